From an optimization exercise on the open Yosys and OpenROAD flow, aimed at small area; shortcuts taken in it are not production practice. RTL that was checked went through simulation tests only; none was proved equivalent to the original. The runs stand in the order in which they began. Some may have run side by side, so a run need not build on the results above it, and the first need not be the original design. Some runs may be left out. An edit can pass the tests and still lose a function that they never use. No functional check of the RTL was part of runs 4 to 7 and 15. The clock cells of runs 6 to 27 come from the design's own scripts or RTL, not from TritonCTS. The clock input has no modelled driver; a real chip could not lean on it and would need a root buffer or a full tree.

**flow/design.v**
```verilog
`timescale 1ns/1ps
module sync_fifo #(
  parameter integer                 DATA_WIDTH = 8,
  parameter integer                 DEPTH = 8,
  parameter bit                     FALL_THROUGH = 1'b0,
  parameter bit                     ZERO_IF_EMPTY = 1'b0,
  parameter bit                     EN_DATA_COUNT = 1'b0,
  parameter bit                     EN_FULL_PORT = 1'b0,
  parameter bit                     EN_EMPTY_PORT = 1'b0,
  parameter integer                 ADDR_WIDTH = $clog2(DEPTH+1)
) (
  input  logic                      clk,
  input  logic                      reset,
  input  logic                      flush,
  input  logic [DATA_WIDTH-1:0]     wdata,
  input  logic                      wvalid,
  output logic                      wready,
  output logic [DATA_WIDTH-1:0]     rdata,
  output logic                      rvalid,
  input  logic                      rready,
  output logic [ADDR_WIDTH-1:0]     data_count,
  output logic                      empty,
  output logic                      full
);
  if (DEPTH == 0) begin : g_degenerate
    assign data_count = '0;
    assign rvalid = wvalid;
    assign wready = rready;
    assign rdata  = wdata;
    assign full   = '0;
    assign empty  = '0;
  end : g_degenerate
  else begin : g_fifo
    localparam integer PTR_WIDTH = (DEPTH == 1) ? 2 : $clog2(DEPTH) + 1;
    localparam integer ROLL_OVER = DEPTH - 1;
    logic                             i_full;
    logic                             i_empty;
    logic                             incr_wptr;
    logic                             incr_rptr;
    logic [PTR_WIDTH-1:0]             wptr;
    logic [PTR_WIDTH-1:0]             rptr;
    logic [PTR_WIDTH-1:0]             next_wptr;
    logic [PTR_WIDTH-1:0]             next_rptr;
    logic [DATA_WIDTH-1:0]            i_rdata;
    logic [DATA_WIDTH-1:0]            mem_rdata;
    assign incr_rptr = rvalid & rready;
    assign incr_wptr = wvalid & wready;
    assign wready = ~i_full;
    assign full   = EN_FULL_PORT ? i_full : 1'b0;
    if (FALL_THROUGH) begin : g_ft
      logic ft_empty;
      assign i_rdata  = (i_empty & wvalid) ? wdata : mem_rdata;
      assign ft_empty = i_empty & ~wvalid;
      assign empty = EN_EMPTY_PORT ? ft_empty : 0;
      assign rvalid   = ~ft_empty;
    end : g_ft
    else begin : g_normal
      assign i_rdata = mem_rdata;
      assign empty = EN_EMPTY_PORT ? i_empty : 1'b0;
      assign rvalid  = ~i_empty;
    end : g_normal
    if (ZERO_IF_EMPTY) begin : g_o_zeros
      assign rdata = empty ? '0 : i_rdata;
    end : g_o_zeros
    else begin : g_normal_o
      assign rdata = i_rdata;
    end : g_normal_o
    if (EN_DATA_COUNT) begin : g_data_count_port
      always_comb begin : comb_data_count
        if (i_full) begin
          data_count = ADDR_WIDTH'(DEPTH);
        end
        else if (wptr[PTR_WIDTH-1] == rptr[PTR_WIDTH-1]) begin
          data_count = ADDR_WIDTH'(wptr[PTR_WIDTH-2:0]) - ADDR_WIDTH'(rptr[PTR_WIDTH-2:0]);
        end
        else begin
          data_count = ADDR_WIDTH'(DEPTH) + ADDR_WIDTH'(wptr[PTR_WIDTH-2:0]) - ADDR_WIDTH'(rptr[PTR_WIDTH-2:0]);
        end
      end : comb_data_count
    end : g_data_count_port
    else begin : g_dummy_data_count_port
      assign data_count = '0;
    end :g_dummy_data_count_port
    always_comb begin : comb_rptr
      next_rptr = rptr;
      if (incr_rptr) begin
        if (rptr[PTR_WIDTH-2:0] == ROLL_OVER[PTR_WIDTH-2:0]) begin
          next_rptr = {~rptr[PTR_WIDTH-1], {(PTR_WIDTH-1){1'b0}}};
        end
        else begin
          next_rptr = rptr + 1'b1;
        end
      end
    end : comb_rptr
    always_comb begin : comb_wptr
      next_wptr = wptr;
      if (incr_wptr) begin
        if (wptr[PTR_WIDTH-2:0] == ROLL_OVER[PTR_WIDTH-2:0]) begin
          next_wptr = {~wptr[PTR_WIDTH-1], {(PTR_WIDTH-1){1'b0}}};
        end
        else begin
          next_wptr = wptr + 1'b1;
        end
      end
    end : comb_wptr
    always_ff @(posedge clk or posedge reset) begin : ff_rptr
      if (reset) begin
        rptr <= '0;
      end
      else if (flush) begin
        rptr <= '0;
      end
      else if (incr_rptr) begin
        rptr <= next_rptr;
      end
    end : ff_rptr
    always_ff @(posedge clk or posedge reset) begin : ff_wptr
      if (reset) begin
        wptr <= '0;
      end
      else if (flush) begin
        wptr <= '0;
      end
      else if (incr_wptr) begin
        wptr <= next_wptr;
      end
    end : ff_wptr
    assign i_full = (wptr == {~rptr[PTR_WIDTH-1], rptr[PTR_WIDTH-2:0]});
    assign i_empty = (wptr == rptr);
    if (DEPTH == 1) begin : g_1_depth_buffer
      logic [DATA_WIDTH-1:0] mem;
      assign mem_rdata = mem;
      always_ff @(posedge clk or posedge reset) begin : ff_mem
        if (reset) begin
          mem <= '0;
        end
        else if (incr_wptr) begin
          mem <= wdata;
        end
      end : ff_mem
    end : g_1_depth_buffer
    else begin : g_depth_mem
      logic [DATA_WIDTH-1:0] mem [DEPTH];
      assign mem_rdata = mem[rptr[PTR_WIDTH-2:0]];
      always_ff @(posedge clk) begin : ff_mem
        if (incr_wptr) begin
          mem[wptr[PTR_WIDTH-2:0]] <= wdata;
        end
      end : ff_mem
    end : g_depth_mem
  end : g_fifo
endmodule
`timescale 1ns/1ps
module axi_addr #(
  parameter bit     ALIGN_ADDR = 1'b1,
  parameter         ADDR_WIDTH = 12,
  parameter         DATA_WIDTH = 32
)(
  input  logic [ADDR_WIDTH-1:0]     addr,
  input  logic [1:0]                burst,
  input  logic [2:0]                size,
  input  logic [7:0]                len,
  output logic [ADDR_WIDTH-1:0]     next_addr
);
  localparam        DATA_SIZE = $clog2(DATA_WIDTH) - 3;
  typedef enum bit [1:0] {
    FIXED = 0,
    INCR = 1,
    WRAP = 2,
    RESERVED = 3
  } burst_e;
  function automatic logic [6:0] gen_align_mask(input bit [2:0] sz);
    case (sz)
      3'b000: gen_align_mask = 7'h7f;
      3'b001: gen_align_mask = 7'h7e;
      3'b010: gen_align_mask = 7'h7c;
      3'b011: gen_align_mask = 7'h78;
      3'b100: gen_align_mask = 7'h70;
      3'b101: gen_align_mask = 7'h60;
      3'b110: gen_align_mask = 7'h40;
      3'b111: gen_align_mask = 7'h00;
    endcase
  endfunction
  logic [ADDR_WIDTH-1:0]    wrap_mask;
  logic [6:0]               align_mask;
  logic [ADDR_WIDTH-1:0]    n_bytes;
  burst_e                   i_burst;
  assign i_burst = burst_e'(burst);
  assign n_bytes = 'h1 << size;
  assign wrap_mask = {{(ADDR_WIDTH-4){1'b0}}, len[3:0]} << size;
  always_comb begin : comb_next_addr
    align_mask = '0;
    next_addr = (i_burst == FIXED) ? addr : addr + n_bytes;
    unique if (i_burst == INCR) begin
      if (ALIGN_ADDR) begin : g_align_addr
        align_mask = gen_align_mask(size);
        next_addr[DATA_SIZE-1:0] = next_addr[DATA_SIZE-1:0] & align_mask[DATA_SIZE-1:0];
      end : g_align_addr
    end
    else if (i_burst == WRAP) begin
      next_addr = (addr & ~wrap_mask) | (next_addr & wrap_mask);
    end
    else begin
      next_addr = next_addr;
    end
  end : comb_next_addr
endmodule
`timescale 1ns/1ps
module axi4_adapter #(
  parameter integer                     AXI_ID_WIDTH = 1,
  parameter integer                     AXI_ADDR_WIDTH = 12,
  parameter integer                     AXI_DATA_WIDTH = 32,
  parameter bit                         ALIGN_ADDR = 1'b1,
  parameter bit                         EN_SEC_MODE = 1'b1,
  parameter bit                         NO_SEC_FAIL = 0,
  parameter bit                         DECOUPLE_W = 1,
  parameter integer                     AXI_BYTE_COUNT  = AXI_DATA_WIDTH / 8
)(
  input  logic                          aclk,
  input  logic                          aresetn,
  input  logic [AXI_ID_WIDTH-1:0]       awid,
  input  logic [AXI_ADDR_WIDTH-1:0]     awaddr,
  input  logic [7:0]                    awlen,
  input  logic [2:0]                    awsize,
  input  logic [1:0]                    awburst,
  /*verilator lint_off UNUSED*/
  input  logic                          awlock,
  input  logic [3:0]                    awcache,
  /*verilator lint_on UNUSED*/
  input  logic [2:0]                    awprot,
  /*verilator lint_off UNUSED*/
  input  logic [3:0]                    awqos,
  input  logic [3:0]                    awregion,
  /*verilator lint_on UNUSED*/
  input  logic                          awvalid,
  output logic                          awready,
  input  logic [AXI_DATA_WIDTH-1:0]     wdata,
  input  logic [AXI_BYTE_COUNT-1:0]     wstrb,
  input  logic                          wlast,
  input  logic                          wvalid,
  output logic                          wready,
  output logic [AXI_ID_WIDTH-1:0]       bid,
  output logic [1:0]                    bresp,
  output logic                          bvalid,
  input  logic                          bready,
  input  logic [AXI_ID_WIDTH-1:0]       arid,
  input  logic [AXI_ADDR_WIDTH-1:0]     araddr,
  input  logic [7:0]                    arlen,
  input  logic [2:0]                    arsize,
  input  logic [1:0]                    arburst,
  /*verilator lint_off UNUSED*/
  input  logic                          arlock,
  input  logic [3:0]                    arcache,
  /*verilator lint_on UNUSED*/
  input  logic [2:0]                    arprot,
  /*verilator lint_off UNUSED*/
  input  logic [3:0]                    arqos,
  input  logic [3:0]                    arregion,
  /*verilator lint_on UNUSED*/
  input  logic                          arvalid,
  output logic                          arready,
  output logic [AXI_ID_WIDTH-1:0]       rid,
  output logic [AXI_DATA_WIDTH-1:0]     rdata,
  output logic [1:0]                    rresp,
  output logic                          rlast,
  output logic                          rvalid,
  input  logic                          rready,
  output logic [AXI_ADDR_WIDTH-1:0]     rif_waddr,
  input  logic                          rif_wvalid,
  output logic                          rif_wr_req,
  output logic [AXI_BYTE_COUNT-1:0]     rif_wstrb,
  output logic [AXI_DATA_WIDTH-1:0]     rif_wdata,
  output logic [AXI_ADDR_WIDTH-1:0]     rif_raddr,
  input  logic                          rif_rvalid,
  output logic                          rif_rd_req,
  input  logic [AXI_DATA_WIDTH-1:0]     rif_rdata
);
  localparam AW_DW = AXI_ID_WIDTH + AXI_ADDR_WIDTH + 13 + integer'(EN_SEC_MODE);
  localparam DSIZE = $clog2(AXI_DATA_WIDTH) - 3;
  if (($clog2(AXI_DATA_WIDTH) < 3) || (2 ** $clog2(AXI_DATA_WIDTH) != AXI_DATA_WIDTH)) begin
    $fatal(1, "AXI4 Adapter expected DATA_WIDTH >= 8-bit and be a power of 2, but got DATA_WIDTH = %d", AXI_DATA_WIDTH);
  end
  logic                         reset;
  logic [AXI_ID_WIDTH-1:0]      awid_q;
  logic [7:0]                   awlen_q;
  logic [2:0]                   awsize_q;
  logic [1:0]                   awburst_q;
  logic                         aw_sec;
  logic [AXI_ADDR_WIDTH-1:0]    waddr;
  logic [AXI_ADDR_WIDTH-1:0]    next_wr_addr;
  logic [AXI_ADDR_WIDTH-1:0]    next_waddr;
  logic                         wready_d;
  logic                         i_bvalid;
  logic [AXI_ID_WIDTH-1:0]      i_bid;
  logic                         w_beat_last;
  logic                         b_wait;
  logic [7:0]                   arlen_q;
  logic [2:0]                   arsize_q;
  logic [1:0]                   arburst_q;
  logic                         arport_0_q;
  logic                         ar_sec;
  logic [AXI_ADDR_WIDTH-1:0]    raddr;
  logic [AXI_ADDR_WIDTH-1:0]    next_raddr;
  logic [AXI_ID_WIDTH-1:0]      i_rid;
  logic [AXI_ADDR_WIDTH-1:0]    i_raddr;
  logic [7:0]                   i_rlen;
  logic [2:0]                   i_rsize;
  logic [1:0]                   i_rburst;
  logic [AXI_ID_WIDTH-1:0]      rid_d;
  logic [AXI_DATA_WIDTH-1:0]    rdata_d;
  logic                         rlast_d;
  logic                         rd_req;
  logic [AXI_ADDR_WIDTH-1:0]    i_rif_raddr;
  logic                         load_r_cnt;
  logic                         en_r_cnt_4_0;
  logic                         en_r_cnt_8_5;
  logic [8:0]                   r_cnt;
  logic [4:0]                   r_cnt_4_0;
  logic [3:0]                   r_cnt_8_5;
  logic [8:0]                   next_r_cnt;
  logic                         wr_err;
  logic                         rd_err;
  logic                         rif_w_err;
  logic                         rif_r_err;
  logic                         rresp_0;
  logic [AW_DW-1:0]             aw_buf_wdata;
  logic [AW_DW-1:0]             aw_buf_rdata;
  logic                         aw_buf_wready;
  logic                         aw_buf_wvalid;
  logic                         aw_buf_rready;
  logic                         aw_buf_rvalid;
  logic                         aw_buf_rready_d;
  logic                         i_aw_buf_rready;
  assign reset = ~aresetn;
  if (EN_SEC_MODE) begin : g_buf_data_with_sec
    assign aw_buf_wdata = {awaddr, awlen, awsize, awburst, awprot[1], awid};
    assign awid_q = aw_buf_rdata[0+:AXI_ID_WIDTH];
  end : g_buf_data_with_sec
  else begin : g_buf_data
    assign aw_buf_wdata = {awaddr, awlen, awsize, awburst, awid};
    assign awid_q = aw_buf_rdata[0+:AXI_ID_WIDTH];
  end : g_buf_data
  assign aw_buf_wvalid = awvalid;
  assign awready = aw_buf_wready;
  sync_fifo #(
    .FALL_THROUGH   (~DECOUPLE_W),
    .DATA_WIDTH     (AW_DW),
    .DEPTH          (1)
  ) u_aw_buf (
    .clk            (aclk),
    .reset          (reset),
    .flush          (1'b0),
    .wdata          (aw_buf_wdata),
    .wvalid         (aw_buf_wvalid),
    .wready         (aw_buf_wready),
    .rdata          (aw_buf_rdata),
    .rvalid         (aw_buf_rvalid),
    .rready         (aw_buf_rready),
    /*verilator lint_off PINCONNECTEMPTY*/
    .data_count     (),
    .empty          (),
    .full           ()
    /*verilator lint_on PINCONNECTEMPTY*/
  );
  always_comb begin : comb_aw_buf_rready
    aw_buf_rready = i_aw_buf_rready;
    if (wvalid && wready && wlast && (!bvalid || bready))
      aw_buf_rready = 1'b1;
  end : comb_aw_buf_rready
  always_comb begin : c_aw_buf_rready_d
    aw_buf_rready_d = i_aw_buf_rready;
    if (aw_buf_rready && aw_buf_rvalid) begin
      aw_buf_rready_d = 1'b0;
    end
    else if (wvalid & wready) begin
      aw_buf_rready_d = wlast & (~bvalid | bready);
    end
    else if (!awready) begin
      if (wready || (i_bvalid && !bready)) begin
        aw_buf_rready_d = 1'b0;
      end
      else begin
        aw_buf_rready_d = 1'b1;
      end
    end
  end : c_aw_buf_rready_d
  always_ff @(posedge aclk or negedge aresetn) begin : ff_i_aw_buf_rready
    if (!aresetn) begin
      i_aw_buf_rready <= 1'b1;
    end
    else if (aw_buf_rready_d ^ i_aw_buf_rready) begin
      i_aw_buf_rready <= aw_buf_rready_d;
    end
  end : ff_i_aw_buf_rready
  always_comb begin : comb_wready
    wready_d = wready;
    if (aw_buf_rready && aw_buf_rvalid) begin
      wready_d = 1'b1;
    end
    else if (wvalid & wready & wlast) begin
      wready_d = 1'b0;
    end
  end : comb_wready
  always_ff @(posedge aclk or negedge aresetn) begin : ff_wready
    if (!aresetn) begin
      wready <= 1'b0;
    end
    else if (wready ^ wready_d) begin
      wready <= wready_d;
    end
  end : ff_wready
  if (EN_SEC_MODE) begin : g_ff_sec_aw
    always_ff @(posedge aclk or negedge aresetn) begin : ff_aw
      if (!aresetn) begin
        awlen_q   <= '0;
        awsize_q  <= '0;
        awburst_q <= '0;
      end
      else if (aw_buf_rready) begin
        {awlen_q, awsize_q, awburst_q, aw_sec} <= aw_buf_rdata[AW_DW-AXI_ADDR_WIDTH-1:AXI_ID_WIDTH];
      end
    end : ff_aw
  end
  else begin : g_ff_aw
    always_ff @(posedge aclk or negedge aresetn) begin : ff_aw
      if (!aresetn) begin
        awlen_q   <= '0;
        awsize_q  <= '0;
        awburst_q <= '0;
      end
      else if (aw_buf_rready) begin
        {awlen_q, awsize_q, awburst_q} <= aw_buf_rdata[AW_DW-AXI_ADDR_WIDTH-1:AXI_ID_WIDTH];
      end
    end : ff_aw
  end : g_ff_aw
  always_comb begin : comb_waddr
    next_waddr = waddr;
    if (aw_buf_rready) begin
      next_waddr = aw_buf_rdata[AW_DW-1:AW_DW-AXI_ADDR_WIDTH];
    end
    else if (wvalid) begin
      next_waddr = next_wr_addr;
    end
  end : comb_waddr
  always_ff @(posedge aclk or negedge aresetn) begin : ff_waddr
    if (!aresetn) begin
      waddr <= '0;
    end
    else if (aw_buf_rready || wvalid) begin
      waddr <= next_waddr;
    end
  end : ff_waddr
  axi_addr #(
    .ALIGN_ADDR   (ALIGN_ADDR),
    .ADDR_WIDTH   (AXI_ADDR_WIDTH),
    .DATA_WIDTH   (AXI_DATA_WIDTH)
  ) u_axi_waddr (
  	.addr         (waddr),
    .burst        (awburst_q),
    .size         (awsize_q),
    .len          (awlen_q),
    .next_addr    (next_wr_addr)
  );
  assign rif_wr_req = (~EN_SEC_MODE | aw_sec) & wvalid & wready;
  assign rif_waddr  = (DSIZE > 0) ?
    {waddr[AXI_ADDR_WIDTH-1:DSIZE], {(DSIZE){1'b0}}} : waddr;
  assign rif_wdata  = wdata;
  assign rif_wstrb  = wstrb;
  if (NO_SEC_FAIL) begin : g_w_err
    assign rif_w_err = (EN_SEC_MODE) ? (aw_sec & ~rif_wvalid) : ~rif_wvalid;
  end : g_w_err
  else begin : g_sec_w_err
    assign rif_w_err  = EN_SEC_MODE ? (~aw_sec | ~rif_wvalid) : ~rif_wvalid;
  end : g_sec_w_err
  assign bresp[1] = (bvalid) ? wr_err : 1'b0;
  assign bresp[0] = 1'b0;
  always_ff @(posedge aclk or negedge aresetn) begin : ff_wr_err
    if (!aresetn) begin
      wr_err <= 1'b0;
    end
    else if (wvalid & wready) begin
      wr_err <= wr_err | rif_w_err;
    end
    else if (bready) begin
      wr_err <= 1'b0;
    end
  end : ff_wr_err
  assign b_wait = bvalid & ~bready;
  assign w_beat_last = wvalid & wready & wlast;
  always_ff @(posedge aclk or negedge aresetn) begin : ff_i_bvalid
    if (!aresetn) begin
      i_bvalid <= 1'b0;
    end
    else if (w_beat_last && b_wait) begin
      i_bvalid <= 1'b1;
    end
    else if (bready) begin
      i_bvalid <= 1'b0;
    end
  end : ff_i_bvalid
  always_ff @(posedge aclk or negedge aresetn) begin : ff_bvalid
    if (!aresetn) begin
      bvalid <= 1'b0;
    end
    else if (w_beat_last) begin
      bvalid <= 1'b1;
    end
    else if (bready) begin
      bvalid <= i_bvalid;
    end
  end : ff_bvalid
  always_ff @(posedge aclk or negedge aresetn) begin : ff_i_bid
    if (!aresetn) begin
      i_bid <= '0;
    end
    else if (aw_buf_rready) begin
      i_bid <= awid_q;
    end
  end: ff_i_bid
  always_ff @(posedge aclk or negedge aresetn) begin : ff_bid
    if (!aresetn) begin
      bid <= '0;
    end
    else if (!bvalid || bready) begin
      bid <= i_bid;
    end
  end: ff_bid
  always_ff @(posedge aclk or negedge aresetn) begin : ff_aready
    if (!aresetn) begin
      arready <= 1'b1;
    end
    else if (arready & arvalid) begin
      arready <= (arlen == 0) & rd_req;
    end
    else if (rready && rvalid && !arready) begin
      arready <= (r_cnt <= 2);
    end
  end : ff_aready
  assign r_cnt = {r_cnt_8_5, r_cnt_4_0};
  always_comb begin : comb_r_cnt
    next_r_cnt = r_cnt;
    if (load_r_cnt) begin
      next_r_cnt = (arlen + 1) + ((rvalid && !rready) ? 1 : 0);
    end
    else if (rready && rvalid) begin
      next_r_cnt = r_cnt - 1;
    end
  end : comb_r_cnt
  assign load_r_cnt = arvalid & arready;
  assign en_r_cnt_4_0 = load_r_cnt | (rready & rvalid);
  assign en_r_cnt_8_5 = en_r_cnt_4_0 & ~(|r_cnt_4_0);
  always_ff @(posedge aclk or negedge aresetn) begin : ff_r_cnt_4_0
    if (!aresetn) begin
      r_cnt_4_0 <= '0;
    end
    else if (en_r_cnt_4_0) begin
      r_cnt_4_0 <= next_r_cnt[4:0];
    end
  end : ff_r_cnt_4_0
  always_ff @(posedge aclk or negedge aresetn) begin : ff_r_cnt_8_5
    if (!aresetn) begin
      r_cnt_8_5 <= '0;
    end
    else if (en_r_cnt_8_5) begin
      r_cnt_8_5 <= next_r_cnt[8:5];
    end
  end : ff_r_cnt_8_5
  assign i_raddr  = arready ? araddr  : raddr;
  assign i_rlen   = arready ? arlen   : arlen_q;
  assign i_rsize  = arready ? arsize  : arsize_q;
  assign i_rburst = arready ? arburst : arburst_q;
  always_ff @(posedge aclk or negedge aresetn) begin : ff_raddr
    if (!aresetn) begin
      raddr <= '0;
    end
    else if (rd_req) begin
      raddr <= next_raddr;
    end
    else if (arready) begin
      raddr <= araddr;
    end
  end : ff_raddr
  always_ff @(posedge aclk or negedge aresetn) begin : ff_ar
    if (!aresetn) begin
      arburst_q   <= '0;
      arsize_q    <= '0;
      arlen_q     <= '0;
      arport_0_q  <= '0;
    end
    else if (arready) begin
      arburst_q   <= arburst;
      arsize_q    <= arsize;
      arlen_q     <= arlen;
      arport_0_q  <= arprot[1];
    end
  end : ff_ar
  axi_addr #(
    .ALIGN_ADDR   (ALIGN_ADDR),
    .ADDR_WIDTH   (AXI_ADDR_WIDTH),
    .DATA_WIDTH   (AXI_DATA_WIDTH)
  ) u_axi_raddr (
  	.addr         (i_raddr),
    .burst        (i_rburst),
    .size         (i_rsize),
    .len          (i_rlen),
    .next_addr    (next_raddr)
  );
  always_ff @(posedge aclk or negedge aresetn) begin : ff_i_rid
    if (!aresetn) begin
      i_rid <= '0;
    end
    else if (arready) begin
      i_rid <= arid;
    end
  end : ff_i_rid
  always_comb begin : comb_rid
    rid_d = rid;
    if (arvalid & arready) begin
      rid_d = arid;
    end
    else begin
      rid_d = i_rid;
    end
  end : comb_rid
  always_ff @(posedge aclk or negedge aresetn) begin : ff_rid
    if (!aresetn) begin
      rid <= '0;
    end
    else if (!arvalid || arready) begin
      rid <= rid_d;
    end
  end : ff_rid
  always_ff @(posedge aclk or negedge aresetn) begin : ff_rvalid
    if (!aresetn) begin
      rvalid <= 1'b0;
    end
    else if (rd_req) begin
      rvalid <= 1'b1;
    end
    else if (rready) begin
      rvalid <= 1'b0;
    end
  end : ff_rvalid
  always_ff @(posedge aclk or negedge aresetn) begin : ff_rdata
    if (!aresetn) begin
      rdata <= '0;
    end
    else if (rd_req) begin
      rdata <= rdata_d;
    end
  end : ff_rdata
  always_comb begin : comb_rlast
    rlast_d = rlast;
    if (!rvalid || rready) begin
      if (arvalid && arready) begin
        rlast_d = (arlen == 0);
      end
      else if (rvalid) begin
        rlast_d = (r_cnt == 2);
      end
      else begin
        rlast_d = (r_cnt == 1);
      end
    end
  end : comb_rlast
  always_ff @(posedge aclk or negedge aresetn) begin : ff_rlast
    if (!aresetn) begin
      rlast <= 1'b0;
    end
    else if (rlast_d ^ rlast) begin
      rlast <= rlast_d;
    end
  end : ff_rlast
  always_comb begin : comb_rd_req
    rd_req = arvalid | ~arready;
    if (rvalid && !rready) begin
      rd_req = 1'b0;
    end
  end : comb_rd_req
  assign i_rif_raddr = arready ? araddr : raddr;
  assign rif_raddr = (DSIZE > 0) ?
  {i_rif_raddr[AXI_ADDR_WIDTH-1:DSIZE], {(DSIZE){1'b0}}} : i_rif_raddr;
  assign ar_sec = arready ? arprot[1] : arport_0_q;
  assign rif_rd_req = (~EN_SEC_MODE | ar_sec) & rd_req;
  assign rdata_d = (EN_SEC_MODE) ? (ar_sec ? rif_rdata : '0) : rif_rdata;
  assign rresp_0 = 1'b0;
  assign rresp = {rd_err, rresp_0};
  if (NO_SEC_FAIL) begin : g_r_err
    assign rif_r_err = (EN_SEC_MODE) ? (ar_sec & ~rif_rvalid) : ~rif_rvalid;
  end : g_r_err
  else begin : g_sec_r_err
    assign rif_r_err = (EN_SEC_MODE) ? (~ar_sec | ~rif_rvalid) : ~rif_rvalid;
  end : g_sec_r_err
  always_ff @(posedge aclk or negedge aresetn) begin : ff_rd_err
    if (!aresetn) begin
      rd_err <= 1'b0;
    end
    else if (rd_req) begin
      rd_err <= rif_r_err;
    end
    else if (rd_err) begin
      rd_err <= 1'b0;
    end
  end : ff_rd_err
endmodule
```
**flow/run.sh**
```bash
#!/bin/bash
# synth_recipe.tcl (not shown) runs the flow's synth.tcl, then flattens the netlist and writes it again
# the make line also repeats each setting of config.mk as NAME=value (left out here)
make -C /OpenROAD-flow-scripts/flow DESIGN_CONFIG=/design/flow/config.mk WORK_HOME=/design/flow/orfs CLKGATE_MAP_FILE= SYNTH_SCRIPT=/design/flow/synth_recipe.tcl finish
```
**flow/config.mk**
```make
export PLATFORM = sky130hd
export DESIGN_NAME = axi4_adapter
export DESIGN_NICKNAME = axi4_adapter
export VERILOG_FILES = /design/flow/design.v
export SDC_FILE = /design/flow/constraint.sdc
export NUM_CORES = 4
export LEC_CHECK = 0
export CAP_MARGIN = 20
export CORE_MARGIN = 2
export CORE_UTILIZATION = 40
export SLEW_MARGIN = 20
```
**flow/constraint.sdc**
```tcl
create_clock -name core_clock -period 4.0 [get_ports {aclk}]
set_input_delay 0.8000 -clock core_clock [delete_from_list [all_inputs] [get_ports {aclk}]]
set_output_delay 0.8000 -clock core_clock [all_outputs]
set_load 0.01 [all_outputs]
```
==> results of run 1 <==
-- how the worst min path moves through the flow --
stage | startpoint | end | slack (ns) | cells past startpoint
CTS | u_aw_buf.g_fifo.g_1_depth_buffer.mem[1] | aw_sec | 0.45 | 0
finish | aresetn | wr_err | 0.45 | 1
floorplan | u_aw_buf.g_fifo.g_1_depth_buffer.mem[1] | aw_sec | 0.42 | 0
global route | u_aw_buf.g_fifo.g_1_depth_buffer.mem[1] | aw_sec | 0.47 | 0
global placement | u_aw_buf.g_fifo.g_1_depth_buffer.mem[1] | aw_sec | 0.43 | 0
detailed placement | u_aw_buf.g_fifo.g_1_depth_buffer.mem[1] | aw_sec | 0.44 | 0
-- flip-flops by register name, summed over array words and instances, names as in the netlist, 2 cells and up --
| name | cells |
|---|---|
| awlen_q | 4 |
| arsize_q | 3 |
| r_cnt_8_5 | 4 |
| waddr | 12 |
| arlen_q | 4 |
| awburst_q | 2 |
| arburst_q | 2 |
| u_aw_buf.g_fifo.g_1_depth_buffer.mem | 23 |
| raddr | 12 |
| r_cnt_4_0 | 5 |
| rdata | 32 |
| awsize_q | 3 |
-- layout by cell type, fill, tap and decap left out, types with 16 or more instances in the layout --
master	instances
ha_1	27
o21ai_0	38
a22o_1	32
mux2i_1	16
clkdlybuf4s50_1	154
nand2_1	60
clkbuf_16	17
inv_1	24
mux2_2	44
dfrtp_1	120
nand3_1	17
nor2_1	41
a21oi_1	35
-- kinds of logic after synthesis --
family	count (synthesis)
multiplexers	69
AND/OR/NAND/NOR	196
other	1
XOR/XNOR	24
flip-flops	123
buffers and inverters	116
AO/OA/AOI/OAI	190
adder cells (fa/ha/maj)	29
-- cell type report --
class | instances | area share
clock inverter | 11 | 0.0202
clock buffer | 21 | 0.0476
tap | 229 | 0.0303
multi-input combinational | 514 | 0.391
inverter | 27 | 0.0107
sequential | 123 | 0.326
timing repair buffer | 166 | 0.174
-- stage by stage --
| step | utilization | hold slack [ns] |
|---|---|---|
| finish | 0.523 | 0.445 |
| floorplan | - | 0.419 |
| detailed placement | 0.487 | 0.437 |
| global route | 0.523 | 0.468 |
| CTS | 0.523 | 0.449 |
| global placement | 0.487 | 0.428 |
-- routing by layer --
layer	share of wire	routed length, um	global-route usage	up-vias
met3	0.088	1650	0.0715	25
li1	-	-	-	2853
met5	0.00069	13	0	-
met2	0.46	8730	0.322	257
met1	0.44	8250	0.254	2933
met4	0.0086	162	0.0494	2
==> impl_metrics.env, run 1 <==
export IMPL_run_status="complete, no violations"
export IMPL_relSlewSlack=0.444
export IMPL_arrival_ns=2.68
export IMPL_multi_input_area_mm2=0.00370
export IMPL_overflow=0
export IMPL_final_area_mm2=0.00946
export IMPL_die_h_um=140
export IMPL_cp_depth=5
export IMPL_slew_violations=0
export IMPL_place_hpwl_um=13400
export IMPL_drive_gt1_frac=0.126
export IMPL_synthTopCellsByCount="dfrtp_1, nand2_1, buf_4"
export IMPL_drc=0
export IMPL_drt_iter0_drc=368
export IMPL_cts_tree="done"
export IMPL_async_flop_share=0.992
export IMPL_clk_pin_slew_ns=0.05
export IMPL_critPathRequiredTime_ns=3.20
export IMPL_endpoint_kind="output pin"
export IMPL_grt_first_pass_wirelength_um=31500
export IMPL_numCtsBuffers=17
export IMPL_io_pins=268
export IMPL_vias=6070
export IMPL_ant_nets=0
export IMPL_syn_instance_count=748
export IMPL_place_congestion=0.871
export IMPL_io_buffer_count=155
export IMPL_filler_cell_count=1600
export IMPL_skew_ns=0.00951
export IMPL_dp_slack_ns=0.254
export IMPL_wire_per_inst_um=17.2
export IMPL_synthAdderAreaFrac=0.0509
export IMPL_diodes=0
export IMPL_rrSetupSlack_ns=0.79
export IMPL_synth_avg_cell_area_um2=9.92
export IMPL_crit_chain="clkdlybuf4s50_1, and2b_1, or2_2, nor2b_2, clkdlybuf4s50_1"
export IMPL_netlist_area_leader_share=0.405
export IMPL_critical_path_class="input port to output pin"
export IMPL_path_buf_inv=2
export IMPL_grt_antenna_before_repair=1
export IMPL_synth_top_family_by_area="compound AO/OA/AOI/OAI gates"
export IMPL_timing_fmax_mhz=287
export IMPL_die_w_um=140
export IMPL_instances_no_fill=1091
export IMPL_cts_sinks=123
export IMPL_syn_area_mm2=0.00742
export IMPL_fp_coreArea_mm2=0.0181
export IMPL_grt_pass1_vias=6247
export IMPL_worstPathMaxFanout=4
export IMPL_grt_max_degree=68
export IMPL_cts_resized_gates=0
export IMPL_fin_crit_sh=0.870
export IMPL_rsz0062_at_grt="false"
export IMPL_fp_dieArea_mm2=0.0197
export IMPL_cpMaxStageDelayCell="clkdlybuf4s50_1"
export IMPL_r2r_end="waddr[8]"
export IMPL_setup_ws_ns=0.520
export IMPL_crit_family="buffers and inverters"
export IMPL_dr_pass1_iters=5
export IMPL_startpoint_type="input port"
export IMPL_finalSetupViolCount=0
export IMPL_worstSetupEndpoint="rif_rd_req"
export IMPL_seq_area_frac_synth=0.416
export IMPL_min_path_type="input port to async pin"
export IMPL_routed_via_density=5.56
export IMPL_synth_xor_area_frac=0.0283
export IMPL_worstSetupStartpoint="rready"
export IMPL_worst_pin_slew_ns=0.834
export IMPL_final_nets=1040
export IMPL_synth_top_area_cell="dfrtp_1"
export IMPL_wl_um=18800
export IMPL_synthFlopType="dfrtp_1"
export IMPL_gr_usage_all_layers=0.198
export IMPL_yosysMostFrequentCell="dfrtp_1"
export IMPL_cts_max_level=4
export IMPL_yosys_warnings=3
export IMPL_synth_area_leaders="dfrtp_1, mux2_2, buf_4"
export IMPL_start_util=0.410
export IMPL_cts_post_setup_buffers_inserted=0
export IMPL_cts_hold_fix_buffers=0
export IMPL_cts_root_buf="clkbuf_16"
export IMPL_muxShareOfSynthArea=0.107
export IMPL_regArea_mm2=0.00309
export IMPL_dp_cells=1059
export IMPL_reg2regPathDepth=8
export IMPL_max_stage_delay_ns=0.57
export IMPL_yosysUniqueCellTypes=72
export IMPL_synth_compound_area_frac=0.177
export IMPL_synth_edf_count=1
export IMPL_min_period_ns=3.48
export IMPL_finalSetupTns_ns=0
export IMPL_timing_final_hold_violations=0
export IMPL_syn_to_final_growth_pct=27.4
export IMPL_crit_top_cell="clkdlybuf4s50_1"
export IMPL_insertion_delay_ns=0.41
export IMPL_num_rows=49
export IMPL_ys_ff_latch=123
export IMPL_cap_violations=0
export IMPL_r2r_start="awsize_q[0]"
export IMPL_synth_simple_area_share=0.130
export IMPL_postPlaceCellArea_mm2=0.00881
export IMPL_clock_path_buffers=2
Power of run 1 is not shown: the default activity estimate is doubtful for this run.
==> run 2, diff against run 1 <==
==> flow/design.v (replaced) <==
`timescale 1ns/1ps
`timescale 1ns/1ps
module axi_addr (
  input  logic [11:0]   addr,
  input  logic          inc,
  input  logic          wrap,
  input  logic [1:0]    size,
  input  logic [3:1]    len,
  output logic [11:0]   next_addr
);
  logic [11:0] lo;       
  logic [11:0] m;        
  logic [5:0]  wm;       
  logic [12:0] c;
  assign lo = {10'h3ff, ~size[1], ~size[1] & ~size[0]};
  assign wm = {2'b00, len, 1'b1} << size;
  assign m  = wrap ? {6'h00, wm} : lo;
  always_comb begin : comb_carry
    c[0] = inc & ~size[1] & ~size[0];
    c[1] = m[1] & ((inc & ~size[1] & size[0]) | (c[0] & addr[0]));
    c[2] = m[2] & ((inc & size[1]) | (c[1] & addr[1]));
    for (int i = 3; i <= 12; i++) begin
      c[i] = ((i < 12) ? m[i] : 1'b1) & c[i-1] & addr[i-1];
    end
  end : comb_carry
  assign next_addr = lo & (addr ^ c[11:0]);
endmodule
`timescale 1ns/1ps
module axi4_adapter #(
  parameter integer                     AXI_ID_WIDTH = 1,
  parameter integer                     AXI_ADDR_WIDTH = 12,
  parameter integer                     AXI_DATA_WIDTH = 32,
  parameter bit                         ALIGN_ADDR = 1'b1,
  parameter bit                         EN_SEC_MODE = 1'b1,
  parameter bit                         NO_SEC_FAIL = 0,
  parameter bit                         DECOUPLE_W = 1,
  parameter integer                     AXI_BYTE_COUNT  = AXI_DATA_WIDTH / 8
)(
  input  logic                          aclk,
  input  logic                          aresetn,
  input  logic [AXI_ID_WIDTH-1:0]       awid,
  input  logic [AXI_ADDR_WIDTH-1:0]     awaddr,
  input  logic [7:0]                    awlen,
  input  logic [2:0]                    awsize,
  input  logic [1:0]                    awburst,
  /*verilator lint_off UNUSED*/
  input  logic                          awlock,
  input  logic [3:0]                    awcache,
  /*verilator lint_on UNUSED*/
  input  logic [2:0]                    awprot,
  /*verilator lint_off UNUSED*/
  input  logic [3:0]                    awqos,
  input  logic [3:0]                    awregion,
  /*verilator lint_on UNUSED*/
  input  logic                          awvalid,
  output logic                          awready,
  input  logic [AXI_DATA_WIDTH-1:0]     wdata,
  input  logic [AXI_BYTE_COUNT-1:0]     wstrb,
  input  logic                          wlast,
  input  logic                          wvalid,
  output logic                          wready,
  output logic [AXI_ID_WIDTH-1:0]       bid,
  output logic [1:0]                    bresp,
  output logic                          bvalid,
  input  logic                          bready,
  input  logic [AXI_ID_WIDTH-1:0]       arid,
  input  logic [AXI_ADDR_WIDTH-1:0]     araddr,
  input  logic [7:0]                    arlen,
  input  logic [2:0]                    arsize,
  input  logic [1:0]                    arburst,
  /*verilator lint_off UNUSED*/
  input  logic                          arlock,
  input  logic [3:0]                    arcache,
  /*verilator lint_on UNUSED*/
  input  logic [2:0]                    arprot,
  /*verilator lint_off UNUSED*/
  input  logic [3:0]                    arqos,
  input  logic [3:0]                    arregion,
  /*verilator lint_on UNUSED*/
  input  logic                          arvalid,
  output logic                          arready,
  output logic [AXI_ID_WIDTH-1:0]       rid,
  output logic [AXI_DATA_WIDTH-1:0]     rdata,
  output logic [1:0]                    rresp,
  output logic                          rlast,
  output logic                          rvalid,
  input  logic                          rready,
  output logic [AXI_ADDR_WIDTH-1:0]     rif_waddr,
  input  logic                          rif_wvalid,
  output logic                          rif_wr_req,
  output logic [AXI_BYTE_COUNT-1:0]     rif_wstrb,
  output logic [AXI_DATA_WIDTH-1:0]     rif_wdata,
  output logic [AXI_ADDR_WIDTH-1:0]     rif_raddr,
  input  logic                          rif_rvalid,
  output logic                          rif_rd_req,
  input  logic [AXI_DATA_WIDTH-1:0]     rif_rdata
);
  logic                         aw_full;
  logic [11:0]                  awb_addr;
  logic [1:0]                   awb_size;
  logic [1:0]                   awb_burst;
  logic [3:1]                   awb_len;
  logic                         awb_sec;
  logic                         awb_id;
  logic                         aw_pop_en;    
  logic [11:0]                  waddr;
  logic [1:0]                   aw_size_q;
  logic [1:0]                   aw_burst_q;
  logic [3:1]                   aw_len_q;
  logic                         aw_sec;
  logic                         i_bid;
  logic                         i_bvalid;
  logic                         wr_err;
  logic                         w_hs;
  logic                         w_last_hs;
  logic                         b_free;
  logic                         aw_pop;
  logic                         aw_take;
  logic                         aw_load;
  logic [11:0]                  next_waddr;
  assign awready   = ~aw_full;
  assign w_hs      = wvalid & wready;
  assign w_last_hs = w_hs & wlast;
  assign b_free    = ~bvalid | bready;
  assign aw_pop    = aw_pop_en | (w_last_hs & b_free);
  assign aw_take   = aw_pop & aw_full;
  always_ff @(posedge aclk or negedge aresetn) begin : ff_aw_full
    if (!aresetn) begin
      aw_full <= 1'b0;
    end
    else if (aw_full) begin
      aw_full <= ~aw_pop;
    end
    else begin
      aw_full <= awvalid;
    end
  end : ff_aw_full
  always_ff @(posedge aclk) begin : ff_awb
    if (awvalid && !aw_full) begin
      awb_addr  <= awaddr;
      awb_size  <= awsize[1:0];
      awb_burst <= awburst;
      awb_len   <= awlen[3:1];
      awb_sec   <= awprot[1];
      awb_id    <= awid;
    end
  end : ff_awb
  always_ff @(posedge aclk or negedge aresetn) begin : ff_aw_pop_en
    if (!aresetn) begin
      aw_pop_en <= 1'b1;
    end
    else if (aw_take) begin
      aw_pop_en <= 1'b0;
    end
    else if (w_hs) begin
      aw_pop_en <= wlast & b_free;
    end
    else if (aw_full) begin
      aw_pop_en <= ~(wready | (i_bvalid & ~bready));
    end
  end : ff_aw_pop_en
  always_ff @(posedge aclk or negedge aresetn) begin : ff_wready
    if (!aresetn) begin
      wready <= 1'b0;
    end
    else if (aw_take) begin
      wready <= 1'b1;
    end
    else if (w_last_hs) begin
      wready <= 1'b0;
    end
  end : ff_wready
  assign aw_load = ~wready | w_last_hs;
  always_ff @(posedge aclk) begin : ff_aw_q
    if (aw_load) begin
      aw_size_q  <= awb_size;
      aw_burst_q <= awb_burst;
      aw_len_q   <= awb_len;
      aw_sec     <= awb_sec;
    end
  end : ff_aw_q
  axi_addr u_axi_waddr (
    .addr       (waddr),
    .inc        (wvalid & (aw_burst_q != 2'd0)),
    .wrap       (aw_burst_q[1]),
    .size       (aw_size_q),
    .len        (aw_len_q),
    .next_addr  (next_waddr)
  );
  always_ff @(posedge aclk) begin : ff_waddr
    waddr <= aw_load ? awb_addr : next_waddr;
  end : ff_waddr
  assign rif_wr_req = aw_sec & w_hs;
  assign rif_waddr  = {waddr[11:2], 2'b00};
  assign rif_wdata  = wdata;
  assign rif_wstrb  = wstrb;
  assign bresp = {wr_err, 1'b0};
  always_ff @(posedge aclk or negedge aresetn) begin : ff_wr_err
    if (!aresetn) begin
      wr_err <= 1'b0;
    end
    else if (w_hs) begin
      wr_err <= wr_err | ~aw_sec | ~rif_wvalid;
    end
    else if (bready) begin
      wr_err <= 1'b0;
    end
  end : ff_wr_err
  always_ff @(posedge aclk or negedge aresetn) begin : ff_i_bvalid
    if (!aresetn) begin
      i_bvalid <= 1'b0;
    end
    else if (w_last_hs && bvalid && !bready) begin
      i_bvalid <= 1'b1;
    end
    else if (bready) begin
      i_bvalid <= 1'b0;
    end
  end : ff_i_bvalid
  always_ff @(posedge aclk or negedge aresetn) begin : ff_bvalid
    if (!aresetn) begin
      bvalid <= 1'b0;
    end
    else if (w_last_hs) begin
      bvalid <= 1'b1;
    end
    else if (bready) begin
      bvalid <= i_bvalid;
    end
  end : ff_bvalid
  always_ff @(posedge aclk) begin : ff_bid
    if (aw_pop) begin
      i_bid <= awb_id;
    end
    if (b_free) begin
      bid <= i_bid;
    end
  end : ff_bid
  logic                         rd_req;
  logic                         ar_hs;
  logic                         ar_sec;
  logic                         ar_sec_q;
  logic [11:0]                  raddr;
  logic [11:0]                  i_raddr;
  logic [11:0]                  next_raddr;
  logic [1:0]                   ar_size_q;
  logic [1:0]                   ar_burst_q;
  logic [3:1]                   ar_len_q;
  logic [1:0]                   i_rsize;
  logic [1:0]                   i_rburst;
  logic [3:1]                   i_rlen;
  logic                         i_rid;
  logic                         rd_err;
  logic                         en_r_cnt_4_0;
  logic                         en_r_cnt_8_5;
  logic [4:0]                   r_cnt_4_0;
  logic [3:0]                   r_cnt_8_5;
  logic [8:0]                   r_cnt;
  logic [8:0]                   next_r_cnt;
  logic                         rlast_d;
  assign ar_hs  = arvalid & arready;
  assign rd_req = (arvalid | ~arready) & ~(rvalid & ~rready);
  always_ff @(posedge aclk or negedge aresetn) begin : ff_arready
    if (!aresetn) begin
      arready <= 1'b1;
    end
    else if (ar_hs) begin
      arready <= (arlen == 8'd0) & rd_req;
    end
    else if (rready && rvalid && !arready) begin
      arready <= (r_cnt <= 9'd2);
    end
  end : ff_arready
  assign r_cnt = {r_cnt_8_5, r_cnt_4_0};
  assign next_r_cnt = ar_hs ? (9'(arlen) + 9'd1 + 9'(rvalid & ~rready)) : (r_cnt - 9'd1);
  assign en_r_cnt_4_0 = ar_hs | (rready & rvalid);
  assign en_r_cnt_8_5 = en_r_cnt_4_0 & ~(|r_cnt_4_0);
  always_ff @(posedge aclk or negedge aresetn) begin : ff_r_cnt
    if (!aresetn) begin
      r_cnt_4_0 <= '0;
      r_cnt_8_5 <= '0;
    end
    else begin
      if (en_r_cnt_4_0) begin
        r_cnt_4_0 <= next_r_cnt[4:0];
      end
      if (en_r_cnt_8_5) begin
        r_cnt_8_5 <= next_r_cnt[8:5];
      end
    end
  end : ff_r_cnt
  assign i_raddr  = arready ? araddr : raddr;
  assign i_rsize  = arready ? arsize[1:0] : ar_size_q;
  assign i_rburst = arready ? arburst : ar_burst_q;
  assign i_rlen   = arready ? arlen[3:1] : ar_len_q;
  assign ar_sec   = arready ? arprot[1] : ar_sec_q;
  axi_addr u_axi_raddr (
    .addr       (i_raddr),
    .inc        (rd_req & (i_rburst != 2'd0)),
    .wrap       (i_rburst[1]),
    .size       (i_rsize),
    .len        (i_rlen),
    .next_addr  (next_raddr)
  );
  always_ff @(posedge aclk) begin : ff_raddr
    raddr      <= next_raddr;
    ar_size_q  <= i_rsize;
    ar_burst_q <= i_rburst;
    ar_len_q   <= i_rlen;
    ar_sec_q   <= ar_sec;
  end : ff_raddr
  always_ff @(posedge aclk) begin : ff_rid
    if (arready) begin
      i_rid <= arid;
    end
    if (!arvalid || arready) begin
      rid <= ar_hs ? arid : i_rid;
    end
  end : ff_rid
  always_ff @(posedge aclk or negedge aresetn) begin : ff_rvalid
    if (!aresetn) begin
      rvalid <= 1'b0;
    end
    else begin
      rvalid <= rd_req | (rvalid & ~rready);
    end
  end : ff_rvalid
  always_ff @(posedge aclk) begin : ff_rdata
    if (rd_req) begin
      rdata <= ar_sec ? rif_rdata : '0;
    end
    rd_err <= rd_req & (~ar_sec | ~rif_rvalid);
  end : ff_rdata
  assign rresp = {rd_err, 1'b0};
  always_comb begin : comb_rlast
    rlast_d = rlast;
    if (!rvalid || rready) begin
      if (ar_hs) begin
        rlast_d = (arlen == 8'd0);
      end
      else if (rvalid) begin
        rlast_d = (r_cnt == 9'd2);
      end
      else begin
        rlast_d = (r_cnt == 9'd1);
      end
    end
  end : comb_rlast
  always_ff @(posedge aclk) begin : ff_rlast
    rlast <= rlast_d;
  end : ff_rlast
  assign rif_rd_req = ar_sec & rd_req;
  assign rif_raddr  = {i_raddr[11:2], 2'b00};
endmodule
==> run 2 against run 1 <==
Against the previous run:
- utilization is 2.6 points higher
- critical path depth is 1 higher
- still clean
- synthesized cell count is 35% lower
- first-iteration DRC count is 18% lower
- design area is 20% lower
- critical endpoint unchanged
==> impl_metrics.env, run 2 <==
export IMPL_routed_via_density=4.90
export IMPL_io_buffer_count=152
export IMPL_synth_top_area_cell="edfxtp_1"
export IMPL_num_rows=43
export IMPL_die_w_um=122
export IMPL_drive_gt1_frac=0.0956
export IMPL_run_status="complete, no violations"
export IMPL_yosys_warnings=2
export IMPL_timing_final_hold_violations=0
export IMPL_cts_resized_gates=0
export IMPL_ys_ff_latch=116
export IMPL_critPathRequiredTime_ns=3.20
export IMPL_crit_chain="clkdlybuf4s50_1, nor2b_1, inv_1, o21ai_0, nor2_1, clkdlybuf4s50_1"
export IMPL_largest_reg_flops=32
export IMPL_cts_root_buf="clkbuf_16"
export IMPL_cts_tree="done"
export IMPL_min_period_ns=3.36
export IMPL_met1_usage=0.200
export IMPL_gr_usage_all_layers=0.167
export IMPL_overflow=0
export IMPL_critical_path_class="input port to output pin"
export IMPL_fin_crit_sh=0.840
export IMPL_arrival_ns=2.56
export IMPL_io_pins=268
export IMPL_final_common_cell="clkdlybuf4s50_1"
export IMPL_wl_um=12300
export IMPL_synth_area_leaders="edfxtp_1, dfxtp_1, buf_4"
export IMPL_async_flop_share=0.147
export IMPL_wire_per_inst_um=15.4
export IMPL_path_buf_inv=3
export IMPL_cts_post_setup_buffers_inserted=0
export IMPL_finalSetupViolCount=0
export IMPL_worstPathMaxFanout=4
export IMPL_grt_first_pass_wirelength_um=19100
export IMPL_syn_instance_count=487
export IMPL_vias=3902
export IMPL_slew_violations=0
export IMPL_crit_top_cell="clkdlybuf4s50_1"
export IMPL_finalSetupTns_ns=0
export IMPL_synth_edf_count=66
export IMPL_start_util=0.405
export IMPL_seq_area_frac_synth=0.552
export IMPL_grt_met2_usage=0.268
export IMPL_clock_path_buffers=2
export IMPL_busiest_layer="met2"
export IMPL_synth_avg_cell_area_um2=11.4
export IMPL_fp_dieArea_mm2=0.0149
export IMPL_worst_pin_slew_ns=0.891
export IMPL_yosysUniqueCellTypes=56
export IMPL_cts_sinks=116
export IMPL_crit_family="buffers and inverters"
export IMPL_startpoint_type="input port"
export IMPL_cpMaxStageDelayCell="clkdlybuf4s50_1"
export IMPL_numCtsBuffers=17
export IMPL_cap_violations=0
export IMPL_drt_iter0_drc=300
export IMPL_rsz0062_at_grt="false"
export IMPL_netlist_area_leader_share=0.356
export IMPL_synthTopCellsByCount="edfxtp_1, buf_4, nand2_1"
export IMPL_timing_fmax_mhz=298
export IMPL_synthFlopType="edfxtp_1"
export IMPL_insertion_delay_ns=0.40
export IMPL_syn_to_final_growth_pct=35.4
export IMPL_min_path_type="flop to flop"
export IMPL_place_hpwl_um=8980
export IMPL_fp_coreArea_mm2=0.0137
export IMPL_drc=0
export IMPL_syn_area_mm2=0.00556
export IMPL_grt_max_degree=34
export IMPL_cts_hold_fix_buffers=0
export IMPL_yosysMostFrequentCell="edfxtp_1"
export IMPL_layout_common_cells="clkdlybuf4s50_1, edfxtp_1, nand2_1"
export IMPL_place_congestion=0.782
export IMPL_diodes=0
export IMPL_skew_ns=0.00650
export IMPL_cts_max_level=4
export IMPL_dr_pass1_iters=5
export IMPL_top_register="rdata"
export IMPL_endpoint_kind="output pin"
export IMPL_grt_use_met3=0.0595
export IMPL_ant_nets=0
export IMPL_final_nets=775
export IMPL_grt_antenna_before_repair=0
export IMPL_clk_pin_slew_ns=0.05
export IMPL_die_h_um=122
export IMPL_max_stage_delay_ns=0.52
export IMPL_relSlewSlack=0.405
export IMPL_grt_pass1_vias=3885
run 2: cell count changes in the layout (fill, tap and decap cells not counted), moves of 13 or more:
cell,before,now
a22o_1,32,2
ha_1,27,9
nand2_1,60,40
nor2_1,41,12
a21oi_1,35,14
mux2_2,44,9
dfrtp_1,120,15
dfxtp_1,0,33
o21ai_0,38,25
nor2b_1,4,38
edfxtp_1,1,66
run 2: per-layer routing:
layer	vias up	wire length, um
met2	155	5950
met1	1846	5160
met4	0	246
li1	1877	-
met3	24	899
met5	-	0
run 2: final cells by class:
| class | instances | area (um2) |
|---|---|---|
| clock buffer | 27 | 483 |
| inverter | 31 | 119 |
| multi-input combinational | 278 | 1930 |
| fill | 1191 | 6190 |
| clock inverter | 5 | 124 |
| timing repair buffer | 160 | 1580 |
| tap | 180 | 225 |
| sequential | 116 | 3070 |
run 2: path summary, 6_finish.rpt:
check	from	end	slack [ns]	cells past startpoint
max	rready	rif_rd_req	0.64	6
min	awb_sec	aw_sec	0.42	0
max reg2reg	arready	raddr[9]	0.77	10
min reg2reg	awb_sec	aw_sec	0.42	0
max in group asynchronous	aresetn	r_cnt_4_0[1]	2.63	1
min in group asynchronous	aresetn	r_cnt_8_5[0]	0.87	1
run 2: cells by family (layout without fill, tap and decap cells):
logic type | after synthesis | in the layout | share of synthesized area
buffers and inverters | 98 | 223 | 0.108
DFF | 116 | 116 | 0.552
AOI/OAI and AO/OA | 70 | 70 | 0.0855
xor gates and xnor gates | 28 | 28 | 0.0441
muxes | 26 | 26 | 0.0556
and+or+nand+nor | 139 | 139 | 0.135
adders and majority gates | 9 | 9 | 0.0202
other | 1 | 6 | 0.000674
run 2: metrics by stage:
step	hold slack [ns]	worst slack [ns]	cell area [um2]	instances	util
6_report	0.417	0.639	7530	797	0.549
5_1_grt	0.425	0.449	7530	797	0.549
4_1_cts	0.419	0.580	7530	797	0.549
3_5_place_dp	0.407	0.274	6920	765	0.505
3_3_place_gp	0.402	0.270	6920	765	0.505
2_1_floorplan	0.400	0.909	5580	492	-
Power of run 2 is not shown: the default activity estimate is doubtful for this run.
==> run 3, diff against run 2 <==
==> flow/flow/run.sh (new file) <==
#!/bin/bash
# Standard ORFS layout, with 1x port buffers and a clock tree of small
# buffers without dummy loads. Each tool's output is logged in this folder.
set -euo pipefail
export BUFFER_PORTS_ARGS="-buffer_cell sky130_fd_sc_hd__buf_1"
export CTS_ARGS="-sink_clustering_enable -repair_clock_nets -dont_use_dummy_load -buf_list {sky130_fd_sc_hd__clkbuf_4 sky130_fd_sc_hd__clkbuf_8}"
bash standard.sh > standard.log 2>&1
==> flow/standard.sh (new file) <==
#!/bin/bash
# synth_recipe.tcl (not shown) runs the flow's synth.tcl, then flattens the netlist and writes it again
# the make line also repeats each setting of config.mk as NAME=value (left out here)
make -C /OpenROAD-flow-scripts/flow DESIGN_CONFIG=/design/flow/config.mk WORK_HOME=/design/flow/orfs CLKGATE_MAP_FILE= SYNTH_SCRIPT=/design/flow/synth_recipe.tcl "${@:-finish}"
removed: flow/run.sh
==> run 3 against run 2 <==
Against the previous run:
- first-iteration DRC count down 35%
- sequential cell count did not move
- global-route usage down 1.1 points
- synthesized cell count stayed put
- die area unchanged
- utilization is 9.7 points lower
- largest cell class unchanged
==> impl_metrics.env, run 3 <==
export IMPL_synthTopCellsByCount="edfxtp_1, buf_4, nand2_1"
export IMPL_relSlewSlack=0.427
export IMPL_dr_pass1_iters=4
export IMPL_regArea_mm2=0.00307
export IMPL_critical_path_class="flop to flop"
export IMPL_worstPathMaxFanout=10
export IMPL_syn_to_final_growth_pct=11.3
export IMPL_ys_ff_latch=116
export IMPL_cpMaxStageDelayCell="dfstp_2"
export IMPL_multi_input_area_mm2=0.00193
export IMPL_arrival_ns=3.60
export IMPL_fp_coreArea_mm2=0.0137
export IMPL_grt_first_pass_wirelength_um=17900
export IMPL_critPathRequiredTime_ns=4.30
export IMPL_endpoint_kind="flop"
export IMPL_vias=3800
export IMPL_yosysMostFrequentCell="edfxtp_1"
export IMPL_startpoint_type="flop"
export IMPL_clk_pin_slew_ns=0.07
export IMPL_slew_violations=0
export IMPL_skew_ns=0.0227
export IMPL_wl_um=11500
export IMPL_max_stage_delay_ns=0.76
export IMPL_min_period_ns=3.30
export IMPL_cts_hold_fix_buffers=0
export IMPL_io_buffer_count=152
export IMPL_num_rows=43
export IMPL_worst_pin_slew_ns=0.859
export IMPL_numCtsBuffers=17
export IMPL_cts_root_buf="clkbuf_8"
export IMPL_grt_antenna_before_repair=0
export IMPL_timing_final_hold_violations=0
export IMPL_final_common_cell="buf_1"
export IMPL_yosysUniqueCellTypes=56
export IMPL_overflow=0
export IMPL_fp_dieArea_mm2=0.0149
export IMPL_finalSetupTns_ns=0
export IMPL_routed_via_density=4.88
export IMPL_wire_per_inst_um=14.8
export IMPL_die_h_um=122
export IMPL_timing_fmax_mhz=303
export IMPL_layout_common_cells="buf_1, edfxtp_1, nand2_1"
export IMPL_drt_iter0_drc=195
export IMPL_crit_chain="mux2i_4, inv_2, a2111oi_0, ha_1, o31ai_1, a21oi_1, ha_1, o22ai_1, nor3_2, mux2_2"
export IMPL_syn_area_mm2=0.00556
export IMPL_grt_pass1_vias=3794
export IMPL_seq_area_frac_synth=0.552
export IMPL_largest_reg_flops=32
export IMPL_synth_edf_count=66
export IMPL_top_register="rdata"
export IMPL_drive_gt1_frac=0.0851
export IMPL_syn_instance_count=487
export IMPL_cts_max_level=4
export IMPL_place_congestion=0.836
export IMPL_io_pins=268
export IMPL_rsz0062_at_grt="false"
export IMPL_finalSetupViolCount=0
export IMPL_filler_cell_count=1360
export IMPL_final_nets=772
export IMPL_run_status="complete, no violations"
export IMPL_drc=0
export IMPL_clock_path_buffers=2
export IMPL_synth_top_area_cell="edfxtp_1"
export IMPL_cts_tree="done"
export IMPL_cap_violations=0
export IMPL_fin_crit_sh=0.825
export IMPL_start_util=0.405
export IMPL_ant_nets=0
export IMPL_min_path_type="input port to async pin"
export IMPL_grt_max_degree=34
export IMPL_synth_area_leaders="edfxtp_1, dfxtp_1, buf_4"
export IMPL_cts_resized_gates=0
export IMPL_yosys_warnings=2
export IMPL_netlist_area_leader_share=0.356
export IMPL_place_hpwl_um=8610
export IMPL_diodes=0
export IMPL_cts_post_setup_buffers_inserted=0
export IMPL_gr_usage_all_layers=0.156
export IMPL_cts_sinks=116
export IMPL_async_flop_share=0.147
export IMPL_synthFlopType="edfxtp_1"
export IMPL_die_w_um=122
export IMPL_synth_avg_cell_area_um2=11.4
export IMPL_insertion_delay_ns=0.41
export IMPL_crit_top_cell="ha_1"
run 3: cell counts after synthesis:
Identical to the previous run, type by type.
run 3: cells by family (layout without fill, tap and decap cells):
| family | Yosys count | in the layout | synth area share |
|---|---|---|---|
| XOR/XNOR | 28 | 28 | 0.0441 |
| AO/OA/AOI/OAI | 70 | 70 | 0.0855 |
| multiplexers | 26 | 26 | 0.0556 |
| buffers and inverters | 98 | 205 | 0.108 |
| AND/OR/NAND/NOR | 139 | 139 | 0.135 |
| other | 1 | 6 | 0.000674 |
| adder cells (fa/ha/maj) | 9 | 9 | 0.0202 |
| flip-flops | 116 | 116 | 0.552 |
run 3: worst paths after layout:
kind                       slack [ns]        from      endpoint  cells past startpoint
max                              0.70     arready      raddr[9]                     10
min                              0.32     aresetn  r_cnt_8_5[3]                      1
max reg2reg                      0.70     arready      raddr[9]                     10
min reg2reg                      0.42  awb_len[3]   aw_len_q[3]                      0
max in group asynchronous        3.32     aresetn     aw_pop_en                      1
min in group core_clock          0.42  awb_len[3]   aw_len_q[3]                      0
run 3: layer usage:
layer	part of all wire	vias up	global-route usage
li1	-	1856	-
met1	0.43	1797	0.186
met2	0.49	133	0.255
met3	0.072	14	0.0576
met4	0.012	0	0.0632
met5	0	-	0
run 3: area by class of cell:
class	count	share of cell area
Sequential cell	116	0.496
Multi-Input combinational cell	278	0.311
Timing Repair Buffer	157	0.0996
Clock buffer	17	0.0378
Tap cell	180	0.0364
Inverter	31	0.0192
run 3: stage by stage:
step                hold WS, ns   util  instance area, um2  std cells  worst slack (ns)
floorplan                 0.400      -                5580        492             0.909
global placement          0.403  0.433                5940        761             0.513
detailed placement        0.405  0.434                5960        762             0.444
CTS                       0.419  0.451                6190        779             0.652
global route              0.333  0.451                6190        779             0.471
finish                    0.323  0.451                6190        779             0.700
run 3: worst max-delay path: cells and delay by family, from the launching register on:
kind	cells	cell delay (ns)
AND/OR/NAND/NOR	1	0.28
adder cells (fa/ha/maj)	2	0.43
multiplexers	2	0.78
flip-flops	1	0.76
AO/OA/AOI/OAI	4	0.79
buffers and inverters	1	0.13
Power of run 3 is not shown: the default activity estimate is doubtful for this run.
==> run 4, diff against run 3 <==
--- a/flow/design.v
+++ b/flow/design.v
@@ -135,15 +135,12 @@
       aw_full <= awvalid;
     end
   end : ff_aw_full
+  logic aw_push;
+  assign aw_push = awvalid & ~aw_full;
   always_ff @(posedge aclk) begin : ff_awb
-    if (awvalid && !aw_full) begin
-      awb_addr  <= awaddr;
-      awb_size  <= awsize[1:0];
-      awb_burst <= awburst;
-      awb_len   <= awlen[3:1];
-      awb_sec   <= awprot[1];
-      awb_id    <= awid;
-    end
+    {awb_addr, awb_size, awb_burst, awb_len, awb_sec, awb_id} <=
+        ({awb_addr, awb_size, awb_burst, awb_len, awb_sec, awb_id} & {21{aw_full | ~awvalid}}) |
+        ({awaddr, awsize[1:0], awburst, awlen[3:1], awprot[1], awid} & {21{aw_push}});
   end : ff_awb
   always_ff @(posedge aclk or negedge aresetn) begin : ff_aw_pop_en
     if (!aresetn) begin
@@ -170,14 +167,13 @@
       wready <= 1'b0;
     end
   end : ff_wready
+  logic aw_keep;
   assign aw_load = ~wready | w_last_hs;
+  assign aw_keep = wready & ~(wvalid & wlast);
   always_ff @(posedge aclk) begin : ff_aw_q
-    if (aw_load) begin
-      aw_size_q  <= awb_size;
-      aw_burst_q <= awb_burst;
-      aw_len_q   <= awb_len;
-      aw_sec     <= awb_sec;
-    end
+    {aw_size_q, aw_burst_q, aw_len_q, aw_sec} <=
+        ({aw_size_q, aw_burst_q, aw_len_q, aw_sec} & {8{aw_keep}}) |
+        ({awb_size, awb_burst, awb_len, awb_sec} & {8{aw_load}});
   end : ff_aw_q
   axi_addr u_axi_waddr (
     .addr       (waddr),
@@ -326,9 +322,7 @@
     end
   end : ff_rvalid
   always_ff @(posedge aclk) begin : ff_rdata
-    if (rd_req) begin
-      rdata <= ar_sec ? rif_rdata : '0;
-    end
+    rdata <= (rdata & {32{~rd_req}}) | (rif_rdata & {32{rd_req & ar_sec}});
     rd_err <= rd_req & (~ar_sec | ~rif_rvalid);
   end : ff_rdata
   assign rresp = {rd_err, 1'b0};
==> flow/flow/run.sh (replaced) <==
#!/bin/bash
set -euo pipefail
export BUFFER_PORTS_ARGS="-buffer_cell sky130_fd_sc_hd__buf_1"
export CTS_ARGS="-sink_clustering_enable -repair_clock_nets -dont_use_dummy_load -sink_clustering_size 20 -sink_clustering_max_diameter 60 -buf_list {sky130_fd_sc_hd__clkbuf_4 sky130_fd_sc_hd__clkbuf_8}"
bash standard.sh > standard.log 2>&1
==> run 4 against run 3 <==
Against the previous run:
- worst hold slack got worse by 0.072 ns
- fmax increased by 1.2%
- clock skew decreased by 0.0033 ns
- sequential share of layout area decreased by 3.9 points
- critical path type unchanged
- critical endpoint unchanged
- largest cell class unchanged
- highest routed layer unchanged
==> impl_metrics.env, run 4 <==
export IMPL_slew_violations=0
export IMPL_overflow=0
export IMPL_diodes=0
export IMPL_endpoint_kind="flop"
export IMPL_min_period_ns=3.26
export IMPL_yosysUniqueCellTypes=54
export IMPL_ant_nets=0
export IMPL_drt_iter0_drc=176
export IMPL_timing_final_hold_violations=0
export IMPL_io_pins=268
export IMPL_wl_um=10900
export IMPL_synth_avg_cell_area_um2=10.6
export IMPL_cts_hold_fix_buffers=0
export IMPL_startpoint_type="flop"
export IMPL_cts_max_level=4
export IMPL_yosysMostFrequentCell="dfxtp_1"
export IMPL_skew_ns=0.0194
export IMPL_cts_resized_gates=0
export IMPL_async_flop_share=0.147
export IMPL_finalSetupTns_ns=0
export IMPL_insertion_delay_ns=0.42
export IMPL_relSlewSlack=0.330
export IMPL_gr_usage_all_layers=0.158
export IMPL_finalSetupViolCount=0
export IMPL_grt_pass1_vias=3783
export IMPL_cts_sinks=116
export IMPL_syn_to_final_growth_pct=11.3
export IMPL_run_status="complete, no violations"
export IMPL_dr_pass1_iters=5
export IMPL_wire_per_inst_um=14.1
export IMPL_max_stage_delay_ns=0.66
export IMPL_synthTopCellsByCount="dfxtp_1, buf_4, a22o_1"
export IMPL_fin_crit_sh=0.815
export IMPL_numCtsBuffers=17
export IMPL_final_nets=774
export IMPL_grt_antenna_before_repair=0
export IMPL_crit_top_cell="ha_1"
export IMPL_die_w_um=119
export IMPL_vias=3826
export IMPL_ys_ff_latch=116
export IMPL_synthFlopType="dfxtp_1"
export IMPL_worst_pin_slew_ns=0.999
export IMPL_seq_area_frac_synth=0.509
export IMPL_rsz0062_at_grt="false"
export IMPL_io_buffer_count=152
export IMPL_drc=0
export IMPL_synth_top_area_cell="dfxtp_1"
export IMPL_arrival_ns=3.57
export IMPL_synth_edf_count=26
export IMPL_critPathRequiredTime_ns=4.31
export IMPL_place_hpwl_um=8040
export IMPL_grt_max_degree=35
export IMPL_start_util=0.413
export IMPL_syn_area_mm2=0.00525
export IMPL_clk_pin_slew_ns=0.07
export IMPL_die_h_um=119
export IMPL_layout_common_cells="buf_1, dfxtp_1, a22o_1"
export IMPL_crit_chain="mux2i_1, inv_2, nor4_1, ha_1, o31ai_1, a21oi_1, ha_1, inv_1, a221oi_4, and2_4, nand2_1, mux2_4"
export IMPL_critical_path_class="flop to flop"
export IMPL_worstPathMaxFanout=8
export IMPL_grt_first_pass_wirelength_um=17600
export IMPL_cts_post_setup_buffers_inserted=0
export IMPL_num_rows=41
export IMPL_fp_coreArea_mm2=0.0127
export IMPL_cpMaxStageDelayCell="dfstp_2"
export IMPL_yosys_warnings=2
export IMPL_synth_area_leaders="dfxtp_1, edfxtp_1, buf_4"
export IMPL_syn_instance_count=495
export IMPL_cts_root_buf="clkbuf_8"
export IMPL_cap_violations=0
export IMPL_min_path_type="input port to async pin"
export IMPL_netlist_area_leader_share=0.278
export IMPL_cts_tree="done"
export IMPL_routed_via_density=4.95
export IMPL_drive_gt1_frac=0.0982
export IMPL_final_common_cell="buf_1"
export IMPL_clock_path_buffers=2
export IMPL_place_congestion=0.796
export IMPL_timing_fmax_mhz=307
export IMPL_fp_dieArea_mm2=0.0141
## run 4: cell count changes after synthesis, moves of 12 or more
| cell | change |
|---|---|
| nand2_1 | -12 |
| nor2_1 | +20 |
| nor2b_1 | -34 |
| dfxtp_1 | +40 |
| a22o_1 | +32 |
| edfxtp_1 | -40 |
## run 4: worst max-delay path: cells and delay by family (launching register included)
family                   cells  cell delay, ns
AO/OA/AOI/OAI                3            0.55
flip-flops                   1            0.66
AND/OR/NAND/NOR              3            0.63
buffers and inverters        2            0.19
multiplexers                 2            0.77
adder cells (fa/ha/maj)      2            0.36
## run 4: metrics by stage
stage	instances	instance area, um2	utilization	hold WS, ns	setup WS, ns
2_1_floorplan	500	5270	-	0.400	0.788
3_3_place_gp	755	5590	0.440	0.407	0.533
3_5_place_dp	755	5590	0.440	0.405	0.524
4_1_cts	772	5830	0.458	0.423	0.718
5_1_grt	773	5840	0.459	0.222	0.502
6_report	773	5840	0.459	0.251	0.740
## run 4: logic make-up (layout without fill, tap and decap cells)
| group | Yosys count | in the layout | synth area share |
|---|---|---|---|
| flops | 116 | 116 | 0.509 |
| other cells | 1 | 6 | 0.000714 |
| buf+inv | 96 | 197 | 0.111 |
| fa+ha+maj | 9 | 9 | 0.0214 |
| mux | 34 | 34 | 0.0720 |
| simple gates | 111 | 111 | 0.101 |
| xor+xnor | 25 | 25 | 0.0417 |
| compound gates | 103 | 103 | 0.144 |
## run 4: metal layers
layer  GRT usage  share of wire  vias to the layer above
met4      0.0513          0.014                        0
met5           0              0                        -
met1       0.179           0.43                     1783
li1            -              -                     1887
met3      0.0835          0.082                       17
met2       0.256           0.48                      139
## run 4: worst paths after layout
| check | from | endpoint | slack [ns] | cells past startpoint |
|---|---|---|---|---|
| max | arready | raddr[9] | 0.74 | 12 |
| min | aresetn | i_bvalid | 0.25 | 1 |
| max reg2reg | arready | raddr[9] | 0.74 | 12 |
| min reg2reg | flop | i_bid | 0.42 | 0 |
| max in group asynchronous | aresetn | arready | 3.23 | 2 |
| min in group core_clock | flop | i_bid | 0.42 | 0 |
## run 4: final cells by class
| cell class | count | area [um2] |
|---|---|---|
| flip-flops and latches | 116 | 2670 |
| clock buffers | 17 | 234 |
| well taps | 172 | 215 |
| multi-input cells | 288 | 2030 |
| inverters | 23 | 86.3 |
| fillers | 1251 | 6880 |
| repair buffers | 157 | 612 |
Power of run 4 is not shown: the default activity estimate is doubtful for this run.
==> run 5, diff against run 4 <==
==> flow/flow/run.sh (replaced) <==
#!/bin/bash
set -euo pipefail
export BUFFER_PORTS_ARGS="-buffer_cell sky130_fd_sc_hd__buf_1"
export CTS_ARGS="-sink_clustering_enable -repair_clock_nets -dont_use_dummy_load -sink_clustering_size 30 -sink_clustering_max_diameter 100 -buf_list {sky130_fd_sc_hd__clkbuf_8 sky130_fd_sc_hd__clkbuf_16}"
bash standard.sh > standard.log 2>&1
==> run 5 against run 4 <==
Against the previous run:
- still clean
- non-clock buffer count unchanged
- critical path depth unchanged
- via count increased by 0.55%
- register-to-register slack about the same
- sequential share of layout area decreased by 1.4 points
- sequential cell count unchanged
- utilization increased by 1.5 points
- first-iteration DRC count increased by 5.7%
- count of clock-buffer cells in the layout unchanged
- critical endpoint unchanged
- largest cell class unchanged
==> impl_metrics.env, run 5 <==
export IMPL_run_status="complete, no violations"
export IMPL_netlist_area_leader_share=0.278
export IMPL_max_stage_delay_ns=0.65
export IMPL_fp_coreArea_mm2=0.0127
export IMPL_cts_sinks=116
export IMPL_fin_crit_sh=0.816
export IMPL_cts_post_setup_buffers_inserted=0
export IMPL_numCtsBuffers=17
export IMPL_arrival_ns=3.56
export IMPL_insertion_delay_ns=0.40
export IMPL_clock_path_buffers=2
export IMPL_drc=0
export IMPL_synth_area_leaders="dfxtp_1, edfxtp_1, buf_4"
export IMPL_clk_pin_slew_ns=0.05
export IMPL_routed_via_density=4.98
export IMPL_cap_violations=0
export IMPL_synth_edf_count=26
export IMPL_grt_antenna_before_repair=0
export IMPL_crit_chain="mux2i_1, inv_2, nor4_1, ha_1, o31ai_1, a21oi_1, ha_1, inv_1, a221oi_4, and2_4, nand2_1, mux2_4"
export IMPL_skew_ns=0.0133
export IMPL_start_util=0.413
export IMPL_grt_met2_usage=0.264
export IMPL_worst_pin_slew_ns=0.996
export IMPL_syn_to_final_growth_pct=15.0
export IMPL_final_nets=774
export IMPL_cts_max_level=4
export IMPL_worstPathMaxFanout=8
export IMPL_timing_final_hold_violations=0
export IMPL_overflow=0
export IMPL_postPlaceCellArea_mm2=0.00559
export IMPL_io_pins=268
export IMPL_endpoint_kind="flop"
export IMPL_cts_tree="done"
export IMPL_cts_resized_gates=0
export IMPL_vias=3847
export IMPL_min_path_type="input port to async pin"
export IMPL_yosys_warnings=2
export IMPL_cpMaxStageDelayCell="dfstp_2"
export IMPL_relSlewSlack=0.332
export IMPL_gr_usage_all_layers=0.161
export IMPL_drt_iter0_drc=186
export IMPL_synth_avg_cell_area_um2=10.6
export IMPL_drive_gt1_frac=0.0982
export IMPL_met1_usage=0.181
export IMPL_grt_first_pass_wirelength_um=17900
export IMPL_yosysUniqueCellTypes=54
export IMPL_slew_violations=0
export IMPL_syn_instance_count=495
export IMPL_cts_root_buf="clkbuf_16"
export IMPL_startpoint_type="flop"
export IMPL_grt_pass1_vias=3814
export IMPL_min_period_ns=3.27
export IMPL_crit_top_cell="ha_1"
export IMPL_die_h_um=119
export IMPL_place_hpwl_um=8040
export IMPL_synth_top_area_cell="dfxtp_1"
export IMPL_multi_input_area_mm2=0.00203
export IMPL_finalSetupViolCount=0
export IMPL_ant_nets=0
export IMPL_die_w_um=119
export IMPL_seq_area_frac_synth=0.509
export IMPL_filler_cell_count=1239
export IMPL_worstSetupStartpoint="arready"
export IMPL_cts_hold_fix_buffers=0
export IMPL_diodes=0
export IMPL_synthTopCellsByCount="dfxtp_1, buf_4, a22o_1"
export IMPL_place_congestion=0.796
export IMPL_wl_um=11100
export IMPL_async_flop_share=0.147
export IMPL_ys_ff_latch=116
export IMPL_syn_area_mm2=0.00525
export IMPL_r2r_start="arready"
export IMPL_dr_pass1_iters=4
export IMPL_timing_fmax_mhz=306
export IMPL_wire_per_inst_um=14.4
export IMPL_yosysMostFrequentCell="dfxtp_1"
export IMPL_layout_common_cells="buf_1, dfxtp_1, a22o_1"
export IMPL_io_buffer_count=152
export IMPL_final_area_mm2=0.00604
export IMPL_fp_dieArea_mm2=0.0141
export IMPL_grt_use_met3=0.0700
export IMPL_critPathRequiredTime_ns=4.29
export IMPL_busiest_layer="met2"
export IMPL_regArea_mm2=0.00267
export IMPL_critical_path_class="flop to flop"
export IMPL_final_common_cell="buf_1"
export IMPL_num_rows=41
export IMPL_path_buf_inv=2
export IMPL_rsz0062_at_grt="false"
export IMPL_finalSetupTns_ns=0
export IMPL_grt_max_degree=35
export IMPL_crit_family="multiplexers"
export IMPL_synthFlopType="dfxtp_1"
## run 5: cell counts after synthesis
No cell type changed its count.
## run 5: cells by family after synthesis
group / count (synthesis) / share of synthesized area
compound gates: 103 / 0.144
other cells: 1 / 0.000714
buf+inv: 96 / 0.111
fa+ha+maj: 9 / 0.0214
flops: 116 / 0.509
mux: 34 / 0.0720
xor+xnor: 25 / 0.0417
simple gates: 111 / 0.101
## run 5: worst reg2reg max path, delay by kind of cell, from the launching register on
family                     cells  cell delay, ns
AOI/OAI and AO/OA              3            0.56
muxes                          2            0.77
adders and majority gates      2            0.36
DFF                            1            0.65
and+or+nand+nor                3            0.63
buffers and inverters          2            0.19
## run 5: through the flow
stage	cells	worst slack (ns)	hold slack (ns)	utilization
2_1_floorplan	500	0.788	0.400	-
3_3_place_gp	755	0.533	0.407	0.440
3_5_place_dp	755	0.524	0.405	0.440
4_1_cts	772	0.719	0.418	0.473
5_1_grt	773	0.499	0.289	0.474
6_report	773	0.735	0.282	0.474
## run 5: final timing paths
path / slack [ns] / cells after the start / end
min: 0.28 / 1 / i_bvalid
max reg2reg: 0.73 / 12 / raddr[9]
max: 0.73 / 12 / raddr[9]
min in group core_clock: 0.42 / 0 / i_bid
min reg2reg: 0.42 / 0 / i_bid
max in group asynchronous: 3.19 / 2 / arready
## run 5: final cells by class
type	instances	area share
Multi-Input combinational cell	288	0.336
Timing Repair Buffer	157	0.101
Sequential cell	116	0.442
Tap cell	172	0.0357
Inverter	23	0.0143
Clock buffer	17	0.0705
## run 5: layer usage
metal | up-vias | part of all wire
li1 | 1889 | -
met1 | 1791 | 0.42
met2 | 140 | 0.48
met3 | 27 | 0.079
met4 | 0 | 0.020
met5 | - | 0
Power of run 5 is not shown: the default activity estimate is doubtful for this run.
==> run 6, diff against run 5 <==
--- a/flow/design.v
+++ b/flow/design.v
@@ -97,16 +97,15 @@
 );
   logic                         aw_full;
   logic [11:0]                  awb_addr;
-  logic [1:0]                   awb_size;
-  logic [1:0]                   awb_burst;
-  logic [3:1]                   awb_len;
+  logic [3:0]                   awb_mode;
   logic                         awb_sec;
   logic                         awb_id;
   logic                         aw_pop_en;    
   logic [11:0]                  waddr;
-  logic [1:0]                   aw_size_q;
-  logic [1:0]                   aw_burst_q;
-  logic [3:1]                   aw_len_q;
+  logic [3:0]                   aw_mode_q;
+  logic [3:0]                   aw_mode;
+  logic                         aw_wrap;
+  logic [1:0]                   aw_size;
   logic                         aw_sec;
   logic                         i_bid;
   logic                         i_bvalid;
@@ -138,9 +137,9 @@
   logic aw_push;
   assign aw_push = awvalid & ~aw_full;
   always_ff @(posedge aclk) begin : ff_awb
-    {awb_addr, awb_size, awb_burst, awb_len, awb_sec, awb_id} <=
-        ({awb_addr, awb_size, awb_burst, awb_len, awb_sec, awb_id} & {21{aw_full | ~awvalid}}) |
-        ({awaddr, awsize[1:0], awburst, awlen[3:1], awprot[1], awid} & {21{aw_push}});
+    {awb_addr, awb_mode, awb_sec, awb_id} <=
+        ({awb_addr, awb_mode, awb_sec, awb_id} & {18{aw_full | ~awvalid}}) |
+        ({awaddr, aw_mode, awprot[1], awid} & {18{aw_push}});
   end : ff_awb
   always_ff @(posedge aclk or negedge aresetn) begin : ff_aw_pop_en
     if (!aresetn) begin
@@ -171,16 +170,21 @@
   assign aw_load = ~wready | w_last_hs;
   assign aw_keep = wready & ~(wvalid & wlast);
   always_ff @(posedge aclk) begin : ff_aw_q
-    {aw_size_q, aw_burst_q, aw_len_q, aw_sec} <=
-        ({aw_size_q, aw_burst_q, aw_len_q, aw_sec} & {8{aw_keep}}) |
-        ({awb_size, awb_burst, awb_len, awb_sec} & {8{aw_load}});
+    {aw_mode_q, aw_sec} <=
+        ({aw_mode_q, aw_sec} & {5{aw_keep}}) |
+        ({awb_mode, awb_sec} & {5{aw_load}});
   end : ff_aw_q
+  assign aw_mode[3:2] = awburst[1] ? awsize[1:0] : 2'b11;
+  assign aw_mode[1:0] = awburst[1] ? {awlen[2], awlen[3] | (awlen[1] & ~awlen[2])} :
+                        awburst[0] ? awsize[1:0] : 2'b11;
+  assign aw_wrap = ~(aw_mode_q[3] & aw_mode_q[2]);
+  assign aw_size = aw_wrap ? aw_mode_q[3:2] : aw_mode_q[1:0];
   axi_addr u_axi_waddr (
     .addr       (waddr),
-    .inc        (wvalid & (aw_burst_q != 2'd0)),
-    .wrap       (aw_burst_q[1]),
-    .size       (aw_size_q),
-    .len        (aw_len_q),
+    .inc        (wvalid & ~(&aw_mode_q)),
+    .wrap       (aw_wrap),
+    .size       (aw_size),
+    .len        ({aw_mode_q[1] & aw_mode_q[0], aw_mode_q[1], aw_mode_q[1] | aw_mode_q[0]}),
     .next_addr  (next_waddr)
   );
   always_ff @(posedge aclk) begin : ff_waddr
==> flow/flow/run.sh (replaced) <==
#!/bin/bash
# Standard ORFS layout with 1x port buffers and a clock tree made by hand
# (flow/cts_manual.tcl). Each tool's output is logged in this folder.
set -euo pipefail
here=$(pwd)
export BUFFER_PORTS_ARGS="-buffer_cell sky130_fd_sc_hd__buf_1"
export PRE_CTS_TCL="$here/flow/cts_manual.tcl"
export MANUAL_CTS_BUF=sky130_fd_sc_hd__clkbuf_16
export MANUAL_CTS_N=4
bash standard.sh > standard.log 2>&1
==> flow/flow/cts_manual.tcl (new file) <==
# Clock tree made by hand: the clock port drives a few clock buffers, each of
# which drives one cluster of flip-flops. Sourced before ORFS's CTS step; it
# replaces clock_tree_synthesis for that step.
proc manual_cts { buf_master nclusters } {
  set block [ord::get_db_block]
  set master [[ord::get_db] findMaster $buf_master]
  set clk_net [$block findNet aclk]
  set sinks {}
  foreach it [$clk_net getITerms] {
    set loc [[$it getInst] getLocation]
    lappend sinks [list [lindex $loc 0] [lindex $loc 1] $it]
  }
  # split into balanced clusters: halves by x, then each half by y
  set groups [list $sinks]
  set axis 0
  while { [llength $groups] < $nclusters } {
    set next {}
    foreach g $groups {
      set s [lsort -integer -index $axis $g]
      set h [expr {[llength $s] / 2}]
      lappend next [lrange $s 0 [expr {$h - 1}]] [lrange $s $h end]
    }
    set groups $next
    set axis [expr {1 - $axis}]
  }
  set i 0
  foreach g $groups {
    set sx 0; set sy 0
    foreach s $g { incr sx [lindex $s 0]; incr sy [lindex $s 1] }
    set n [llength $g]
    set inst [odb::dbInst_create $block $master "clkbuf_m_$i"]
    set net [odb::dbNet_create $block "clknet_m_$i"]
    $net setSigType CLOCK
    foreach s $g {
      set it [lindex $s 2]
      $it disconnect
      $it connect $net
    }
    [$inst findITerm A] connect $clk_net
    [$inst findITerm X] connect $net
    $inst setLocation [expr {$sx / $n}] [expr {$sy / $n}]
    $inst setPlacementStatus PLACED
    puts "manual_cts: $buf_master clkbuf_m_$i drives $n sinks"
    incr i
  }
}

rename clock_tree_synthesis orfs_clock_tree_synthesis
proc clock_tree_synthesis { args } {
  manual_cts $::env(MANUAL_CTS_BUF) $::env(MANUAL_CTS_N)
  set_propagated_clock [all_clocks]
}
==> run 6 against run 5 <==
Against the previous run:
- still clean on timing, DRC and antenna
- sequential cell count down 6
- synthesized cell count grew 2.0%
- wire length fell by 3.3%
- sequential share of layout area increased by 0.56 points
- critical path type is now input port to flop
- highest routed layer is now met5
- via count rose by 0.23%
- die area decreased by 1.7%
- utilization decreased by 2.9 points
- register-to-register slack is essentially flat
- cell count decreased by 0.52%
==> impl_metrics.env, run 6 <==
export IMPL_reg2regPathDepth=11
export IMPL_final_nets=770
export IMPL_worstSetupStartpoint="rready"
export IMPL_start_util=0.409
export IMPL_filler_cell_count=1290
export IMPL_synth_top_area_cell="dfxtp_1"
export IMPL_grt_pass1_vias=3651
export IMPL_clk_pin_slew_ns=0.11
export IMPL_seq_area_frac_synth=0.489
export IMPL_worstPathMaxFanout=10
export IMPL_skew_ns=0.0110
export IMPL_die_w_um=118
export IMPL_relSlewSlack=0.493
export IMPL_r2r_start="arready"
export IMPL_syn_instance_count=505
export IMPL_ys_ff_latch=110
export IMPL_yosys_warnings=2
export IMPL_insertion_delay_ns=0.17
export IMPL_wl_um=10800
export IMPL_arrival_ns=3.35
export IMPL_ant_nets=0
export IMPL_finalSetupTns_ns=0
export IMPL_worstSetupEndpoint="raddr[11]"
export IMPL_routed_via_density=5.01
export IMPL_diodes=0
export IMPL_startpoint_type="input port"
export IMPL_cts_post_setup_buffers_inserted=0
export IMPL_critPathRequiredTime_ns=4.07
export IMPL_rrSetupSlack_ns=0.74
export IMPL_synthTopCellsByCount="dfxtp_1, buf_4, nand2_1"
export IMPL_timing_final_hold_violations=0
export IMPL_dr_pass1_iters=4
export IMPL_run_status="complete, no violations"
export IMPL_synth_area_leaders="dfxtp_1, edfxtp_1, buf_4"
export IMPL_cpMaxStageDelayCell="nor4_4"
export IMPL_endpoint_kind="flop"
export IMPL_timing_fmax_mhz=304
export IMPL_rsz0062_at_grt="false"
export IMPL_syn_area_mm2=0.00516
export IMPL_synth_edf_count=23
export IMPL_cp_depth=14
export IMPL_crit_chain="buf_1, nor2b_1, inv_1, o21ai_2, a21oi_1, and3_1, ha_1, o21ai_0, a21oi_1, ha_1, o221ai_2, nor4_4, nand4_1, xnor2_1"
export IMPL_max_stage_delay_ns=0.63
export IMPL_hold_slack_ns=0.441
export IMPL_crit_family="simple AND/OR/NAND/NOR gates"
export IMPL_finalSetupViolCount=0
export IMPL_drive_gt1_frac=0.0704
export IMPL_syn_to_final_growth_pct=9.07
export IMPL_regArea_mm2=0.00252
export IMPL_cap_violations=0
export IMPL_postPlaceCellArea_mm2=0.00552
export IMPL_die_h_um=118
export IMPL_multi_input_area_mm2=0.00206
export IMPL_critical_path_class="input port to flop"
export IMPL_worst_pin_slew_ns=0.759
export IMPL_place_hpwl_um=8130
export IMPL_synth_avg_cell_area_um2=10.2
export IMPL_synthFlopType="dfxtp_1"
export IMPL_gr_usage_all_layers=0.146
export IMPL_grt_first_pass_wirelength_um=17600
export IMPL_drt_iter0_drc=168
export IMPL_final_common_cell="buf_1"
export IMPL_overflow=0
export IMPL_grt_max_degree=34
export IMPL_wire_per_inst_um=14.0
export IMPL_vias=3856
export IMPL_drc=0
export IMPL_fp_dieArea_mm2=0.0138
export IMPL_layout_common_cells="buf_1, dfxtp_1, nand2_1"
export IMPL_io_buffer_count=152
export IMPL_cts_resized_gates=0
export IMPL_place_congestion=0.804
export IMPL_r2r_end="raddr[11]"
export IMPL_cts_hold_fix_buffers=0
export IMPL_yosysUniqueCellTypes=54
export IMPL_slew_violations=0
export IMPL_min_period_ns=3.29
export IMPL_async_flop_share=0.155
export IMPL_fp_coreArea_mm2=0.0126
export IMPL_path_buf_inv=2
export IMPL_num_rows=41
export IMPL_yosysMostFrequentCell="dfxtp_1"
export IMPL_io_pins=268
export IMPL_fin_crit_sh=0.822
export IMPL_final_area_mm2=0.00563
export IMPL_netlist_area_leader_share=0.272
export IMPL_min_path_type="flop to flop"
export IMPL_grt_antenna_before_repair=1
-- run 6: cell types whose count changed after synthesis, moves of 4 or more --
cell      before  now
nand2_1       28   34
nor2_1        32   26
clkbuf_1      13   18
mux2_2        20   15
a21oi_1       25   29
inv_1         20   24
o221ai_1       0    4
-- run 6: cell families (layout without fill, tap and decap cells) --
group	after synthesis	count (layout)	share of synthesized area
flip-flops	110	110	0.489
AO/OA/AOI/OAI	107	107	0.147
multiplexers	28	28	0.0594
AND/OR/NAND/NOR	121	121	0.120
buffers and inverters	103	190	0.118
XOR/XNOR	26	26	0.0442
other	1	6	0.000727
adder cells (fa/ha/maj)	9	9	0.0218
-- run 6: cell type report --
| cell class | count | share of cell area |
|---|---|---|
| Sequential cell | 110 | 0.448 |
| Multi-Input combinational cell | 297 | 0.367 |
| Timing Repair Buffer | 159 | 0.111 |
| Tap cell | 172 | 0.0383 |
| Inverter | 27 | 0.0180 |
| Buffer | 4 | 0.0178 |
-- run 6: per-layer routing --
layer | global-route usage | up-vias | wire length (um) | part of all wire
met4 | 0.0444 | 2 | 350 | 0.033
met2 | 0.250 | 130 | 4960 | 0.46
met1 | 0.186 | 1790 | 4680 | 0.43
met3 | 0.0320 | 42 | 759 | 0.070
met5 | 0 | - | 13 | 0.0012
li1 | - | 1892 | - | -
-- run 6: how the worst min path moves through the flow --
stage,cells after the start,to
2_1_floorplan,0,bid
3_3_place_gp,0,i_bid
3_5_place_dp,0,i_bid
4_1_cts,0,i_bid
5_1_grt,0,bid
6_report,0,i_bid
-- run 6: worst reg2reg max path: cells and delay by family (launching register included) --
kind | cells | cell delay [ns]
multiplexers | 1 | 0.23
XOR/XNOR | 1 | 0.16
adder cells (fa/ha/maj) | 2 | 0.32
AND/OR/NAND/NOR | 3 | 1.01
flip-flops | 1 | 0.80
AO/OA/AOI/OAI | 4 | 0.62
-- run 6: stage by stage --
| step | setup slack (ns) | instances | utilization |
|---|---|---|---|
| after floorplan | 0.954 | 510 | - |
| after global placement | 0.610 | 765 | 0.437 |
| after detailed placement | 0.524 | 765 | 0.438 |
| after CTS | 0.713 | 769 | 0.446 |
| after global routing | 0.485 | 769 | 0.446 |
| final | 0.713 | 769 | 0.446 |
Power of run 6 is not shown: the default activity estimate is doubtful for this run.
==> run 7, diff against run 6 <==
--- a/flow/config.mk
+++ b/flow/config.mk
@@ -7,5 +7,5 @@
 export LEC_CHECK = 0
 export CAP_MARGIN = 20
 export CORE_MARGIN = 2
-export CORE_UTILIZATION = 40
+export CORE_UTILIZATION = 65
 export SLEW_MARGIN = 20
==> run 7 against run 6 <==
Against the previous run:
- setup slack worse by 0.073 ns
- still clean on timing, DRC and antenna
- via count up 2.2%
- clock skew down 0.0026 ns
- register-to-register slack about the same
- wire length up 2.9%
- cell count down 8.8%
- die area down 37%
- sequential share of layout area up 0.61 points
- design area down 1.3%
- synthesized area unchanged
- first-iteration DRC count down 30%
- global-route usage up 8.8 points
==> impl_metrics.env, run 7 <==
export IMPL_instances_no_fill=701
export IMPL_min_path_type="flop to flop"
export IMPL_route_met3_wl_um=696
export IMPL_num_rows=32
export IMPL_grt_antenna_before_repair=0
export IMPL_max_stage_delay_ns=0.57
export IMPL_seq_area_frac_synth=0.489
export IMPL_overflow=0
export IMPL_slew_violations=0
export IMPL_final_nets=772
export IMPL_routed_via_density=5.62
export IMPL_die_w_um=93.1
export IMPL_cts_resized_gates=0
export IMPL_dr_pass1_iters=4
export IMPL_r2r_start="arready"
export IMPL_wl_um=11100
export IMPL_arrival_ns=3.43
export IMPL_wire_per_inst_um=15.8
export IMPL_grt_pass1_vias=3700
export IMPL_synthFlopType="dfxtp_1"
export IMPL_yosysMostFrequentCell="dfxtp_1"
export IMPL_place_congestion=0.878
export IMPL_syn_instance_count=505
export IMPL_dp_slack_ns=0.497
export IMPL_grt_first_pass_wirelength_um=16700
export IMPL_cts_hold_fix_buffers=0
export IMPL_cpMaxStageDelayCell="nor4_4"
export IMPL_final_common_cell="buf_1"
export IMPL_netlist_area_leader_share=0.272
export IMPL_synth_area_leaders="dfxtp_1, edfxtp_1, buf_4"
export IMPL_syn_area_mm2=0.00516
export IMPL_synth_avg_cell_area_um2=10.2
export IMPL_io_pins=268
export IMPL_syn_to_final_growth_pct=7.62
export IMPL_hold_end="bid"
export IMPL_r2r_end="raddr[11]"
export IMPL_reg2regPathDepth=11
export IMPL_filler_cell_count=614
export IMPL_yosysUniqueCellTypes=54
export IMPL_run_status="complete, no violations"
export IMPL_ys_ff_latch=110
export IMPL_synth_edf_count=23
export IMPL_yosys_warnings=2
export IMPL_drive_gt1_frac=0.0718
export IMPL_fp_coreArea_mm2=0.00769
export IMPL_drt_iter0_drc=117
export IMPL_setup_ws_ns=0.639
export IMPL_timing_fmax_mhz=298
export IMPL_min_period_ns=3.36
export IMPL_synth_top_area_cell="dfxtp_1"
export IMPL_async_flop_share=0.155
export IMPL_min_from="i_bid"
export IMPL_finalSetupViolCount=0
export IMPL_cap_violations=0
export IMPL_place_hpwl_um=8320
export IMPL_grt_max_degree=35
export IMPL_fin_crit_sh=0.840
export IMPL_fp_dieArea_mm2=0.00866
export IMPL_wl_met2_um=5680
export IMPL_clk_pin_slew_ns=0.10
export IMPL_rsz0062_at_grt="false"
export IMPL_rrSetupSlack_ns=0.75
export IMPL_startpoint_type="input port"
export IMPL_start_util=0.671
export IMPL_die_h_um=93.1
export IMPL_diodes=0
export IMPL_holdPathStages=0
export IMPL_worstPathMaxFanout=10
export IMPL_cts_post_setup_buffers_inserted=0
export IMPL_wirelength_met1_um=4510
export IMPL_insertion_delay_ns=0.16
export IMPL_relSlewSlack=0.444
export IMPL_highest_layer="met4"
export IMPL_critPathRequiredTime_ns=4.07
export IMPL_drc=0
export IMPL_timing_final_hold_violations=0
export IMPL_gr_usage_all_layers=0.234
export IMPL_crit_chain="buf_1, nor2b_1, inv_1, o21ai_2, a21oi_1, and3_1, ha_1, o21ai_0, a21oi_1, ha_1, o221ai_2, nor4_4, nand4_1, xnor2_1"
export IMPL_fin_util=0.722
export IMPL_endpoint_kind="flop"
export IMPL_ant_nets=0
export IMPL_vias=3940
export IMPL_synthTopCellsByCount="dfxtp_1, buf_4, nand2_1"
export IMPL_skew_ns=0.00840
export IMPL_worst_pin_slew_ns=0.829
export IMPL_dp_cells=696
export IMPL_finalSetupTns_ns=0
export IMPL_layout_common_cells="buf_1, dfxtp_1, nand2_1"
export IMPL_critical_path_class="input port to flop"
export IMPL_io_buffer_count=152
-- run 7: area by class of cell --
cell class	instances	area, um2	area share
flip-flops and latches	110	2520	0.454
multi-input cells	297	2060	0.371
repair buffers	161	642	0.116
well taps	102	128	0.0230
inverters	27	101	0.0183
plain buffers	4	100	0.0180
-- run 7: worst max-delay path: cells and delay by family --
kind,cells,cell delay [ns]
AND/OR/NAND/NOR,4,1.10
buffers and inverters,2,0.41
adder cells (fa/ha/maj),2,0.32
XOR/XNOR,1,0.16
AO/OA/AOI/OAI,5,0.65
-- run 7: logic make-up after synthesis --
group,Yosys count,share of synthesized area
muxes,28,0.0594
adders and majority gates,9,0.0218
DFF,110,0.489
and+or+nand+nor,121,0.120
AOI/OAI and AO/OA,107,0.147
other,1,0.000727
buffers and inverters,103,0.118
xor gates and xnor gates,26,0.0442
-- run 7: how the worst max path moves through the flow --
stage,start,end,slack (ns)
after floorplan,wvalid,waddr[5],0.95
after global placement,rready,raddr[11],0.56
after detailed placement,rready,raddr[11],0.50
after CTS,rready,raddr[11],0.67
after global routing,rready,raddr[11],0.41
final,rready,raddr[11],0.64
-- run 7: through the flow --
| stage | instance area (um2) | hold slack [ns] |
|---|---|---|
| final | 5550 | 0.431 |
| after global placement | 5440 | 0.404 |
| after CTS | 5540 | 0.439 |
| after detailed placement | 5440 | 0.409 |
| after floorplan | 5180 | 0.400 |
| after global routing | 5550 | 0.455 |
-- run 7: routing by layer --
layer,vias to the layer above,track usage
li1,1907,-
met1,1856,0.281
met2,153,0.449
met3,24,0.0338
met4,0,0.0404
met5,-,0
Power of run 7 is not shown: the default activity estimate is doubtful for this run.
==> run 8, diff against run 7 <==
--- a/flow/design.v
+++ b/flow/design.v
@@ -8,22 +8,27 @@
   input  logic [3:1]    len,
   output logic [11:0]   next_addr
 );
-  logic [11:0] lo;       
-  logic [11:0] m;        
-  logic [5:0]  wm;       
+  logic [11:0] t;        
+  logic [6:1]  m;        
   logic [12:0] c;
-  assign lo = {10'h3ff, ~size[1], ~size[1] & ~size[0]};
-  assign wm = {2'b00, len, 1'b1} << size;
-  assign m  = wrap ? {6'h00, wm} : lo;
+  logic        s0, s1, s2;
+  assign s0 = ~size[1] & ~size[0];
+  assign s1 = ~size[1] & size[0];
+  assign s2 = size[1];
+  assign t  = addr | {10'h000, size[1], size[1] | size[0]};
+  assign m[1] = ~wrap | ~s0 | len[1];
+  assign m[2] = ~wrap | s2 | (s1 & len[1]) | (s0 & len[2]);
+  assign m[3] = ~wrap | (s2 & len[1]) | (s1 & len[2]) | (s0 & len[3]);
+  assign m[4] = ~wrap | (s2 & len[2]) | (s1 & len[3]);
+  assign m[5] = ~wrap | (s2 & len[3]);
+  assign m[6] = ~wrap;
   always_comb begin : comb_carry
-    c[0] = inc & ~size[1] & ~size[0];
-    c[1] = m[1] & ((inc & ~size[1] & size[0]) | (c[0] & addr[0]));
-    c[2] = m[2] & ((inc & size[1]) | (c[1] & addr[1]));
-    for (int i = 3; i <= 12; i++) begin
-      c[i] = ((i < 12) ? m[i] : 1'b1) & c[i-1] & addr[i-1];
+    c[0] = inc;
+    for (int i = 1; i <= 12; i++) begin
+      c[i] = c[i-1] & t[i-1] & ((i <= 6) ? m[i] : 1'b1);
     end
   end : comb_carry
-  assign next_addr = lo & (addr ^ c[11:0]);
+  assign next_addr = t ^ c[11:0];
 endmodule
 `timescale 1ns/1ps
 module axi4_adapter #(
@@ -123,7 +128,7 @@
   assign b_free    = ~bvalid | bready;
   assign aw_pop    = aw_pop_en | (w_last_hs & b_free);
   assign aw_take   = aw_pop & aw_full;
-  always_ff @(posedge aclk or negedge aresetn) begin : ff_aw_full
+  always_ff @(posedge aclk) begin : ff_aw_full
     if (!aresetn) begin
       aw_full <= 1'b0;
     end
@@ -137,11 +142,14 @@
   logic aw_push;
   assign aw_push = awvalid & ~aw_full;
   always_ff @(posedge aclk) begin : ff_awb
-    {awb_addr, awb_mode, awb_sec, awb_id} <=
-        ({awb_addr, awb_mode, awb_sec, awb_id} & {18{aw_full | ~awvalid}}) |
-        ({awaddr, aw_mode, awprot[1], awid} & {18{aw_push}});
+    if (aw_push) begin
+      awb_addr <= awaddr;
+      awb_mode <= aw_mode;
+      awb_sec  <= awprot[1];
+      awb_id   <= awid;
+    end
   end : ff_awb
-  always_ff @(posedge aclk or negedge aresetn) begin : ff_aw_pop_en
+  always_ff @(posedge aclk) begin : ff_aw_pop_en
     if (!aresetn) begin
       aw_pop_en <= 1'b1;
     end
@@ -155,7 +163,7 @@
       aw_pop_en <= ~(wready | (i_bvalid & ~bready));
     end
   end : ff_aw_pop_en
-  always_ff @(posedge aclk or negedge aresetn) begin : ff_wready
+  always_ff @(posedge aclk) begin : ff_wready
     if (!aresetn) begin
       wready <= 1'b0;
     end
@@ -170,9 +178,8 @@
   assign aw_load = ~wready | w_last_hs;
   assign aw_keep = wready & ~(wvalid & wlast);
   always_ff @(posedge aclk) begin : ff_aw_q
-    {aw_mode_q, aw_sec} <=
-        ({aw_mode_q, aw_sec} & {5{aw_keep}}) |
-        ({awb_mode, awb_sec} & {5{aw_load}});
+    aw_mode_q <= (aw_mode_q & {4{aw_keep}}) | (awb_mode & {4{aw_load}});
+    aw_sec    <= (aw_sec & aw_keep) | (awb_sec & aw_load);
   end : ff_aw_q
   assign aw_mode[3:2] = awburst[1] ? awsize[1:0] : 2'b11;
   assign aw_mode[1:0] = awburst[1] ? {awlen[2], awlen[3] | (awlen[1] & ~awlen[2])} :
@@ -195,7 +202,7 @@
   assign rif_wdata  = wdata;
   assign rif_wstrb  = wstrb;
   assign bresp = {wr_err, 1'b0};
-  always_ff @(posedge aclk or negedge aresetn) begin : ff_wr_err
+  always_ff @(posedge aclk) begin : ff_wr_err
     if (!aresetn) begin
       wr_err <= 1'b0;
     end
@@ -206,7 +213,7 @@
       wr_err <= 1'b0;
     end
   end : ff_wr_err
-  always_ff @(posedge aclk or negedge aresetn) begin : ff_i_bvalid
+  always_ff @(posedge aclk) begin : ff_i_bvalid
     if (!aresetn) begin
       i_bvalid <= 1'b0;
     end
@@ -217,7 +224,7 @@
       i_bvalid <= 1'b0;
     end
   end : ff_i_bvalid
-  always_ff @(posedge aclk or negedge aresetn) begin : ff_bvalid
+  always_ff @(posedge aclk) begin : ff_bvalid
     if (!aresetn) begin
       bvalid <= 1'b0;
     end
@@ -260,7 +267,7 @@
   logic                         rlast_d;
   assign ar_hs  = arvalid & arready;
   assign rd_req = (arvalid | ~arready) & ~(rvalid & ~rready);
-  always_ff @(posedge aclk or negedge aresetn) begin : ff_arready
+  always_ff @(posedge aclk) begin : ff_arready
     if (!aresetn) begin
       arready <= 1'b1;
     end
@@ -268,14 +275,37 @@
       arready <= (arlen == 8'd0) & rd_req;
     end
     else if (rready && rvalid && !arready) begin
-      arready <= (r_cnt <= 9'd2);
+      arready <= ~(|r_cnt[8:2]) & ~(r_cnt[1] & r_cnt[0]);    
     end
   end : ff_arready
   assign r_cnt = {r_cnt_8_5, r_cnt_4_0};
-  assign next_r_cnt = ar_hs ? (9'(arlen) + 9'd1 + 9'(rvalid & ~rready)) : (r_cnt - 9'd1);
+  logic       r_ext;
+  logic [8:0] r_ld;
+  logic [8:0] r_dec;
+  logic [8:0] r_cy;
+  logic [9:0] r_bw;
+  assign r_ext = rvalid & ~rready;
+  always_comb begin : comb_r_cnt_arith
+    r_cy[0] = 1'b0;
+    r_ld[0] = arlen[0] ^ ~r_ext;
+    r_cy[1] = arlen[0] & ~r_ext;
+    r_ld[1] = arlen[1] ^ (r_ext | r_cy[1]);
+    r_cy[2] = arlen[1] & (r_ext | r_cy[1]);
+    for (int i = 2; i < 8; i++) begin
+      r_ld[i]   = arlen[i] ^ r_cy[i];
+      r_cy[i+1] = arlen[i] & r_cy[i];
+    end
+    r_ld[8] = r_cy[8];
+    r_bw[0] = 1'b1;
+    for (int i = 0; i < 9; i++) begin
+      r_dec[i]  = r_cnt[i] ^ r_bw[i];
+      r_bw[i+1] = r_bw[i] & ~r_cnt[i];
+    end
+  end : comb_r_cnt_arith
+  assign next_r_cnt = ar_hs ? r_ld : r_dec;
   assign en_r_cnt_4_0 = ar_hs | (rready & rvalid);
   assign en_r_cnt_8_5 = en_r_cnt_4_0 & ~(|r_cnt_4_0);
-  always_ff @(posedge aclk or negedge aresetn) begin : ff_r_cnt
+  always_ff @(posedge aclk) begin : ff_r_cnt
     if (!aresetn) begin
       r_cnt_4_0 <= '0;
       r_cnt_8_5 <= '0;
@@ -317,7 +347,7 @@
       rid <= ar_hs ? arid : i_rid;
     end
   end : ff_rid
-  always_ff @(posedge aclk or negedge aresetn) begin : ff_rvalid
+  always_ff @(posedge aclk) begin : ff_rvalid
     if (!aresetn) begin
       rvalid <= 1'b0;
     end
==> flow/flow/run.sh (replaced) <==
#!/bin/bash
# The standard ORFS layout (standard.sh) with:
#  - an area-oriented ABC script for the combinational mapping (flow/my_synth.tcl),
#  - 1x buffers on the ports,
#  - a clock tree made by hand: the clock port drives four clock buffers, each
#    driving one quarter of the flip-flops (flow/cts_manual.tcl).
# Each tool's output is logged in this folder.
set -euo pipefail
here=$(pwd)
orig=$(grep -o 'SYNTH_SCRIPT=[^ ]*' standard.sh | head -1 | cut -d= -f2-)
export ORIG_SYNTH_SCRIPT="$orig"
export MY_ABC_SCRIPT="$here/flow/abc_area.script"
sed "s#SYNTH_SCRIPT=[^ ]*#SYNTH_SCRIPT=$here/flow/my_synth.tcl#" standard.sh > my_standard.sh
export BUFFER_PORTS_ARGS="-buffer_cell sky130_fd_sc_hd__buf_1"
export PRE_CTS_TCL="$here/flow/cts_manual.tcl"
export MANUAL_CTS_BUF=sky130_fd_sc_hd__clkbuf_16
export MANUAL_CTS_N=4
bash my_standard.sh > standard.log 2>&1
==> flow/flow/abc_area.script (new file) <==
&get -n
&st
&deepsyn -T 60
&st
&dch
&nf -R 1000 -p
&st
&syn2
&if -g -K 6
&synch2
&nf -R 1000 -p
&put
topo
==> flow/flow/my_synth.tcl (new file) <==
# The standard flow's synthesis script (ORIG_SYNTH_SCRIPT) with its final ABC mapping run
# on flow/abc_area.script (area-oriented) instead of ORFS's speed script.
# Only the combinational mapping changes; the registers are the same.
proc abc { args } {
  set i [lsearch -exact $args -script]
  if { $i >= 0 } {
    set args [lreplace $args [expr {$i + 1}] [expr {$i + 1}] $::env(MY_ABC_SCRIPT)]
  }
  yosys abc {*}$args
}
source $::env(ORIG_SYNTH_SCRIPT)
--- a/flow/config.mk
+++ b/flow/config.mk
@@ -7,5 +7,5 @@
 export LEC_CHECK = 0
 export CAP_MARGIN = 20
 export CORE_MARGIN = 2
-export CORE_UTILIZATION = 65
+export CORE_UTILIZATION = 40
 export SLEW_MARGIN = 20
==> run 8 against run 7 <==
Against the previous run:
- utilization fell by 24 points
- critical endpoint unchanged
- fmax down 13%
- sequential share of layout area is 2.9 points lower
- first-iteration DRC count increased by 26%
- highest routed layer unchanged
- synthesized area down 6.1%
- wire length fell by 12%
- global-route usage shrank 9.3 points
- synthesized cell count fell by 16%
- cell count increased by 0.29%
- register-to-register slack got worse by 0.54 ns
==> impl_metrics.env, run 8 <==
export IMPL_r2r_start="aw_mode_q[1]"
export IMPL_cpMaxStageDelayCell="ha_2"
export IMPL_worstSetupStartpoint="arburst[1]"
export IMPL_dr_pass1_iters=4
export IMPL_wl_um=9800
export IMPL_filler_cell_count=1137
export IMPL_skew_ns=0.00671
export IMPL_overflow=0
export IMPL_start_util=0.407
export IMPL_worstPathMaxFanout=2
export IMPL_highest_layer="met4"
export IMPL_grt_pass1_vias=3410
export IMPL_io_buffer_count=152
export IMPL_arrival_ns=3.91
export IMPL_timing_final_hold_violations=0
export IMPL_syn_to_final_growth_pct=18.4
export IMPL_syn_instance_count=426
export IMPL_routed_via_density=4.99
export IMPL_synth_avg_cell_area_um2=11.4
export IMPL_num_rows=40
export IMPL_startpoint_type="input port"
export IMPL_drc=0
export IMPL_largest_reg_flops=32
export IMPL_synthTopCellsByCount="dfxtp_1, buf_4, ha_1"
export IMPL_final_common_cell="buf_1"
export IMPL_cap_violations=0
export IMPL_ys_ff_latch=110
export IMPL_fin_crit_sh=0.963
export IMPL_min_period_ns=3.85
export IMPL_wl_met2_um=4770
export IMPL_yosysMostFrequentCell="dfxtp_1"
export IMPL_synth_top_area_cell="dfxtp_1"
export IMPL_place_congestion=0.782
export IMPL_finalSetupViolCount=0
export IMPL_top_register="rdata"
export IMPL_slew_violations=0
export IMPL_multi_input_area_mm2=0.00219
export IMPL_cts_hold_fix_buffers=0
export IMPL_fp_dieArea_mm2=0.0130
export IMPL_hold_end="i_bid"
export IMPL_crit_chain="buf_2, mux2i_4, clkinv_2, nor2_1, nor2_1, ha_2, o31a_1, ha_2, o21a_1, ha_2, o21a_1, ha_1, a21boi_1, ha_2, and2_1, ha_1, and2_4, ha_4, ha_4, ha_4, ha_4, ha_4, xor2_1"
export IMPL_final_nets=758
export IMPL_holdPathStages=0
export IMPL_grt_antenna_before_repair=0
export IMPL_reg2regPathDepth=22
export IMPL_relSlewSlack=0.563
export IMPL_gr_usage_all_layers=0.142
export IMPL_worst_pin_slew_ns=0.656
export IMPL_place_hpwl_um=7500
export IMPL_endpoint_kind="flop"
export IMPL_synth_area_leaders="dfxtp_1, edfxtp_1, ha_1"
export IMPL_critPathRequiredTime_ns=4.06
export IMPL_async_flop_share=0
export IMPL_syn_area_mm2=0.00484
export IMPL_run_status="complete, no violations"
export IMPL_min_path_type="flop to flop"
export IMPL_rrSetupSlack_ns=0.21
export IMPL_crit_family="adder cells"
export IMPL_rsz0062_at_grt="false"
export IMPL_critical_path_class="input port to flop"
export IMPL_yosysUniqueCellTypes=40
export IMPL_regArea_mm2=0.00244
export IMPL_wirelength_met1_um=4220
export IMPL_synth_edf_count=23
export IMPL_ant_nets=0
export IMPL_io_pins=268
export IMPL_drive_gt1_frac=0.121
export IMPL_clk_pin_slew_ns=0.10
export IMPL_path_buf_inv=2
export IMPL_r2r_end="waddr[10]"
export IMPL_diodes=0
export IMPL_layout_common_cells="buf_1, dfxtp_1, a22o_1"
export IMPL_vias=3505
export IMPL_fp_coreArea_mm2=0.0119
export IMPL_die_h_um=114
export IMPL_synthFlopType="dfxtp_1"
export IMPL_route_met3_wl_um=706
export IMPL_hold_slack_ns=0.433
export IMPL_wire_per_inst_um=13.9
export IMPL_grt_max_degree=34
export IMPL_die_w_um=114
export IMPL_crit_top_cell="ha_4"
export IMPL_yosys_warnings=2
export IMPL_timing_fmax_mhz=260
export IMPL_insertion_delay_ns=0.16
export IMPL_seq_area_frac_synth=0.502
export IMPL_min_from="awb_id"
export IMPL_netlist_area_leader_share=0.360
export IMPL_max_stage_delay_ns=0.17
export IMPL_drt_iter0_drc=148
export IMPL_grt_first_pass_wirelength_um=15700
[run 8: cell types whose count changed after synthesis, moves of 12 or more]
cell	change
clkbuf_1	-18
clkinv_1	+20
dfrtp_1	-15
dfxtp_1	+17
ha_1	+29
inv_1	-24
mux2_1	+30
mux2_2	-15
nor2_1	-13
xnor2_1	-12
[run 8: how the worst max path moves through the flow]
stage / end / slack, ns / depth (start not counted)
after floorplan: raddr[11] / 0.01 / 21
after global placement: waddr[10] / -0.25 / 21
after detailed placement: waddr[10] / -0.35 / 21
after CTS: waddr[10] / 0.009 / 21
final: raddr[11] / 0.15 / 23
after global routing: waddr[10] / 0.001 / 21
[run 8: logic make-up (layout without fill, tap and decap cells)]
family / Yosys count / in the layout / share of synthesized area
fa+ha+maj: 38 / 38 / 0.0982
other cells: 1 / 6 / 0.000774
xor+xnor: 3 / 3 / 0.00543
simple gates: 72 / 72 / 0.0721
flops: 110 / 110 / 0.502
buf+inv: 74 / 199 / 0.0992
compound gates: 92 / 92 / 0.140
mux: 36 / 36 / 0.0821
[run 8: what timing repair did]
item | CTS | global route
buffers inserted | 0 | 0
pin swaps | 2 | 11
setup endpoints to repair | 5 | 5
gates resized for setup | 17 | 29
[run 8: metal layers]
layer,GRT usage,vias up
met2,0.258,125
met4,0.0179,0
met5,0,-
li1,-,1744
met3,0.0303,10
met1,0.177,1626
[run 8: cell type report]
type,count,share of cell area
well taps,147,0.0321
inverters,20,0.0133
flip-flops and latches,110,0.425
repair buffers,175,0.130
plain buffers,4,0.0175
multi-input cells,247,0.382
[run 8: stage by stage]
step | TNS [ns] | area [um2] | cells | setup WS, ns | util
after floorplan | 0 | 4920 | 431 | 0.0140 | -
after global placement | -0.836 | 5450 | 699 | -0.254 | 0.457
after detailed placement | -1.36 | 5450 | 699 | -0.355 | 0.457
after CTS | 0 | 5580 | 703 | 0.00878 | 0.469
after global routing | 0 | 5730 | 703 | 0.00137 | 0.481
final | 0 | 5730 | 703 | 0.149 | 0.481
Power of run 8 is not shown: the default activity estimate is doubtful for this run.
==> run 9, diff against run 8 <==
--- a/flow/flow/run.sh
+++ b/flow/flow/run.sh
@@ -11,6 +11,7 @@
 export ORIG_SYNTH_SCRIPT="$orig"
 export MY_ABC_SCRIPT="$here/flow/abc_area.script"
 sed "s#SYNTH_SCRIPT=[^ ]*#SYNTH_SCRIPT=$here/flow/my_synth.tcl#" standard.sh > my_standard.sh
+export ADDER_MAP_FILE=
 export BUFFER_PORTS_ARGS="-buffer_cell sky130_fd_sc_hd__buf_1"
 export PRE_CTS_TCL="$here/flow/cts_manual.tcl"
 export MANUAL_CTS_BUF=sky130_fd_sc_hd__clkbuf_16
==> run 9 against run 8 <==
Against the previous run:
- sequential cell count is the same
- worst hold slack about the same
- design area is 9.1% lower
- die area fell by 2.6%
- critical endpoint unchanged
==> impl_metrics.env, run 9 <==
export IMPL_busiest_layer="met2"
export IMPL_skew_ns=0.00889
export IMPL_top_register="rdata"
export IMPL_synth_area_leaders="dfxtp_1, edfxtp_1, buf_4"
export IMPL_yosys_warnings=2
export IMPL_wire_per_inst_um=14.0
export IMPL_syn_to_final_growth_pct=10.5
export IMPL_rsz0062_at_grt="false"
export IMPL_insertion_delay_ns=0.17
export IMPL_startpoint_type="flop"
export IMPL_grt_first_pass_wirelength_um=16400
export IMPL_overflow=0
export IMPL_synth_xor_area_frac=0.0632
export IMPL_timing_final_hold_violations=0
export IMPL_wl_um=9970
export IMPL_async_flop_share=0
export IMPL_relSlewSlack=0.328
export IMPL_cts_post_setup_buffers_inserted=0
export IMPL_arrival_ns=3.25
export IMPL_seq_area_frac_synth=0.516
export IMPL_met1_usage=0.211
export IMPL_synthAdderAreaFrac=0
export IMPL_drt_iter0_drc=180
export IMPL_worst_pin_slew_ns=1.00
export IMPL_grt_met2_usage=0.249
export IMPL_run_status="complete, no violations"
export IMPL_reg2regPathDepth=11
export IMPL_cts_resized_gates=0
export IMPL_min_path_type="flop to flop"
export IMPL_ys_ff_latch=110
export IMPL_num_rows=39
export IMPL_grt_antenna_before_repair=0
export IMPL_place_congestion=0.780
export IMPL_gr_usage_all_layers=0.151
export IMPL_ant_nets=0
export IMPL_layout_common_cells="buf_1, dfxtp_1, nand2_1"
export IMPL_finalSetupTns_ns=0
export IMPL_yosysMostFrequentCell="dfxtp_1"
export IMPL_cap_violations=0
export IMPL_yosysUniqueCellTypes=34
export IMPL_start_util=0.411
export IMPL_synth_compound_area_frac=0.137
export IMPL_synth_edf_count=23
export IMPL_fin_crit_sh=0.790
export IMPL_endpoint_kind="flop"
export IMPL_grt_use_met3=0.0254
export IMPL_io_pins=268
export IMPL_fp_dieArea_mm2=0.0127
export IMPL_dr_pass1_iters=4
export IMPL_drc=0
export IMPL_synth_top_area_cell="dfxtp_1"
export IMPL_cts_hold_fix_buffers=0
export IMPL_largest_reg_flops=32
export IMPL_vias=3544
export IMPL_netlist_area_leader_share=0.369
export IMPL_worstPathMaxFanout=17
export IMPL_final_nets=734
export IMPL_die_w_um=113
export IMPL_holdPathStages=0
export IMPL_instances_no_fill=713
export IMPL_diodes=0
export IMPL_slew_violations=0
export IMPL_grt_pass1_vias=3521
export IMPL_filler_cell_count=1131
export IMPL_routed_via_density=4.97
export IMPL_clk_pin_slew_ns=0.10
export IMPL_finalSetupViolCount=0
export IMPL_synthFlopType="dfxtp_1"
export IMPL_syn_instance_count=459
export IMPL_muxShareOfSynthArea=0.0600
export IMPL_synth_simple_area_share=0.127
export IMPL_min_period_ns=3.16
export IMPL_synthTopCellsByCount="dfxtp_1, buf_4, nand2_1"
export IMPL_timing_fmax_mhz=316
export IMPL_fp_coreArea_mm2=0.0115
export IMPL_grt_max_degree=34
export IMPL_drive_gt1_frac=0.0158
export IMPL_hold_slack_ns=0.433
export IMPL_syn_area_mm2=0.00471
export IMPL_critPathRequiredTime_ns=4.09
export IMPL_critical_path_class="flop to flop"
export IMPL_dp_cells=709
export IMPL_final_common_cell="buf_1"
export IMPL_io_buffer_count=152
export IMPL_synth_avg_cell_area_um2=10.3
export IMPL_place_hpwl_um=7430
export IMPL_die_h_um=113
export IMPL_synth_top_family_by_area="compound AO/OA/AOI/OAI gates"
[run 9: cell count changes after synthesis, sizes merged, moves of 6 or more]
cell and delta:
o211ai -7, nand2 +17, xor2 +15, nor2 +6, clkinv -7, xnor2 +16
nand3 +10, mux2 -12, ha -38, o21ai +19
[run 9: final timing paths]
check / start / endpoint / slack [ns]
setup / recovery: arready / raddr[11] / 0.84
hold / removal: i_bid / bid / 0.43
setup reg to reg: arready / raddr[11] / 0.84
hold reg to reg: i_bid / bid / 0.43
[run 9: area by class of cell]
class / count / area, um2 / area share
Tap cell: 143 / 179 / 0.0343
Multi-Input combinational cell: 287 / 1850 / 0.355
Sequential cell: 110 / 2430 / 0.467
Inverter: 13 / 48.8 / 0.00937
Timing Repair Buffer: 156 / 601 / 0.115
Buffer: 4 / 100 / 0.0192
[run 9: metrics by stage]
step                 util  setup slack, ns  instance area, um2
floorplan               -            0.689                4730
global placement    0.446            0.793                5110
detailed placement  0.446            0.730                5110
CTS                 0.454            0.859                5210
global route        0.454            0.458                5210
finish              0.454            0.838                5210
[run 9: cell families after synthesis]
kind of cell           after synthesis
AO/OA/AOI/OAI                       97
XOR/XNOR                            34
buffers and inverters               67
flip-flops                         110
other                                1
AND/OR/NAND/NOR                    124
multiplexers                        26
[run 9: worst max-delay path: stages, from the launching register on]
cell     delay [ns]
dfxtp_1        0.77
buf_4          0.34
mux2i_1        0.11
o21ai_0        0.17
nand2_1        0.10
nor3_1         0.34
o211a_1        0.28
nand2_1        0.12
nor3b_1        0.34
and2_0         0.26
nand2_1        0.09
xnor2_1        0.16
[run 9: layer usage]
layer | wire [um] | part of all wire
met5 | 0 | 0
met4 | 148 | 0.015
met3 | 664 | 0.067
met2 | 4470 | 0.45
met1 | 4690 | 0.47
Power of run 9 is not shown: the default activity estimate is doubtful for this run.
==> run 10, diff against run 9 <==
--- a/flow/flow/run.sh
+++ b/flow/flow/run.sh
@@ -11,9 +11,8 @@
 export ORIG_SYNTH_SCRIPT="$orig"
 export MY_ABC_SCRIPT="$here/flow/abc_area.script"
 sed "s#SYNTH_SCRIPT=[^ ]*#SYNTH_SCRIPT=$here/flow/my_synth.tcl#" standard.sh > my_standard.sh
-export ADDER_MAP_FILE=
 export BUFFER_PORTS_ARGS="-buffer_cell sky130_fd_sc_hd__buf_1"
 export PRE_CTS_TCL="$here/flow/cts_manual.tcl"
 export MANUAL_CTS_BUF=sky130_fd_sc_hd__clkbuf_16
 export MANUAL_CTS_N=4
-bash my_standard.sh > standard.log 2>&1
+bash standard.sh > standard.log 2>&1
==> run 10 against run 9 <==
Against the previous run:
- critical path type is now input port to flop
- sequential cell count stayed put
- first-iteration DRC count decreased by 9.4%
- fmax fell by 19%
- synthesized cell count decreased by 3.3%
- design area is 11% higher
- die area up 5.2%
- critical path depth rose by 9
- via count shrank 0.93%
- utilization rose by 2.5 points
- worst hold slack got worse by 0.0037 ns
- synthesized area up 5.4%
==> impl_metrics.env, run 10 <==
export IMPL_final_nets=757
export IMPL_top_register="rdata"
export IMPL_place_congestion=0.846
export IMPL_synth_area_leaders="dfxtp_1, edfxtp_1, ha_1"
export IMPL_setup_ws_ns=0.0982
export IMPL_finalSetupViolCount=0
export IMPL_async_flop_share=0
export IMPL_min_period_ns=3.90
export IMPL_layout_common_cells="buf_1, dfxtp_1, a22o_1"
export IMPL_drive_gt1_frac=0.184
export IMPL_instances_no_fill=723
export IMPL_gr_usage_all_layers=0.134
export IMPL_die_w_um=115
export IMPL_die_h_um=115
export IMPL_largest_reg_flops=32
export IMPL_fin_crit_sh=0.975
export IMPL_skew_ns=0.00654
export IMPL_arrival_ns=3.98
export IMPL_grt_pass1_vias=3340
export IMPL_fp_dieArea_mm2=0.0133
export IMPL_num_rows=40
export IMPL_overflow=0
export IMPL_synth_avg_cell_area_um2=11.2
export IMPL_drc=0
export IMPL_r2r_start="aw_mode_q[1]"
export IMPL_synthTopCellsByCount="dfxtp_1, buf_4, ha_1"
export IMPL_cts_hold_fix_buffers=0
export IMPL_dp_cells=717
export IMPL_drt_iter0_drc=163
export IMPL_timing_final_hold_violations=0
export IMPL_startpoint_type="input port"
export IMPL_run_status="complete, no violations"
export IMPL_dp_slack_ns=-0.248
export IMPL_io_pins=268
export IMPL_hold_slack_ns=0.429
export IMPL_yosysUniqueCellTypes=45
export IMPL_finalSetupTns_ns=0
export IMPL_insertion_delay_ns=0.17
export IMPL_fp_coreArea_mm2=0.0121
export IMPL_synthFlopType="dfxtp_1"
export IMPL_clk_pin_slew_ns=0.11
export IMPL_yosysMostFrequentCell="dfxtp_1"
export IMPL_timing_fmax_mhz=256
export IMPL_grt_first_pass_wirelength_um=15100
export IMPL_endpoint_kind="flop"
export IMPL_ant_nets=0
export IMPL_worstSetupStartpoint="arsize[0]"
export IMPL_regArea_mm2=0.00244
export IMPL_place_hpwl_um=7410
export IMPL_syn_to_final_growth_pct=16.3
export IMPL_worst_pin_slew_ns=1.03
export IMPL_worstPathMaxFanout=3
export IMPL_min_from="awb_id"
export IMPL_filler_cell_count=1126
export IMPL_yosys_warnings=2
export IMPL_critPathRequiredTime_ns=4.07
export IMPL_ys_ff_latch=110
export IMPL_io_buffer_count=152
export IMPL_synth_edf_count=23
export IMPL_vias=3511
export IMPL_dr_pass1_iters=4
export IMPL_routed_via_density=4.86
export IMPL_critical_path_class="input port to flop"
export IMPL_syn_instance_count=444
export IMPL_slew_violations=0
export IMPL_min_path_type="flop to flop"
export IMPL_wl_um=9930
export IMPL_cap_violations=0
export IMPL_final_common_cell="buf_1"
export IMPL_grt_antenna_before_repair=0
export IMPL_grt_max_degree=35
export IMPL_syn_area_mm2=0.00497
export IMPL_start_util=0.412
export IMPL_seq_area_frac_synth=0.489
export IMPL_rrSetupSlack_ns=0.18
export IMPL_wire_per_inst_um=13.7
export IMPL_diodes=0
export IMPL_synth_top_area_cell="dfxtp_1"
export IMPL_relSlewSlack=0.308
export IMPL_multi_input_area_mm2=0.00221
export IMPL_netlist_area_leader_share=0.350
[run 10: cell types whose count changed in the layout (fill, tap and decap cells not counted), sizes merged, moves of 8 or more]
cell	change
buf	+16
clkinv	-13
ha	+38
inv	+19
mux2	+11
nand2	-18
nand3	-8
o211ai	+8
o21ai	-23
xnor2	-16
xor2	-15
[run 10: kinds of logic (layout without fill, tap and decap cells)]
kind of cell               count (synthesis)  count (layout)  synth area share
AOI/OAI and AO/OA                         92              92             0.137
xor gates and xnor gates                   3               3           0.00529
adders and majority gates                 38              38            0.0956
buffers and inverters                     90             196             0.118
DFF                                      110             110             0.489
muxes                                     36              36            0.0821
other                                      1               6          0.000754
and+or+nand+nor                           74              74            0.0715
[run 10: cell type report]
type | instances | area share
inverters | 19 | 0.0123
flip-flops and latches | 110 | 0.422
plain buffers | 4 | 0.0173
well taps | 168 | 0.0364
multi-input cells | 249 | 0.383
repair buffers | 173 | 0.130
[run 10: timing repair]
item / in CTS / in global routing
gates resized for setup: 7 / 29
buffers inserted: 0 / 2
setup endpoints to repair: 1 / 4
pin swaps: 0 / 6
[run 10: layer usage]
layer,share of wire,track usage
met3,0.070,0.0199
met5,0,0
met1,0.43,0.178
met2,0.48,0.237
met4,0.013,0.0217
[run 10: path summary, 6_finish.rpt]
path                                   to  cells past startpoint
worst max-delay path            raddr[11]                     20
worst min-delay path                i_bid                      0
worst max register to register  waddr[10]                     22
worst min register to register      i_bid                      0
[run 10: stage by stage]
| step | area [um2] | utilization |
|---|---|---|
| finish | 5780 | 0.479 |
| global placement | 5540 | 0.459 |
| CTS | 5650 | 0.468 |
| global route | 5780 | 0.479 |
| floorplan | 5120 | - |
| detailed placement | 5540 | 0.459 |
[run 10: critical path, cell delays in order]
cell and delay, ns:
buf_1 0.09, mux2i_2 0.25, inv_2 0.07, o41a_1 0.41
ha_2 0.19, o31a_1 0.10, ha_2 0.16, a21boi_2 0.14
ha_2 0.18, o31a_1 0.10, ha_2 0.17, o21a_1 0.10
ha_2 0.15, and2_1 0.13, ha_2 0.18, ha_4 0.16
ha_4 0.16, ha_4 0.16, ha_4 0.15, xor2_1 0.13
Power of run 10 is not shown: the default activity estimate is doubtful for this run.
==> run 11, diff against run 10 <==
--- a/flow/flow/run.sh
+++ b/flow/flow/run.sh
@@ -1,6 +1,8 @@
 #!/bin/bash
 # The standard ORFS layout (standard.sh) with:
 #  - an area-oriented ABC script for the combinational mapping (flow/my_synth.tcl),
+#    and no extraction of half/full adder cells (ADDER_MAP_FILE empty), which
+#    leaves the hand-written carry chains to ABC,
 #  - 1x buffers on the ports,
 #  - a clock tree made by hand: the clock port drives four clock buffers, each
 #    driving one quarter of the flip-flops (flow/cts_manual.tcl).
@@ -11,8 +13,9 @@
 export ORIG_SYNTH_SCRIPT="$orig"
 export MY_ABC_SCRIPT="$here/flow/abc_area.script"
 sed "s#SYNTH_SCRIPT=[^ ]*#SYNTH_SCRIPT=$here/flow/my_synth.tcl#" standard.sh > my_standard.sh
+export ADDER_MAP_FILE=
 export BUFFER_PORTS_ARGS="-buffer_cell sky130_fd_sc_hd__buf_1"
 export PRE_CTS_TCL="$here/flow/cts_manual.tcl"
 export MANUAL_CTS_BUF=sky130_fd_sc_hd__clkbuf_16
 export MANUAL_CTS_N=4
-bash standard.sh > standard.log 2>&1
+bash my_standard.sh > standard.log 2>&1
==> run 11 against run 10 <==
Against the previous run:
- clock skew up 0.0023 ns
- utilization decreased by 2.5 points
- critical path depth decreased by 9
- synthesized area decreased by 5.2%
- setup slack better by 0.74 ns
- synthesized cell count grew 3.4%
- worst hold slack improved by 0.0037 ns
- largest cell class unchanged
==> impl_metrics.env, run 11 <==
export IMPL_cts_resized_gates=0
export IMPL_num_rows=39
export IMPL_overflow=0
export IMPL_cts_post_setup_buffers_inserted=0
export IMPL_worstSetupStartpoint="arready"
export IMPL_crit_family="simple AND/OR/NAND/NOR gates"
export IMPL_netlist_area_leader_share=0.369
export IMPL_critical_path_class="flop to flop"
export IMPL_io_pins=268
export IMPL_min_from="i_bid"
export IMPL_rsz0062_at_grt="false"
export IMPL_path_buf_inv=1
export IMPL_timing_final_hold_violations=0
export IMPL_grt_pass1_vias=3521
export IMPL_synth_top_area_cell="dfxtp_1"
export IMPL_top_register="rdata"
export IMPL_wire_per_inst_um=14.0
export IMPL_place_hpwl_um=7430
export IMPL_fp_coreArea_mm2=0.0115
export IMPL_grt_antenna_before_repair=0
export IMPL_drc=0
export IMPL_io_buffer_count=152
export IMPL_crit_top_cell="nand2_1"
export IMPL_synth_area_leaders="dfxtp_1, edfxtp_1, buf_4"
export IMPL_min_path_type="flop to flop"
export IMPL_skew_ns=0.00889
export IMPL_seq_area_frac_synth=0.516
export IMPL_yosysMostFrequentCell="dfxtp_1"
export IMPL_ant_nets=0
export IMPL_finalSetupViolCount=0
export IMPL_ys_ff_latch=110
export IMPL_dr_pass1_iters=4
export IMPL_min_period_ns=3.16
export IMPL_gr_usage_all_layers=0.151
export IMPL_drive_gt1_frac=0.0158
export IMPL_cts_hold_fix_buffers=0
export IMPL_worst_pin_slew_ns=1.00
export IMPL_syn_to_final_growth_pct=10.5
export IMPL_critPathRequiredTime_ns=4.09
export IMPL_hold_slack_ns=0.433
export IMPL_worstPathMaxFanout=17
export IMPL_yosys_warnings=2
export IMPL_largest_reg_flops=32
export IMPL_endpoint_kind="flop"
export IMPL_synthTopCellsByCount="dfxtp_1, buf_4, nand2_1"
export IMPL_wl_um=9970
export IMPL_fin_crit_sh=0.790
export IMPL_r2r_start="arready"
export IMPL_diodes=0
export IMPL_vias=3544
export IMPL_drt_iter0_drc=180
export IMPL_crit_chain="buf_4, mux2i_1, o21ai_0, nand2_1, nor3_1, o211a_1, nand2_1, nor3b_1, and2_0, nand2_1, xnor2_1"
export IMPL_layout_common_cells="buf_1, dfxtp_1, nand2_1"
export IMPL_synth_avg_cell_area_um2=10.3
export IMPL_startpoint_type="flop"
export IMPL_final_common_cell="buf_1"
export IMPL_clk_pin_slew_ns=0.10
export IMPL_arrival_ns=3.25
export IMPL_final_nets=734
export IMPL_cpMaxStageDelayCell="dfxtp_1"
export IMPL_die_h_um=113
export IMPL_syn_area_mm2=0.00471
export IMPL_start_util=0.411
export IMPL_filler_cell_count=1131
export IMPL_async_flop_share=0
export IMPL_die_w_um=113
export IMPL_place_congestion=0.780
export IMPL_finalSetupTns_ns=0
export IMPL_insertion_delay_ns=0.17
export IMPL_instances_no_fill=713
export IMPL_max_stage_delay_ns=0.77
export IMPL_syn_instance_count=459
export IMPL_grt_first_pass_wirelength_um=16400
export IMPL_yosysUniqueCellTypes=34
export IMPL_timing_fmax_mhz=316
export IMPL_cap_violations=0
export IMPL_fp_dieArea_mm2=0.0127
export IMPL_synth_edf_count=23
export IMPL_slew_violations=0
export IMPL_grt_max_degree=34
export IMPL_run_status="complete, no violations"
export IMPL_synthFlopType="dfxtp_1"
export IMPL_relSlewSlack=0.328
export IMPL_routed_via_density=4.97
export IMPL_dp_cells=709
==> run 11: cell types whose count changed in the layout (fill, tap and decap cells not counted), sizes merged, moves of 8 or more <==
cell	change
ha	-38
o21ai	+23
inv	-19
nand2	+18
buf	-16
xnor2	+16
xor2	+15
clkinv	+13
mux2	-11
nand3	+8
o211ai	-8
==> run 11: worst paths after layout <==
path / to / slack (ns) / cells past startpoint
worst min register to register: bid / 0.43 / 0
worst max-delay path: raddr[11] / 0.84 / 11
worst max register to register: raddr[11] / 0.84 / 11
worst min-delay path: bid / 0.43 / 0
==> run 11: routing by layer <==
layer / wire length (um) / up-vias / track usage / part of all wire
met5: 0 / - / 0 / 0
met4: 148 / 0 / 0.0285 / 0.015
met3: 664 / 19 / 0.0254 / 0.067
met2: 4470 / 115 / 0.249 / 0.45
met1: 4690 / 1624 / 0.211 / 0.47
li1: - / 1786 / - / -
==> run 11: worst reg2reg max path, cell delays in order, from the launching register on <==
cell     delay [ns]
dfxtp_1        0.77
buf_4          0.35
mux2i_1        0.12
o21ai_0        0.17
nand2_1        0.10
nor3_1         0.34
o211a_1        0.28
nand2_1        0.12
nor3b_1        0.34
and2_0         0.26
nand2_1        0.09
xnor2_1        0.16
==> run 11: area by class of cell <==
class / instances / area, um2 / area share
Multi-Input combinational cell: 287 / 1850 / 0.355
Sequential cell: 110 / 2430 / 0.467
Buffer: 4 / 100 / 0.0192
Tap cell: 143 / 179 / 0.0343
Timing Repair Buffer: 156 / 601 / 0.115
Inverter: 13 / 48.8 / 0.00937
==> run 11: through the flow <==
stage	worst slack, ns	utilization	instance area (um2)
after floorplan	0.689	-	4730
after global placement	0.793	0.446	5110
after detailed placement	0.730	0.446	5110
after CTS	0.859	0.454	5210
after global routing	0.458	0.454	5210
final	0.838	0.454	5210
==> run 11: kinds of logic (layout without fill, tap and decap cells) <==
kind of cell              Yosys count  in the layout  share of synthesized area
muxes                              26             26                     0.0600
DFF                               110            110                      0.516
AOI/OAI and AO/OA                  97             97                      0.137
and+or+nand+nor                   124            124                      0.127
other                               1              6                   0.000795
xor gates and xnor gates           34             34                     0.0632
buffers and inverters              67            173                     0.0963
Power of run 11 is not shown: the default activity estimate is doubtful for this run.
==> run 12, diff against run 11 <==
--- a/flow/design.v
+++ b/flow/design.v
@@ -250,12 +250,11 @@
   logic [11:0]                  raddr;
   logic [11:0]                  i_raddr;
   logic [11:0]                  next_raddr;
-  logic [1:0]                   ar_size_q;
-  logic [1:0]                   ar_burst_q;
-  logic [3:1]                   ar_len_q;
-  logic [1:0]                   i_rsize;
-  logic [1:0]                   i_rburst;
-  logic [3:1]                   i_rlen;
+  logic [3:0]                   ar_mode;
+  logic [3:0]                   ar_mode_q;
+  logic [3:0]                   i_rmode;
+  logic                         ar_wrap;
+  logic [1:0]                   ar_size;
   logic                         i_rid;
   logic                         rd_err;
   logic                         en_r_cnt_4_0;
@@ -320,23 +319,24 @@
     end
   end : ff_r_cnt
   assign i_raddr  = arready ? araddr : raddr;
-  assign i_rsize  = arready ? arsize[1:0] : ar_size_q;
-  assign i_rburst = arready ? arburst : ar_burst_q;
-  assign i_rlen   = arready ? arlen[3:1] : ar_len_q;
+  assign ar_mode[3:2] = arburst[1] ? arsize[1:0] : 2'b11;
+  assign ar_mode[1:0] = arburst[1] ? {arlen[2], arlen[3] | (arlen[1] & ~arlen[2])} :
+                        arburst[0] ? arsize[1:0] : 2'b11;
+  assign i_rmode  = arready ? ar_mode : ar_mode_q;
+  assign ar_wrap  = ~(i_rmode[3] & i_rmode[2]);
+  assign ar_size  = ar_wrap ? i_rmode[3:2] : i_rmode[1:0];
   assign ar_sec   = arready ? arprot[1] : ar_sec_q;
   axi_addr u_axi_raddr (
     .addr       (i_raddr),
-    .inc        (rd_req & (i_rburst != 2'd0)),
-    .wrap       (i_rburst[1]),
-    .size       (i_rsize),
-    .len        (i_rlen),
+    .inc        (rd_req & ~(&i_rmode)),
+    .wrap       (ar_wrap),
+    .size       (ar_size),
+    .len        ({i_rmode[1] & i_rmode[0], i_rmode[1], i_rmode[1] | i_rmode[0]}),
     .next_addr  (next_raddr)
   );
   always_ff @(posedge aclk) begin : ff_raddr
     raddr      <= next_raddr;
-    ar_size_q  <= i_rsize;
-    ar_burst_q <= i_rburst;
-    ar_len_q   <= i_rlen;
+    ar_mode_q  <= i_rmode;
     ar_sec_q   <= ar_sec;
   end : ff_raddr
   always_ff @(posedge aclk) begin : ff_rid
==> run 12 against run 11 <==
Against the previous run:
- sequential share of layout area shrank 0.66 points
- sequential cell count decreased by 3
- die area fell by 1.2%
- design area fell by 1.1%
- register-to-register slack got worse by 0.32 ns
- critical path depth unchanged
- via count increased by 0.31%
- critical path type is now input port to flop
- critical endpoint is now waddr[11]
==> impl_metrics.env, run 12 <==
export IMPL_syn_to_final_growth_pct=10.6
export IMPL_muxShareOfSynthArea=0.0441
export IMPL_drive_gt1_frac=0.0158
export IMPL_synth_edf_count=23
export IMPL_finalSetupViolCount=0
export IMPL_r2r_start="aw_mode_q[1]"
export IMPL_run_status="complete, no violations"
export IMPL_syn_instance_count=460
export IMPL_synthFlopType="dfxtp_1"
export IMPL_seq_area_frac_synth=0.509
export IMPL_synth_compound_area_frac=0.146
export IMPL_filler_cell_count=1153
export IMPL_critical_path_class="input port to flop"
export IMPL_die_w_um=112
export IMPL_arrival_ns=3.57
export IMPL_wire_per_inst_um=13.4
export IMPL_relSlewSlack=0.355
export IMPL_endpoint_kind="flop"
export IMPL_worstSetupStartpoint="wvalid"
export IMPL_wl_um=9590
export IMPL_diodes=0
export IMPL_wl_met2_um=4280
export IMPL_place_congestion=0.796
export IMPL_fin_crit_sh=0.874
export IMPL_insertion_delay_ns=0.16
export IMPL_netlist_area_leader_share=0.361
export IMPL_synth_simple_area_share=0.133
export IMPL_fp_coreArea_mm2=0.0114
export IMPL_die_h_um=112
export IMPL_ant_nets=0
export IMPL_cts_post_setup_buffers_inserted=0
export IMPL_layout_common_cells="buf_1, dfxtp_1, nand2_1"
export IMPL_synth_xor_area_frac=0.0639
export IMPL_gr_usage_all_layers=0.147
export IMPL_start_util=0.410
export IMPL_min_path_type="flop to flop"
export IMPL_grt_first_pass_wirelength_um=16000
export IMPL_ys_ff_latch=107
export IMPL_rsz0062_at_grt="false"
export IMPL_routed_via_density=4.98
export IMPL_yosysMostFrequentCell="dfxtp_1"
export IMPL_min_from="i_bid"
export IMPL_io_pins=268
export IMPL_io_buffer_count=152
export IMPL_synthTopCellsByCount="dfxtp_1, buf_4, nand2_1"
export IMPL_grt_max_degree=38
export IMPL_vias=3555
export IMPL_cts_hold_fix_buffers=0
export IMPL_synth_top_area_cell="dfxtp_1"
export IMPL_cts_resized_gates=0
export IMPL_skew_ns=0.00345
export IMPL_async_flop_share=0
export IMPL_route_met3_wl_um=762
export IMPL_grt_antenna_before_repair=0
export IMPL_slew_violations=0
export IMPL_dr_pass1_iters=4
export IMPL_cap_violations=0
export IMPL_timing_final_hold_violations=0
export IMPL_final_common_cell="buf_1"
export IMPL_timing_fmax_mhz=286
export IMPL_largest_reg_flops=32
export IMPL_overflow=0
export IMPL_min_period_ns=3.49
export IMPL_place_hpwl_um=7280
export IMPL_top_register="rdata"
export IMPL_drc=0
export IMPL_synth_area_leaders="dfxtp_1, edfxtp_1, buf_4"
export IMPL_dp_cells=710
export IMPL_instances_no_fill=714
export IMPL_highest_layer="met4"
export IMPL_startpoint_type="input port"
export IMPL_drt_iter0_drc=126
export IMPL_final_nets=735
export IMPL_wirelength_met1_um=4390
export IMPL_finalSetupTns_ns=0
export IMPL_worst_pin_slew_ns=0.963
export IMPL_grt_pass1_vias=3482
export IMPL_fp_dieArea_mm2=0.0125
export IMPL_synth_top_family_by_area="compound AO/OA/AOI/OAI gates"
export IMPL_syn_area_mm2=0.00466
export IMPL_clk_pin_slew_ns=0.10
export IMPL_worstPathMaxFanout=6
export IMPL_num_rows=39
export IMPL_yosysUniqueCellTypes=41
export IMPL_yosys_warnings=2
export IMPL_critPathRequiredTime_ns=4.07
export IMPL_synth_avg_cell_area_um2=10.1
export IMPL_synthAdderAreaFrac=0.00215
[run 12: cell count changes after synthesis, moves of 4 or more]
cell	change
o211ai_1	+4
mux2_1	-6
a21oi_1	-4
clkinv_1	+4
nand2b_1	-4
nor2_1	+6
[run 12: through the flow]
stage | instance area, um2 | hold slack [ns] | setup slack, ns | utilization
after floorplan | 4680 | 0.400 | 0.728 | -
after global placement | 5050 | 0.408 | 0.329 | 0.444
after detailed placement | 5050 | 0.417 | 0.315 | 0.444
after CTS | 5150 | 0.440 | 0.482 | 0.453
after global routing | 5150 | 0.450 | 0.177 | 0.453
final | 5150 | 0.433 | 0.506 | 0.453
[run 12: final timing paths]
| path | end | slack [ns] | cells past startpoint |
|---|---|---|---|
| worst max-delay path | waddr[11] | 0.51 | 11 |
| worst min register to register | bid | 0.43 | 0 |
| worst min-delay path | bid | 0.43 | 0 |
| worst max register to register | waddr[11] | 0.52 | 13 |
[run 12: metal layers]
layer / up-vias / GRT usage
li1: 1799 / -
met3: 19 / 0.0321
met2: 128 / 0.247
met4: 0 / 0.0222
met5: - / 0
met1: 1609 / 0.200
[run 12: kinds of logic after synthesis]
group                      Yosys count
muxes                               19
adders and majority gates            1
and+or+nand+nor                    128
other                                1
buffers and inverters               71
DFF                                107
AOI/OAI and AO/OA                   99
xor gates and xnor gates            34
[run 12: critical path, cell delays in order]
cell and delay [ns]:
buf_1 0.20, o21ai_0 0.22, or4b_1 0.63, nor4b_1 0.49, nand3_1 0.18, nor3_1 0.26, nand4_1 0.18, nor2b_1 0.22
nand2_1 0.09, xor2_1 0.14, o21ai_0 0.15
[run 12: layout make-up]
type | instances | area (um2) | share of cell area
Buffer | 4 | 100 | 0.0194
Inverter | 17 | 63.8 | 0.0124
Sequential cell | 107 | 2370 | 0.460
Tap cell | 143 | 179 | 0.0347
Multi-Input combinational cell | 287 | 1840 | 0.357
Timing Repair Buffer | 156 | 601 | 0.117
Power of run 12 is not shown: the default activity estimate is doubtful for this run.
==> run 13, diff against run 12 <==
--- a/flow/config.mk
+++ b/flow/config.mk
@@ -7,5 +7,5 @@
 export LEC_CHECK = 0
 export CAP_MARGIN = 20
 export CORE_MARGIN = 2
-export CORE_UTILIZATION = 40
+export CORE_UTILIZATION = 60
 export SLEW_MARGIN = 20
==> run 13 against run 12 <==
Against the previous run:
- register-to-register slack better by 0.09 ns
- critical path depth is the same
- first-iteration DRC count is 25% lower
- worst hold slack improved by 0.0066 ns
- global-route usage grew 7.2 points
- setup slack better by 0.061 ns
- largest cell class unchanged
==> impl_metrics.env, run 13 <==
export IMPL_relSlewSlack=0.330
export IMPL_grt_max_degree=38
export IMPL_syn_area_mm2=0.00466
export IMPL_ys_ff_latch=107
export IMPL_finalSetupTns_ns=0
export IMPL_endpoint_kind="flop"
export IMPL_fin_crit_sh=0.858
export IMPL_largest_reg_flops=32
export IMPL_dp_cells=669
export IMPL_worstPathMaxFanout=6
export IMPL_arrival_ns=3.45
export IMPL_die_w_um=92.1
export IMPL_seq_area_frac_synth=0.509
export IMPL_crit_family="simple AND/OR/NAND/NOR gates"
export IMPL_skew_ns=0.00759
export IMPL_drc=0
export IMPL_worstSetupEndpoint="waddr[11]"
export IMPL_ant_nets=0
export IMPL_crit_chain="buf_1, o21ai_0, or4b_1, nor4b_2, nand3_1, nor3_1, nand4_1, nor2b_1, nand2_1, xor2_1, o21ai_0"
export IMPL_diodes=0
export IMPL_wl_um=9830
export IMPL_grt_pass1_vias=3400
export IMPL_fin_util=0.672
export IMPL_min_period_ns=3.43
export IMPL_run_status="complete, no violations"
export IMPL_rrSetupSlack_ns=0.61
export IMPL_grt_antenna_before_repair=0
export IMPL_syn_instance_count=460
export IMPL_num_rows=32
export IMPL_grt_first_pass_wirelength_um=15600
export IMPL_instances_no_fill=673
export IMPL_startpoint_type="input port"
export IMPL_layout_common_cells="buf_1, dfxtp_1, nand2_1"
export IMPL_gr_usage_all_layers=0.219
export IMPL_cp_depth=11
export IMPL_async_flop_share=0
export IMPL_timing_final_hold_violations=0
export IMPL_yosys_warnings=2
export IMPL_clk_pin_slew_ns=0.10
export IMPL_cpMaxStageDelayCell="or4b_1"
export IMPL_multi_input_area_mm2=0.00184
export IMPL_r2r_end="waddr[11]"
export IMPL_finalSetupViolCount=0
export IMPL_io_buffer_count=152
export IMPL_worstSetupStartpoint="wvalid"
export IMPL_fp_coreArea_mm2=0.00761
export IMPL_critPathRequiredTime_ns=4.02
export IMPL_place_congestion=0.891
export IMPL_regArea_mm2=0.00237
export IMPL_drive_gt1_frac=0.0175
export IMPL_slew_violations=0
export IMPL_fp_dieArea_mm2=0.00848
export IMPL_place_hpwl_um=7460
export IMPL_synthTopCellsByCount="dfxtp_1, buf_4, nand2_1"
export IMPL_wire_per_inst_um=14.6
export IMPL_path_buf_inv=1
export IMPL_synth_top_area_cell="dfxtp_1"
export IMPL_routed_via_density=5.39
export IMPL_crit_top_cell="o21ai_0"
export IMPL_dp_slack_ns=0.275
export IMPL_timing_fmax_mhz=291
export IMPL_dr_pass1_iters=4
export IMPL_syn_to_final_growth_pct=9.67
export IMPL_synth_area_leaders="dfxtp_1, edfxtp_1, buf_4"
export IMPL_overflow=0
export IMPL_filler_cell_count=656
export IMPL_die_h_um=92.1
export IMPL_vias=3627
export IMPL_setup_ws_ns=0.566
export IMPL_synthFlopType="dfxtp_1"
export IMPL_netlist_area_leader_share=0.361
export IMPL_rsz0062_at_grt="false"
export IMPL_insertion_delay_ns=0.16
export IMPL_cap_violations=0
export IMPL_reg2regPathDepth=13
export IMPL_r2r_start="aw_mode_q[1]"
export IMPL_synth_avg_cell_area_um2=10.1
export IMPL_top_register="rdata"
export IMPL_final_common_cell="buf_1"
export IMPL_worst_pin_slew_ns=1.00
export IMPL_synth_edf_count=23
export IMPL_start_util=0.612
export IMPL_final_nets=735
export IMPL_critical_path_class="input port to flop"
export IMPL_yosysMostFrequentCell="dfxtp_1"
export IMPL_io_pins=268
export IMPL_yosysUniqueCellTypes=41
export IMPL_min_path_type="flop to flop"
export IMPL_max_stage_delay_ns=0.64
export IMPL_drt_iter0_drc=95
[run 13: cell types whose count changed in the layout (fill, tap and decap cells not counted)]
cell,change
nor4b_2,+1
nor4b_1,-1
[run 13: routing by layer]
layer  up-vias  global-route usage  share of wire
met3        12              0.0493          0.078
met2       130               0.384           0.47
met1      1690               0.284           0.44
met4         0              0.0311          0.013
met5         -                   0              0
li1       1795                   -              -
[run 13: cell type report]
class,count,share of cell area
flip-flops and latches,107,0.464
multi-input cells,287,0.361
repair buffers,156,0.118
well taps,102,0.0250
plain buffers,4,0.0196
inverters,17,0.0125
[run 13: worst min path at each step]
stage / from / to / cells past startpoint
2_1_floorplan: i_bid / bid / 0
3_3_place_gp: i_bid / bid / 0
3_5_place_dp: awb_id / i_bid / 0
4_1_cts: awb_id / i_bid / 0
5_1_grt: awb_id / i_bid / 0
6_report: awb_id / i_bid / 0
[run 13: cell families (layout without fill, tap and decap cells)]
logic type,after synthesis,in the layout,synth area share
adder cells (fa/ha/maj),1,1,0.00215
multiplexers,19,19,0.0441
flip-flops,107,107,0.509
other,1,6,0.000805
XOR/XNOR,34,34,0.0639
AO/OA/AOI/OAI,99,99,0.146
AND/OR/NAND/NOR,128,128,0.133
buffers and inverters,71,177,0.101
[run 13: repair_timing]
item	CTS	global route
setup endpoints to repair	0	1
gates resized for setup	0	1
endpoints found under the hold margin	0	0
setup buffers	0	0
hold buffers	0	0
[run 13: worst register-to-register path, stage by stage (launching register included)]
cell and delay (ns):
dfxtp_1 0.44, clkinv_1 0.18, nand2_1 0.12, o22a_1 0.15, o21ai_0 0.14, or4b_1 0.64, nor4b_2 0.39, nand3_1 0.16
nor3_1 0.25, nand4_1 0.20, nor2b_1 0.23, nand2_1 0.12, xor2_1 0.17, o21ai_0 0.09
[run 13: through the flow]
stage,hold slack (ns),instance area [um2]
after global placement,0.400,5000
after CTS,0.440,5100
after detailed placement,0.423,5000
final,0.440,5110
after floorplan,0.400,4680
after global routing,0.454,5110
Power of run 13 is not shown: the default activity estimate is doubtful for this run.
==> run 14, diff against run 13 <==
--- a/flow/config.mk
+++ b/flow/config.mk
@@ -7,5 +7,6 @@
 export LEC_CHECK = 0
 export CAP_MARGIN = 20
 export CORE_MARGIN = 2
-export CORE_UTILIZATION = 60
+export CORE_UTILIZATION = 40
+export GPL_TIMING_DRIVEN = 0
 export SLEW_MARGIN = 20
==> run 14 against run 13 <==
Against the previous run:
- clock skew decreased by 0.0016 ns
- register-to-register slack got worse by 0.11 ns
- synthesized area unchanged
- largest cell class unchanged
==> impl_metrics.env, run 14 <==
export IMPL_skew_ns=0.00595
export IMPL_timing_final_hold_violations=0
export IMPL_io_pins=268
export IMPL_seq_area_frac_synth=0.509
export IMPL_filler_cell_count=1100
export IMPL_largest_reg_flops=32
export IMPL_timing_fmax_mhz=286
export IMPL_die_w_um=112
export IMPL_io_buffer_count=188
export IMPL_yosysUniqueCellTypes=41
export IMPL_num_rows=39
export IMPL_cts_hold_fix_buffers=0
export IMPL_drt_iter0_drc=142
export IMPL_wl_um=10300
export IMPL_finalSetupTns_ns=0
export IMPL_fp_coreArea_mm2=0.0114
export IMPL_synthTopCellsByCount="dfxtp_1, buf_4, nand2_1"
export IMPL_cap_violations=0
export IMPL_insertion_delay_ns=0.16
export IMPL_gr_usage_all_layers=0.152
export IMPL_min_from="i_bid"
export IMPL_grt_met2_usage=0.263
export IMPL_routed_via_density=4.75
export IMPL_grt_use_met3=0.0234
export IMPL_overflow=0
export IMPL_synth_top_area_cell="dfxtp_1"
export IMPL_grt_max_degree=39
export IMPL_r2r_end="waddr[11]"
export IMPL_cts_post_setup_buffers_inserted=0
export IMPL_synthFlopType="dfxtp_1"
export IMPL_final_common_cell="buf_1"
export IMPL_syn_to_final_growth_pct=22.3
export IMPL_vias=3802
export IMPL_syn_area_mm2=0.00466
export IMPL_startpoint_type="flop"
export IMPL_netlist_area_leader_share=0.361
export IMPL_min_path_type="flop to flop"
export IMPL_critPathRequiredTime_ns=4.07
export IMPL_yosysMostFrequentCell="dfxtp_1"
export IMPL_run_status="complete, no violations"
export IMPL_die_h_um=112
export IMPL_drive_gt1_frac=0.0988
export IMPL_yosys_warnings=2
export IMPL_place_congestion=0.803
export IMPL_slew_violations=0
export IMPL_top_register="rdata"
export IMPL_wire_per_inst_um=12.8
export IMPL_grt_antenna_before_repair=0
export IMPL_final_nets=822
export IMPL_arrival_ns=3.58
export IMPL_busiest_layer="met2"
export IMPL_cts_resized_gates=0
export IMPL_synth_avg_cell_area_um2=10.1
export IMPL_r2r_start="aw_mode_q[1]"
export IMPL_holdPathStages=0
export IMPL_reg2regPathDepth=13
export IMPL_finalSetupViolCount=0
export IMPL_dr_pass1_iters=5
export IMPL_rrSetupSlack_ns=0.50
export IMPL_ys_ff_latch=107
export IMPL_diodes=0
export IMPL_relSlewSlack=0.353
export IMPL_grt_first_pass_wirelength_um=16600
export IMPL_met1_usage=0.210
export IMPL_hold_end="bid"
export IMPL_layout_common_cells="buf_1, dfxtp_1, buf_4"
export IMPL_place_hpwl_um=7790
export IMPL_hold_slack_ns=0.429
export IMPL_start_util=0.410
export IMPL_clk_pin_slew_ns=0.10
export IMPL_grt_pass1_vias=3594
export IMPL_worst_pin_slew_ns=0.968
export IMPL_ant_nets=0
export IMPL_endpoint_kind="flop"
export IMPL_min_period_ns=3.50
export IMPL_fp_dieArea_mm2=0.0125
export IMPL_synth_edf_count=23
export IMPL_async_flop_share=0
export IMPL_rsz0062_at_grt="false"
export IMPL_synth_area_leaders="dfxtp_1, edfxtp_1, buf_4"
export IMPL_syn_instance_count=460
export IMPL_worstPathMaxFanout=6
export IMPL_fin_crit_sh=0.875
export IMPL_drc=0
export IMPL_critical_path_class="flop to flop"
==> run 14: area by class of cell <==
type	count	area, um2	share of cell area
Inverter	17	63.8	0.0112
Tap cell	143	179	0.0314
Sequential cell	107	2370	0.417
Buffer	58	505	0.0888
Multi-Input combinational cell	287	1850	0.325
Timing Repair Buffer	189	721	0.127
==> run 14: kinds of logic (layout without fill, tap and decap cells) <==
group,after synthesis,count (layout),synth area share
XOR/XNOR,34,34,0.0639
flip-flops,107,107,0.509
multiplexers,19,19,0.0441
AND/OR/NAND/NOR,128,128,0.133
buffers and inverters,71,264,0.101
AO/OA/AOI/OAI,99,99,0.146
other,1,6,0.000805
adder cells (fa/ha/maj),1,1,0.00215
==> run 14: worst max-delay path by stage <==
stage | cells past startpoint | endpoint | startpoint
6_report | 13 | waddr[11] | aw_mode_q[1]
3_3_place_gp | 12 | raddr[11] | rready
5_1_grt | 13 | waddr[11] | aw_mode_q[1]
2_1_floorplan | 10 | waddr[11] | wvalid
4_1_cts | 13 | waddr[11] | aw_mode_q[1]
3_5_place_dp | 11 | waddr[11] | wvalid
==> run 14: worst max-delay path: stages (launching register included) <==
cell	delay (ns)
dfxtp_1	0.44
clkinv_1	0.18
nand2_1	0.12
o22a_1	0.15
o21ai_0	0.17
or4b_1	0.65
nor4b_2	0.38
nand3_1	0.17
nor3_2	0.31
nand4_1	0.21
nor2b_1	0.23
nand2_1	0.09
xor2_1	0.14
o21ai_0	0.16
==> run 14: through the flow <==
stage	setup WS, ns	instance area [um2]	utilization	cells
after floorplan	0.728	4680	-	465
after global placement	0.0145	5560	0.489	796
after detailed placement	-0.0229	5580	0.491	797
after CTS	0.144	5680	0.500	801
after global routing	0.128	5700	0.501	801
final	0.498	5700	0.501	801
==> run 14: routing by layer <==
layer / share of wire / vias up / wire [um]
met5: 0 / - / 0
met3: 0.072 / 8 / 743
li1: - / 1967 / -
met4: 0.013 / 0 / 136
met1: 0.45 / 1697 / 4660
met2: 0.46 / 130 / 4710
Power of run 14 is not shown: the default activity estimate is doubtful for this run.
==> run 15, diff against run 14 <==
--- a/flow/design.v
+++ b/flow/design.v
@@ -259,10 +259,7 @@
   logic                         rd_err;
   logic                         en_r_cnt_4_0;
   logic                         en_r_cnt_8_5;
-  logic [4:0]                   r_cnt_4_0;
   logic [3:0]                   r_cnt_8_5;
-  logic [8:0]                   r_cnt;
-  logic [8:0]                   next_r_cnt;
   logic                         rlast_d;
   assign ar_hs  = arvalid & arready;
   assign rd_req = (arvalid | ~arready) & ~(rvalid & ~rready);
@@ -274,47 +271,55 @@
       arready <= (arlen == 8'd0) & rd_req;
     end
     else if (rready && rvalid && !arready) begin
-      arready <= ~(|r_cnt[8:2]) & ~(r_cnt[1] & r_cnt[0]);    
+      arready <= ~(|r_cnt_8_5) & (r_lo_zero | ~(|r_lm1[4:1]));    
     end
   end : ff_arready
-  assign r_cnt = {r_cnt_8_5, r_cnt_4_0};
+  logic [4:0] r_lm1;
+  logic       r_lo_zero;      
   logic       r_ext;
-  logic [8:0] r_ld;
-  logic [8:0] r_dec;
-  logic [8:0] r_cy;
-  logic [9:0] r_bw;
-  assign r_ext = rvalid & ~rready;
+  logic [4:0] r_ld_lo;
+  logic [3:0] r_ld_hi;
+  logic [4:0] r_dec_lo;
+  logic [3:0] r_dec_hi;
+  logic [5:0] r_cy;
+  logic [5:0] r_bw;
+  logic [4:0] r_cy_hi;
+  logic [4:0] r_bw_hi;
+  logic       r_c5;
+  assign r_ext     = rvalid & ~rready;
+  assign r_lo_zero = &r_lm1;
+  assign r_c5      = &arlen[4:1] & (arlen[0] | r_ext);
   always_comb begin : comb_r_cnt_arith
-    r_cy[0] = 1'b0;
-    r_ld[0] = arlen[0] ^ ~r_ext;
-    r_cy[1] = arlen[0] & ~r_ext;
-    r_ld[1] = arlen[1] ^ (r_ext | r_cy[1]);
-    r_cy[2] = arlen[1] & (r_ext | r_cy[1]);
-    for (int i = 2; i < 8; i++) begin
-      r_ld[i]   = arlen[i] ^ r_cy[i];
-      r_cy[i+1] = arlen[i] & r_cy[i];
-    end
-    r_ld[8] = r_cy[8];
+    r_cy[0] = r_ext;
     r_bw[0] = 1'b1;
-    for (int i = 0; i < 9; i++) begin
-      r_dec[i]  = r_cnt[i] ^ r_bw[i];
-      r_bw[i+1] = r_bw[i] & ~r_cnt[i];
+    for (int i = 0; i < 5; i++) begin
+      r_ld_lo[i]  = arlen[i] ^ r_cy[i];
+      r_cy[i+1]   = arlen[i] & r_cy[i];
+      r_dec_lo[i] = r_lm1[i] ^ r_bw[i];
+      r_bw[i+1]   = r_bw[i] & ~r_lm1[i];
+    end
+    r_cy_hi[0] = r_c5;
+    r_bw_hi[0] = 1'b1;
+    for (int i = 0; i < 4; i++) begin
+      r_ld_hi[i]    = ((i < 3) ? arlen[i+5] : 1'b0) ^ r_cy_hi[i];
+      r_cy_hi[i+1]  = ((i < 3) ? arlen[i+5] : 1'b0) & r_cy_hi[i];
+      r_dec_hi[i]   = r_cnt_8_5[i] ^ r_bw_hi[i];
+      r_bw_hi[i+1]  = r_bw_hi[i] & ~r_cnt_8_5[i];
     end
   end : comb_r_cnt_arith
-  assign next_r_cnt = ar_hs ? r_ld : r_dec;
   assign en_r_cnt_4_0 = ar_hs | (rready & rvalid);
-  assign en_r_cnt_8_5 = en_r_cnt_4_0 & ~(|r_cnt_4_0);
+  assign en_r_cnt_8_5 = en_r_cnt_4_0 & r_lo_zero;
   always_ff @(posedge aclk) begin : ff_r_cnt
     if (!aresetn) begin
-      r_cnt_4_0 <= '0;
+      r_lm1     <= 5'h1f;
       r_cnt_8_5 <= '0;
     end
     else begin
       if (en_r_cnt_4_0) begin
-        r_cnt_4_0 <= next_r_cnt[4:0];
+        r_lm1 <= ar_hs ? r_ld_lo : r_dec_lo;
       end
       if (en_r_cnt_8_5) begin
-        r_cnt_8_5 <= next_r_cnt[8:5];
+        r_cnt_8_5 <= ar_hs ? r_ld_hi : r_dec_hi;
       end
     end
   end : ff_r_cnt
@@ -367,10 +372,10 @@
         rlast_d = (arlen == 8'd0);
       end
       else if (rvalid) begin
-        rlast_d = (r_cnt == 9'd2);
+        rlast_d = ~(|r_cnt_8_5) & (r_lm1 == 5'd1);    
       end
       else begin
-        rlast_d = (r_cnt == 9'd1);
+        rlast_d = ~(|r_cnt_8_5) & (r_lm1 == 5'd0);    
       end
     end
   end : comb_rlast
--- a/flow/config.mk
+++ b/flow/config.mk
@@ -8,5 +8,4 @@
 export CAP_MARGIN = 20
 export CORE_MARGIN = 2
 export CORE_UTILIZATION = 40
-export GPL_TIMING_DRIVEN = 0
 export SLEW_MARGIN = 20
==> run 15 against run 14 <==
Against the previous run:
- still clean
- first-iteration DRC count increased by 9.9%
- clock skew is 0.0015 ns higher
- cell count is 9.2% lower
- critical path depth up 1
- register-to-register slack gained 0.53 ns
- synthesized cell count rose by 2.4%
- utilization shrank 4.4 points
- global-route usage fell by 0.46 points
- design area fell by 8.1%
- via count shrank 3.8%
- worst hold slack improved by 0.0091 ns
- sequential cell count unchanged
==> impl_metrics.env, run 15 <==
export IMPL_run_status="complete, no violations"
export IMPL_final_nets=748
export IMPL_startpoint_type="input port"
export IMPL_syn_area_mm2=0.00473
export IMPL_ant_nets=0
export IMPL_yosys_warnings=2
export IMPL_io_buffer_count=152
export IMPL_syn_to_final_growth_pct=10.8
export IMPL_min_path_type="flop to flop"
export IMPL_die_w_um=113
export IMPL_gr_usage_all_layers=0.148
export IMPL_num_rows=39
export IMPL_finalSetupViolCount=0
export IMPL_rsz0062_at_grt="false"
export IMPL_io_pins=268
export IMPL_critPathRequiredTime_ns=4.06
export IMPL_wire_per_inst_um=13.7
export IMPL_place_congestion=0.788
export IMPL_drc=0
export IMPL_diodes=0
export IMPL_ys_ff_latch=107
export IMPL_fp_coreArea_mm2=0.0115
export IMPL_top_register="rdata"
export IMPL_vias=3658
export IMPL_timing_final_hold_violations=0
export IMPL_min_period_ns=3.25
export IMPL_synth_xor_area_frac=0.0630
export IMPL_synth_top_area_cell="dfxtp_1"
export IMPL_largest_reg_flops=32
export IMPL_seq_area_frac_synth=0.502
export IMPL_netlist_area_leader_share=0.356
export IMPL_place_hpwl_um=7400
export IMPL_dr_pass1_iters=4
export IMPL_worstPathMaxFanout=7
export IMPL_grt_max_degree=37
export IMPL_relSlewSlack=0.354
export IMPL_overflow=0
export IMPL_routed_via_density=5.03
export IMPL_muxShareOfSynthArea=0.0437
export IMPL_synthTopCellsByCount="dfxtp_1, buf_4, nor2_1"
export IMPL_cts_post_setup_buffers_inserted=0
export IMPL_insertion_delay_ns=0.17
export IMPL_holdPathStages=0
export IMPL_critical_path_class="input port to flop"
export IMPL_synth_compound_area_frac=0.160
export IMPL_yosysMostFrequentCell="dfxtp_1"
export IMPL_die_h_um=113
export IMPL_fin_crit_sh=0.813
export IMPL_grt_antenna_before_repair=0
export IMPL_wl_um=9980
export IMPL_synth_edf_count=23
export IMPL_reg2regPathDepth=13
export IMPL_drive_gt1_frac=0.0188
export IMPL_synthAdderAreaFrac=0.00212
export IMPL_syn_instance_count=471
export IMPL_finalSetupTns_ns=0
export IMPL_cap_violations=0
export IMPL_start_util=0.412
export IMPL_synth_top_family_by_area="compound AO/OA/AOI/OAI gates"
export IMPL_synth_avg_cell_area_um2=10.0
export IMPL_layout_common_cells="buf_1, dfxtp_1, nor2_1"
export IMPL_synthFlopType="dfxtp_1"
export IMPL_worst_pin_slew_ns=0.965
export IMPL_clk_pin_slew_ns=0.10
export IMPL_slew_violations=0
export IMPL_synth_simple_area_share=0.131
export IMPL_arrival_ns=3.31
export IMPL_fp_dieArea_mm2=0.0127
export IMPL_endpoint_kind="flop"
export IMPL_grt_first_pass_wirelength_um=16200
export IMPL_synth_area_leaders="dfxtp_1, edfxtp_1, buf_4"
export IMPL_drt_iter0_drc=156
export IMPL_cts_hold_fix_buffers=0
export IMPL_async_flop_share=0
export IMPL_skew_ns=0.00746
export IMPL_timing_fmax_mhz=308
export IMPL_final_common_cell="buf_1"
export IMPL_yosysUniqueCellTypes=42
export IMPL_cts_resized_gates=0
export IMPL_grt_pass1_vias=3515
[run 15: changes by cell type after synthesis, moves of 3 or more]
cell      change
a21oi_1      +18
a22oi_1       +3
nand2_1      -11
nor2_1       +12
nor4_1        +3
o211ai_1      -3
o21ai_0       -9
o22ai_1       -3
o31ai_1       +3
xnor2_1       -5
xor2_1        +5
[run 15: kinds of logic (layout without fill, tap and decap cells)]
logic type      Yosys count  count (layout)
compound gates          112             112
flops                   107             107
buf+inv                  69             177
fa+ha+maj                 1               1
mux                      19              19
simple gates            128             128
other cells               1               6
xor+xnor                 34              34
[run 15: area by class of cell]
| cell class | count | area, um2 |
|---|---|---|
| well taps | 143 | 179 |
| fillers | 1124 | 6230 |
| multi-input cells | 300 | 1910 |
| flip-flops and latches | 107 | 2370 |
| inverters | 15 | 56.3 |
| repair buffers | 158 | 616 |
| plain buffers | 4 | 100 |
[run 15: critical path, stage by stage]
cell	delay [ns]
buf_1	0.18
nand2_1	0.10
o22ai_1	0.44
clkinv_1	0.17
buf_4	0.19
and3_1	0.16
nor2_1	0.09
o21ai_0	0.12
nand2b_1	0.20
and4b_1	0.35
nand2_1	0.11
nor2_1	0.18
nand2_1	0.09
xnor2_1	0.12
[run 15: per-stage QoR]
step,cell area [um2],hold slack (ns),std cells,utilization,setup WS (ns)
2_1_floorplan,4740,0.400,476,-,0.784
3_3_place_gp,5140,0.412,723,0.448,0.655
3_5_place_dp,5140,0.407,723,0.448,0.562
4_1_cts,5240,0.444,727,0.457,0.729
5_1_grt,5240,0.449,727,0.457,0.407
6_report,5240,0.438,727,0.457,0.748
[run 15: per-layer routing]
metal  GRT usage  vias up  part of all wire  wire length (um)
met4      0.0146        0            0.0098                98
met1       0.184     1688              0.43              4280
met5           0        -                 0                 0
met3      0.0359        7             0.075               746
li1            -     1852                 -                 -
met2       0.269      111              0.49              4860
[run 15: worst paths after layout]
kind | from | end | slack [ns]
setup reg to reg | arready | raddr[11] | 1.03
hold reg to reg | i_bid | bid | 0.44
setup / recovery | arburst[1] | raddr[11] | 0.75
hold / removal | i_bid | bid | 0.44
Power of run 15 is not shown: the default activity estimate is doubtful for this run.
==> run 16, diff against run 15 <==
==> flow/design.v: back to that of run 12 <==
==> flow/flow/abc_area.script (replaced) <==
&get -n
&st
&deepsyn -T 60
&st
&dch -f
&nf -R 1000 -p
&st
&dch -f
&nf -R 1000 -p
&put
topo
==> run 16 against run 15 <==
Against the previous run:
- via count fell by 3.0%
- synthesized cell count fell by 3.6%
- worst hold slack got worse by 0.0051 ns
- global-route usage fell by 0.62 points
- synthesized area fell by 3.7%
- cell count fell by 1.5%
- first-iteration DRC count fell by 5.1%
- sequential share of layout area rose by 0.91 points
- utilization rose by 1.1 points
- setup slack got worse by 0.49 ns
- design area fell by 1.9%
==> impl_metrics.env, run 16 <==
export IMPL_run_status="complete, no violations"
export IMPL_clk_pin_slew_ns=0.10
export IMPL_yosysMostFrequentCell="dfxtp_1"
export IMPL_synth_avg_cell_area_um2=10.0
export IMPL_dp_slack_ns=0.0421
export IMPL_grt_max_degree=34
export IMPL_endpoint_kind="flop"
export IMPL_io_pins=268
export IMPL_yosysUniqueCellTypes=44
export IMPL_fp_coreArea_mm2=0.0110
export IMPL_dr_pass1_iters=4
export IMPL_overflow=0
export IMPL_ys_ff_latch=107
export IMPL_place_hpwl_um=7080
export IMPL_final_common_cell="buf_1"
export IMPL_synth_area_leaders="dfxtp_1, edfxtp_1, buf_4"
export IMPL_synthTopCellsByCount="dfxtp_1, buf_4, nand2_1"
export IMPL_timing_fmax_mhz=267
export IMPL_timing_final_hold_violations=0
export IMPL_relSlewSlack=0.505
export IMPL_critPathRequiredTime_ns=4.09
export IMPL_arrival_ns=3.83
export IMPL_skew_ns=0.00527
export IMPL_wl_um=9420
export IMPL_synthFlopType="dfxtp_1"
export IMPL_drive_gt1_frac=0.0417
export IMPL_insertion_delay_ns=0.16
export IMPL_setup_ws_ns=0.259
export IMPL_routed_via_density=4.95
export IMPL_finalSetupTns_ns=0
export IMPL_diodes=0
export IMPL_drt_iter0_drc=148
export IMPL_worstPathMaxFanout=4
export IMPL_syn_instance_count=454
export IMPL_place_congestion=0.829
export IMPL_die_w_um=111
export IMPL_vias=3547
export IMPL_final_nets=740
export IMPL_io_buffer_count=152
export IMPL_wire_per_inst_um=13.2
export IMPL_cap_violations=0
export IMPL_async_flop_share=0
export IMPL_min_path_type="flop to flop"
export IMPL_slew_violations=0
export IMPL_cts_post_setup_buffers_inserted=0
export IMPL_cts_hold_fix_buffers=0
export IMPL_seq_area_frac_synth=0.521
export IMPL_synth_edf_count=23
export IMPL_fp_dieArea_mm2=0.0122
export IMPL_grt_antenna_before_repair=0
export IMPL_syn_to_final_growth_pct=12.9
export IMPL_syn_area_mm2=0.00455
export IMPL_num_rows=38
export IMPL_yosys_warnings=2
export IMPL_grt_pass1_vias=3362
export IMPL_top_register="rdata"
export IMPL_die_h_um=111
export IMPL_gr_usage_all_layers=0.142
export IMPL_ant_nets=0
export IMPL_synth_top_area_cell="dfxtp_1"
export IMPL_fin_crit_sh=0.935
export IMPL_min_period_ns=3.74
export IMPL_critical_path_class="input port to flop"
export IMPL_worst_pin_slew_ns=0.741
export IMPL_netlist_area_leader_share=0.370
export IMPL_grt_first_pass_wirelength_um=15400
export IMPL_startpoint_type="input port"
export IMPL_largest_reg_flops=32
export IMPL_finalSetupViolCount=0
export IMPL_start_util=0.414
export IMPL_layout_common_cells="buf_1, dfxtp_1, nand2_1"
export IMPL_drc=0
[run 16: cell types whose count changed in the layout (fill, tap and decap cells not counted), sizes merged, moves of 3 or more]
cell,previous run,this run
nand2,31,49
a21oi,35,24
buf,158,167
nand3,14,7
xor2,18,11
mux2,13,7
xnor2,16,12
a22oi,3,0
nand3b,0,3
nor3,5,8
nor4,5,2
o21ai,14,17
[run 16: what timing repair did]
item / 4_1_cts / 5_1_grt
resized for setup: 0 / 5
endpoints found under the hold margin: 0 / 0
endpoints found under the setup margin: 0 / 2
[run 16: critical path, stage by stage]
cell and delay [ns]:
buf_1 0.09, nor2b_1 0.19, nor3_1 0.08, nor2_1 0.13, nand2_1 0.14, a31o_1 0.24, a31oi_1 0.17, o21ai_0 0.16
nor2b_1 0.17, nand4_1 0.14, a311o_1 0.38, nor2_1 0.13, nand4_1 0.17, nor3_2 0.18, nand2_1 0.12, nor2_2 0.13
nand2_1 0.10, nor2_1 0.13, xor2_1 0.18
[run 16: routing by layer]
metal | part of all wire | wire length, um | track usage
met2 | 0.45 | 4280 | 0.250
met4 | 0.014 | 135 | 0.0183
met5 | 0 | 0 | 0
met3 | 0.061 | 573 | 0.0197
met1 | 0.47 | 4430 | 0.190
[run 16: kinds of logic after synthesis]
family / count (synthesis) / synth area share
muxes: 15 / 0.0349
AOI/OAI and AO/OA: 101 / 0.154
DFF: 107 / 0.521
other: 1 / 0.000824
and+or+nand+nor: 140 / 0.145
xor gates and xnor gates: 23 / 0.0443
buffers and inverters: 67 / 0.0998
[run 16: layout make-up]
cell class,instances,area [um2]
plain buffers,4,100
fillers,1102,5850
inverters,13,48.8
multi-input cells,285,1760
flip-flops and latches,107,2370
well taps,140,175
repair buffers,167,683
[run 16: final timing paths]
kind	from	to	slack, ns	cells past startpoint
worst max register to register	arready	raddr[11]	0.46	18
worst min-delay path	i_bid	bid	0.43	0
worst max-delay path	arlen[1]	raddr[11]	0.26	19
worst min register to register	i_bid	bid	0.43	0
[run 16: metrics by stage]
stage                     cells  instance area (um2)  hold slack (ns)   util
after floorplan             459                 4570            0.400      -
after global placement      712                 5020            0.414  0.457
after detailed placement    712                 5020            0.412  0.457
after CTS                   716                 5120            0.436  0.466
after global routing        716                 5140            0.452  0.468
final                       716                 5140            0.433  0.468
Power of run 16 is not shown: the default activity estimate is doubtful for this run.
==> run 17, diff against run 16 <==
--- a/flow/design.v
+++ b/flow/design.v
@@ -142,12 +142,10 @@
   logic aw_push;
   assign aw_push = awvalid & ~aw_full;
   always_ff @(posedge aclk) begin : ff_awb
-    if (aw_push) begin
-      awb_addr <= awaddr;
-      awb_mode <= aw_mode;
-      awb_sec  <= awprot[1];
-      awb_id   <= awid;
-    end
+    awb_addr <= (awb_addr & {12{aw_full}}) | (awaddr & {12{aw_push}});
+    awb_mode <= (awb_mode & {4{aw_full}}) | (aw_mode & {4{aw_push}});
+    awb_sec  <= (awb_sec & aw_full) | (awprot[1] & aw_push);
+    awb_id   <= (awb_id & aw_full) | (awid & aw_push);
   end : ff_awb
   always_ff @(posedge aclk) begin : ff_aw_pop_en
     if (!aresetn) begin
==> run 17 against run 16 <==
Against the previous run:
- die area decreased by 1.1%
- synthesized cell count increased by 4.0%
- worst hold slack got worse by 0.00081 ns
- cell count increased by 4.2%
- critical path depth unchanged
- first-iteration DRC count increased by 9.5%
- design area increased by 1.1%
- setup slack improved by 0.080 ns
- highest routed layer unchanged
==> impl_metrics.env, run 17 <==
export IMPL_run_status="complete, no violations"
export IMPL_seq_area_frac_synth=0.487
export IMPL_final_common_cell="buf_1"
export IMPL_synthTopCellsByCount="dfxtp_1, nand2_1, buf_4"
export IMPL_cts_hold_fix_buffers=0
export IMPL_drive_gt1_frac=0.0644
export IMPL_grt_max_degree=35
export IMPL_wire_per_inst_um=13.4
export IMPL_netlist_area_leader_share=0.454
export IMPL_syn_area_mm2=0.00450
export IMPL_multi_input_area_mm2=0.00190
export IMPL_grt_antenna_before_repair=0
export IMPL_regArea_mm2=0.00219
export IMPL_synthFlopType="dfxtp_1"
export IMPL_yosysUniqueCellTypes=42
export IMPL_max_stage_delay_ns=0.29
export IMPL_routed_via_density=5.02
export IMPL_io_buffer_count=152
export IMPL_worst_pin_slew_ns=0.820
export IMPL_ys_ff_latch=107
export IMPL_crit_chain="buf_1, nand3b_1, nor2_1, nor2_1, nand2_1, nor2_1, a311oi_2, nand2_1, or2_0, a2111oi_2, buf_4, and3_1, and2_0, and4_1, nand2_1, nor3_2, nand2_1, nor2_1, xor2_1"
export IMPL_synth_simple_area_share=0.131
export IMPL_timing_final_hold_violations=0
export IMPL_insertion_delay_ns=0.16
export IMPL_async_flop_share=0
export IMPL_clk_pin_slew_ns=0.10
export IMPL_cpMaxStageDelayCell="a311oi_2"
export IMPL_die_h_um=110
export IMPL_rsz0062_at_grt="false"
export IMPL_layout_common_cells="buf_1, dfxtp_1, nand2_1"
export IMPL_yosysMostFrequentCell="dfxtp_1"
export IMPL_drc=0
export IMPL_cap_violations=0
export IMPL_diodes=0
export IMPL_timing_fmax_mhz=273
export IMPL_arrival_ns=3.75
export IMPL_synth_area_leaders="dfxtp_1, buf_4, a22o_1"
export IMPL_crit_family="simple AND/OR/NAND/NOR gates"
export IMPL_path_buf_inv=2
export IMPL_ant_nets=0
export IMPL_grt_pass1_vias=3443
export IMPL_io_pins=268
export IMPL_muxShareOfSynthArea=0.0328
export IMPL_final_nets=770
export IMPL_vias=3748
export IMPL_grt_first_pass_wirelength_um=15400
export IMPL_synth_xor_area_frac=0.0409
export IMPL_critPathRequiredTime_ns=4.09
export IMPL_critical_path_class="input port to flop"
export IMPL_yosys_warnings=2
export IMPL_synthAdderAreaFrac=0
export IMPL_synth_avg_cell_area_um2=9.53
export IMPL_slew_violations=0
export IMPL_min_period_ns=3.66
export IMPL_largest_reg_flops=32
export IMPL_syn_instance_count=472
export IMPL_relSlewSlack=0.453
export IMPL_place_hpwl_um=7560
export IMPL_finalSetupTns_ns=0
export IMPL_syn_to_final_growth_pct=15.5
export IMPL_fin_crit_sh=0.915
export IMPL_min_path_type="flop to flop"
export IMPL_wl_um=9970
export IMPL_worstPathMaxFanout=2
export IMPL_synth_edf_count=5
export IMPL_fp_dieArea_mm2=0.0121
export IMPL_place_congestion=0.843
export IMPL_synth_top_family_by_area="compound AO/OA/AOI/OAI gates"
export IMPL_synth_top_area_cell="dfxtp_1"
export IMPL_fp_coreArea_mm2=0.0109
export IMPL_gr_usage_all_layers=0.153
export IMPL_die_w_um=110
export IMPL_drt_iter0_drc=162
export IMPL_num_rows=38
export IMPL_endpoint_kind="flop"
export IMPL_top_register="rdata"
export IMPL_overflow=0
export IMPL_filler_cell_count=1103
export IMPL_start_util=0.413
export IMPL_startpoint_type="input port"
export IMPL_skew_ns=0.0110
export IMPL_synth_compound_area_frac=0.206
export IMPL_dr_pass1_iters=4
export IMPL_finalSetupViolCount=0
[run 17: final cells by class]
cell class | count | share of cell area
Multi-Input combinational cell | 302 | 0.366
Buffer | 4 | 0.0193
Sequential cell | 107 | 0.422
Inverter | 14 | 0.0101
Tap cell | 140 | 0.0337
Timing Repair Buffer | 179 | 0.149
[run 17: cell families after synthesis]
logic type	after synthesis
buf+inv	68
compound gates	131
simple gates	130
mux	14
flops	107
xor+xnor	21
other cells	1
[run 17: metrics by stage]
stage               worst slack, ns  cell area (um2)  hold WS (ns)   util  instances
floorplan                    0.0763             4520         0.400      -        477
detailed placement           -0.129             5060         0.411  0.464        741
global route                0.00718             5190         0.450  0.477        746
finish                        0.339             5190         0.433  0.477        746
CTS                          0.0155             5160         0.438  0.474        745
global placement            -0.0593             5060         0.402  0.464        741
[run 17: layer usage]
layer	part of all wire	global-route usage
met4	0.016	0.0244
met1	0.43	0.193
met2	0.46	0.272
met3	0.088	0.0306
met5	0	0
[run 17: worst register-to-register path: cells and delay by family (launching register included)]
kind	cells	cell delay, ns
AND/OR/NAND/NOR	11	1.66
AO/OA/AOI/OAI	4	0.88
flip-flops	1	0.47
XOR/XNOR	1	0.19
buffers and inverters	1	0.17
[run 17: final timing paths]
path         cells past startpoint       start  slack [ns]        end
min reg2reg                      0       i_bid        0.43        bid
max                             19  arburst[1]        0.34  raddr[11]
max reg2reg                     17     arready        0.56  raddr[11]
min                              0       i_bid        0.43        bid
[run 17: repair_timing]
item | in CTS | in global routing
setup buffers | 0 | 1
resized for setup | 0 | 8
setup endpoints to repair | 0 | 5
Power of run 17 is not shown: the default activity estimate is doubtful for this run.
==> run 18, diff against run 17 <==
==> flow/flow/abc_area.script (replaced) <==
&get -n
&st
&deepsyn -T 60
&st
&dch -f
&nf -R 30 -p
&st
&dch -f
&nf -R 30 -p
&put
topo
==> run 18 against run 17 <==
Against the previous run:
- still clean on timing, DRC and antenna
- register-to-register slack got worse by 0.06 ns
- sequential share of layout area rose by 0.61 points
- utilization fell by 0.91 points
- die area rose by 0.76%
- synthesized area rose by 0.78%
- setup slack improved by 0.15 ns
- clock skew barely moved
- worst hold slack improved by 0.0010 ns
- critical path depth fell by 4
- cell count fell by 1.2%
- synthesized cell count rose by 0.64%
- design area fell by 1.5%
==> impl_metrics.env, run 18 <==
export IMPL_crit_family="simple AND/OR/NAND/NOR gates"
export IMPL_min_path_type="flop to flop"
export IMPL_grt_first_pass_wirelength_um=16500
export IMPL_ys_ff_latch=107
export IMPL_syn_instance_count=475
export IMPL_syn_area_mm2=0.00453
export IMPL_overflow=0
export IMPL_max_stage_delay_ns=0.35
export IMPL_synthFlopType="dfxtp_1"
export IMPL_synth_top_area_cell="dfxtp_1"
export IMPL_startpoint_type="input port"
export IMPL_drive_gt1_frac=0.0352
export IMPL_grt_max_degree=35
export IMPL_clk_pin_slew_ns=0.10
export IMPL_vias=3770
export IMPL_cap_violations=0
export IMPL_grt_pass1_vias=3601
export IMPL_yosys_warnings=2
export IMPL_dp_cells=733
export IMPL_cpMaxStageDelayCell="nor4b_1"
export IMPL_fin_crit_sh=0.878
export IMPL_yosysUniqueCellTypes=45
export IMPL_place_congestion=0.827
export IMPL_routed_via_density=5.12
export IMPL_drc=0
export IMPL_seq_area_frac_synth=0.483
export IMPL_finalSetupTns_ns=0
export IMPL_rsz0062_at_grt="false"
export IMPL_synth_avg_cell_area_um2=9.55
export IMPL_slew_violations=0
export IMPL_arrival_ns=3.62
export IMPL_worst_pin_slew_ns=0.849
export IMPL_cts_post_setup_buffers_inserted=0
export IMPL_num_rows=38
export IMPL_largest_reg_flops=32
export IMPL_synth_edf_count=5
export IMPL_fp_coreArea_mm2=0.0109
export IMPL_endpoint_kind="flop"
export IMPL_worstPathMaxFanout=6
export IMPL_async_flop_share=0
export IMPL_wire_per_inst_um=13.7
export IMPL_io_buffer_count=152
export IMPL_yosysMostFrequentCell="dfxtp_1"
export IMPL_critical_path_class="input port to flop"
export IMPL_diodes=0
export IMPL_timing_fmax_mhz=285
export IMPL_critPathRequiredTime_ns=4.10
export IMPL_cts_resized_gates=0
export IMPL_crit_top_cell="nor3_1"
export IMPL_insertion_delay_ns=0.17
export IMPL_path_buf_inv=2
export IMPL_fp_dieArea_mm2=0.0122
export IMPL_gr_usage_all_layers=0.151
export IMPL_synthTopCellsByCount="dfxtp_1, buf_4, nand2_1"
export IMPL_start_util=0.415
export IMPL_min_period_ns=3.51
export IMPL_layout_common_cells="buf_1, dfxtp_1, nand2_1"
export IMPL_drt_iter0_drc=153
export IMPL_io_pins=268
export IMPL_die_h_um=110
export IMPL_ant_nets=0
export IMPL_run_status="complete, no violations"
export IMPL_grt_antenna_before_repair=0
export IMPL_die_w_um=110
export IMPL_timing_final_hold_violations=0
export IMPL_syn_to_final_growth_pct=12.9
export IMPL_skew_ns=0.0113
export IMPL_dr_pass1_iters=5
export IMPL_finalSetupViolCount=0
export IMPL_filler_cell_count=1118
export IMPL_netlist_area_leader_share=0.450
export IMPL_instances_no_fill=737
export IMPL_wl_um=10100
export IMPL_relSlewSlack=0.433
export IMPL_synth_area_leaders="dfxtp_1, buf_4, a22o_1"
export IMPL_top_register="rdata"
export IMPL_crit_chain="buf_1, nor2b_1, nor3_1, nor3_1, buf_4, o21a_1, o2111a_1, nor4b_1, nand2_1, nor4b_2, nand3_1, nor2_1, nand2_1, nor3_1, xor2_1"
export IMPL_cts_hold_fix_buffers=0
export IMPL_place_hpwl_um=7430
export IMPL_final_common_cell="buf_1"
export IMPL_final_nets=761
-- run 18: logic make-up after synthesis --
| group | share of synthesized area |
|---|---|
| muxes | 0.0356 |
| and+or+nand+nor | 0.132 |
| AOI/OAI and AO/OA | 0.208 |
| buffers and inverters | 0.103 |
| DFF | 0.483 |
| xor gates and xnor gates | 0.0367 |
| other | 0.000827 |
-- run 18: path summary, 6_finish.rpt --
kind	cells past startpoint	slack [ns]	endpoint	start
setup / recovery	15	0.49	raddr[11]	arlen[1]
hold reg to reg	0	0.43	bid	i_bid
setup reg to reg	13	0.50	raddr[11]	arready
hold / removal	0	0.43	bid	i_bid
-- run 18: metrics by stage --
| stage | util | hold slack [ns] | worst slack, ns | cell area [um2] |
|---|---|---|---|---|
| 6_report | 0.468 | 0.434 | 0.486 | 5120 |
| 5_1_grt | 0.468 | 0.438 | 0.125 | 5120 |
| 4_1_cts | 0.467 | 0.435 | 0.319 | 5110 |
| 3_5_place_dp | 0.458 | 0.408 | 0.190 | 5010 |
| 3_3_place_gp | 0.458 | 0.405 | 0.231 | 5010 |
| 2_1_floorplan | - | 0.400 | 0.151 | 4550 |
-- run 18: area by class of cell --
cell class | instances | area, um2 | share of cell area
well taps | 140 | 175 | 0.0342
repair buffers | 167 | 683 | 0.133
flip-flops and latches | 107 | 2190 | 0.428
inverters | 16 | 60.1 | 0.0117
plain buffers | 4 | 100 | 0.0196
multi-input cells | 303 | 1910 | 0.373
-- run 18: metal layers --
| layer | routed length (um) | part of all wire | up-vias | GRT usage |
|---|---|---|---|---|
| met5 | 0 | 0 | - | 0 |
| met4 | 169 | 0.017 | 0 | 0.0250 |
| met3 | 867 | 0.086 | 22 | 0.0362 |
| met2 | 4490 | 0.44 | 133 | 0.258 |
| met1 | 4570 | 0.45 | 1719 | 0.197 |
| li1 | - | - | 1896 | - |
Power of run 18 is not shown: the default activity estimate is doubtful for this run.
==> run 19, diff against run 18 <==
--- a/flow/flow/run.sh
+++ b/flow/flow/run.sh
@@ -15,6 +15,7 @@
 sed "s#SYNTH_SCRIPT=[^ ]*#SYNTH_SCRIPT=$here/flow/my_synth.tcl#" standard.sh > my_standard.sh
 export ADDER_MAP_FILE=
 export BUFFER_PORTS_ARGS="-buffer_cell sky130_fd_sc_hd__buf_1"
+export PRE_GLOBAL_PLACE_TCL="$here/flow/pre_gpl.tcl"
 export PRE_CTS_TCL="$here/flow/cts_manual.tcl"
 export MANUAL_CTS_BUF=sky130_fd_sc_hd__clkbuf_16
 export MANUAL_CTS_N=4
==> flow/flow/abc_area.script (replaced) <==
&get -n
&st
&deepsyn -T 60
&st
&dch -f
&nf -R 1000 -p
&st
&dch -f
&nf -R 1000 -p
&put
topo
==> flow/flow/pre_gpl.tcl (new file) <==
# Global placement runs without timing-driven mode (GPL_TIMING_DRIVEN 0), which
# would otherwise remove the synthesis buffers; remove them here instead.
remove_buffers
--- a/flow/config.mk
+++ b/flow/config.mk
@@ -8,4 +8,5 @@
 export CAP_MARGIN = 20
 export CORE_MARGIN = 2
 export CORE_UTILIZATION = 40
+export GPL_TIMING_DRIVEN = 0
 export SLEW_MARGIN = 20
==> run 19 against run 18 <==
Against the previous run:
- global-route usage decreased by 0.40 points
- first-iteration DRC count grew 7.8%
- critical path depth is 3 higher
- design area down 1.1%
- die area down 0.75%
- fmax decreased by 5.5%
- register-to-register slack lost 0.11 ns
- worst hold slack improved by 0.0036 ns
- sequential share of layout area grew 0.55 points
- utilization down 0.31 points
- sequential cell count unchanged
- setup slack lost 0.20 ns
==> impl_metrics.env, run 19 <==
export IMPL_relSlewSlack=0.352
export IMPL_die_h_um=110
export IMPL_critPathRequiredTime_ns=4.10
export IMPL_r2r_start="arready"
export IMPL_io_pins=268
export IMPL_reg2regPathDepth=17
export IMPL_synth_top_area_cell="dfxtp_1"
export IMPL_startpoint_type="input port"
export IMPL_drt_iter0_drc=165
export IMPL_hold_slack_ns=0.437
export IMPL_busiest_layer="met2"
export IMPL_netlist_area_leader_share=0.454
export IMPL_syn_to_final_growth_pct=12.5
export IMPL_min_from="i_bid"
export IMPL_syn_instance_count=472
export IMPL_synth_area_leaders="dfxtp_1, buf_4, a22o_1"
export IMPL_worstSetupStartpoint="arburst[1]"
export IMPL_min_period_ns=3.72
export IMPL_critical_path_class="input port to flop"
export IMPL_drc=0
export IMPL_place_congestion=0.839
export IMPL_insertion_delay_ns=0.16
export IMPL_largest_reg_flops=32
export IMPL_synth_avg_cell_area_um2=9.53
export IMPL_arrival_ns=3.82
export IMPL_worst_pin_slew_ns=0.947
export IMPL_ys_ff_latch=107
export IMPL_wl_um=9780
export IMPL_cpMaxStageDelayCell="or2_0"
export IMPL_endpoint_kind="flop"
export IMPL_finalSetupViolCount=0
export IMPL_worstSetupEndpoint="raddr[11]"
export IMPL_met1_usage=0.180
export IMPL_min_path_type="flop to flop"
export IMPL_timing_final_hold_violations=0
export IMPL_top_register="rdata"
export IMPL_skew_ns=0.00975
export IMPL_fin_util=0.465
export IMPL_diodes=0
export IMPL_gr_usage_all_layers=0.147
export IMPL_ant_nets=0
export IMPL_max_stage_delay_ns=0.29
export IMPL_die_w_um=110
export IMPL_worstPathMaxFanout=3
export IMPL_synthFlopType="dfxtp_1"
export IMPL_layout_common_cells="buf_1, dfxtp_1, nand2_1"
export IMPL_syn_area_mm2=0.00450
export IMPL_slew_violations=0
export IMPL_drive_gt1_frac=0.0362
export IMPL_dp_cells=715
export IMPL_io_buffer_count=152
export IMPL_timing_fmax_mhz=269
export IMPL_grt_max_degree=36
export IMPL_routed_via_density=5.05
export IMPL_final_common_cell="buf_1"
export IMPL_overflow=0
export IMPL_yosysMostFrequentCell="dfxtp_1"
export IMPL_grt_use_met3=0.0364
export IMPL_final_nets=744
export IMPL_start_util=0.413
export IMPL_yosysUniqueCellTypes=42
export IMPL_dr_pass1_iters=4
export IMPL_run_status="complete, no violations"
export IMPL_synthTopCellsByCount="dfxtp_1, nand2_1, buf_4"
export IMPL_synth_edf_count=5
export IMPL_grt_met2_usage=0.267
export IMPL_num_rows=38
export IMPL_fp_coreArea_mm2=0.0109
export IMPL_async_flop_share=0
export IMPL_cap_violations=0
export IMPL_grt_pass1_vias=3252
export IMPL_place_hpwl_um=7270
export IMPL_vias=3637
export IMPL_r2r_end="raddr[11]"
export IMPL_fp_dieArea_mm2=0.0121
export IMPL_yosys_warnings=2
export IMPL_wire_per_inst_um=13.6
export IMPL_seq_area_frac_synth=0.487
export IMPL_fin_crit_sh=0.929
export IMPL_grt_antenna_before_repair=0
export IMPL_clk_pin_slew_ns=0.10
export IMPL_crit_chain="buf_1, nand3b_1, nor2_1, nor2_1, nand2_1, nor2_1, a311oi_2, nand2_1, or2_0, a2111oi_4, and3_4, and2_0, and4_4, nand2_1, nor3_4, nand2_1, nor2_1, xor2_1"
export IMPL_instances_no_fill=720
export IMPL_rrSetupSlack_ns=0.39
export IMPL_grt_first_pass_wirelength_um=14900
==> run 19: cell count changes in the layout (fill, tap and decap cells not counted), moves of 3 or more <==
cell     change
buf_4       -14
nand2_1     +10
nor2_1       -5
nor3_1       -5
mux2_1       -3
==> run 19: logic make-up after synthesis <==
group | after synthesis | synth area share
simple gates | 130 | 0.131
compound gates | 131 | 0.206
xor+xnor | 21 | 0.0409
other cells | 1 | 0.000833
flops | 107 | 0.487
buf+inv | 68 | 0.102
mux | 14 | 0.0328
==> run 19: repair_timing <==
item,CTS,global route
pin swaps,0,4
hold buffers,0,0
gates resized for setup,6,14
setup buffers,0,1
setup endpoints to repair,5,5
==> run 19: worst min path at each step <==
stage | endpoint | slack (ns) | depth (start not counted)
after floorplan | bid | 0.40 | 0
after CTS | bid | 0.44 | 0
final | bid | 0.44 | 0
after detailed placement | bid | 0.42 | 0
after global placement | bid | 0.40 | 0
after global routing | bid | 0.46 | 0
==> run 19: layout make-up <==
| cell class | count | area (um2) |
|---|---|---|
| buffer | 4 | 100 |
| fill | 1115 | 5830 |
| inverter | 14 | 52.6 |
| multi-input combinational | 302 | 1960 |
| sequential | 107 | 2200 |
| tap | 140 | 175 |
| timing repair buffer | 153 | 579 |
==> run 19: worst max-delay path: cells and delay by family <==
family / cells / cell delay (ns)
simple gates: 14 / 2.24
compound gates: 2 / 0.53
xor+xnor: 1 / 0.14
buf+inv: 1 / 0.08
==> run 19: layer usage <==
layer	share of wire	routed length, um
met5	0	0
met4	0.0099	97
met3	0.099	966
met1	0.42	4120
met2	0.47	4600
==> run 19: per-stage QoR <==
stage / TNS (ns) / cell area [um2] / setup slack (ns)
finish: 0 / 5060 / 0.282
global route: -0.00596 / 5060 / -0.00596
CTS: 0 / 4990 / 0.00496
detailed placement: -2.76 / 4860 / -0.736
global placement: -2.33 / 4860 / -0.663
floorplan: 0 / 4520 / 0.0763
Power of run 19 is not shown: the default activity estimate is doubtful for this run.
==> run 20, diff against run 19 <==
--- a/flow/config.mk
+++ b/flow/config.mk
@@ -5,8 +5,8 @@
 export SDC_FILE = /design/flow/constraint.sdc
 export NUM_CORES = 4
 export LEC_CHECK = 0
-export CAP_MARGIN = 20
+export CAP_MARGIN = 5
 export CORE_MARGIN = 2
 export CORE_UTILIZATION = 40
 export GPL_TIMING_DRIVEN = 0
-export SLEW_MARGIN = 20
+export SLEW_MARGIN = 5
==> run 20 against run 19 <==
Against the previous run:
- critical path depth unchanged
- die area unchanged
- sequential share of layout area about the same
- utilization about the same
- first-iteration DRC count increased by 18%
- setup slack got worse by 0.038 ns
- register-to-register slack got worse by 0.05 ns
- largest cell class unchanged
- wire length increased by 1.4%
- clock skew increased by 0.0014 ns
==> impl_metrics.env, run 20 <==
export IMPL_io_pins=268
export IMPL_synthFlopType="dfxtp_1"
export IMPL_io_buffer_count=152
export IMPL_syn_instance_count=472
export IMPL_fp_coreArea_mm2=0.0109
export IMPL_critical_path_class="input port to flop"
export IMPL_grt_pass1_vias=3302
export IMPL_critPathRequiredTime_ns=4.10
export IMPL_finalSetupTns_ns=0
export IMPL_async_flop_share=0
export IMPL_drive_gt1_frac=0.0345
export IMPL_top_register="rdata"
export IMPL_timing_fmax_mhz=266
export IMPL_worst_pin_slew_ns=1.20
export IMPL_filler_cell_count=1106
export IMPL_yosysUniqueCellTypes=42
export IMPL_synthTopCellsByCount="dfxtp_1, nand2_1, buf_4"
export IMPL_max_stage_delay_ns=0.29
export IMPL_arrival_ns=3.86
export IMPL_min_path_type="flop to flop"
export IMPL_dr_pass1_iters=4
export IMPL_drc=0
export IMPL_seq_area_frac_synth=0.487
export IMPL_vias=3634
export IMPL_wl_um=9920
export IMPL_ys_ff_latch=107
export IMPL_synth_edf_count=5
export IMPL_cpMaxStageDelayCell="or2_1"
export IMPL_cap_violations=0
export IMPL_min_from="i_bid"
export IMPL_layout_common_cells="buf_1, dfxtp_1, nand2_1"
export IMPL_place_congestion=0.839
export IMPL_fp_dieArea_mm2=0.0121
export IMPL_run_status="complete, no violations"
export IMPL_endpoint_kind="flop"
export IMPL_largest_reg_flops=32
export IMPL_timing_final_hold_violations=0
export IMPL_num_rows=38
export IMPL_die_w_um=110
export IMPL_diodes=0
export IMPL_die_h_um=110
export IMPL_worstSetupStartpoint="arburst[1]"
export IMPL_regArea_mm2=0.00220
export IMPL_overflow=0
export IMPL_yosys_warnings=2
export IMPL_hold_slack_ns=0.437
export IMPL_grt_max_degree=36
export IMPL_crit_chain="buf_1, nand2_2, o22a_2, buf_4, nand2_1, nor2_1, a311oi_2, nand2_1, or2_1, a2111oi_4, and3_4, and2_0, and4_4, nand2_1, nor3_4, nand2_1, nor2_1, xor2_1"
export IMPL_final_common_cell="buf_1"
export IMPL_min_period_ns=3.76
export IMPL_fin_crit_sh=0.939
export IMPL_synth_top_area_cell="dfxtp_1"
export IMPL_ant_nets=0
export IMPL_syn_area_mm2=0.00450
export IMPL_syn_to_final_growth_pct=12.5
export IMPL_startpoint_type="input port"
export IMPL_skew_ns=0.0112
export IMPL_grt_first_pass_wirelength_um=15200
export IMPL_slew_violations=0
export IMPL_grt_antenna_before_repair=0
export IMPL_rrSetupSlack_ns=0.34
export IMPL_insertion_delay_ns=0.17
export IMPL_synth_area_leaders="dfxtp_1, buf_4, a22o_1"
export IMPL_rsz0062_at_grt="false"
export IMPL_relSlewSlack=0.200
export IMPL_netlist_area_leader_share=0.454
export IMPL_crit_top_cell="nand2_1"
export IMPL_finalSetupViolCount=0
export IMPL_yosysMostFrequentCell="dfxtp_1"
export IMPL_place_hpwl_um=7260
export IMPL_r2r_start="arready"
export IMPL_gr_usage_all_layers=0.150
export IMPL_routed_via_density=5.05
export IMPL_wire_per_inst_um=13.8
export IMPL_worstPathMaxFanout=6
export IMPL_multi_input_area_mm2=0.00196
export IMPL_synth_avg_cell_area_um2=9.53
export IMPL_drt_iter0_drc=195
export IMPL_final_nets=744
export IMPL_clk_pin_slew_ns=0.10
export IMPL_start_util=0.413
[run 20: cell counts after synthesis]
Identical to the previous run, type by type.
[run 20: path summary, 6_finish.rpt]
path | endpoint | cells after the start
setup / recovery | raddr[11] | 18
hold / removal | bid | 0
setup reg to reg | raddr[11] | 17
hold reg to reg | bid | 0
[run 20: logic make-up (layout without fill, tap and decap cells)]
kind of cell              after synthesis  in the layout  share of synthesized area
DFF                                   107            107                      0.487
muxes                                  14             14                     0.0328
and+or+nand+nor                       130            130                      0.131
xor gates and xnor gates               21             21                     0.0409
buffers and inverters                  68            171                      0.102
AOI/OAI and AO/OA                     131            131                      0.206
other                                   1              6                   0.000833
[run 20: layout make-up]
type,instances,share of cell area
Inverter,14,0.0104
Buffer,4,0.0198
Sequential cell,107,0.434
Timing Repair Buffer,153,0.114
Multi-Input combinational cell,302,0.387
Tap cell,140,0.0346
[run 20: repair_timing]
item	in CTS	in global routing
setup endpoints to repair	5	5
pin swaps	0	3
gates resized for setup	8	13
hold buffers	0	0
setup buffers	0	1
[run 20: layer usage]
layer | global-route usage | up-vias | part of all wire
li1 | - | 1838 | -
met1 | 0.185 | 1663 | 0.43
met2 | 0.273 | 120 | 0.47
met3 | 0.0376 | 13 | 0.090
met4 | 0.0145 | 0 | 0.010
met5 | 0 | - | 0
[run 20: critical path, delay by kind of cell]
kind,cells,cell delay [ns]
AND/OR/NAND/NOR,12,1.82
AO/OA/AOI/OAI,3,0.82
buffers and inverters,2,0.26
XOR/XNOR,1,0.14
[run 20: per-stage QoR]
stage	utilization	area, um2	setup WS, ns	instances
finish	0.465	5060	0.244	720
global route	0.465	5060	0.0147	720
CTS	0.460	5010	0.0521	719
detailed placement	0.447	4860	-0.753	715
global placement	0.447	4860	-0.663	715
floorplan	-	4520	0.0763	477
Power of run 20 is not shown: the default activity estimate is doubtful for this run.
==> run 21, diff against run 20 <==
==> flow/flow/abc_area.script (replaced) <==
&get -n
&st
&deepsyn -T 60
&st
&dch -f
&nf -R 30 -p
&st
&dch -f
&nf -R 30 -p
&put
topo
--- a/flow/config.mk
+++ b/flow/config.mk
@@ -5,8 +5,8 @@
 export SDC_FILE = /design/flow/constraint.sdc
 export NUM_CORES = 4
 export LEC_CHECK = 0
-export CAP_MARGIN = 5
+export CAP_MARGIN = 20
 export CORE_MARGIN = 2
 export CORE_UTILIZATION = 40
 export GPL_TIMING_DRIVEN = 0
-export SLEW_MARGIN = 5
+export SLEW_MARGIN = 20
==> run 21 against run 20 <==
Against the previous run:
- fmax fell by 1.3%
- via count is 1.8% higher
- critical endpoint is now waddr[11]
- register-to-register slack worse by 0.10 ns
- clock skew down 0.0021 ns
- critical path depth fell by 6
- first-iteration DRC count is 35% lower
- wire length down 1.4%
- sequential cell count did not move
==> impl_metrics.env, run 21 <==
export IMPL_die_h_um=110
export IMPL_seq_area_frac_synth=0.483
export IMPL_layout_common_cells="buf_1, dfxtp_1, nand2_1"
export IMPL_syn_instance_count=475
export IMPL_num_rows=38
export IMPL_yosys_warnings=2
export IMPL_critical_path_class="input port to flop"
export IMPL_rsz0062_at_grt="false"
export IMPL_grt_antenna_before_repair=0
export IMPL_fin_crit_sh=0.952
export IMPL_diodes=0
export IMPL_clk_pin_slew_ns=0.10
export IMPL_cts_post_setup_buffers_inserted=0
export IMPL_drc=0
export IMPL_place_hpwl_um=7180
export IMPL_dp_slack_ns=-0.715
export IMPL_min_period_ns=3.81
export IMPL_ant_nets=0
export IMPL_dr_pass1_iters=4
export IMPL_io_pins=268
export IMPL_worst_pin_slew_ns=0.980
export IMPL_timing_fmax_mhz=263
export IMPL_routed_via_density=5.12
export IMPL_wire_per_inst_um=13.5
export IMPL_grt_first_pass_wirelength_um=15800
export IMPL_critPathRequiredTime_ns=4.03
export IMPL_synth_top_area_cell="dfxtp_1"
export IMPL_top_register="rdata"
export IMPL_skew_ns=0.00913
export IMPL_ys_ff_latch=107
export IMPL_slew_violations=0
export IMPL_drive_gt1_frac=0.0223
export IMPL_cts_hold_fix_buffers=0
export IMPL_setup_ws_ns=0.193
export IMPL_cap_violations=0
export IMPL_largest_reg_flops=32
export IMPL_io_buffer_count=152
export IMPL_final_nets=746
export IMPL_worstPathMaxFanout=6
export IMPL_syn_to_final_growth_pct=11.2
export IMPL_endpoint_kind="flop"
export IMPL_synthFlopType="dfxtp_1"
export IMPL_grt_max_degree=36
export IMPL_synth_area_leaders="dfxtp_1, buf_4, a22o_1"
export IMPL_postPlaceCellArea_mm2=0.00490
export IMPL_drt_iter0_drc=126
export IMPL_place_congestion=0.814
export IMPL_grt_pass1_vias=3513
export IMPL_die_w_um=110
export IMPL_arrival_ns=3.84
export IMPL_synthTopCellsByCount="dfxtp_1, buf_4, nand2_1"
export IMPL_startpoint_type="input port"
export IMPL_yosysUniqueCellTypes=45
export IMPL_synth_avg_cell_area_um2=9.55
export IMPL_run_status="complete, no violations"
export IMPL_min_path_type="flop to flop"
export IMPL_vias=3700
export IMPL_relSlewSlack=0.330
export IMPL_start_util=0.415
export IMPL_yosysMostFrequentCell="dfxtp_1"
export IMPL_insertion_delay_ns=0.16
export IMPL_final_area_mm2=0.00504
export IMPL_fp_dieArea_mm2=0.0122
export IMPL_filler_cell_count=1091
export IMPL_netlist_area_leader_share=0.450
export IMPL_timing_final_hold_violations=0
export IMPL_finalSetupViolCount=0
export IMPL_syn_area_mm2=0.00453
export IMPL_async_flop_share=0
export IMPL_finalSetupTns_ns=0
export IMPL_synth_edf_count=5
export IMPL_gr_usage_all_layers=0.146
export IMPL_final_common_cell="buf_1"
export IMPL_wl_um=9780
export IMPL_fp_coreArea_mm2=0.0109
export IMPL_overflow=0
-- run 21: path summary, 6_finish.rpt --
path                            cells after the start         start   endpoint  slack, ns
worst max register to register                     13  aw_mode_q[3]  waddr[11]       0.24
worst min-delay path                                0         i_bid        bid       0.43
worst min register to register                      0         i_bid        bid       0.43
worst max-delay path                               12        wvalid  waddr[11]       0.19
-- run 21: kinds of logic after synthesis --
logic type             share of synthesized area
multiplexers                              0.0356
buffers and inverters                      0.103
XOR/XNOR                                  0.0367
flip-flops                                 0.483
AND/OR/NAND/NOR                            0.132
other                                   0.000827
AO/OA/AOI/OAI                              0.208
-- run 21: layout make-up --
class / instances / area, um2 / area share
Sequential cell: 107 / 2200 / 0.435
Multi-Input combinational cell: 303 / 1940 / 0.385
Timing Repair Buffer: 152 / 571 / 0.113
Tap cell: 140 / 175 / 0.0347
Buffer: 4 / 100 / 0.0198
Inverter: 16 / 60.1 / 0.0119
-- run 21: per-stage QoR --
stage / cells / util / hold WS (ns)
5_1_grt: 722 / 0.461 / 0.438
4_1_cts: 722 / 0.459 / 0.434
6_report: 722 / 0.461 / 0.430
3_5_place_dp: 718 / 0.448 / 0.408
2_1_floorplan: 480 / - / 0.400
3_3_place_gp: 718 / 0.447 / 0.405
-- run 21: per-layer routing --
metal / global-route usage / up-vias / share of wire
met5: 0 / - / 0
met4: 0.0283 / 0 / 0.018
met3: 0.0362 / 24 / 0.088
met2: 0.249 / 124 / 0.44
met1: 0.189 / 1685 / 0.46
li1: - / 1867 / -
-- run 21: worst max-delay path: stages --
cell       delay [ns]
buf_1            0.24
o41ai_1          0.18
a2111oi_0        0.80
nand4_1          0.23
a21oi_1          0.21
and2_0           0.21
and3_1           0.24
nand3_1          0.15
and3b_1          0.34
and3_1           0.22
xnor2_1          0.13
a21oi_1          0.08
-- run 21: timing repair --
action | CTS | global route
pin swaps | 0 | 1
setup endpoints to repair | 6 | 4
gates resized for setup | 5 | 5
Power of run 21 is not shown: the default activity estimate is doubtful for this run.
==> run 22, diff against run 21 <==
--- a/flow/design.v
+++ b/flow/design.v
@@ -142,10 +142,12 @@
   logic aw_push;
   assign aw_push = awvalid & ~aw_full;
   always_ff @(posedge aclk) begin : ff_awb
-    awb_addr <= (awb_addr & {12{aw_full}}) | (awaddr & {12{aw_push}});
-    awb_mode <= (awb_mode & {4{aw_full}}) | (aw_mode & {4{aw_push}});
-    awb_sec  <= (awb_sec & aw_full) | (awprot[1] & aw_push);
-    awb_id   <= (awb_id & aw_full) | (awid & aw_push);
+    if (aw_push) begin
+      awb_addr <= awaddr;
+      awb_mode <= aw_mode;
+      awb_sec  <= awprot[1];
+      awb_id   <= awid;
+    end
   end : ff_awb
   always_ff @(posedge aclk) begin : ff_aw_pop_en
     if (!aresetn) begin
==> run 22 against run 21 <==
Against the previous run:
- synthesized area increased by 0.58%
- register-to-register slack improved by 0.09 ns
- worst hold slack improved by 0.0033 ns
- setup slack got worse by 0.055 ns
- synthesized cell count decreased by 4.6%
- highest routed layer unchanged
- utilization increased by 1.1 points
- design area increased by 2.8%
- cell count decreased by 2.5%
==> impl_metrics.env, run 22 <==
export IMPL_route_met3_wl_um=729
export IMPL_r2r_end="raddr[11]"
export IMPL_synth_edf_count=23
export IMPL_dr_pass1_iters=6
export IMPL_place_hpwl_um=7190
export IMPL_place_congestion=0.851
export IMPL_startpoint_type="input port"
export IMPL_setup_ws_ns=0.138
export IMPL_rrSetupSlack_ns=0.33
export IMPL_largest_reg_flops=32
export IMPL_path_buf_inv=1
export IMPL_max_stage_delay_ns=0.40
export IMPL_io_buffer_count=152
export IMPL_gr_usage_all_layers=0.144
export IMPL_critical_path_class="input port to flop"
export IMPL_ys_ff_latch=107
export IMPL_holdPathStages=0
export IMPL_insertion_delay_ns=0.17
export IMPL_reg2regPathDepth=14
export IMPL_synthFlopType="dfxtp_1"
export IMPL_diodes=0
export IMPL_async_flop_share=0
export IMPL_wire_per_inst_um=13.6
export IMPL_synth_top_area_cell="dfxtp_1"
export IMPL_worstPathMaxFanout=5
export IMPL_seq_area_frac_synth=0.520
export IMPL_grt_max_degree=35
export IMPL_ant_nets=0
export IMPL_finalSetupViolCount=0
export IMPL_wirelength_met1_um=4130
export IMPL_drt_iter0_drc=138
export IMPL_fp_coreArea_mm2=0.0110
export IMPL_drc=0
export IMPL_synth_area_leaders="dfxtp_1, edfxtp_1, buf_4"
export IMPL_synth_avg_cell_area_um2=10.1
export IMPL_grt_pass1_vias=3425
export IMPL_arrival_ns=3.96
export IMPL_crit_top_cell="nor4_4"
export IMPL_yosysMostFrequentCell="dfxtp_1"
export IMPL_hold_end="i_bid"
export IMPL_fp_dieArea_mm2=0.0123
export IMPL_filler_cell_count=1073
export IMPL_grt_antenna_before_repair=0
export IMPL_num_rows=38
export IMPL_crit_chain="clkbuf_2, nor2b_4, nor3_2, nor4_4, o31ai_1, a31oi_1, o211a_1, o2111ai_2, or3_4, nand4b_1, nor4_4, and3_4, nand2_1, nor2_1, xor2_1"
export IMPL_grt_first_pass_wirelength_um=15500
export IMPL_syn_area_mm2=0.00456
export IMPL_die_h_um=111
export IMPL_crit_family="simple AND/OR/NAND/NOR gates"
export IMPL_start_util=0.415
export IMPL_final_common_cell="buf_1"
export IMPL_die_w_um=111
export IMPL_netlist_area_leader_share=0.369
export IMPL_overflow=0
export IMPL_relSlewSlack=0.404
export IMPL_drive_gt1_frac=0.0514
export IMPL_syn_to_final_growth_pct=13.7
export IMPL_min_path_type="flop to flop"
export IMPL_endpoint_kind="flop"
export IMPL_wl_met2_um=4550
export IMPL_io_pins=268
export IMPL_min_from="awb_id"
export IMPL_routed_via_density=5.06
export IMPL_yosys_warnings=2
export IMPL_cts_hold_fix_buffers=0
export IMPL_run_status="complete, no violations"
export IMPL_top_register="rdata"
export IMPL_highest_layer="met4"
export IMPL_r2r_start="arready"
export IMPL_slew_violations=0
export IMPL_regArea_mm2=0.00238
export IMPL_fin_crit_sh=0.966
export IMPL_synthTopCellsByCount="dfxtp_1, buf_4, nand2_1"
export IMPL_vias=3561
export IMPL_wl_um=9600
export IMPL_min_period_ns=3.86
export IMPL_critPathRequiredTime_ns=4.09
export IMPL_cap_violations=0
export IMPL_skew_ns=0.00891
export IMPL_multi_input_area_mm2=0.00187
export IMPL_hold_slack_ns=0.433
export IMPL_syn_instance_count=453
export IMPL_timing_final_hold_violations=0
export IMPL_dp_slack_ns=-0.797
export IMPL_final_nets=728
export IMPL_yosysUniqueCellTypes=43
export IMPL_clk_pin_slew_ns=0.10
export IMPL_cpMaxStageDelayCell="or3_4"
export IMPL_worst_pin_slew_ns=0.872
export IMPL_timing_fmax_mhz=259
export IMPL_layout_common_cells="buf_1, dfxtp_1, nand2_1"
[run 22: kinds of logic after synthesis]
kind of cell              share of synthesized area
AOI/OAI and AO/OA                             0.152
xor gates and xnor gates                     0.0461
buffers and inverters                         0.100
DFF                                           0.520
muxes                                        0.0348
other                                      0.000822
and+or+nand+nor                               0.145
[run 22: worst max-delay path by stage]
stage	startpoint	endpoint	slack (ns)	depth (start not counted)
global placement	rready	raddr[11]	-0.69	14
global route	arlen[1]	raddr[11]	-0.07	15
floorplan	rready	raddr[11]	0.04	13
finish	arlen[2]	raddr[11]	0.14	15
detailed placement	rready	raddr[11]	-0.80	14
CTS	arready	raddr[11]	0.02	14
[run 22: layout make-up]
cell class	instances	area share
Tap cell	140	0.0338
Inverter	14	0.0101
Sequential cell	107	0.458
Buffer	4	0.0193
Multi-Input combinational cell	283	0.360
Timing Repair Buffer	156	0.118
[run 22: timing repair]
| action | 4_1_cts | 5_1_grt |
|---|---|---|
| setup buffers | 0 | 2 |
| gates cloned | 0 | 0 |
| pin swaps | 1 | 5 |
| setup endpoints to repair | 6 | 2 |
| gates resized for setup | 7 | 17 |
[run 22: per-stage QoR]
step | TNS (ns) | instances | utilization | area, um2
after detailed placement | -3.13 | 698 | 0.451 | 4950
after CTS | 0 | 702 | 0.464 | 5100
after global placement | -2.67 | 696 | 0.448 | 4920
after floorplan | 0 | 458 | - | 4580
final | 0 | 704 | 0.472 | 5190
after global routing | -0.0745 | 704 | 0.472 | 5190
[run 22: worst register-to-register path, delay by kind of cell, from the launching register on]
| family | cells | cell delay, ns |
|---|---|---|
| AO/OA/AOI/OAI | 5 | 1.11 |
| XOR/XNOR | 1 | 0.16 |
| flip-flops | 1 | 0.58 |
| AND/OR/NAND/NOR | 8 | 1.76 |
[run 22: routing by layer]
layer,up-vias,track usage
li1,1774,-
met1,1621,0.179
met2,143,0.258
met3,23,0.0312
met4,0,0.0283
met5,-,0
Power of run 22 is not shown: the default activity estimate is doubtful for this run.
==> run 23, diff against run 22 <==
--- a/flow/design.v
+++ b/flow/design.v
@@ -142,12 +142,10 @@
   logic aw_push;
   assign aw_push = awvalid & ~aw_full;
   always_ff @(posedge aclk) begin : ff_awb
-    if (aw_push) begin
-      awb_addr <= awaddr;
-      awb_mode <= aw_mode;
-      awb_sec  <= awprot[1];
-      awb_id   <= awid;
-    end
+    awb_addr <= (awb_addr & {12{aw_full}}) | (awaddr & {12{aw_push}});
+    awb_mode <= (awb_mode & {4{aw_full}}) | (aw_mode & {4{aw_push}});
+    awb_sec  <= (awb_sec & aw_full) | (awprot[1] & aw_push);
+    awb_id   <= (awb_id & aw_full) | (awid & aw_push);
   end : ff_awb
   always_ff @(posedge aclk) begin : ff_aw_pop_en
     if (!aresetn) begin
==> run 23 against run 22 <==
Against the previous run:
- global-route usage grew 0.21 points
- cell count up 2.6%
- clock skew about the same
- utilization is 1.1 points lower
- wire length rose by 1.8%
- first-iteration DRC count shrank 8.7%
- worst hold slack got worse by 0.0033 ns
- critical endpoint is now waddr[11]
==> impl_metrics.env, run 23 <==
export IMPL_io_pins=268
export IMPL_regArea_mm2=0.00220
export IMPL_grt_max_degree=36
export IMPL_wl_um=9780
export IMPL_start_util=0.415
export IMPL_dp_slack_ns=-0.715
export IMPL_cpMaxStageDelayCell="a2111oi_0"
export IMPL_dr_pass1_iters=4
export IMPL_final_common_cell="buf_1"
export IMPL_routed_via_density=5.12
export IMPL_synth_area_leaders="dfxtp_1, buf_4, a22o_1"
export IMPL_place_congestion=0.814
export IMPL_synthFlopType="dfxtp_1"
export IMPL_num_rows=38
export IMPL_cap_violations=0
export IMPL_worst_pin_slew_ns=0.980
export IMPL_finalSetupViolCount=0
export IMPL_route_met3_wl_um=864
export IMPL_critical_path_class="input port to flop"
export IMPL_die_w_um=110
export IMPL_worstPathMaxFanout=6
export IMPL_top_register="rdata"
export IMPL_skew_ns=0.00913
export IMPL_setup_ws_ns=0.193
export IMPL_synth_avg_cell_area_um2=9.55
export IMPL_clk_pin_slew_ns=0.10
export IMPL_filler_cell_count=1091
export IMPL_relSlewSlack=0.330
export IMPL_insertion_delay_ns=0.16
export IMPL_vias=3700
export IMPL_ys_ff_latch=107
export IMPL_critPathRequiredTime_ns=4.03
export IMPL_syn_instance_count=475
export IMPL_place_hpwl_um=7180
export IMPL_io_buffer_count=152
export IMPL_dp_cells=718
export IMPL_cts_hold_fix_buffers=0
export IMPL_async_flop_share=0
export IMPL_timing_final_hold_violations=0
export IMPL_die_h_um=110
export IMPL_final_area_mm2=0.00504
export IMPL_synth_edf_count=5
export IMPL_final_nets=746
export IMPL_fin_crit_sh=0.952
export IMPL_drive_gt1_frac=0.0223
export IMPL_grt_first_pass_wirelength_um=15800
export IMPL_yosys_warnings=2
export IMPL_synth_top_area_cell="dfxtp_1"
export IMPL_synthTopCellsByCount="dfxtp_1, buf_4, nand2_1"
export IMPL_fp_coreArea_mm2=0.0109
export IMPL_syn_area_mm2=0.00453
export IMPL_highest_layer="met4"
export IMPL_gr_usage_all_layers=0.146
export IMPL_endpoint_kind="flop"
export IMPL_postPlaceCellArea_mm2=0.00490
export IMPL_wl_met2_um=4270
export IMPL_overflow=0
export IMPL_ant_nets=0
export IMPL_arrival_ns=3.84
export IMPL_grt_pass1_vias=3513
export IMPL_rsz0062_at_grt="false"
export IMPL_wire_per_inst_um=13.5
export IMPL_diodes=0
export IMPL_drc=0
export IMPL_crit_chain="buf_1, o41ai_1, a2111oi_0, nand4_1, a21oi_1, and2_0, and3_1, nand3_1, and3b_1, and3_1, xnor2_1, a21oi_1"
export IMPL_fin_util=0.461
export IMPL_grt_antenna_before_repair=0
export IMPL_crit_family="simple AND/OR/NAND/NOR gates"
export IMPL_syn_to_final_growth_pct=11.2
export IMPL_path_buf_inv=1
export IMPL_run_status="complete, no violations"
export IMPL_netlist_area_leader_share=0.450
export IMPL_max_stage_delay_ns=0.80
export IMPL_layout_common_cells="buf_1, dfxtp_1, nand2_1"
export IMPL_drt_iter0_drc=126
export IMPL_min_period_ns=3.81
export IMPL_wirelength_met1_um=4470
export IMPL_instances_no_fill=722
export IMPL_multi_input_area_mm2=0.00194
export IMPL_cts_post_setup_buffers_inserted=0
export IMPL_yosysUniqueCellTypes=45
export IMPL_slew_violations=0
export IMPL_seq_area_frac_synth=0.483
export IMPL_min_path_type="flop to flop"
export IMPL_startpoint_type="input port"
export IMPL_fp_dieArea_mm2=0.0122
export IMPL_timing_fmax_mhz=263
export IMPL_yosysMostFrequentCell="dfxtp_1"
export IMPL_largest_reg_flops=32
-- run 23: kinds of logic after synthesis --
family | synth area share
AO/OA/AOI/OAI | 0.208
AND/OR/NAND/NOR | 0.132
flip-flops | 0.483
buffers and inverters | 0.103
XOR/XNOR | 0.0367
multiplexers | 0.0356
other | 0.000827
-- run 23: repair_timing --
| item | in CTS | in global routing |
|---|---|---|
| pin swaps | 0 | 1 |
| setup endpoints to repair | 6 | 4 |
| resized for setup | 5 | 5 |
| gates cloned | 0 | 0 |
-- run 23: per-layer routing --
metal / global-route usage / vias up
li1: - / 1867
met2: 0.249 / 124
met3: 0.0362 / 24
met1: 0.189 / 1685
met5: 0 / -
met4: 0.0283 / 0
-- run 23: final cells by class --
| type | instances | area share |
|---|---|---|
| buffer | 4 | 0.0198 |
| tap | 140 | 0.0347 |
| sequential | 107 | 0.435 |
| inverter | 16 | 0.0119 |
| timing repair buffer | 152 | 0.113 |
| multi-input combinational | 303 | 0.385 |
-- run 23: worst paths after layout --
kind,start,endpoint,slack (ns),cells after the start
worst max-delay path,wvalid,waddr[11],0.19,12
worst min-delay path,i_bid,bid,0.43,0
worst max register to register,aw_mode_q[3],waddr[11],0.24,13
worst min register to register,i_bid,bid,0.43,0
-- run 23: per-stage QoR --
stage / setup TNS, ns / hold slack [ns]
after floorplan: 0 / 0.400
after global placement: -2.47 / 0.405
after detailed placement: -2.48 / 0.408
after CTS: 0 / 0.434
after global routing: 0 / 0.438
final: 0 / 0.430
Power of run 23 is not shown: the default activity estimate is doubtful for this run.
==> run 24, diff against run 23 <==
==> flow/flow/abc_area.script (replaced) <==
&get -n
&st
&deepsyn -T 60
&st
&dch -f
&nf -R 60 -p
&st
&dch -f
&nf -R 60 -p
&put
topo
==> run 24 against run 23 <==
Against the previous run:
- sequential share of layout area decreased by 0.39 points
- sequential cell count did not move
- register-to-register slack better by 0.23 ns
- synthesized cell count decreased by 0.42%
- still clean on timing, DRC and antenna
- global-route usage up 0.69 points
- clock skew barely moved
- first-iteration DRC count increased by 25%
- design area up 0.89%
- critical path depth increased by 5
- fmax up 2.7%
==> impl_metrics.env, run 24 <==
export IMPL_run_status="complete, no violations"
export IMPL_worstPathMaxFanout=4
export IMPL_worst_pin_slew_ns=0.894
export IMPL_num_rows=38
export IMPL_synth_avg_cell_area_um2=9.52
export IMPL_syn_area_mm2=0.00450
export IMPL_drt_iter0_drc=158
export IMPL_crit_chain="buf_1, nand2_1, nor3_1, nor2_1, nand2_1, nor2_1, a311oi_4, o221ai_2, nor4_4, and3_4, nand4_1, nor3b_2, nand2_1, nor3_2, nand2_1, nor2_1, xor2_1"
export IMPL_synthFlopType="dfxtp_1"
export IMPL_fin_crit_sh=0.927
export IMPL_yosysMostFrequentCell="dfxtp_1"
export IMPL_arrival_ns=3.81
export IMPL_skew_ns=0.00962
export IMPL_gr_usage_all_layers=0.153
export IMPL_endpoint_kind="flop"
export IMPL_synthAdderAreaFrac=0
export IMPL_finalSetupViolCount=0
export IMPL_synth_area_leaders="dfxtp_1, buf_4, a22o_1"
export IMPL_final_nets=749
export IMPL_grt_pass1_vias=3332
export IMPL_vias=3669
export IMPL_grt_antenna_before_repair=0
export IMPL_grt_first_pass_wirelength_um=15300
export IMPL_fp_dieArea_mm2=0.0121
export IMPL_synth_edf_count=5
export IMPL_die_w_um=110
export IMPL_synth_xor_area_frac=0.0428
export IMPL_crit_family="simple AND/OR/NAND/NOR gates"
export IMPL_seq_area_frac_synth=0.487
export IMPL_syn_to_final_growth_pct=13.0
export IMPL_startpoint_type="input port"
export IMPL_timing_fmax_mhz=270
export IMPL_diodes=0
export IMPL_dr_pass1_iters=4
export IMPL_slew_violations=0
export IMPL_yosysUniqueCellTypes=40
export IMPL_routed_via_density=5.06
export IMPL_path_buf_inv=1
export IMPL_start_util=0.412
export IMPL_io_buffer_count=152
export IMPL_async_flop_share=0
export IMPL_largest_reg_flops=32
export IMPL_muxShareOfSynthArea=0.0350
export IMPL_cpMaxStageDelayCell="a311oi_4"
export IMPL_dp_cells=717
export IMPL_overflow=0
export IMPL_crit_top_cell="nand2_1"
export IMPL_filler_cell_count=1118
export IMPL_cts_hold_fix_buffers=0
export IMPL_wl_um=10000
export IMPL_yosys_warnings=2
export IMPL_drive_gt1_frac=0.0376
export IMPL_multi_input_area_mm2=0.00193
export IMPL_io_pins=268
export IMPL_insertion_delay_ns=0.16
export IMPL_max_stage_delay_ns=0.34
export IMPL_place_congestion=0.790
export IMPL_synth_top_family_by_area="compound AO/OA/AOI/OAI gates"
export IMPL_die_h_um=110
export IMPL_place_hpwl_um=7340
export IMPL_synthTopCellsByCount="dfxtp_1, nand2_1, buf_4"
export IMPL_critPathRequiredTime_ns=4.10
export IMPL_ant_nets=0
export IMPL_syn_instance_count=473
export IMPL_min_path_type="flop to flop"
export IMPL_wire_per_inst_um=13.8
export IMPL_fp_coreArea_mm2=0.0109
export IMPL_synth_top_area_cell="dfxtp_1"
export IMPL_layout_common_cells="buf_1, dfxtp_1, nand2_1"
export IMPL_ys_ff_latch=107
export IMPL_top_register="rdata"
export IMPL_synth_simple_area_share=0.125
export IMPL_timing_final_hold_violations=0
export IMPL_min_period_ns=3.71
export IMPL_netlist_area_leader_share=0.453
export IMPL_cap_violations=0
export IMPL_clk_pin_slew_ns=0.10
export IMPL_critical_path_class="input port to flop"
export IMPL_finalSetupTns_ns=0
export IMPL_relSlewSlack=0.389
export IMPL_synth_compound_area_frac=0.206
export IMPL_instances_no_fill=725
export IMPL_drc=0
export IMPL_grt_max_degree=34
export IMPL_regArea_mm2=0.00220
export IMPL_final_common_cell="buf_1"
[run 24: worst reg2reg max path, cell delays in order, from the launching register on]
cell and delay, ns:
dfxtp_4 0.49, nand2_1 0.19, nor3_1 0.28, nor2_1 0.12, nand2_1 0.12, nor2_1 0.08
a311oi_4 0.34, o221ai_2 0.19, nor4_4 0.20, and3_4 0.24, nand4_1 0.16, nor3b_2 0.27
nand2_1 0.14, nor3_2 0.25, nand2_1 0.12, nor2_1 0.13, xor2_1 0.14
[run 24: final timing paths]
check        startpoint        end  slack (ns)  cells after the start
min               i_bid        bid        0.43                      0
min reg2reg       i_bid        bid        0.43                      0
max          arburst[1]  raddr[11]        0.29                     17
max reg2reg     arready  raddr[11]        0.47                     16
[run 24: logic make-up (layout without fill, tap and decap cells)]
logic type      count (synthesis)  in the layout
other cells                     1              6
mux                            15             15
compound gates                133            133
xor+xnor                       22             22
buf+inv                        71            178
flops                         107            107
simple gates                  124            124
[run 24: layout make-up]
cell class	count	area share
repair buffers	157	0.122
well taps	140	0.0344
inverters	17	0.0125
flip-flops and latches	107	0.432
plain buffers	4	0.0197
multi-input cells	300	0.380
[run 24: metal layers]
metal / wire (um) / up-vias / track usage
li1: - / 1855 / -
met1: 4230 / 1684 / 0.189
met2: 4850 / 112 / 0.281
met3: 721 / 18 / 0.0235
met4: 201 / 0 / 0.0304
met5: 0 / - / 0
[run 24: metrics by stage]
stage / setup slack [ns] / util / cell area (um2) / hold slack [ns]
after detailed placement: -0.468 / 0.446 / 4880 / 0.408
after floorplan: 0.0513 / - / 4520 / 0.400
after global placement: -0.828 / 0.445 / 4860 / 0.406
final: 0.292 / 0.465 / 5090 / 0.430
after global routing: -0.0394 / 0.465 / 5090 / 0.443
after CTS: 0.0526 / 0.458 / 5010 / 0.435
[run 24: timing repair]
item	4_1_cts	5_1_grt
endpoints found under the setup margin	4	3
buffers inserted	0	4
hold endpoints to repair	0	0
pin swaps	0	6
resized for setup	6	9
gates cloned	0	0
Power of run 24 is not shown: the default activity estimate is doubtful for this run.
==> run 25, diff against run 24 <==
==> flow/flow/abc_area.script (replaced) <==
&get -n
&st
&deepsyn -T 60
&st
&dch -f
&nf -R 10 -p
&st
&dch -f
&nf -R 10 -p
&put
topo
--- a/flow/config.mk
+++ b/flow/config.mk
@@ -7,6 +7,6 @@
 export LEC_CHECK = 0
 export CAP_MARGIN = 20
 export CORE_MARGIN = 2
-export CORE_UTILIZATION = 40
+export CORE_UTILIZATION = 55
 export GPL_TIMING_DRIVEN = 0
 export SLEW_MARGIN = 20
==> run 25 against run 24 <==
Against the previous run:
- first-iteration DRC count is 37% lower
- die area fell by 26%
- design area is 2.0% lower
- wire length up 3.5%
- sequential share of layout area is 0.89 points higher
- sequential cell count did not move
- critical endpoint unchanged
==> impl_metrics.env, run 25 <==
export IMPL_min_path_type="flop to flop"
export IMPL_arrival_ns=3.68
export IMPL_fin_crit_sh=0.894
export IMPL_synth_top_area_cell="dfxtp_1"
export IMPL_final_area_mm2=0.00499
export IMPL_wire_per_inst_um=15.0
export IMPL_final_nets=750
export IMPL_synth_avg_cell_area_um2=9.51
export IMPL_place_hpwl_um=7900
export IMPL_top_register="rdata"
export IMPL_dp_slack_ns=-0.264
export IMPL_yosysMostFrequentCell="dfxtp_1"
export IMPL_yosysUniqueCellTypes=44
export IMPL_cts_post_setup_buffers_inserted=0
export IMPL_syn_instance_count=479
export IMPL_rrSetupSlack_ns=0.56
export IMPL_rsz0062_at_grt="false"
export IMPL_holdPathStages=2
export IMPL_io_buffer_count=152
export IMPL_grt_first_pass_wirelength_um=15900
export IMPL_instances_no_fill=691
export IMPL_async_flop_share=0
export IMPL_synthTopCellsByCount="dfxtp_1, nand2_1, buf_4"
export IMPL_cts_hold_fix_buffers=0
export IMPL_synthFlopType="dfxtp_1"
export IMPL_syn_area_mm2=0.00456
export IMPL_critical_path_class="input port to flop"
export IMPL_drc=0
export IMPL_syn_to_final_growth_pct=9.45
export IMPL_fp_coreArea_mm2=0.00813
export IMPL_io_pins=268
export IMPL_place_congestion=0.822
export IMPL_endpoint_kind="flop"
export IMPL_postPlaceCellArea_mm2=0.00487
export IMPL_seq_area_frac_synth=0.481
export IMPL_start_util=0.560
export IMPL_overflow=0
export IMPL_drt_iter0_drc=99
export IMPL_r2r_start="arready"
export IMPL_finalSetupViolCount=0
export IMPL_setup_ws_ns=0.423
export IMPL_diodes=0
export IMPL_vias=3661
export IMPL_layout_common_cells="buf_1, dfxtp_1, nand2_1"
export IMPL_drive_gt1_frac=0.0137
export IMPL_worstPathMaxFanout=5
export IMPL_largest_reg_flops=32
export IMPL_routed_via_density=5.30
export IMPL_dp_cells=687
export IMPL_min_from="awb_mode[1]"
export IMPL_relSlewSlack=0.458
export IMPL_grt_max_degree=36
export IMPL_netlist_area_leader_share=0.448
export IMPL_startpoint_type="input port"
export IMPL_reg2regPathDepth=11
export IMPL_worst_pin_slew_ns=0.812
export IMPL_dr_pass1_iters=5
export IMPL_synth_edf_count=5
export IMPL_cap_violations=0
export IMPL_slew_violations=0
export IMPL_grt_antenna_before_repair=0
export IMPL_r2r_end="raddr[11]"
export IMPL_timing_final_hold_violations=0
export IMPL_die_w_um=95.0
export IMPL_ys_ff_latch=107
export IMPL_ant_nets=0
export IMPL_gr_usage_all_layers=0.218
export IMPL_clk_pin_slew_ns=0.10
export IMPL_num_rows=33
export IMPL_run_status="complete, no violations"
export IMPL_synth_area_leaders="dfxtp_1, buf_4, a22o_1"
export IMPL_final_common_cell="buf_1"
export IMPL_min_period_ns=3.58
export IMPL_timing_fmax_mhz=280
export IMPL_grt_pass1_vias=3328
export IMPL_hold_end="awb_mode[1]"
export IMPL_yosys_warnings=2
export IMPL_fp_dieArea_mm2=0.00903
export IMPL_critPathRequiredTime_ns=4.10
export IMPL_wl_um=10400
export IMPL_fin_util=0.613
export IMPL_insertion_delay_ns=0.17
export IMPL_skew_ns=0.0127
export IMPL_die_h_um=95.0
-- run 25: cell types whose count changed after synthesis, sizes merged, moves of 3 or more --
cell | previous run | this run
nor2 | 20 | 23
nand2 | 61 | 58
xnor2 | 14 | 10
a21oi | 24 | 28
o21ai | 31 | 27
nor2b | 3 | 8
and4 | 0 | 3
-- run 25: layout make-up --
class                           count  area [um2]
Buffer                              4         100
Tap cell                          105         131
Fill cell                         775        3150
Inverter                           15        56.3
Multi-Input combinational cell    308        1930
Sequential cell                   107        2200
Timing Repair Buffer              152         571
-- run 25: routing by layer --
layer  vias up  routed length (um)  track usage
met3        21                1280       0.0933
met2       133                4550        0.361
li1       1868                   -            -
met1      1639                4300        0.267
met5         -                   0            0
met4         0                 219       0.0399
-- run 25: worst max-delay path by stage --
stage	cells past startpoint	start	slack, ns	endpoint
2_1_floorplan	10	rready	0.55	raddr[11]
3_3_place_gp	11	rready	-0.25	raddr[11]
3_5_place_dp	11	rready	-0.26	raddr[11]
4_1_cts	11	rready	0.29	raddr[11]
5_1_grt	12	arburst[1]	0.17	raddr[11]
6_report	12	arlen[1]	0.42	raddr[11]
-- run 25: worst max-delay path, stage by stage --
cell and delay, ns:
buf_1 0.14, nor2b_1 0.20, nor3_1 0.06, or3_1 0.44
a21oi_1 0.25, o2111a_1 0.26, nor4b_1 0.49, and4_1 0.35
and4_1 0.27, nand2_1 0.08, nor3_1 0.19, xor2_1 0.15
-- run 25: what timing repair did --
action / 4_1_cts / 5_1_grt
gates resized for setup: 2 / 2
endpoints found under the setup margin: 3 / 1
pin swaps: 0 / 0
-- run 25: logic make-up after synthesis --
family	count (synthesis)	synth area share
AND/OR/NAND/NOR	136	0.142
AO/OA/AOI/OAI	131	0.201
flip-flops	107	0.481
buffers and inverters	69	0.101
XOR/XNOR	20	0.0384
multiplexers	15	0.0352
other	1	0.000823
-- run 25: metrics by stage --
step / hold slack [ns] / setup TNS [ns]
after floorplan: 0.400 / 0
after global placement: 0.402 / -0.641
after detailed placement: 0.432 / -0.655
after CTS: 0.451 / 0
after global routing: 0.466 / 0
final: 0.448 / 0
Power of run 25 is not shown: the default activity estimate is doubtful for this run.
==> run 26, diff against run 25 <==
--- a/flow/config.mk
+++ b/flow/config.mk
@@ -7,6 +7,6 @@
 export LEC_CHECK = 0
 export CAP_MARGIN = 20
 export CORE_MARGIN = 2
-export CORE_UTILIZATION = 55
+export CORE_UTILIZATION = 40
 export GPL_TIMING_DRIVEN = 0
 export SLEW_MARGIN = 20
==> run 26 against run 25 <==
Against the previous run:
- clock skew decreased by 0.0021 ns
- synthesized area did not move
- still clean
- sequential share of layout area down 0.41 points
- synthesized cell count did not move
- wire length decreased by 3.2%
- fmax decreased by 0.96%
- setup slack worse by 0.035 ns
- critical path type is now flop to flop
- global-route usage is 6.8 points lower
- die area is 36% higher
==> impl_metrics.env, run 26 <==
export IMPL_yosysMostFrequentCell="dfxtp_1"
export IMPL_timing_fmax_mhz=277
export IMPL_place_congestion=0.791
export IMPL_syn_area_mm2=0.00456
export IMPL_worstPathMaxFanout=25
export IMPL_netlist_area_leader_share=0.448
export IMPL_die_w_um=111
export IMPL_worst_pin_slew_ns=0.879
export IMPL_insertion_delay_ns=0.17
export IMPL_dr_pass1_iters=4
export IMPL_fin_crit_sh=0.903
export IMPL_io_pins=268
export IMPL_synth_top_area_cell="dfxtp_1"
export IMPL_io_buffer_count=152
export IMPL_routed_via_density=5.07
export IMPL_grt_max_degree=36
export IMPL_run_status="complete, no violations"
export IMPL_seq_area_frac_synth=0.481
export IMPL_fp_dieArea_mm2=0.0123
export IMPL_min_path_type="flop to flop"
export IMPL_wire_per_inst_um=13.8
export IMPL_gr_usage_all_layers=0.150
export IMPL_diodes=0
export IMPL_drt_iter0_drc=161
export IMPL_startpoint_type="flop"
export IMPL_top_register="rdata"
export IMPL_endpoint_kind="flop"
export IMPL_vias=3679
export IMPL_place_hpwl_um=7400
export IMPL_cts_hold_fix_buffers=0
export IMPL_largest_reg_flops=32
export IMPL_ys_ff_latch=107
export IMPL_ant_nets=0
export IMPL_rsz0062_at_grt="false"
export IMPL_syn_to_final_growth_pct=10.4
export IMPL_relSlewSlack=0.413
export IMPL_finalSetupViolCount=0
export IMPL_slew_violations=0
export IMPL_filler_cell_count=1107
export IMPL_min_period_ns=3.61
export IMPL_drive_gt1_frac=0.0137
export IMPL_synthFlopType="dfxtp_1"
export IMPL_yosysUniqueCellTypes=44
export IMPL_dp_slack_ns=-0.314
export IMPL_wl_um=10000
export IMPL_critical_path_class="flop to flop"
export IMPL_cap_violations=0
export IMPL_syn_instance_count=479
export IMPL_num_rows=38
export IMPL_synthTopCellsByCount="dfxtp_1, nand2_1, buf_4"
export IMPL_final_nets=750
export IMPL_critPathRequiredTime_ns=4.11
export IMPL_cts_post_setup_buffers_inserted=0
export IMPL_synth_area_leaders="dfxtp_1, buf_4, a22o_1"
export IMPL_grt_pass1_vias=3445
export IMPL_synth_avg_cell_area_um2=9.51
export IMPL_start_util=0.415
export IMPL_async_flop_share=0
export IMPL_layout_common_cells="buf_1, dfxtp_1, nand2_1"
export IMPL_setup_ws_ns=0.388
export IMPL_drc=0
export IMPL_fp_coreArea_mm2=0.0110
export IMPL_grt_antenna_before_repair=0
export IMPL_final_common_cell="buf_1"
export IMPL_die_h_um=111
export IMPL_skew_ns=0.0105
export IMPL_yosys_warnings=2
export IMPL_clk_pin_slew_ns=0.11
export IMPL_timing_final_hold_violations=0
export IMPL_synth_edf_count=5
export IMPL_grt_first_pass_wirelength_um=16100
export IMPL_overflow=0
export IMPL_arrival_ns=3.72
run 26: area by class of cell:
type                       instances  area [um2]  share of cell area
multi-input combinational        308        1930               0.384
timing repair buffer             152         571               0.113
sequential                       107        2190               0.436
tap                              140         175              0.0348
inverter                          15        56.3              0.0112
buffer                             4         100              0.0199
run 26: final timing paths:
kind | startpoint | end | slack, ns | depth (start not counted)
min reg2reg | i_bid | bid | 0.43 | 0
max reg2reg | arready | raddr[11] | 0.39 | 11
min | i_bid | bid | 0.43 | 0
max | arready | raddr[11] | 0.39 | 11
run 26: what timing repair did:
item	CTS	global route
setup endpoints to repair	3	2
resized for setup	2	1
hold endpoints to repair	0	0
run 26: per-stage QoR:
stage          setup TNS (ns)  hold WS (ns)  utilization  cells  instance area [um2]
3_5_place_dp           -0.862         0.411        0.448    722                 4920
2_1_floorplan               0         0.400            -    484                 4570
6_report                    0         0.435        0.458    726                 5030
4_1_cts                     0         0.438        0.457    726                 5020
3_3_place_gp           -0.645         0.402        0.447    722                 4910
5_1_grt                     0         0.452        0.458    726                 5030
run 26: cells by family after synthesis:
kind of cell | after synthesis | synth area share
simple gates | 136 | 0.142
other cells | 1 | 0.000823
flops | 107 | 0.481
compound gates | 131 | 0.201
mux | 15 | 0.0352
xor+xnor | 20 | 0.0384
buf+inv | 69 | 0.101
run 26: worst max-delay path, cell delays in order, from the launching register on:
cell,delay (ns)
dfxtp_2,0.70
nand2_1,0.22
o22ai_1,0.36
clkinv_1,0.27
a31oi_1,0.22
o2111a_1,0.25
nor4b_1,0.47
and4_1,0.35
and4_1,0.28
nand2_1,0.09
nor3_1,0.19
xor2_1,0.15
run 26: layer usage:
metal  part of all wire  vias up  track usage
li1                   -     1873            -
met1               0.45     1654        0.190
met2               0.44      138        0.254
met3              0.096       14       0.0498
met4              0.013        0       0.0200
met5                  0        -            0
Power of run 26 is not shown: the default activity estimate is doubtful for this run.
==> run 27, diff against run 26 <==
==> flow/flow/abc_area.script (replaced) <==
&get -n
&st
&syn2
&deepsyn -T 60
&st
&dch -f
&nf -R 10 -p
&st
&dch -f
&nf -R 10 -p
&put
topo
==> run 27 against run 26 <==
Against the previous run:
- still clean on timing, DRC and antenna
- wire length up 0.74%
- fmax shrank 1.8%
- cell count fell by 1.5%
- clock skew grew 0.00084 ns
- global-route usage grew 0.58 points
- critical path depth rose by 2
- design area hardly changed
- sequential cell count unchanged
- die area fell by 0.42%
- via count grew 1.1%
- sequential share of layout area about the same
- register-to-register slack better by 0.05 ns
- critical endpoint is now raddr[9]
- largest cell class unchanged
- highest routed layer unchanged
==> impl_metrics.env, run 27 <==
export IMPL_run_status="complete, no violations"
export IMPL_syn_area_mm2=0.00454
export IMPL_num_rows=38
export IMPL_final_nets=739
export IMPL_drc=0
export IMPL_timing_fmax_mhz=272
export IMPL_top_register="rdata"
export IMPL_cts_hold_fix_buffers=0
export IMPL_synth_area_leaders="dfxtp_1, buf_4, a22o_1"
export IMPL_fp_coreArea_mm2=0.0109
export IMPL_start_util=0.415
export IMPL_routed_via_density=5.20
export IMPL_overflow=0
export IMPL_vias=3718
export IMPL_syn_instance_count=468
export IMPL_gr_usage_all_layers=0.155
export IMPL_worst_pin_slew_ns=0.928
export IMPL_wire_per_inst_um=14.1
export IMPL_path_buf_inv=1
export IMPL_filler_cell_count=1098
export IMPL_skew_ns=0.0114
export IMPL_arrival_ns=3.75
export IMPL_cpMaxStageDelayCell="nor4_1"
export IMPL_crit_family="simple AND/OR/NAND/NOR gates"
export IMPL_fin_crit_sh=0.920
export IMPL_dp_slack_ns=-0.379
export IMPL_timing_final_hold_violations=0
export IMPL_diodes=0
export IMPL_critPathRequiredTime_ns=4.07
export IMPL_die_w_um=110
export IMPL_wl_um=10100
export IMPL_finalSetupViolCount=0
export IMPL_final_common_cell="buf_1"
export IMPL_rsz0062_at_grt="false"
export IMPL_setup_ws_ns=0.322
export IMPL_io_pins=268
export IMPL_synthTopCellsByCount="dfxtp_1, buf_4, a22o_1"
export IMPL_endpoint_kind="flop"
export IMPL_crit_chain="buf_1, nand3b_1, o221a_1, and2_0, a31o_1, nor4_1, and3_1, o2111ai_1, a211oi_2, and4_1, and4_2, nand3_1, nor2b_1"
export IMPL_yosysUniqueCellTypes=45
export IMPL_grt_max_degree=36
export IMPL_yosysMostFrequentCell="dfxtp_1"
export IMPL_cap_violations=0
export IMPL_slew_violations=0
export IMPL_largest_reg_flops=32
export IMPL_fin_util=0.460
export IMPL_worstPathMaxFanout=5
export IMPL_max_stage_delay_ns=0.33
export IMPL_seq_area_frac_synth=0.483
export IMPL_synthFlopType="dfxtp_1"
export IMPL_layout_common_cells="buf_1, dfxtp_1, a22o_1"
export IMPL_cts_post_setup_buffers_inserted=0
export IMPL_drt_iter0_drc=171
export IMPL_grt_first_pass_wirelength_um=16700
export IMPL_async_flop_share=0
export IMPL_netlist_area_leader_share=0.450
export IMPL_drive_gt1_frac=0.0226
export IMPL_synth_edf_count=5
export IMPL_ant_nets=0
export IMPL_ys_ff_latch=107
export IMPL_fp_dieArea_mm2=0.0122
export IMPL_syn_to_final_growth_pct=10.9
export IMPL_io_buffer_count=152
export IMPL_place_congestion=0.786
export IMPL_grt_antenna_before_repair=0
export IMPL_grt_pass1_vias=3516
export IMPL_clk_pin_slew_ns=0.10
export IMPL_critical_path_class="input port to flop"
export IMPL_synth_avg_cell_area_um2=9.69
export IMPL_min_period_ns=3.68
export IMPL_min_path_type="flop to flop"
export IMPL_place_hpwl_um=7460
export IMPL_die_h_um=110
export IMPL_yosys_warnings=2
export IMPL_insertion_delay_ns=0.16
export IMPL_finalSetupTns_ns=0
export IMPL_startpoint_type="input port"
export IMPL_relSlewSlack=0.381
export IMPL_synth_top_area_cell="dfxtp_1"
export IMPL_dr_pass1_iters=4
run 27: cell count changes after synthesis, moves of 3 or more:
cell and delta:
xor2_1 -5, nand2b_1 +5, o21a_1 +3, mux2i_1 -5, nand2_1 -23, o211ai_1 +3, nor2_1 +15, mux2_1 +4
o21ai_0 -5, xnor2_1 +5, clkinv_1 -6, a2111oi_0 +3
run 27: what timing repair did:
| action | in CTS | in global routing |
|---|---|---|
| endpoints found under the setup margin | 6 | 5 |
| gates resized for setup | 2 | 8 |
| pin swaps | 0 | 0 |
run 27: logic make-up (layout without fill, tap and decap cells):
kind of cell | Yosys count | in the layout | share of synthesized area
mux | 14 | 14 | 0.0342
other cells | 1 | 6 | 0.000827
buf+inv | 63 | 165 | 0.0968
flops | 107 | 107 | 0.483
compound gates | 132 | 132 | 0.207
xor+xnor | 20 | 20 | 0.0386
simple gates | 131 | 131 | 0.139
run 27: metrics by stage:
step           instances  instance area, um2  hold WS [ns]
2_1_floorplan        473                4550         0.400
5_1_grt              715                5030         0.439
6_report             715                5030         0.431
3_5_place_dp         711                4900         0.405
3_3_place_gp         711                4890         0.414
4_1_cts              715                5000         0.430
run 27: per-layer routing:
metal,vias to the layer above,GRT usage,share of wire
met5,-,0,0
met4,0,0.0267,0.019
met3,21,0.0335,0.075
met2,139,0.273,0.47
met1,1705,0.199,0.44
li1,1853,-,-
run 27: area by class of cell:
cell class              count  area [um2]  share of cell area
plain buffers               4         100              0.0199
flip-flops and latches    107        2200               0.436
well taps                 140         175              0.0348
repair buffers            152         571               0.113
inverters                   9        33.8             0.00671
multi-input cells         303        1960               0.389
run 27: final timing paths:
check        slack [ns]  cells after the start       end  startpoint
min reg2reg        0.43                      0       bid       i_bid
min                0.43                      0       bid       i_bid
max                0.32                     13  raddr[9]  arburst[1]
max reg2reg        0.44                     13  raddr[9]     arready
Power of run 27 is not shown: the default activity estimate is doubtful for this run.

==> port drivers added, routing unchanged <==
The results above use ideal ports. As a check the final layouts listed here were re-extracted and re-timed, cells and wires unchanged.
Step 1 sets driving cells, clkbuf_16 on the clock port and buf_2 on the other inputs (assumed; they add their load-dependent delay and slew).
Step 2 moves the port delays by t, midway between the first and last clock arrival at a register: inputs arrive t later, outputs are due t later. That takes back most of the time a late clock gives input paths.
a / b / c = ideal / step 1 / step 2; a / b = the first two.
| run | t, ns | slack for setup (ns) | worst slew at a driven data input, ns |
|---|---|---|---|
| run 1 | 0.451 | 0.520 / 0.495 / 0.195 | 0.08 |
| run 2 | 0.439 | 0.639 / 0.615 / 0.259 | 0.08 |
| run 3 | 0.436 | 0.700 / 0.700 / 0.484 | 0.08 |
| run 4 | 0.446 | 0.740 / 0.740 / 0.537 | 0.07 |
| run 5 | 0.438 | 0.735 / 0.735 / 0.519 | 0.07 |
| run 6 | 0.245 | 0.713 / 0.743 / 0.517 | 0.08 |
| run 7 | 0.241 | 0.639 / 0.694 / 0.453 | 0.10 |
| run 8 | 0.247 | 0.149 / 0.210 / -0.037 | 0.07 |
| run 9 | 0.240 | 0.838 / 0.838 / 0.690 | 0.07 |
| run 10 | 0.245 | 0.098 / 0.157 / -0.088 | 0.07 |
| run 11 | 0.240 | 0.838 / 0.838 / 0.690 | 0.07 |
| run 12 | 0.237 | 0.506 / 0.517 / 0.295 | 0.07 |
| run 13 | 0.233 | 0.566 / 0.603 / 0.370 | 0.08 |
| run 14 | 0.238 | 0.498 / 0.498 / 0.290 | 0.05 |
| run 15 | 0.244 | 0.748 / 0.810 / 0.565 | 0.07 |
| run 16 | 0.241 | 0.259 / 0.313 / 0.072 | 0.07 |
| run 17 | 0.240 | 0.339 / 0.399 / 0.159 | 0.08 |
| run 18 | 0.241 | 0.486 / 0.501 / 0.297 | 0.07 |
| run 19 | 0.242 | 0.282 / 0.344 / 0.102 | 0.07 |
| run 20 | 0.243 | 0.244 / 0.300 / 0.056 | 0.07 |
| run 21 | 0.240 | 0.193 / 0.236 / 0.005 | 0.07 |
| run 22 | 0.237 | 0.138 / 0.186 / -0.052 | 0.08 |
| run 23 | 0.240 | 0.193 / 0.236 / 0.005 | 0.07 |
| run 24 | 0.241 | 0.292 / 0.342 / 0.101 | 0.08 |
| run 25 | 0.239 | 0.423 / 0.471 / 0.231 | 0.15 |
| run 26 | 0.244 | 0.388 / 0.388 / 0.254 | 0.08 |
| run 27 | 0.241 | 0.322 / 0.383 / 0.142 | 0.07 |
With both steps, setup timing fails in run 8, run 10 and run 22, where it was met with ideal ports. For run 2, which loses most, drivers alone change the setup slack by -0.024 ns; drivers and shift together by -0.380 ns.
